Context: an optimization exercise on an open-source flow, tuned for small area, a short achievable clock period and few clock cycles per item. The choices shown serve that exercise and are no tape-out recipe. Where RTL was checked, it was by simulation tests only, not by an equivalence proof against the original. Order is by start time. A run may have started before the one above it ended, and the first run may already hold edits. Not every run is shown, and edits may drop behaviour that the tests do not exercise. Only the layout flow was run in runs 3 to 7, 9 to 12, 22 and 24; the RTL was not checked for function there. In runs 15 to 30 the design's own scripts or RTL, not TritonCTS, make the clock network. No driver is modelled on the clock port, so clock power and skew are understated where the tree is cut down; a real chip needs a root buffer or a tree. Power is estimated from default activity; no workload was simulated.

### design/flow/config.mk
export PLATFORM = sky130hd
export DESIGN_NAME = crc_code_faulty_memory
export DESIGN_NICKNAME = crc_code_faulty_memory
export VERILOG_FILES = /design/flow/design.v
export SDC_FILE = /design/flow/constraint.sdc
export NUM_CORES = 4
export LEC_CHECK = 0
export CAP_MARGIN = 20
export CORE_MARGIN = 2
export CORE_UTILIZATION = 40
export PLACE_DENSITY = 0.6
export SLEW_MARGIN = 20
### design/flow/constraint.sdc
create_clock -name core_clock -period 6.0 [get_ports {clk}]
set_input_delay 1.2000 -clock core_clock [delete_from_list [all_inputs] [get_ports {clk}]]
set_output_delay 1.2000 -clock core_clock [all_outputs]
set_load 0.01 [all_outputs]
### design/flow/design.v
module crc_code_faulty_memory(
    input clk,
    input rst,
    input write,
    input read,
    input [7:0] data_in,
    input [3:0] addr_in,
    input [3:0] fault_addr,
    input [1:0] burst_error_length,
    input fault_enable,
    output mem_write_busy,
    output read_busy,
    output data_valid,
    output error_detected,
    output completed,
    output [7:0] data_out
);
    reg [7:0] mem [0:15];
    always @(posedge clk) begin
        if (write)
            mem[addr_in] <= data_in;
    end
    wire [4:0] burst_end = {1'b0, fault_addr} + {3'b000, burst_error_length};
    reg  [7:0] dmask;
    integer j;
    always @(*) begin
        for (j = 0; j < 8; j = j + 1)
            dmask[j] = fault_enable && (fault_addr <= j + 4) && (burst_end >= j + 4);
    end
    wire err = fault_enable && (fault_addr < 4'd12);
    reg       rd_p;
    reg       err_p;
    reg [3:0] addr_p;
    reg [7:0] dmask_p;
    always @(posedge clk or posedge rst) begin
        if (rst)
            rd_p <= 1'b0;
        else
            rd_p <= read;
    end
    always @(posedge clk) begin
        err_p   <= err;
        addr_p  <= addr_in;
        dmask_p <= dmask;
    end
    reg       done_r, valid_r, error_r;
    reg [7:0] data_r;
    always @(posedge clk or posedge rst) begin
        if (rst) begin
            done_r  <= 1'b0;
            valid_r <= 1'b0;
            error_r <= 1'b0;
        end else begin
            done_r  <= rd_p;
            valid_r <= rd_p & ~err_p;
            error_r <= rd_p & err_p;
        end
    end
    always @(posedge clk) begin
        data_r <= mem[addr_p] ^ dmask_p;
    end
    assign mem_write_busy = 1'b0;
    assign read_busy      = 1'b0;
    assign completed      = done_r;
    assign data_valid     = valid_r;
    assign error_detected = error_r;
    assign data_out       = data_r;
endmodule
### design/flow/run.sh
#!/bin/bash
# synth_recipe.tcl (not shown) runs the flow's synth.tcl, then flattens the netlist and writes it again
# the make line also repeats each setting of config.mk as NAME=value (left out here)
make -C /OpenROAD-flow-scripts/flow DESIGN_CONFIG=/design/flow/config.mk WORK_HOME=/design/flow/orfs CLKGATE_MAP_FILE= SYNTH_SCRIPT=/design/flow/synth_recipe.tcl finish
==> out/results.md, run 1 <==
| Result | Value |
|:---|:---|
| Post-detailed-placement half-perimeter wirelength | 6990 um |
| Number of rows created at floorplan | 44 |
| Predominant post-synthesis flop cell | edfxtp_1 |
| Register-to-register setup slack | 3.50 ns |
| Post-synthesis area per instance | 20.1 um^2 |
| Num ports | 36 |
| Unrepaired setup endpoints after global routing | no |
| Worst EP required | 6.35 ns |
| Antenna Cells | 0 |
| Most frequent cell on the critical path | a211oi_1 |
| Syn Inst Count | 298 |
| Fraction of power consumed by the clock network | 42.0% |
| Status | no timing/DRC/antenna violations |
| Most frequently used cell type in the post-synthesis netlist | edfxtp_1 |
| Cell Area, Synth | 6000 um^2 |
| Post-synthesis register bit count | 153 |
| R2r worst-path depth | 4 |
| Area enclosed by the die boundary | 16000 um^2 |
| Slew @ Worst Pin | 1.02 ns |
| Total number of H-tree levels | 4 |
| Vias | 2819 |
| Maximum fanout along the worst path | 6 |
| Crit path buffers/inverters | 2 |
| Endpoint of the worst register-to-register path | data_r[1]$_DFF_P_ |
| Total power per unit cell area | 332 nW/um^2 |
| Number of DRC violations after detailed-routing iteration 0 | 241 |
| Post-detailed-route DRC marker count | 0 |
| Number of nets with antenna violations after detailed routing | 0 |
| Max capacitance violation total | 0 |
| Critical path cell sequence | clkdlybuf4s50_1 -> ha_1 -> fa_1 -> inv_1 -> a211oi_1 -> nor2_1 -> a211oi_1 |
| Gates resized, CTS repair | 0 |
| Start point of the worst hold path | rd_p$_DFF_PP0_ |
| Clock root cell | clkbuf_16 |
| Fmax | 347 MHz |
| Worst-case vdd ir drop | 0.202 mV |
| Internal power consumption | 1.85 mW |
| Count of cells along the worst hold path | 0 |
| Static power due to leakage | 2.46 nW |
| Commonest cells post-synth | edfxtp_1, mux4_1, mux2i_1, dfxtp_1, nor2_1 |
| Tcrit/Tclk final | 48.1% |
| Number of global-route vias before repair | 2897 |
| Min Tclk post-route | 2.88 ns |
| Post-Route Utilization | 48.2% |
| Vias per cell | 5.27 |
| Largest net degree at the start of global routing | 33 |
| Sequential fraction of the synthesis area | 72.7% |
| Gp weighted congestion | 0.787 |
| Sw frac | 20.7% |
| Top area cells in the synthesized netlist | edfxtp_1, mux4_1, dfxtp_1 |
| Final setup TNS | 0 ns |
| Sink count of the clock tree | 153 |
| Largest area contributor in the synthesized netlist | edfxtp_1 |
| CTS clock-pin slew for the worst setup and hold paths | 0.06 ns |
| Wire length of the first global-routing pass | 17400 um |
| Kind of path behind the tightest hold check | flip-flop to flip-flop |
| Destination of the worst hold path | done_r$_DFF_PP0_ |
| DRT Wirelength | 11400 um |
| TritonCTS clock tree | built |
| 1st-pass router iterations | 4 |
| Number of nets at the end of the flow | 365 |
| Standard cell core area | 14600 um^2 |
| Setup skew after layout | 0.0234 ns |
| Filler cell count | 1197 |
| Share of cells above drive strength 1 | 10.5% |
| Overall overflow remaining after global route | 0 |
| Distinct cell type count after synthesis | 38 |
| Number of antenna violations at the first check in global routing | 0 |
| Cell with the biggest individual delay on the critical path | fa_1 |
| Share of flip-flops with an asynchronous set or reset | 2.61% |
| Worst Setup Start Kind | primary input |
| Final setup violation count | 0 |
| Worst skew pair latency | 0.43 ns |
| Sequential share of power | 51.7% |
| Buffers added on ports | 33 |
| Category of the most critical setup path | primary input to flip-flop |
| Final hold violation count | 0 |
| Die X | 126 um |
| Die Y | 126 um |
| Synth-to-layout area growth | 17.2% |
| Post-CTS Repair Setup Buffers | 0 |
| Largest incremental delay on the critical path | 0.62 ns |
| Hold-fix buffers at CTS | 0 |
| Clock Path Buffers | 2 |
| Post-synth EDFFs | 128 |
| Fraction of synthesized cell area taken by the top area cell type | 64.1% |
| Tot GR Track Use | 15.3% |
| Total CTS buffers | 17 |
| Psw | 0.484 mW |
| Cell family with the largest share of critical-path delay | adder cells |
| Yosys warning count | 1 |
| Crit path capture type | flip-flop |
| Routed wire length per instance | 21.3 um |
| Effective utilization at floorplan | 41.1% |
| Remaining max-slew budget at the tightest pin | 31.8% |
| Number of pins with negative max-slew slack in the final report | 0 |
| Comb pwr share | 6.3% |
| Arrival time worst endpoint | 3.23 ns |
## final cells by class
cell class	instances	area [um^2]	share of cell area [%]
clock buffer	25	475	6.76
clock inverter	6	67.6	0.961
inverter	4	15.0	0.214
tap	184	230	3.27
timing repair buffer	36	353	5.02
sequential	153	4370	62.1
multi-input combinational	127	1520	21.7
## cell usage in the layout (no fill, tap or decap), drive strengths merged, types with 2 or more instances in the layout
cell           count
inv                6
clkbuf            25
nand2              4
clkinvlp           2
clkdlybuf4s50     33
o22ai              2
nor2              15
dfxtp             21
conb               2
a211oi             2
dfrtp              4
xor2               9
o21ai              2
nor3               4
nand3b             2
a21oi              5
a221oi             2
ha                 2
mux2i             24
nand3              3
edfxtp           128
mux4              32
and2               2
buf                3
nand2b             3
## power groups by stage
stage	Clock [mW]	Combinational, mW	Sequential (mW)
3_5_place_dp	0	0.147	1.23
4_1_cts	1.01	0.148	1.21
2_1_floorplan	0	0.0825	1.22
6_report	0.982	0.146	1.21
5_1_grt	1.05	0.159	1.21
3_3_place_gp	0	0.144	1.23
## flip-flops by register name, indices dropped and copies added, names as in the netlist, named ones only
signal	cells
error_r	1
done_r	1
err_p	1
valid_r	1
mem	128
rd_p	1
dmask_p	8
data_r	8
## through the flow
stage,instance area [um^2],std cells,hold WS [ns],setup slack (ns),power (mW)
6_report,7030,535,0.395,3.12,2.34
2_1_floorplan,6000,299,0.359,3.31,1.30
5_1_grt,7030,535,0.423,2.96,2.42
3_3_place_gp,6480,504,0.372,2.54,1.37
3_5_place_dp,6480,504,0.376,2.44,1.38
4_1_cts,7030,535,0.397,2.89,2.37
## how the worst max path moves through the flow
stage                        startpoint                   to  cells after the start
after floorplan              addr_in[2]  mem[0][0]$_DFFE_PP_                      2
after global placement            write  mem[0][1]$_DFFE_PP_                      3
after detailed placement          write  mem[0][2]$_DFFE_PP_                      3
after CTS                         write  mem[0][6]$_DFFE_PP_                      3
after global routing      fault_addr[0]   dmask_p[6]$_DFF_P_                      7
final                     fault_addr[0]   dmask_p[6]$_DFF_P_                      7
## logic make-up (layout without fill, tap and decap cells)
family | Yosys count | after routing | share of synthesized area, %
buffers and inverters | 19 | 71 | 2.02
other | 1 | 2 | 0.0625
DFF | 153 | 153 | 72.7
and+or+nand+nor | 38 | 38 | 3.11
adders and majority gates | 3 | 3 | 0.751
xor gates and xnor gates | 9 | 9 | 1.31
AOI/OAI and AO/OA | 19 | 19 | 2.23
muxes | 56 | 56 | 17.8
## routing by layer
metal  vias to the layer above  GRT usage, %  wire, um  part of all wire, %
met5                         -             0         0                    0
met4                         0          4.85        67                 0.59
met1                      1442          20.9      5200                   46
met2                        76          23.3      5550                   49
met3                         5          5.19       585                  5.1
li1                       1296             -         -                    -
Testbench counts, summed over its fixed seeds: cycles 4,806, items 4,800.
==> inputs of run 2 (changes only) <==
--- a/design/flow/design.v
+++ b/design/flow/design.v
@@ -30,17 +30,2 @@
     wire err = fault_enable && (fault_addr < 4'd12);
-    reg       rd_p;
-    reg       err_p;
-    reg [3:0] addr_p;
-    reg [7:0] dmask_p;
-    always @(posedge clk or posedge rst) begin
-        if (rst)
-            rd_p <= 1'b0;
-        else
-            rd_p <= read;
-    end
-    always @(posedge clk) begin
-        err_p   <= err;
-        addr_p  <= addr_in;
-        dmask_p <= dmask;
-    end
     reg       done_r, valid_r, error_r;
@@ -53,5 +38,5 @@
         end else begin
-            done_r  <= rd_p;
-            valid_r <= rd_p & ~err_p;
-            error_r <= rd_p & err_p;
+            done_r  <= read;
+            valid_r <= read & ~err;
+            error_r <= read & err;
         end
@@ -59,3 +44,3 @@
     always @(posedge clk) begin
-        data_r <= mem[addr_p] ^ dmask_p;
+        data_r <= mem[addr_in] ^ dmask;
     end
==> out/results.md, run 2 <==
| Result | Value | vs previous |
|:---|:---|:---|
| Status | no timing/DRC/antenna violations |  |
| Final setup violation count | 0 | unchanged |
| Highest-count cells in the layout ignoring fill and taps | edfxtp_1, mux4_2, clkdlybuf4s50_1 |  |
| Maximum fanout along the worst path | 21 | +15 |
| Overall overflow remaining after global route | 0 | unchanged |
| Max capacitance violation total | 0 | unchanged |
| Worst slack at placement | 1.99 ns | -0.449 ns |
| Met2 wire length | 5620 um | +1.2% |
| Number of pins with negative max-slew slack in the final report | 0 | unchanged |
| Post-synthesis area per instance | 19.0 um^2 | -5.5% |
| Tot GR Track Use | 16.3% | +1.0 points |
| Post-synthesis register bit count | 139 | -9.2% |
| Distinct cell type count after synthesis | 39 | +2.6% |
| Remaining max-slew budget at the tightest pin | 32.6% | +0.82 points |
| Min Tclk post-route | 3.57 ns | +0.684 ns |
| Die X | 122 um | -3.6% |
| Static power due to leakage | 2.12 nW | -14% |
| Cell with the biggest individual delay on the critical path | clkdlybuf4s50_1 |  |
| Hold-fix buffers at CTS | 0 | unchanged |
| Unrepaired setup endpoints after global routing | no |  |
| Final setup TNS | 0 ns | unchanged |
| Flip-flop count of the largest register after layout | 128 | unchanged |
| Effective utilization at floorplan | 40.5% | -0.61 points |
| Sequential fraction of the synthesis area | 73.4% | +0.65 points |
| Sequential share of power | 50.4% | -1.3 points |
| Area enclosed by the die boundary | 14900 um^2 | -7.1% |
| Fmax | 280 MHz | -19% |
| Comb pwr share | 7.5% | +1.2 points |
| Top layer used by detailed routing | met4 |  |
| Vias | 2836 | +0.60% |
| Slew @ Worst Pin | 1.01 ns | -0.0140 ns |
| Post-route met1 wirelength | 4620 um | -11% |
| Wire length of the first global-routing pass | 17000 um | -2.5% |
| Worst Setup Start Kind | primary input |  |
| CTS clock-pin slew for the worst setup and hold paths | 0.05 ns | about the same |
| Number of rows created at floorplan | 43 | -2.3% |
| Fraction of power consumed by the clock network | 42.0% | about the same |
| Final hold violation count | 0 | unchanged |
| Synth-to-layout area growth | 18.3% |  |
| Fraction of synthesized cell area taken by the top area cell type | 69.2% | +5.1 points |
| Predominant post-synthesis flop cell | edfxtp_1 |  |
| Commonest cells post-synth | edfxtp_1, mux4_2, nor2_1, nand2_1, a22oi_1 |  |
| Vias per cell | 5.42 | +2.9% |
| Total placed instance area | 6040 um^2 | -6.8% |
| Cell family with the largest share of critical-path delay | buffers and inverters |  |
| Dpl cells | 492 | -2.4% |
| Setup skew after layout | 0.00791 ns | -0.0155 ns |
| Worst EP required | 6.04 ns | -0.31 ns |
| Tcrit/Tclk final | 59.5% | +11 points |
| Gates resized, CTS repair | 0 | unchanged |
| Number of global-route vias before repair | 2957 | +2.1% |
| Share of cells above drive strength 1 | 19.2% | +8.7 points |
| Yosys warning count | 1 | unchanged |
| Kind of path behind the tightest hold check | flip-flop to flip-flop |  |
| Register bank with the most flops | mem |  |
| Category of the most critical setup path | primary input to flip-flop |  |
| Sw frac | 20.8% | +0.061 points |
| Post-synth EDFFs | 128 | unchanged |
| Non-filler instance count after layout | 523 | -2.2% |
| Total area of sequential cells | 4080 um^2 | -6.6% |
| Number of nets at the end of the flow | 358 | -1.9% |
| Filler cell count | 1149 | -4.0% |
| Buffers added on ports | 33 | unchanged |
| Standard cell core area | 13700 um^2 | -6.0% |
| Most common library cell in the layout ignoring fill and taps | edfxtp_1 |  |
| Total CTS buffers | 17 | unchanged |
| Total number of H-tree levels | 4 | unchanged |
| Top area cells in the synthesized netlist | edfxtp_1, mux4_2, dfxtp_1 |  |
| Internal power consumption | 1.72 mW | -7.2% |
| Arrival time worst endpoint | 3.60 ns | +0.37 ns |
| Post-detailed-placement half-perimeter wirelength | 7340 um | +4.9% |
| Cell Area, Synth | 5560 um^2 | -7.4% |
| Worst-case vdd ir drop | 0.245 mV | +21% |
| Critical path cell sequence | clkdlybuf4s50_1 -> buf_4 -> nand2_1 -> nor2_1 |  |
| Clock Path Buffers | 2 | unchanged |
| Psw | 0.451 mW | -6.8% |
| Number of DRC violations after detailed-routing iteration 0 | 174 | -28% |
| Most frequently used cell type in the post-synthesis netlist | edfxtp_1 |  |
| Total met3 wirelength after detailed routing | 810 um | +38% |
| Largest registers | mem x128, data_r x8 |  |
| 1st-pass router iterations | 5 | +1 |
| Antenna Cells | 0 | unchanged |
| Clock root cell | clkbuf_16 |  |
| Post-CTS Repair Setup Buffers | 0 | unchanged |
| Syn Inst Count | 292 | -2.0% |
| Largest area contributor in the synthesized netlist | edfxtp_1 |  |
| Worst skew pair latency | 0.41 ns | -0.02 ns |
| Post-detailed-route DRC marker count | 0 | unchanged |
| Setup slack after layout | 2.43 ns | -0.684 ns |
| Number of nets with antenna violations after detailed routing | 0 | unchanged |
| Crit path buffers/inverters | 2 | unchanged |
| Post-route total power | 2.17 mW | -7.1% |
| DRT Wirelength | 11200 um | -1.8% |
| TritonCTS clock tree | built |  |
| Crit path capture type | flip-flop |  |
| Num ports | 36 | unchanged |
| Largest net degree at the start of global routing | 40 | +21% |
| Sink count of the clock tree | 139 | -9.2% |
| Total power per unit cell area | 330 nW/um^2 | -0.62% |
| Area of the multi-input gates | 1400 um^2 | -7.8% |
| Gp weighted congestion | 0.869 | +10% |
| Die Y | 122 um | -3.6% |
| Routed wire length per instance | 21.4 um | +0.49% |
| Final non-filler cell area | 6570 um^2 | -6.5% |
| Share of flip-flops with an asynchronous set or reset | 2.16% | -0.46 points |
| Largest incremental delay on the critical path | 1.13 ns | +0.51 ns |
| Number of antenna violations at the first check in global routing | 0 | unchanged |
## run 2: cell types whose count changed after synthesis, sizes merged, moves of 3 or more
cell    before  now
nand2        4   14
clkbuf       3    7
dfxtp       21    8
nor2b        1    5
o21ai        2    5
a22oi        0   16
xor2         9    3
xnor2        0    5
mux2i       24    1
inv          4    1
buf         12    9
## run 2: layer usage
| metal | up-vias | track usage [%] |
|---|---|---|
| li1 | 1261 | - |
| met1 | 1444 | 21.5 |
| met2 | 119 | 26.1 |
| met3 | 12 | 4.45 |
| met4 | 0 | 6.11 |
| met5 | - | 0 |
## run 2: logic make-up after synthesis
logic type      count (synthesis)  share of synthesized area, %
simple gates                   55                          4.89
compound gates                 36                          4.75
flops                         139                          73.4
other cells                     1                        0.0675
xor+xnor                        8                          1.26
buf+inv                        17                          1.69
fa+ha+maj                       3                         0.810
mux                            33                          13.1
## run 2: cell type report
type	instances	share of cell area, %
clock buffers	20	6.64
inverters	1	0.0571
well taps	180	3.43
flip-flops and latches	139	62.1
clock inverters	10	1.20
repair buffers	36	5.25
multi-input cells	137	21.4
## run 2: worst paths after layout
| kind | from | endpoint | slack, ns | cells after the start |
|---|---|---|---|---|
| worst max-delay path | addr_in[1] | mem[3][0]$_DFFE_PP_ | 2.43 | 4 |
| worst min-delay path | mem[15][0]$_DFFE_PP_ | data_r[0]$_DFF_P_ | 0.80 | 4 |
| worst max register to register | mem[2][6]$_DFFE_PP_ | data_r[6]$_DFF_P_ | 4.37 | 4 |
| worst min register to register | mem[15][0]$_DFFE_PP_ | data_r[0]$_DFF_P_ | 0.80 | 4 |
| max in group asynchronous | rst | valid_r$_DFF_PP0_ | 4.90 | 2 |
| min in group asynchronous | rst | error_r$_DFF_PP0_ | 0.97 | 2 |
## run 2: worst reg2reg max path, stage by stage, from the launching register on
cell      delay, ns
edfxtp_1       0.38
mux4_2         0.49
a22oi_1        0.34
nand2_1        0.16
xnor2_1        0.15
## run 2: stage by stage
stage	hold slack (ns)	utilization, %
2_1_floorplan	0.732	-
3_3_place_gp	0.774	44.0
3_5_place_dp	0.798	44.0
4_1_cts	0.804	47.8
5_1_grt	0.837	47.9
6_report	0.797	47.9
## run 2: power by group through the flow
stage	logic [mW]	clock network (mW)	registers, mW
detailed placement	0.165	0	1.12
finish	0.164	0.912	1.09
global placement	0.163	0	1.11
global route	0.178	0.974	1.10
floorplan	0.0861	0	1.12
CTS	0.166	0.931	1.10
Testbench counts for the RTL of run 2, summed over its fixed seeds: cycles 4,800, items 4,800.
==> inputs of run 3 (changes only) <==
--- a/design/flow/design.v
+++ b/design/flow/design.v
@@ -22,3 +22,20 @@
     end
-    wire [4:0] burst_end = {1'b0, fault_addr} + {3'b000, burst_error_length};
+    reg       rd_p;
+    reg [3:0] addr_p;
+    reg [3:0] fault_addr_p;
+    reg [1:0] burst_len_p;
+    reg       fault_en_p;
+    always @(posedge clk or posedge rst) begin
+        if (rst)
+            rd_p <= 1'b0;
+        else
+            rd_p <= read;
+    end
+    always @(posedge clk) begin
+        addr_p       <= addr_in;
+        fault_addr_p <= fault_addr;
+        burst_len_p  <= burst_error_length;
+        fault_en_p   <= fault_enable;
+    end
+    wire [4:0] burst_end = {1'b0, fault_addr_p} + {3'b000, burst_len_p};
     reg  [7:0] dmask;
@@ -27,5 +44,5 @@
         for (j = 0; j < 8; j = j + 1)
-            dmask[j] = fault_enable && (fault_addr <= j + 4) && (burst_end >= j + 4);
+            dmask[j] = fault_en_p && (fault_addr_p <= j + 4) && (burst_end >= j + 4);
     end
-    wire err = fault_enable && (fault_addr < 4'd12);
+    wire err = fault_en_p && (fault_addr_p < 4'd12);
     reg       done_r, valid_r, error_r;
@@ -38,5 +55,5 @@
         end else begin
-            done_r  <= read;
-            valid_r <= read & ~err;
-            error_r <= read & err;
+            done_r  <= rd_p;
+            valid_r <= rd_p & ~err;
+            error_r <= rd_p & err;
         end
@@ -44,3 +61,3 @@
     always @(posedge clk) begin
-        data_r <= mem[addr_in] ^ dmask;
+        data_r <= mem[addr_p] ^ dmask;
     end
==> out/results.md, run 3 <==
| Result | Value | vs previous |
|:---|:---|:---|
| Status | no timing/DRC/antenna violations |  |
| Register-to-register setup slack | 3.17 ns | -1.20 ns |
| Critical path destination | data_r[1]$_DFF_P_ |  |
| Predominant post-synthesis flop cell | edfxtp_1 |  |
| Area enclosed by the die boundary | 16000 um^2 | +7.4% |
| Yosys warning count | 1 | unchanged |
| Share of cells above drive strength 1 | 15.2% | -4.0 points |
| Arrival time worst endpoint | 3.13 ns | -0.47 ns |
| Sequential share of power | 50.9% | +0.5 points |
| Register bank with the most flops | mem |  |
| Number of DRC violations after detailed-routing iteration 0 | 261 | +50% |
| Gates resized, CTS repair | 0 | unchanged |
| Post-detailed-placement half-perimeter wirelength | 7820 um | +6.6% |
| Number of global-route vias before repair | 3075 | +4.0% |
| Max capacitance violation total | 0 | unchanged |
| TritonCTS clock tree | built |  |
| Syn Inst Count | 328 | +12% |
| Unrepaired setup endpoints after global routing | no |  |
| Vias per cell | 5.39 | -0.58% |
| Comb pwr share | 6.6% | -0.9 points |
| Number of nets at the end of the flow | 394 | +10% |
| Top area cells in the synthesized netlist | edfxtp_1, dfxtp_1, mux4_2 |  |
| Non-filler instance count after layout | 565 | +8.0% |
| DRT Wirelength | 12300 um | +9.5% |
| Overall overflow remaining after global route | 0 | unchanged |
| Min Tclk post-route | 2.83 ns | -0.735 ns |
| Distinct cell type count after synthesis | 48 | +23% |
| Tot GR Track Use | 16.0% | -0.30 points |
| Gp weighted congestion | 0.785 | -9.6% |
| Total area of sequential cells | 4330 um^2 | +6.0% |
| Flip-flop count of the largest register after layout | 128 | unchanged |
| Clock Path Buffers | 2 | unchanged |
| Top layer used by detailed routing | met4 |  |
| Category of the most critical setup path | flip-flop to flip-flop |  |
| Clock root cell | clkbuf_16 |  |
| Vias | 3046 | +7.4% |
| Antenna Cells | 0 | unchanged |
| Worst-case vdd ir drop | 0.203 mV | -17% |
| Wire length of the first global-routing pass | 18500 um | +9.0% |
| Most common library cell in the layout ignoring fill and taps | edfxtp_1 |  |
| Highest-count cells in the layout ignoring fill and taps | edfxtp_1, clkdlybuf4s50_1, mux2i_1 |  |
| Largest area contributor in the synthesized netlist | edfxtp_1 |  |
| Die X | 126 um | +3.6% |
| Total CTS buffers | 17 | unchanged |
| Buffers added on ports | 33 | unchanged |
| Sink count of the clock tree | 151 | +8.6% |
| Total power per unit cell area | 336 nW/um^2 | +1.6% |
| Post-route met1 wirelength | 5350 um | +16% |
| Routed wire length per instance | 21.7 um | +1.3% |
| Largest net degree at the start of global routing | 38 | -5.0% |
| Total number of H-tree levels | 4 | unchanged |
| Worst skew pair latency | 0.42 ns | about the same |
| Met2 wire length | 6010 um | +7.0% |
| Post-detailed-route DRC marker count | 0 | unchanged |
| Worst slack at placement | 2.78 ns | +0.789 ns |
| Post-CTS Repair Setup Buffers | 0 | unchanged |
| Number of antenna violations at the first check in global routing | 0 | unchanged |
| CTS clock-pin slew for the worst setup and hold paths | 0.06 ns | about the same |
| Die Y | 126 um | +3.6% |
| Effective utilization at floorplan | 41.0% | +0.50 points |
| Internal power consumption | 1.82 mW | +5.9% |
| Share of flip-flops with an asynchronous set or reset | 2.65% | +0.49 points |
| Remaining max-slew budget at the tightest pin | 30.8% | -1.8 points |
| Kind of path behind the tightest hold check | flip-flop to flip-flop |  |
| Final hold violation count | 0 | unchanged |
| Sequential fraction of the synthesis area | 72.3% | -1.1 points |
| Area of the multi-input gates | 1510 um^2 | +7.8% |
| Fraction of synthesized cell area taken by the top area cell type | 64.2% | -4.9 points |
| Synth-to-layout area growth | 16.8% |  |
| Static power due to leakage | 2.34 nW | +11% |
| Commonest cells post-synth | edfxtp_1, dfxtp_1, mux2i_1, nor2_1, mux4_2 |  |
| Final setup violation count | 0 | unchanged |
| Worst EP required | 6.30 ns | +0.26 ns |
| Post-synthesis area per instance | 18.2 um^2 | -4.2% |
| Psw | 0.523 mW | +16% |
| Number of pins with negative max-slew slack in the final report | 0 | unchanged |
| Tcrit/Tclk final | 47.2% | -12 points |
| Most frequently used cell type in the post-synthesis netlist | edfxtp_1 |  |
| Slew @ Worst Pin | 1.04 ns | +0.0297 ns |
| Number of nets with antenna violations after detailed routing | 0 | unchanged |
| 1st-pass router iterations | 4 | -1 |
| Largest registers | mem x128, data_r x8, fault_addr_p x4 |  |
| Num ports | 36 | unchanged |
| Final setup TNS | 0 ns | unchanged |
| Dpl cells | 533 | +8.3% |
| Endpoint of the worst register-to-register path | data_r[1]$_DFF_P_ |  |
| Post-synthesis register bit count | 151 | +8.6% |
| Sw frac | 22.3% | +1.5 points |
| Post-synth EDFFs | 128 | unchanged |
| Fmax | 353 MHz | +26% |
| Total met3 wirelength after detailed routing | 777 um | -4.1% |
| Fraction of power consumed by the clock network | 42.5% | +0.5 points |
| Standard cell core area | 14600 um^2 | +6.3% |
| Setup slack after layout | 3.17 ns | +0.735 ns |
| Hold-fix buffers at CTS | 0 | unchanged |
| R2r worst-path depth | 6 | +2 |
| Crit path capture type | flip-flop |  |
| Maximum fanout along the worst path | 15 | -29% |
| Setup skew after layout | 0.00427 ns | -0.00364 ns |
| Filler cell count | 1214 | +5.7% |
| Worst Setup Start Kind | flip-flop |  |
| Cell Area, Synth | 5980 um^2 | +7.7% |
| Number of rows created at floorplan | 44 | +2.3% |
[run 3: cell families (layout without fill, tap and decap cells)]
logic type      after synthesis  in the layout  synth area share, %
compound gates               42             42                 4.87
xor+xnor                      8              8                 1.17
fa+ha+maj                     3              3                0.753
buf+inv                      19             71                 2.68
flops                       151            151                 72.3
mux                          45             45                 13.1
other cells                   1              2               0.0627
simple gates                 59             59                 5.10
[run 3: power by group through the flow]
stage / Combinational, mW / Sequential [mW] / Clock, mW
floorplan: 0.0918 / 1.21 / 0
global placement: 0.153 / 1.22 / 0
detailed placement: 0.156 / 1.22 / 0
CTS: 0.157 / 1.19 / 1.02
global route: 0.168 / 1.20 / 1.06
finish: 0.154 / 1.19 / 0.998
[run 3: worst min path at each step]
stage | slack [ns] | start | endpoint | depth (start not counted)
floorplan | 0.36 | rd_p$_DFF_PP0_ | done_r$_DFF_PP0_ | 0
global placement | 0.38 | rd_p$_DFF_PP0_ | done_r$_DFF_PP0_ | 0
detailed placement | 0.38 | rd_p$_DFF_PP0_ | done_r$_DFF_PP0_ | 0
CTS | 0.40 | rd_p$_DFF_PP0_ | done_r$_DFF_PP0_ | 0
global route | 0.41 | rd_p$_DFF_PP0_ | done_r$_DFF_PP0_ | 0
finish | 0.39 | rd_p$_DFF_PP0_ | done_r$_DFF_PP0_ | 0
[run 3: layout make-up]
type                            count  area share [%]
Clock buffer                       19            6.19
Clock inverter                     13            1.72
Inverter                            2           0.107
Multi-Input combinational cell    159            21.6
Sequential cell                   151            61.9
Tap cell                          184            3.29
Timing Repair Buffer               37            5.16
[run 3: routing by layer]
| layer | GRT usage (%) | vias to the layer above |
|---|---|---|
| li1 | - | 1387 |
| met1 | 21.8 | 1536 |
| met2 | 25.4 | 115 |
| met3 | 4.60 | 8 |
| met4 | 4.85 | 0 |
| met5 | 0 | - |
[run 3: stage by stage]
stage / power (mW) / utilization, % / hold slack, ns / cell area [um^2]
after CTS: 2.37 / 47.9 / 0.399 / 6980
final: 2.35 / 47.9 / 0.393 / 6990
after detailed placement: 1.37 / 44.1 / 0.385 / 6430
after floorplan: 1.30 / - / 0.361 / 5990
after global placement: 1.37 / 44.0 / 0.379 / 6430
after global routing: 2.42 / 47.9 / 0.407 / 6990
[run 3: critical path, cell delays in order, from the launching register on]
cell and delay [ns]:
dfxtp_1 0.91, buf_4 0.40, mux4_2 0.53, nor2b_1 0.15
a211oi_1 0.39, a21oi_1 0.13, xor2_1 0.19
==> inputs of run 4 (changes only) <==
--- a/design/flow/config.mk
+++ b/design/flow/config.mk
@@ -9,4 +9,5 @@
 export CORE_MARGIN = 2
-export CORE_UTILIZATION = 40
-export PLACE_DENSITY = 0.6
+export CORE_UTILIZATION = 70
+export PLACE_DENSITY = 0.8
+export SETUP_SLACK_MARGIN = 3.8
 export SLEW_MARGIN = 20
==> out/results.md, run 4 <==
| Result | Value | vs previous |
|:---|:---|:---|
| Vias | 3392 | +11% |
| Post-detailed-route DRC marker count | 0 | unchanged |
| Critical path cell sequence | buf_2 |  |
| Global-route met1 utilization | 45.1% | +23 points |
| Final non-filler cell area | 7110 um^2 | +1.7% |
| Cell family with the largest share of critical-path delay | flip-flops |  |
| R2r worst-path depth | 5 | -1 |
| Antenna Cells | 0 | unchanged |
| Setup slack after layout | 3.79 ns | +0.623 ns |
| Final setup violation count | 0 | unchanged |
| Endpoint of the worst register-to-register path | data_r[6]$_DFF_P_ |  |
| Largest area contributor in the synthesized netlist | edfxtp_1 |  |
| CTS clock-pin slew for the worst setup and hold paths | 0.06 ns | about the same |
| Commonest cells post-synth | edfxtp_1, dfxtp_1, mux2i_1, nor2_1, mux4_2 |  |
| Unrepaired setup endpoints after global routing | yes |  |
| Synth-to-layout area growth | 18.8% |  |
| Remaining max-slew budget at the tightest pin | 44.0% | +13 points |
| Effective utilization at floorplan | 72.5% | +31 points |
| Total power per unit cell area | 337 nW/um^2 | +0.48% |
| Met3 track demand over resource in global routing | 6.90% | +2.3 points |
| Routed wire length per instance | 28.4 um | +31% |
| Total CTS buffers | 17 | unchanged |
| Largest incremental delay on the critical path | 0.36 ns | -0.55 ns |
| Area enclosed by the die boundary | 9300 um^2 | -42% |
| Most common library cell in the layout ignoring fill and taps | edfxtp_1 |  |
| Fraction of synthesized cell area taken by the top area cell type | 64.2% | unchanged |
| Sink count of the clock tree | 151 | unchanged |
| Flip-flop count of the largest register after layout | 128 | unchanged |
| Buffers added on ports | 33 | unchanged |
| Max capacitance violation total | 0 | unchanged |
| Number of rows created at floorplan | 33 | -25% |
| Gp weighted congestion | 0.794 | +1.1% |
| Global routing usage on met2 | 53.1% | +28 points |
| Vias per cell | 6.91 | +28% |
| Sequential fraction of the synthesis area | 72.3% | unchanged |
| 1st-pass router iterations | 5 | +1 |
| Crit path capture type | output pin |  |
| Fmax | 452 MHz | +28% |
| Final hold slack | 0.404 ns | +0.0106 ns |
| Worst Setup Start Kind | flip-flop |  |
| Die X | 96.5 um | -24% |
| Worst EP required | 4.80 ns | -1.50 ns |
| Share of flip-flops with an asynchronous set or reset | 2.65% | unchanged |
| Register bank with the most flops | mem |  |
| Worst slack at placement | 2.79 ns | +0.00672 ns |
| Number of antenna violations at the first check in global routing | 0 | unchanged |
| Setup skew after layout | 0.0110 ns | +0.00672 ns |
| Clock Path Buffers | 2 | unchanged |
| Yosys warning count | 1 | unchanged |
| Num ports | 36 | unchanged |
| Category of the most critical setup path | flip-flop to output pin |  |
| Start point of the worst hold path | rd_p$_DFF_PP0_ |  |
| Post-detailed-placement half-perimeter wirelength | 7730 um | -1.1% |
| Tcrit/Tclk final | 36.8% | -10 points |
| Slew @ Worst Pin | 0.839 ns | -0.199 ns |
| Overall overflow remaining after global route | 0 | unchanged |
| Hold-fix buffers at CTS | 0 | unchanged |
| Worst-case vdd ir drop | 0.218 mV | +7.6% |
| Clock root cell | clkbuf_8 |  |
| Busiest metal layer after global routing | met2 |  |
| Number of nets with antenna violations after detailed routing | 0 | unchanged |
| Kind of path behind the tightest hold check | flip-flop to flip-flop |  |
| Total number of H-tree levels | 4 | unchanged |
| Count of cells along the worst hold path | 0 | unchanged |
| Register-to-register setup slack | 3.88 ns | +0.71 ns |
| Static power due to leakage | 2.42 nW | +3.4% |
| Largest registers | mem x128, data_r x8, fault_addr_p x4 |  |
| Post-synthesis register bit count | 151 | unchanged |
| Wire length of the first global-routing pass | 20500 um | +11% |
| Total placed instance area | 6360 um^2 | -1.1% |
| Final setup TNS | 0 ns | unchanged |
| Number of global-route vias before repair | 3347 | +8.8% |
| Final hold violation count | 0 | unchanged |
| Min Tclk post-route | 2.21 ns | -0.623 ns |
| Tot GR Track Use | 32.8% | +17 points |
| Die Y | 96.5 um | -24% |
| Number of nets at the end of the flow | 400 | +1.5% |
| DRT Wirelength | 14000 um | +14% |
| Distinct cell type count after synthesis | 48 | unchanged |
| Cell Area, Synth | 5980 um^2 | unchanged |
| Highest-count cells in the layout ignoring fill and taps | edfxtp_1, mux2i_1, dfxtp_1, clkdlybuf4s50_1 |  |
| Standard cell core area | 8260 um^2 | -43% |
| Destination of the worst hold path | done_r$_DFF_PP0_ |  |
| Arrival time worst endpoint | 1.01 ns | -2.12 ns |
| Number of pins with negative max-slew slack in the final report | 0 | unchanged |
| Status | no timing/DRC/antenna violations |  |
| Syn Inst Count | 328 | unchanged |
| Maximum fanout along the worst path | 1 | -14 |
| Worst skew pair latency | 0.52 ns | +0.10 ns |
| TritonCTS clock tree | built |  |
| Share of cells above drive strength 1 | 24.9% | +9.6 points |
| Post-synth EDFFs | 128 | unchanged |
| Most frequently used cell type in the post-synthesis netlist | edfxtp_1 |  |
| Post-synthesis area per instance | 18.2 um^2 | unchanged |
| Top area cells in the synthesized netlist | edfxtp_1, dfxtp_1, mux4_2 |  |
| Cell with the biggest individual delay on the critical path | dfrtp_1 |  |
| Predominant post-synthesis flop cell | edfxtp_1 |  |
| Number of DRC violations after detailed-routing iteration 0 | 390 | +49% |
| Largest net degree at the start of global routing | 38 | unchanged |
| Crit path buffers/inverters | 1 | unchanged |
-- run 4: cell types whose count changed in the layout (fill, tap and decap cells not counted), sizes merged --
cell and delta:
buf +17, bufinv +1, clkbuf -2, clkdlybuf4s15 +2
clkdlybuf4s50 -16, clkinvlp -1, dlygate4sd2 +3, inv +1
-- run 4: report_power, final --
group	internal [mW]	switching [mW]	total (mW)	leakage, nW
clock	0.601	0.440	1.04	0.277
combinational	0.0709	0.0938	0.165	0.774
sequential	1.17	0.0209	1.19	1.37
total	1.84	0.555	2.40	2.42
-- run 4: how the worst max path moves through the flow --
stage | from | to | slack [ns] | cells past startpoint
5_1_grt | valid_r$_DFF_PP0_ | data_valid | 3.75 | 1
6_report | done_r$_DFF_PP0_ | completed | 3.79 | 1
2_1_floorplan | addr_in[2] | mem[0][0]$_DFFE_PP_ | 3.67 | 2
4_1_cts | valid_r$_DFF_PP0_ | data_valid | 3.77 | 1
3_5_place_dp | addr_in[0] | mem[13][3]$_DFFE_PP_ | 2.79 | 3
3_3_place_gp | addr_in[0] | mem[14][1]$_DFFE_PP_ | 2.89 | 3
-- run 4: through the flow --
| stage | instances | total power [mW] | utilization, % |
|---|---|---|---|
| after CTS | 491 | 2.39 | 85.9 |
| final | 491 | 2.40 | 86.1 |
| after global placement | 452 | 1.36 | 77.0 |
| after global routing | 491 | 2.45 | 86.1 |
| after detailed placement | 452 | 1.37 | 77.0 |
| after floorplan | 329 | 1.30 | - |
-- run 4: cell families (layout without fill, tap and decap cells) --
kind of cell / Yosys count / in the layout / share of synthesized area [%]
buf+inv: 19 / 76 / 2.68
simple gates: 59 / 59 / 5.10
fa+ha+maj: 3 / 3 / 0.753
mux: 45 / 45 / 13.1
xor+xnor: 8 / 8 / 1.17
flops: 151 / 151 / 72.3
other cells: 1 / 2 / 0.0627
compound gates: 42 / 42 / 4.87
-- run 4: area by class of cell --
class                      instances  area, um^2
multi-input combinational        159        1650
clock inverter                    14         165
fill                             355        1150
tap                              105         131
timing repair buffer              43         403
sequential                       151        4330
inverter                           2        7.51
clock buffer                      17         414
-- run 4: repair_timing --
item                                   in CTS  in global routing
cloned                                      0                  0
setup endpoints to repair                 147                 10
endpoints found under the hold margin       0                  0
gates resized for setup                    79                  5
buffers inserted                            8                  0
pin swaps                                   6                  0
-- run 4: layer usage --
layer  share of wire, %  wire (um)
met1                 38       5260
met2                 51       7100
met3                8.4       1170
met4                3.0        418
met5                  0          0
==> inputs of run 5 (changes only) <==
--- a/design/flow/config.mk
+++ b/design/flow/config.mk
@@ -9,5 +9,5 @@
 export CORE_MARGIN = 2
-export CORE_UTILIZATION = 70
-export PLACE_DENSITY = 0.8
-export SETUP_SLACK_MARGIN = 3.8
+export CORE_UTILIZATION = 40
+export PLACE_DENSITY = 0.6
+export SETUP_SLACK_MARGIN = 3.5
 export SLEW_MARGIN = 20
==> out/results.md, run 5 <==
| Result | Value | vs previous |
|:---|:---|:---|
| Status | no timing/DRC/antenna violations |  |
| Post-synthesis register bit count | 151 | unchanged |
| Commonest cells post-synth | edfxtp_1, dfxtp_1, mux2i_1, nor2_1, mux4_2 |  |
| Clock Path Buffers | 2 | unchanged |
| TritonCTS clock tree | built |  |
| Number of rows created at floorplan | 44 | +33% |
| Share of cells above drive strength 1 | 19.3% | -5.5 points |
| Register bank with the most flops | mem |  |
| Most frequently used cell type in the post-synthesis netlist | edfxtp_1 |  |
| Post-synthesis area per instance | 18.2 um^2 | unchanged |
| Overall overflow remaining after global route | 0 | unchanged |
| CTS clock-pin slew for the worst setup and hold paths | 0.06 ns | about the same |
| Tot GR Track Use | 15.9% | -17 points |
| Number of DRC violations after detailed-routing iteration 0 | 215 | -45% |
| Kind of path behind the tightest hold check | flip-flop to flip-flop |  |
| Wire length of the first global-routing pass | 18300 um | -10% |
| Distinct cell type count after synthesis | 48 | unchanged |
| Num ports | 36 | unchanged |
| Antenna Cells | 0 | unchanged |
| Worst EP required | 6.06 ns | +1.26 ns |
| Largest registers | mem x128, data_r x8, fault_addr_p x4 |  |
| Highest-count cells in the layout ignoring fill and taps | edfxtp_1, clkdlybuf4s50_1, mux2i_1 |  |
| Number of nets with antenna violations after detailed routing | 0 | unchanged |
| Filler cell count | 1153 | +220% |
| Remaining max-slew budget at the tightest pin | 41.5% | -2.5 points |
| Category of the most critical setup path | primary input to flip-flop |  |
| Area enclosed by the die boundary | 16000 um^2 | +71% |
| Register-to-register setup slack | 3.78 ns | -0.10 ns |
| Slew @ Worst Pin | 0.876 ns | +0.0371 ns |
| Largest area contributor in the synthesized netlist | edfxtp_1 |  |
| Cell Area, Synth | 5980 um^2 | unchanged |
| Predominant post-synthesis flop cell | edfxtp_1 |  |
| Worst slack at placement | 2.78 ns | -0.00782 ns |
| Endpoint of the worst register-to-register path | data_r[6]$_DFF_P_ |  |
| Min Tclk post-route | 2.62 ns | +0.409 ns |
| Share of flip-flops with an asynchronous set or reset | 2.65% | unchanged |
| Gp weighted congestion | 0.779 | -1.8% |
| Post-detailed-placement half-perimeter wirelength | 7670 um | -0.90% |
| Syn Inst Count | 328 | unchanged |
| R2r worst-path depth | 6 | +1 |
| Total number of H-tree levels | 4 | unchanged |
| Flip-flop count of the largest register after layout | 128 | unchanged |
| Worst Setup Start Kind | primary input |  |
| Standard cell core area | 14600 um^2 | +77% |
| Total placed instance area | 6440 um^2 | +1.2% |
| Number of global-route vias before repair | 3066 | -8.4% |
| Maximum fanout along the worst path | 8 | +7 |
| Final setup violation count | 0 | unchanged |
| Setup slack after layout | 3.38 ns | -0.409 ns |
| Most common library cell in the layout ignoring fill and taps | edfxtp_1 |  |
| Unrepaired setup endpoints after global routing | yes |  |
| Post-detailed-route DRC marker count | 0 | unchanged |
| Die X | 126 um | +31% |
| Crit path capture type | flip-flop |  |
| Sequential fraction of the synthesis area | 72.3% | unchanged |
| Total area of sequential cells | 4330 um^2 | -0.14% |
| Fraction of synthesized cell area taken by the top area cell type | 64.2% | unchanged |
| Number of nets at the end of the flow | 397 | -0.75% |
| Yosys warning count | 1 | unchanged |
| Post-synth EDFFs | 128 | unchanged |
| Die Y | 126 um | +31% |
| Buffers added on ports | 33 | unchanged |
| Number of antenna violations at the first check in global routing | 0 | unchanged |
| Vias | 3051 | -10% |
| Sink count of the clock tree | 151 | unchanged |
| Count of cells along the worst hold path | 0 | unchanged |
| Dpl cells | 534 | +18% |
| Tcrit/Tclk final | 43.7% | +6.8 points |
| 1st-pass router iterations | 4 | -1 |
| DRT Wirelength | 11900 um | -15% |
| Area of the multi-input gates | 1610 um^2 | -2.8% |
| Start point of the worst hold path | rd_p$_DFF_PP0_ |  |
| Fmax | 382 MHz | -16% |
| Worst skew pair latency | 0.42 ns | -0.10 ns |
| Number of pins with negative max-slew slack in the final report | 0 | unchanged |
| Total power per unit cell area | 332 nW/um^2 | -1.5% |
| Static power due to leakage | 2.46 nW | +1.7% |
| Final setup TNS | 0 ns | unchanged |
| Arrival time worst endpoint | 2.68 ns | +1.67 ns |
| Hold-fix buffers at CTS | 0 | unchanged |
| Synth-to-layout area growth | 19.9% |  |
| Post-Route Utilization | 49.2% | -37 points |
| Non-filler instance count after layout | 567 | +15% |
| Worst setup path startpoint | addr_in[1] |  |
| Routed wire length per instance | 21.0 um | -26% |
| Vias per cell | 5.38 | -22% |
| Top area cells in the synthesized netlist | edfxtp_1, dfxtp_1, mux4_2 |  |
| Final hold slack | 0.404 ns | +0.0000900 ns |
| Post-route total power | 2.38 mW | -0.61% |
| Effective utilization at floorplan | 41.0% | -31 points |
| Setup skew after layout | 0.0127 ns | +0.00170 ns |
| Final non-filler cell area | 7170 um^2 | +0.93% |
| Worst-case vdd ir drop | 0.291 mV | +33% |
| Final hold violation count | 0 | unchanged |
| Destination of the worst hold path | done_r$_DFF_PP0_ |  |
| Clock root cell | clkbuf_16 |  |
| Largest net degree at the start of global routing | 38 | unchanged |
| Total CTS buffers | 17 | unchanged |
| Max capacitance violation total | 0 | unchanged |
[run 5: cell types whose count changed in the layout (fill, tap and decap cells not counted), sizes merged]
cell	previous run	this run
buf	21	7
dlymetal6s2s	0	8
clkdlybuf4s50	17	24
clkdlybuf4s15	2	0
dlygate4sd2	3	1
inv	8	6
clkbuf	17	18
clkinvlp	2	3
[run 5: power breakdown]
group | switching, mW | internal [mW] | leakage, nW
logic | 0.0897 | 0.0762 | 0.819
clock network | 0.416 | 0.615 | 0.273
registers | 0.0144 | 1.17 | 1.37
[run 5: cell type report]
cell class | count | area share [%]
clock inverter | 13 | 2.04
sequential | 151 | 60.3
clock buffer | 18 | 5.98
inverter | 2 | 0.105
multi-input combinational | 159 | 22.4
tap | 184 | 3.21
timing repair buffer | 40 | 5.95
[run 5: routing by layer]
metal	global-route usage, %	up-vias	wire (um)
met5	0	-	0
met4	4.20	0	109
met3	5.48	14	639
met2	25.0	103	5840
met1	21.3	1538	5310
li1	-	1396	-
[run 5: worst max path at each step]
stage               slack (ns)                   end
finish                    3.38   mem[2][5]$_DFFE_PP_
global placement          2.84  mem[12][3]$_DFFE_PP_
detailed placement        2.78  mem[12][2]$_DFFE_PP_
floorplan                 3.53   mem[3][0]$_DFFE_PP_
global route              3.33   mem[2][5]$_DFFE_PP_
CTS                       3.33   mem[5][0]$_DFFE_PP_
[run 5: worst max-delay path: stages]
cell	delay (ns)
clkdlybuf4s50_1	0.73
nand2b_1	0.29
nor2_2	0.46
[run 5: cell families after synthesis]
| kind of cell | synth area share [%] |
|---|---|
| xor gates and xnor gates | 1.17 |
| AOI/OAI and AO/OA | 4.87 |
| adders and majority gates | 0.753 |
| and+or+nand+nor | 5.10 |
| muxes | 13.1 |
| buffers and inverters | 2.68 |
| DFF | 72.3 |
| other | 0.0627 |
[run 5: repair_timing]
item	CTS	global route
setup endpoints to repair	97	111
setup buffers	1	1
pin swaps	0	1
gates resized for setup	13	23
==> inputs of run 6 (changes only) <==
--- a/design/flow/config.mk
+++ b/design/flow/config.mk
@@ -11,3 +11,3 @@
 export PLACE_DENSITY = 0.6
-export SETUP_SLACK_MARGIN = 3.5
+export SETUP_SLACK_MARGIN = 3.8
 export SLEW_MARGIN = 20
==> out/results.md, run 6 <==
| Result | Value | vs previous |
|:---|:---|:---|
| Internal power consumption | 1.87 mW | +0.34% |
| Largest net degree at the start of global routing | 38 | unchanged |
| TritonCTS clock tree | built |  |
| Vias | 3093 | +1.4% |
| Psw | 0.544 mW | +4.6% |
| Most frequently used cell type in the post-synthesis netlist | edfxtp_1 |  |
| Syn Inst Count | 328 | unchanged |
| Routed wire length per instance | 21.4 um | +2.0% |
| Fraction of power consumed by the clock network | 44.0% | +0.7 points |
| Dpl cells | 532 | -0.37% |
| Die X | 126 um | unchanged |
| Overall overflow remaining after global route | 0 | unchanged |
| Total area of sequential cells | 4330 um^2 | unchanged |
| Clock Path Buffers | 2 | unchanged |
| Share of cells above drive strength 1 | 24.0% | +4.6 points |
| Wire length of the first global-routing pass | 19000 um | +3.8% |
| Category of the most critical setup path | flip-flop to output pin |  |
| Area of the multi-input gates | 1660 um^2 | +3.0% |
| Static power due to leakage | 2.43 nW | -1.2% |
| Standard cell core area | 14600 um^2 | unchanged |
| Fmax | 465 MHz | +22% |
| Final setup TNS | 0 ns | unchanged |
| Unrepaired setup endpoints after global routing | yes |  |
| Filler cell count | 1178 | +2.2% |
| Number of nets with antenna violations after detailed routing | 0 | unchanged |
| Total number of H-tree levels | 4 | unchanged |
| Crit path buffers/inverters | 1 | unchanged |
| Die Y | 126 um | unchanged |
| Tcrit/Tclk final | 35.9% | -7.8 points |
| Top area cells in the synthesized netlist | edfxtp_1, dfxtp_1, mux4_2 |  |
| 1st-pass router iterations | 4 | unchanged |
| Post-synthesis area per instance | 18.2 um^2 | unchanged |
| Fraction of synthesized cell area taken by the top area cell type | 64.2% | unchanged |
| Max capacitance violation total | 0 | unchanged |
| Worst Setup Start Kind | flip-flop |  |
| Sequential share of power | 49.1% | -0.7 points |
| Distinct cell type count after synthesis | 48 | unchanged |
| Tot GR Track Use | 16.6% | +0.69 points |
| Post-detailed-route DRC marker count | 0 | unchanged |
| Number of nets at the end of the flow | 401 | +1.0% |
| Share of flip-flops with an asynchronous set or reset | 2.65% | unchanged |
| Cell family with the largest share of critical-path delay | flip-flops |  |
| Predominant post-synthesis flop cell | edfxtp_1 |  |
| Slew @ Worst Pin | 0.888 ns | +0.0120 ns |
| Highest-count cells in the layout ignoring fill and taps | edfxtp_1, mux2i_1, dfxtp_1 |  |
| Arrival time worst endpoint | 0.95 ns | -1.73 ns |
| Num ports | 36 | unchanged |
| Vias per cell | 5.41 | +0.49% |
| Non-filler instance count after layout | 572 | +0.88% |
| Total power per unit cell area | 333 nW/um^2 | +0.41% |
| Cell with the biggest individual delay on the critical path | dfxtp_1 |  |
| Worst skew pair latency | 0.42 ns | about the same |
| CTS clock-pin slew for the worst setup and hold paths | 0.06 ns | about the same |
| Buffers added on ports | 33 | unchanged |
| Final hold violation count | 0 | unchanged |
| Number of antenna violations at the first check in global routing | 0 | unchanged |
| Number of DRC violations after detailed-routing iteration 0 | 306 | +42% |
| Largest area contributor in the synthesized netlist | edfxtp_1 |  |
| Min Tclk post-route | 2.15 ns | -0.468 ns |
| Maximum fanout along the worst path | 1 | -7 |
| Register bank with the most flops | mem |  |
| Sink count of the clock tree | 151 | unchanged |
| Status | no timing/DRC/antenna violations |  |
| Worst-case vdd ir drop | 0.258 mV | -12% |
| Total CTS buffers | 17 | unchanged |
| Antenna Cells | 0 | unchanged |
| Setup skew after layout | 0.0106 ns | -0.00211 ns |
| Effective utilization at floorplan | 41.0% | unchanged |
| Number of pins with negative max-slew slack in the final report | 0 | unchanged |
| Final hold slack | 0.391 ns | -0.0124 ns |
| Critical path cell sequence | clkdlybuf4s15_1 |  |
| Crit path capture type | output pin |  |
| Gp weighted congestion | 0.793 | +1.7% |
| Clock root cell | clkbuf_16 |  |
| Number of rows created at floorplan | 44 | unchanged |
| Post-synthesis register bit count | 151 | unchanged |
| Largest registers | mem x128, data_r x8, fault_addr_p x4 |  |
| Number of global-route vias before repair | 3078 | +0.39% |
| Cell Area, Synth | 5980 um^2 | unchanged |
| Kind of path behind the tightest hold check | flip-flop to flip-flop |  |
| Post-detailed-placement half-perimeter wirelength | 7740 um | +0.98% |
| Commonest cells post-synth | edfxtp_1, dfxtp_1, mux2i_1, nor2_1, mux4_2 |  |
| Sequential fraction of the synthesis area | 72.3% | unchanged |
| Remaining max-slew budget at the tightest pin | 40.7% | -0.80 points |
| Most common library cell in the layout ignoring fill and taps | edfxtp_1 |  |
| Flip-flop count of the largest register after layout | 128 | unchanged |
| Sw frac | 22.6% | +0.71 points |
| Final setup violation count | 0 | unchanged |
| Synth-to-layout area growth | 20.9% |  |
| Worst EP required | 4.80 ns | -1.26 ns |
| DRT Wirelength | 12200 um | +2.9% |
| Yosys warning count | 1 | unchanged |
| Comb pwr share | 6.8% | -0.2 points |
| Area enclosed by the die boundary | 16000 um^2 | unchanged |
| Post-synth EDFFs | 128 | unchanged |
| Largest incremental delay on the critical path | 0.31 ns | -0.42 ns |
-- run 6: cell types whose count changed in the layout (fill, tap and decap cells not counted), sizes merged --
cell           previous run  this run
buf                       7        15
clkbuf                   18        23
clkdlybuf4s15             0         5
clkdlybuf4s50            24        17
clkinv                    4         1
dlygate4sd2               1         3
dlymetal6s2s              8         0
inv                       6         9
-- run 6: cell type report --
class                      instances  share of cell area (%)
sequential                       151                    59.8
tap                              184                    3.18
timing repair buffer              44                    5.88
clock buffer                      19                    5.98
multi-input combinational        159                    22.9
inverter                           2                   0.104
clock inverter                    13                    2.18
-- run 6: repair_timing --
action,in CTS,in global routing
setup endpoints to repair,140,9
hold buffers,0,0
pin swaps,7,0
endpoints found under the hold margin,0,0
setup buffers,8,0
gates resized for setup,61,8
-- run 6: cells by family after synthesis --
| group | share of synthesized area, % |
|---|---|
| flip-flops | 72.3 |
| AND/OR/NAND/NOR | 5.10 |
| multiplexers | 13.1 |
| AO/OA/AOI/OAI | 4.87 |
| buffers and inverters | 2.68 |
| XOR/XNOR | 1.17 |
| adder cells (fa/ha/maj) | 0.753 |
| other | 0.0627 |
-- run 6: power groups by stage --
stage                     Combinational (mW)  Sequential [mW]  Clock [mW]
after global routing                   0.179             1.19        1.13
after floorplan                       0.0937             1.21           0
after CTS                              0.168             1.19        1.08
after global placement                 0.163             1.21           0
final                                  0.164             1.19        1.06
after detailed placement               0.165             1.21           0
-- run 6: path summary, 6_finish.rpt --
check | from | end | slack [ns] | depth (start not counted)
max | data_r[6]$_DFF_P_ | data_out[6] | 3.85 | 1
min | rd_p$_DFF_PP0_ | done_r$_DFF_PP0_ | 0.39 | 0
max reg2reg | flip-flop | data_r[1]$_DFF_P_ | 3.93 | 6
min reg2reg | rd_p$_DFF_PP0_ | done_r$_DFF_PP0_ | 0.39 | 0
max in group asynchronous | rst | error_r$_DFF_PP0_ | 4.90 | 2
min in group asynchronous | rst | rd_p$_DFF_PP0_ | 0.96 | 2
-- run 6: metrics by stage --
stage          util (%)  setup slack (ns)  power, mW  instance area [um^2]
2_1_floorplan         -              3.67       1.30                  6040
3_5_place_dp       44.3              2.83       1.37                  6470
4_1_cts            49.7              3.80       2.44                  7250
5_1_grt            49.6              3.80       2.50                  7230
3_3_place_gp       44.3              2.87       1.37                  6470
6_report           49.6              3.85       2.41                  7230
-- run 6: routing by layer --
| metal | global-route usage [%] | vias to the layer above | part of all wire (%) |
|---|---|---|---|
| met5 | 0 | - | 0 |
| met4 | 5.49 | 0 | 1.2 |
| met3 | 5.40 | 9 | 7.0 |
| met2 | 23.9 | 122 | 46 |
| met1 | 24.0 | 1558 | 46 |
| li1 | - | 1404 | - |
==> inputs of run 7 (changes only) <==
--- a/design/flow/config.mk
+++ b/design/flow/config.mk
@@ -9,4 +9,4 @@
 export CORE_MARGIN = 2
-export CORE_UTILIZATION = 40
-export PLACE_DENSITY = 0.6
+export CORE_UTILIZATION = 85
+export PLACE_DENSITY = 0.9
 export SETUP_SLACK_MARGIN = 3.8
==> out/results.md, run 7 <==
| Result | Value | vs previous |
|:---|:---|:---|
| Status | did not finish |  |
| Terminating stage of the flow | clock tree synthesis (4_1_cts) |  |
| Error | [ERROR DPL-0038] Utilization greater than 100%, impossible to legalize |  |
| Fraction of synthesized cell area taken by the top area cell type | 64.2% | unchanged |
| Top area cells in the synthesized netlist | edfxtp_1, dfxtp_1, mux4_2 |  |
| Sequential fraction of the synthesis area | 72.3% | unchanged |
| Post-synthesis area per instance | 18.2 um^2 | unchanged |
| Dpl cells | 443 | -17% |
| Commonest cells post-synth | edfxtp_1, dfxtp_1, mux2i_1, nor2_1, mux4_2 |  |
| Post-synthesis register bit count | 151 | unchanged |
| Gp weighted congestion | 0.871 | +9.9% |
| Total number of H-tree levels | 4 | unchanged |
| Cell Area, Synth | 5980 um^2 | unchanged |
| Sink count of the clock tree | 151 | unchanged |
| Post-detailed-placement half-perimeter wirelength | 9410 um | +22% |
| Die Y | 87.9 um | -30% |
| Num ports | 36 | unchanged |
| Most frequently used cell type in the post-synthesis netlist | edfxtp_1 |  |
| Number of rows created at floorplan | 30 | -32% |
| Total CTS buffers | 17 | unchanged |
| Effective utilization at floorplan | 88.1% | +47 points |
| Clock root cell | clkbuf_8 |  |
| Share of flip-flops with an asynchronous set or reset | 2.65% | unchanged |
| Predominant post-synthesis flop cell | edfxtp_1 |  |
| Largest area contributor in the synthesized netlist | edfxtp_1 |  |
| Die X | 87.9 um | -30% |
| Yosys warning count | 1 | unchanged |
| Post-synth EDFFs | 128 | unchanged |
| Syn Inst Count | 328 | unchanged |
| Worst slack at placement | 2.69 ns | -0.136 ns |
| Total placed instance area | 6350 um^2 | -1.8% |
| Buffers added on ports | 33 | unchanged |
| Clock Path Buffers | 2 | unchanged |
| Distinct cell type count after synthesis | 48 | unchanged |
==> run 7: cell counts after synthesis <==
Identical to the previous run, type by type.
==> run 7: logic make-up after synthesis <==
kind of cell	count (synthesis)	synth area share, %
other	1	0.0627
buffers and inverters	19	2.68
adder cells (fa/ha/maj)	3	0.753
multiplexers	45	13.1
flip-flops	151	72.3
AO/OA/AOI/OAI	42	4.87
AND/OR/NAND/NOR	59	5.10
XOR/XNOR	8	1.17
==> run 7: how the worst max path moves through the flow <==
stage / startpoint / endpoint
2_1_floorplan: addr_in[2] / mem[0][0]$_DFFE_PP_
3_3_place_gp: addr_in[0] / mem[15][3]$_DFFE_PP_
3_5_place_dp: addr_in[0] / mem[7][6]$_DFFE_PP_
==> run 7: power by group through the flow <==
stage,registers [mW],logic [mW],clock network [mW]
after detailed placement,1.21,0.167,0
after global placement,1.21,0.152,0
after floorplan,1.21,0.0937,0
==> inputs of run 8 (changes only) <==
==> design/flow/design.v (replaced) <==
module crc_code_faulty_memory(
    input clk,
    input rst,
    input write,
    input read,
    input [7:0] data_in,
    input [3:0] addr_in,
    input [3:0] fault_addr,
    input [1:0] burst_error_length,
    input fault_enable,
    output mem_write_busy,
    output read_busy,
    output data_valid,
    output error_detected,
    output completed,
    output [7:0] data_out
);
    reg [7:0] mem [0:15];
    always @(posedge clk) begin
        if (write)
            mem[addr_in] <= data_in;
    end
    wire [4:0] burst_end = {1'b0, fault_addr} + {3'b000, burst_error_length};
    reg  [7:0] dmask;
    integer j;
    always @(*) begin
        for (j = 0; j < 8; j = j + 1)
            dmask[j] = fault_enable && (fault_addr <= j + 4) && (burst_end >= j + 4);
    end
    wire err = fault_enable && (fault_addr < 4'd12);
    reg       done_r, valid_r, error_r;
    reg [7:0] data_r;
    always @(posedge clk or posedge rst) begin
        if (rst) begin
            done_r  <= 1'b0;
            valid_r <= 1'b0;
            error_r <= 1'b0;
        end else begin
            done_r  <= read;
            valid_r <= read & ~err;
            error_r <= read & err;
        end
    end
    always @(posedge clk) begin
        data_r <= mem[addr_in] ^ dmask;
    end
    assign mem_write_busy = 1'b0;
    assign read_busy      = 1'b0;
    assign completed      = done_r;
    assign data_valid     = valid_r;
    assign error_detected = error_r;
    assign data_out       = data_r;
endmodule
--- a/design/flow/config.mk
+++ b/design/flow/config.mk
@@ -9,4 +9,4 @@
 export CORE_MARGIN = 2
-export CORE_UTILIZATION = 85
-export PLACE_DENSITY = 0.9
+export CORE_UTILIZATION = 70
+export PLACE_DENSITY = 0.8
 export SETUP_SLACK_MARGIN = 3.8
==> out/results.md, run 8 <==
| Result | Value | vs previous |
|:---|:---|:---|
| Status | no timing/DRC/antenna violations |  |
| Min Tclk post-route | 2.57 ns |  |
| Final setup violation count | 0 |  |
| Max capacitance violation total | 0 |  |
| Post-detailed-placement half-perimeter wirelength | 6800 um | -28% |
| Num ports | 36 | unchanged |
| Overall overflow remaining after global route | 0 |  |
| Slew @ Worst Pin | 0.670 ns |  |
| Syn Inst Count | 292 | -11% |
| Die Y | 93.1 um | +5.9% |
| Gp weighted congestion | 0.759 | -13% |
| Dpl cells | 413 | -6.8% |
| Sequential fraction of the synthesis area | 73.4% | +1.1 points |
| Largest area contributor in the synthesized netlist | edfxtp_1 |  |
| Final non-filler cell area | 7020 um^2 |  |
| Number of DRC violations after detailed-routing iteration 0 | 382 |  |
| Standard cell core area | 7730 um^2 |  |
| Most frequently used cell type in the post-synthesis netlist | edfxtp_1 |  |
| Critical path cell sequence | buf_6 -> ha_4 -> fa_2 -> buf_12 -> nor2b_4 -> o211ai_1 -> a21oi_2 -> xor2_2 |  |
| Yosys warning count | 1 | unchanged |
| Largest incremental delay on the critical path | 0.58 ns |  |
| Worst skew pair latency | 0.53 ns |  |
| Total number of H-tree levels | 4 | unchanged |
| Commonest cells post-synth | edfxtp_1, mux4_2, nor2_1, nand2_1, a22oi_1 |  |
| Static power due to leakage | 2.38 nW |  |
| Cell with the biggest individual delay on the critical path | fa_2 |  |
| Highest-count cells in the layout ignoring fill and taps | edfxtp_1, mux4_2, clkbuf_16 |  |
| Predominant post-synthesis flop cell | edfxtp_1 |  |
| CTS clock-pin slew for the worst setup and hold paths | 0.06 ns |  |
| DRT Wirelength | 15200 um |  |
| Largest registers | mem x128, data_r x8 |  |
| Top area cells in the synthesized netlist | edfxtp_1, mux4_2, dfxtp_1 |  |
| Category of the most critical setup path | primary input to flip-flop |  |
| Share of cells above drive strength 1 | 41.9% |  |
| Vias per cell | 7.35 |  |
| Effective utilization at floorplan | 71.9% | -16 points |
| Worst Setup Start Kind | primary input |  |
| Worst-case vdd ir drop | 0.280 mV |  |
| Tot GR Track Use | 38.2% |  |
| 1st-pass router iterations | 5 |  |
| Comb pwr share | 9.1% |  |
| Synth-to-layout area growth | 26.3% |  |
| Clock Path Buffers | 2 | unchanged |
| Fmax | 389 MHz |  |
| Register bank with the most flops | mem |  |
| TritonCTS clock tree | built |  |
| Sink count of the clock tree | 139 | -7.9% |
| Die X | 93.1 um | +5.9% |
| Post-synthesis area per instance | 19.0 um^2 | +4.3% |
| Total power per unit cell area | 338 nW/um^2 |  |
| Non-filler instance count after layout | 465 |  |
| Number of global-route vias before repair | 3345 |  |
| Number of nets with antenna violations after detailed routing | 0 |  |
| Flip-flop count of the largest register after layout | 128 |  |
| Total CTS buffers | 17 | unchanged |
| Post-detailed-route DRC marker count | 0 |  |
| Vias | 3420 |  |
| Post-synth EDFFs | 128 | unchanged |
| Fraction of power consumed by the clock network | 44.4% |  |
| Clock root cell | clkbuf_8 |  |
| Number of pins with negative max-slew slack in the final report | 0 |  |
| Final hold violation count | 0 |  |
| Fraction of synthesized cell area taken by the top area cell type | 69.2% | +4.9 points |
| Psw | 0.553 mW |  |
| Crit path capture type | flip-flop |  |
| Wire length of the first global-routing pass | 22400 um |  |
| Kind of path behind the tightest hold check | flip-flop to flip-flop |  |
| Unrepaired setup endpoints after global routing | yes |  |
| Sequential share of power | 46.4% |  |
| Tcrit/Tclk final | 42.8% |  |
| Internal power consumption | 1.82 mW |  |
| Buffers added on ports | 33 | unchanged |
| Largest net degree at the start of global routing | 40 |  |
| Sw frac | 23.3% |  |
| Post-synthesis register bit count | 139 | -7.9% |
| Filler cell count | 222 |  |
| Maximum fanout along the worst path | 5 |  |
| Final setup TNS | 0 ns |  |
| Area enclosed by the die boundary | 8670 um^2 |  |
| Number of nets at the end of the flow | 376 |  |
| Total placed instance area | 6110 um^2 | -3.9% |
| Routed wire length per instance | 32.7 um |  |
| Setup skew after layout | 0.0169 ns |  |
| Number of antenna violations at the first check in global routing | 0 |  |
| Most common library cell in the layout ignoring fill and taps | edfxtp_1 |  |
| Number of rows created at floorplan | 32 | +6.7% |
| Cell Area, Synth | 5560 um^2 | -7.1% |
| Worst EP required | 6.43 ns |  |
| Remaining max-slew budget at the tightest pin | 55.2% |  |
| Share of flip-flops with an asynchronous set or reset | 2.16% | -0.49 points |
| Antenna Cells | 0 |  |
| Distinct cell type count after synthesis | 39 | -19% |
| Arrival time worst endpoint | 3.00 ns |  |
==> run 8: cell types whose count changed after synthesis, moves of 4 or more <==
| cell | previous run | this run |
|---|---|---|
| a22oi_1 | 2 | 13 |
| clkbuf_1 | 3 | 7 |
| buf_6 | 6 | 2 |
| mux4_2 | 16 | 32 |
| dfxtp_1 | 19 | 8 |
| mux4_1 | 8 | 0 |
| mux2i_1 | 19 | 1 |
| a21oi_1 | 9 | 4 |
| a221oi_1 | 5 | 0 |
| nand2_1 | 8 | 14 |
==> run 8: metrics by stage <==
| step | util (%) | hold WS [ns] | power [mW] | setup WS, ns |
|---|---|---|---|---|
| finish | 90.8 | 0.793 | 2.37 | 3.43 |
| global route | 90.8 | 0.819 | 2.42 | 3.42 |
| CTS | 90.0 | 0.818 | 2.33 | 3.68 |
| detailed placement | 79.0 | 0.766 | 1.29 | 2.39 |
| global placement | 79.0 | 0.763 | 1.28 | 2.48 |
| floorplan | - | 0.727 | 1.22 | 3.42 |
==> run 8: final timing paths <==
path,from,endpoint,cells after the start,slack (ns)
max reg2reg,mem[9][2]$_DFFE_PP_,data_r[2]$_DFF_P_,4,4.29
min in group asynchronous,rst,done_r$_DFF_PP0_,2,0.88
min,mem[12][5]$_DFFE_PP_,data_r[5]$_DFF_P_,4,0.79
min reg2reg,mem[12][5]$_DFFE_PP_,data_r[5]$_DFF_P_,4,0.79
max in group asynchronous,rst,valid_r$_DFF_PP0_,2,4.98
max,burst_error_length[0],data_r[2]$_DFF_P_,8,3.43
==> run 8: kinds of logic (layout without fill, tap and decap cells) <==
group	count (synthesis)	in the layout	share of synthesized area (%)
DFF	139	139	73.4
and+or+nand+nor	55	55	4.89
AOI/OAI and AO/OA	36	36	4.75
muxes	33	33	13.1
buffers and inverters	17	87	1.69
xor gates and xnor gates	8	8	1.26
adders and majority gates	3	3	0.810
other	1	2	0.0675
==> run 8: worst max-delay path, delay by kind of cell <==
family | cells | cell delay, ns
and+or+nand+nor | 1 | 0.12
AOI/OAI and AO/OA | 2 | 0.47
adders and majority gates | 2 | 0.74
buffers and inverters | 2 | 0.22
xor gates and xnor gates | 1 | 0.24
==> run 8: per-layer routing <==
| layer | global-route usage (%) | vias up | share of wire [%] | wire, um |
|---|---|---|---|---|
| met1 | 50.8 | 1691 | 34 | 5110 |
| met4 | 15.0 | 0 | 4.6 | 698 |
| met2 | 62.3 | 355 | 50 | 7680 |
| met5 | 0 | - | 0 | 0 |
| li1 | - | 1303 | - | - |
| met3 | 9.67 | 71 | 11 | 1720 |
==> run 8: power groups by stage <==
stage                     clock [mW]  sequential [mW]  combinational [mW]
after floorplan                    0             1.12               0.104
after global placement             0             1.11               0.165
after detailed placement           0             1.12               0.169
after CTS                       1.04             1.10               0.194
after global routing            1.09             1.10               0.225
final                           1.05             1.10               0.216
==> run 8: what timing repair did <==
action,CTS,global route
cloned,1,0
hold buffers,0,0
endpoints found under the setup margin,147,59
pin swaps,17,14
setup buffers,19,0
gates resized for setup,99,19
hold endpoints to repair,0,0
==> run 8: layout make-up <==
cell class | count | area, um^2 | area share (%)
Inverter | 1 | 3.75 | 0.0535
Tap cell | 102 | 128 | 1.82
Clock inverter | 15 | 174 | 2.48
Multi-Input combinational cell | 137 | 1670 | 23.8
Timing Repair Buffer | 54 | 546 | 7.77
Sequential cell | 139 | 4090 | 58.2
Clock buffer | 17 | 414 | 5.90
Testbench counts for the RTL of run 8, summed over its fixed seeds: cycles 4,800, items 4,800.
==> inputs of run 9 (changes only) <==
--- a/design/flow/design.v
+++ b/design/flow/design.v
@@ -22,3 +22,20 @@
     end
-    wire [4:0] burst_end = {1'b0, fault_addr} + {3'b000, burst_error_length};
+    reg       rd_p;
+    reg [3:0] addr_p;
+    reg [3:0] fault_addr_p;
+    reg [1:0] burst_len_p;
+    reg       fault_en_p;
+    always @(posedge clk or posedge rst) begin
+        if (rst)
+            rd_p <= 1'b0;
+        else
+            rd_p <= read;
+    end
+    always @(posedge clk) begin
+        addr_p       <= addr_in;
+        fault_addr_p <= fault_addr;
+        burst_len_p  <= burst_error_length;
+        fault_en_p   <= fault_enable;
+    end
+    wire [4:0] burst_end = {1'b0, fault_addr_p} + {3'b000, burst_len_p};
     reg  [7:0] dmask;
@@ -27,5 +44,5 @@
         for (j = 0; j < 8; j = j + 1)
-            dmask[j] = fault_enable && (fault_addr <= j + 4) && (burst_end >= j + 4);
+            dmask[j] = fault_en_p && (fault_addr_p <= j + 4) && (burst_end >= j + 4);
     end
-    wire err = fault_enable && (fault_addr < 4'd12);
+    wire err = fault_en_p && (fault_addr_p < 4'd12);
     reg       done_r, valid_r, error_r;
@@ -38,5 +55,5 @@
         end else begin
-            done_r  <= read;
-            valid_r <= read & ~err;
-            error_r <= read & err;
+            done_r  <= rd_p;
+            valid_r <= rd_p & ~err;
+            error_r <= rd_p & err;
         end
@@ -44,3 +61,3 @@
     always @(posedge clk) begin
-        data_r <= mem[addr_in] ^ dmask;
+        data_r <= mem[addr_p] ^ dmask;
     end
--- a/design/flow/config.mk
+++ b/design/flow/config.mk
@@ -11,3 +11,3 @@
 export PLACE_DENSITY = 0.8
-export SETUP_SLACK_MARGIN = 3.8
+export SETUP_SLACK_MARGIN = 4.0
 export SLEW_MARGIN = 20
==> out/results.md, run 9 <==
| Result | Value | vs previous |
|:---|:---|:---|
| Area enclosed by the die boundary | 9300 um^2 | +7.3% |
| Clock Path Buffers | 2 | unchanged |
| Origin of the critical flop-to-flop path | fault_addr_p[0]$_DFF_P_ |  |
| Worst skew pair latency | 0.53 ns | about the same |
| DRT Wirelength | 13200 um | -13% |
| TritonCTS clock tree | built |  |
| Status | no timing/DRC/antenna violations |  |
| Distinct cell type count after synthesis | 48 | +23% |
| Vias | 3264 | -4.6% |
| Unrepaired setup endpoints after global routing | yes |  |
| Predominant post-synthesis flop cell | edfxtp_1 |  |
| Worst-case vdd ir drop | 0.290 mV | +3.7% |
| Area of the multi-input gates | 1700 um^2 | +1.8% |
| Die Y | 96.5 um | +3.6% |
| Sequential share of power | 50.9% | +4.5 points |
| Gp weighted congestion | 0.810 | +6.7% |
| Number of global-route vias before repair | 3294 | -1.5% |
| Worst slack at placement | 2.82 ns | +0.431 ns |
| R2r worst-path depth | 8 | +4 |
| Endpoint of the worst register-to-register path | data_r[1]$_DFF_P_ |  |
| Static power due to leakage | 2.46 nW | +3.4% |
| Setup slack after layout | 3.79 ns | +0.359 ns |
| Share of the synthesized netlist area taken by xor and xnor gates | 1.17% | -0.090 points |
| Complex-gate fraction of the synthesized area | 4.87% | +0.12 points |
| Number of pins with negative max-slew slack in the final report | 0 | unchanged |
| Remaining max-slew budget at the tightest pin | 39.8% | -15 points |
| Worst EP required | 4.80 ns | -1.63 ns |
| Worst Setup Start Kind | flip-flop |  |
| Total number of H-tree levels | 4 | unchanged |
| Category of the most critical setup path | flip-flop to output pin |  |
| Standard cell core area | 8260 um^2 | +6.9% |
| Number of DRC violations after detailed-routing iteration 0 | 263 | -31% |
| 1st-pass router iterations | 5 | unchanged |
| Sequential fraction of the synthesis area | 72.3% | -1.1 points |
| Share of flip-flops with an asynchronous set or reset | 2.65% | +0.49 points |
| Wire length of the first global-routing pass | 19600 um | -13% |
| Cell family with the largest share of critical-path delay | flip-flops |  |
| Register bank with the most flops | mem |  |
| Number of nets at the end of the flow | 406 | +8.0% |
| Number of rows created at floorplan | 33 | +3.1% |
| Commonest cells post-synth | edfxtp_1, dfxtp_1, mux2i_1, nor2_1, mux4_2 |  |
| Area share of and/or/nand/nor cells after synthesis | 5.10% | +0.22 points |
| Vias per cell | 6.55 | -11% |
| Effective utilization at floorplan | 72.5% | +0.53 points |
| Adder-Cell Fraction of Synth Area | 0.753% | -0.058 points |
| Share of synthesized area spent on multiplexers | 13.1% | -0.056 points |
| Start point of the worst hold path | rd_p$_DFF_PP0_ |  |
| Total power per unit cell area | 324 nW/um^2 | -4.0% |
| Combinational family with the most area after synthesis | multiplexers |  |
| Sink count of the clock tree | 151 | +8.6% |
| Flip-flop count of the largest register after layout | 128 | unchanged |
| Count of cells along the worst hold path | 0 | -4 |
| Die X | 96.5 um | +3.6% |
| Max capacitance violation total | 0 | unchanged |
| Overall overflow remaining after global route | 0 | unchanged |
| Crit path capture type | output pin |  |
| Crit path buffers/inverters | 1 | -1 |
| Tcrit/Tclk final | 36.8% | -6.0 points |
| Total CTS buffers | 17 | unchanged |
| Share of cells above drive strength 1 | 29.8% | -12 points |
| Number of nets with antenna violations after detailed routing | 0 | unchanged |
| Post-detailed-placement half-perimeter wirelength | 7430 um | +9.3% |
| Min Tclk post-route | 2.21 ns | -0.359 ns |
| Destination of the worst hold path | done_r$_DFF_PP0_ |  |
| Cell Area, Synth | 5980 um^2 | +7.7% |
| Syn Inst Count | 328 | +12% |
| Arrival time worst endpoint | 1.01 ns | -1.99 ns |
| Sw frac | 24.0% | +0.70 points |
| Fraction of synthesized cell area taken by the top area cell type | 64.2% | -4.9 points |
| Largest area contributor in the synthesized netlist | edfxtp_1 |  |
| Setup skew after layout | 0.00926 ns | -0.00766 ns |
| Post-Route Utilization | 87.3% | -3.5 points |
| Post-synthesis register bit count | 151 | +8.6% |
| Post-detailed-route DRC marker count | 0 | unchanged |
| Register-to-register setup slack | 4.01 ns | -0.28 ns |
| Largest registers | mem x128, data_r x8, fault_addr_p x4 |  |
| Hold-fix buffers at CTS | 0 | unchanged |
| Num ports | 36 | unchanged |
| Comb pwr share | 7.9% | -1.2 points |
| Maximum fanout along the worst path | 1 | -4 |
| Kind of path behind the tightest hold check | flip-flop to flip-flop |  |
| Largest net degree at the start of global routing | 38 | -5.0% |
| CTS clock-pin slew for the worst setup and hold paths | 0.06 ns | about the same |
| Fraction of power consumed by the clock network | 41.1% | -3.3 points |
| Cell with the biggest individual delay on the critical path | dfrtp_1 |  |
| Fmax | 452 MHz | +16% |
| Most common library cell in the layout ignoring fill and taps | edfxtp_1 |  |
| Final setup TNS | 0 ns | unchanged |
| Post-synth EDFFs | 128 | unchanged |
| Psw | 0.562 mW | +1.5% |
| Tot GR Track Use | 31.1% | -7.1 points |
| Antenna Cells | 0 | unchanged |
| Highest-count cells in the layout ignoring fill and taps | edfxtp_1, mux2i_1, clkbuf_16, clkdlybuf4s50_1, mux4_2 |  |
| Critical path cell sequence | buf_6 |  |
| Most frequently used cell type in the post-synthesis netlist | edfxtp_1 |  |
| Clock root cell | clkbuf_8 |  |
| Internal power consumption | 1.77 mW | -2.3% |
| Post-synthesis area per instance | 18.2 um^2 | -4.2% |
| Number of antenna violations at the first check in global routing | 0 | unchanged |
| Final hold violation count | 0 | unchanged |
| Total area of sequential cells | 4340 um^2 | +6.2% |
| Routed wire length per instance | 26.5 um | -19% |
| Final setup violation count | 0 | unchanged |
| Slew @ Worst Pin | 0.901 ns | +0.232 ns |
| Largest incremental delay on the critical path | 0.37 ns | -0.21 ns |
| Filler cell count | 337 | +52% |
| Top area cells in the synthesized netlist | edfxtp_1, dfxtp_1, mux4_2 |  |
| Yosys warning count | 1 | unchanged |
| Synth-to-layout area growth | 20.5% |  |
| Buffers added on ports | 33 | unchanged |
[run 9: worst max path at each step]
stage                                start             endpoint  slack [ns]  depth (start not counted)
after global placement          addr_in[0]  mem[3][6]$_DFFE_PP_        2.93                          3
final                     done_r$_DFF_PP0_            completed        3.79                          1
after floorplan                 addr_in[2]  mem[0][0]$_DFFE_PP_        3.70                          2
after detailed placement        addr_in[0]  mem[3][3]$_DFFE_PP_        2.82                          3
after CTS                 done_r$_DFF_PP0_            completed        3.77                          1
after global routing      done_r$_DFF_PP0_            completed        3.76                          1
[run 9: worst register-to-register path: stages, from the launching register on]
cell,delay (ns)
dfxtp_4,0.37
ha_4,0.18
fa_2,0.55
buf_4,0.14
nor2_1,0.05
o21ai_0,0.19
nand3b_1,0.11
a21oi_1,0.17
xor2_1,0.15
[run 9: cells by family (layout without fill, tap and decap cells)]
logic type / after synthesis / count (layout)
muxes: 45 / 45
other: 1 / 2
and+or+nand+nor: 59 / 59
xor gates and xnor gates: 8 / 8
buffers and inverters: 19 / 83
DFF: 151 / 151
adders and majority gates: 3 / 3
AOI/OAI and AO/OA: 42 / 42
[run 9: power by group through the flow]
stage	Combinational (mW)	Sequential (mW)	Clock (mW)
after floorplan	0.0966	1.21	0
after global placement	0.162	1.21	0
after detailed placement	0.164	1.21	0
after CTS	0.168	1.19	0.959
after global routing	0.198	1.19	1.01
final	0.185	1.19	0.961
[run 9: final cells by class]
cell class	count	area share, %
Tap cell	105	1.82
Clock inverter	14	1.58
Clock buffer	18	5.80
Multi-Input combinational cell	159	23.6
Timing Repair Buffer	49	6.94
Inverter	2	0.104
Sequential cell	151	60.2
[run 9: per-stage QoR]
step	total power [mW]	cell area [um^2]	hold slack, ns	instances
finish	2.34	7210	0.415	498
global route	2.40	7210	0.447	498
floorplan	1.30	6110	0.361	329
detailed placement	1.37	6440	0.397	453
global placement	1.37	6440	0.381	453
CTS	2.31	7100	0.421	494
[run 9: repair_timing]
| action | CTS | global route |
|---|---|---|
| pin swaps | 5 | 7 |
| resized for setup | 73 | 26 |
| setup buffers | 9 | 3 |
| setup endpoints to repair | 147 | 98 |
| gates cloned | 0 | 1 |
[run 9: per-layer routing]
layer  wire (um)  vias to the layer above  track usage (%)
met2        6880                      172             51.2
li1            -                     1411                -
met4         323                        0             11.7
met1        5000                     1653             40.1
met5           0                        -                0
met3        1010                       28             9.08
==> inputs of run 10 (changes only) <==
--- a/design/flow/config.mk
+++ b/design/flow/config.mk
@@ -10,4 +10,6 @@
 export CORE_UTILIZATION = 70
+export CTS_BUF_LIST = sky130_fd_sc_hd__clkbuf_8
+export CTS_CLUSTER_SIZE = 40
 export PLACE_DENSITY = 0.8
-export SETUP_SLACK_MARGIN = 4.0
+export SETUP_SLACK_MARGIN = 3.8
 export SLEW_MARGIN = 20
==> out/results.md, run 10 <==
| Result | Value | vs previous |
|:---|:---|:---|
| Remaining max-slew budget at the tightest pin | 42.7% | +2.8 points |
| Number of DRC violations after detailed-routing iteration 0 | 358 | +36% |
| Unrepaired setup endpoints after global routing | yes |  |
| Final non-filler cell area | 6960 um^2 | -3.5% |
| Commonest cells post-synth | edfxtp_1, dfxtp_1, mux2i_1, nor2_1, mux4_2 |  |
| Worst skew pair latency | 0.44 ns | -0.09 ns |
| Final setup violation count | 0 | unchanged |
| Cell Area, Synth | 5980 um^2 | unchanged |
| 1st-pass router iterations | 5 | unchanged |
| Largest area contributor in the synthesized netlist | edfxtp_1 |  |
| Number of nets with antenna violations after detailed routing | 0 | unchanged |
| Worst-case vdd ir drop | 0.251 mV | -13% |
| Die Y | 96.5 um | unchanged |
| Vias | 3252 | -0.37% |
| Most frequently used cell type in the post-synthesis netlist | edfxtp_1 |  |
| Worst setup path startpoint | addr_in[2] |  |
| Met3 track demand over resource in global routing | 9.15% | +0.078 points |
| Synth-to-layout area growth | 16.3% |  |
| Sequential fraction of the synthesis area | 72.3% | unchanged |
| Overall overflow remaining after global route | 0 | unchanged |
| Total CTS buffers | 17 | unchanged |
| Busiest metal layer after global routing | met2 |  |
| Effective utilization at floorplan | 72.5% | unchanged |
| Post-synthesis register bit count | 151 | unchanged |
| Min Tclk post-route | 2.20 ns | -0.00744 ns |
| Category of the most critical setup path | primary input to flip-flop |  |
| Share of flip-flops with an asynchronous set or reset | 2.65% | unchanged |
| Post-detailed-route DRC marker count | 0 | unchanged |
| Worst EP required | 6.12 ns | +1.32 ns |
| Tot GR Track Use | 31.0% | -0.15 points |
| Post-synth EDFFs | 128 | unchanged |
| Worst slack at placement | 2.79 ns | -0.0291 ns |
| Total power per unit cell area | 306 nW/um^2 | -5.5% |
| Maximum fanout along the worst path | 8 | +7 |
| Number of rows created at floorplan | 33 | unchanged |
| Area enclosed by the die boundary | 9300 um^2 | unchanged |
| Worst Setup Start Kind | primary input |  |
| Global routing usage on met2 | 48.7% | -2.4 points |
| Arrival time worst endpoint | 2.32 ns | +1.31 ns |
| Die X | 96.5 um | unchanged |
| Largest net degree at the start of global routing | 38 | unchanged |
| Slew @ Worst Pin | 0.859 ns | -0.0424 ns |
| Start point of the worst hold path | rd_p$_DFF_PP0_ |  |
| Share of cells above drive strength 1 | 25.3% | -4.5 points |
| Final setup TNS | 0 ns | unchanged |
| CTS clock-pin slew for the worst setup and hold paths | 0.08 ns | +0.02 ns |
| Flip-flop count of the largest register after layout | 128 | unchanged |
| Distinct cell type count after synthesis | 48 | unchanged |
| Yosys warning count | 1 | unchanged |
| Sink count of the clock tree | 151 | unchanged |
| Setup skew after layout | 0.0116 ns | +0.00230 ns |
| Gp weighted congestion | 0.794 | -2.0% |
| Syn Inst Count | 328 | unchanged |
| Wire length of the first global-routing pass | 19200 um | -1.9% |
| Status | no timing/DRC/antenna violations |  |
| Setup slack after layout | 3.80 ns | +0.00744 ns |
| Standard cell core area | 8260 um^2 | unchanged |
| Predominant post-synthesis flop cell | edfxtp_1 |  |
| Number of global-route vias before repair | 3272 | -0.67% |
| Clock Path Buffers | 2 | unchanged |
| Antenna Cells | 0 | unchanged |
| Number of nets at the end of the flow | 402 | -0.99% |
| Largest registers | mem x128, data_r x8, fault_addr_p x4 |  |
| Final hold violation count | 0 | unchanged |
| Total number of H-tree levels | 4 | unchanged |
| Most common library cell in the layout ignoring fill and taps | edfxtp_1 |  |
| Max capacitance violation total | 0 | unchanged |
| Clock root cell | clkbuf_8 |  |
| Top area cells in the synthesized netlist | edfxtp_1, dfxtp_1, mux4_2 |  |
| Total placed instance area | 6360 um^2 | -1.2% |
| Fmax | 454 MHz | +0.34% |
| Number of antenna violations at the first check in global routing | 0 | unchanged |
| DRT Wirelength | 13000 um | -1.8% |
| Routed wire length per instance | 26.3 um | -0.79% |
| Static power due to leakage | 2.35 nW | -4.4% |
| Number of pins with negative max-slew slack in the final report | 0 | unchanged |
| Buffers added on ports | 33 | unchanged |
| Fraction of synthesized cell area taken by the top area cell type | 64.2% | unchanged |
| Global-route met1 utilization | 40.2% | +0.14 points |
| Post-synthesis area per instance | 18.2 um^2 | unchanged |
| Post-detailed-placement half-perimeter wirelength | 7730 um | +4.1% |
| Highest-count cells in the layout ignoring fill and taps | edfxtp_1, mux2i_1, dfxtp_1, clkbuf_8, clkdlybuf4s50_1 |  |
| Filler cell count | 376 | +12% |
| Kind of path behind the tightest hold check | flip-flop to flip-flop |  |
| Crit path capture type | flip-flop |  |
| Register bank with the most flops | mem |  |
| TritonCTS clock tree | built |  |
| Vias per cell | 6.60 | +0.64% |
| Tcrit/Tclk final | 36.7% | -0.12 points |
| Num ports | 36 | unchanged |
## run 10: worst paths after layout
check,endpoint,slack [ns],cells past startpoint
setup / recovery,mem[2][2]$_DFFE_PP_,3.80,4
setup reg to reg,data_r[2]$_DFF_P_,3.89,5
hold / removal,done_r$_DFF_PP0_,0.41,0
max in group asynchronous,done_r$_DFF_PP0_,4.92,2
min in group asynchronous,valid_r$_DFF_PP0_,0.92,2
hold reg to reg,done_r$_DFF_PP0_,0.41,0
## run 10: through the flow
stage               total power, mW  hold slack (ns)  cells  util, %
CTS                            2.13            0.407    491     84.4
detailed placement             1.37            0.380    452     77.0
global placement               1.36            0.372    452     77.0
finish                         2.13            0.412    493     84.3
global route                   2.19            0.420    493     84.3
floorplan                      1.30            0.361    329        -
## run 10: metal layers
layer / wire [um] / vias up
met5: 0 / -
met4: 508 / 0
met3: 1180 / 42
met2: 6510 / 216
met1: 4780 / 1595
li1: - / 1399
## run 10: repair_timing
item,4_1_cts,5_1_grt
gates cloned,0,0
pin swaps,7,2
gates resized for setup,68,15
hold endpoints to repair,0,0
hold buffers,0,0
setup endpoints to repair,147,23
buffers inserted,8,2
## run 10: kinds of logic (layout without fill, tap and decap cells)
logic type	Yosys count	in the layout	synth area share, %
xor gates and xnor gates	8	8	1.17
DFF	151	151	72.3
other	1	2	0.0627
and+or+nand+nor	59	59	5.10
adders and majority gates	3	3	0.753
muxes	45	45	13.1
buffers and inverters	19	78	2.68
AOI/OAI and AO/OA	42	42	4.87
## run 10: critical path, stage by stage
cell	delay, ns
clkdlybuf4s15_1	0.27
or3b_4	0.46
buf_12	0.15
nor2_4	0.24
## run 10: cell type report
| class | instances | area (um^2) | share of cell area, % |
|---|---|---|---|
| clock buffers | 17 | 234 | 3.36 |
| inverters | 2 | 7.51 | 0.108 |
| multi-input cells | 159 | 1650 | 23.7 |
| flip-flops and latches | 151 | 4330 | 62.2 |
| repair buffers | 45 | 442 | 6.35 |
| clock inverters | 14 | 165 | 2.37 |
| well taps | 105 | 131 | 1.89 |
## run 10: where the power goes
group	switching [mW]	internal (mW)
Sequential	0.0200	1.17
Clock	0.401	0.378
Combinational	0.0907	0.0722
==> inputs of run 11 (changes only) <==
==> design/flow/flow/run.sh (new file) <==
#!/bin/bash
# Layout: the standard flow (standard.sh), with its synthesis unchanged and
# these ORFS settings for the later steps:
#  - port buffers of the smallest plain buffer (the resizer sizes them up as
#    timing needs) instead of the default delay-cell buffers;
#  - clock tree synthesis without dummy loads.
set -uo pipefail
EXTRA=("BUFFER_PORTS_ARGS=-buffer_cell sky130_fd_sc_hd__buf_1" "CTS_ARGS=-sink_clustering_enable -repair_clock_nets -dont_use_dummy_load -buf_list sky130_fd_sc_hd__clkbuf_8")
bash standard.sh synth > synth.log 2>&1 || { tail -n 30 synth.log; exit 1; }
bash standard.sh "${EXTRA[@]}" finish > layout.log 2>&1 || { tail -n 30 layout.log; exit 1; }
==> design/flow/standard.sh (new file) <==
#!/bin/bash
# synth_recipe.tcl (not shown) runs the flow's synth.tcl, then flattens the netlist and writes it again
# the make line also repeats each setting of config.mk as NAME=value (left out here)
make -C /OpenROAD-flow-scripts/flow DESIGN_CONFIG=/design/flow/config.mk WORK_HOME=/design/flow/orfs CLKGATE_MAP_FILE= SYNTH_SCRIPT=/design/flow/synth_recipe.tcl "${@:-finish}"
--- a/design/flow/config.mk
+++ b/design/flow/config.mk
@@ -10,4 +10,2 @@
 export CORE_UTILIZATION = 70
-export CTS_BUF_LIST = sky130_fd_sc_hd__clkbuf_8
-export CTS_CLUSTER_SIZE = 40
 export PLACE_DENSITY = 0.8
removed: design/flow/run.sh
==> out/results.md, run 11 <==
| Result | Value | vs previous |
|:---|:---|:---|
| Status | no timing/DRC/antenna violations |  |
| Static power due to leakage | 2.14 nW | -8.8% |
| Die Y | 96.5 um | unchanged |
| Crit path capture type | flip-flop |  |
| Largest net degree at the start of global routing | 38 | unchanged |
| Most common library cell in the layout ignoring fill and taps | edfxtp_1 |  |
| Number of nets with antenna violations after detailed routing | 0 | unchanged |
| Standard cell core area | 8260 um^2 | unchanged |
| Kind of path behind the tightest hold check | flip-flop to flip-flop |  |
| Die X | 96.5 um | unchanged |
| 1st-pass router iterations | 5 | unchanged |
| Antenna Cells | 0 | unchanged |
| Vias per cell | 6.55 | -0.71% |
| Busiest metal layer after global routing | met2 |  |
| Clock root cell | clkbuf_8 |  |
| Syn Inst Count | 328 | unchanged |
| Remaining max-slew budget at the tightest pin | 40.9% | -1.8 points |
| Post-synthesis area per instance | 18.2 um^2 | unchanged |
| DRT Wirelength | 11000 um | -15% |
| Critical path destination | mem[14][3]$_DFFE_PP_ |  |
| Number of antenna violations at the first check in global routing | 0 | unchanged |
| Share of flip-flops with an asynchronous set or reset | 2.65% | unchanged |
| Post-detailed-placement half-perimeter wirelength | 7170 um | -7.3% |
| Number of global-route vias before repair | 2963 | -9.4% |
| Commonest cells post-synth | edfxtp_1, dfxtp_1, mux2i_1, nor2_1, mux4_2 |  |
| Number of DRC violations after detailed-routing iteration 0 | 299 | -16% |
| Gp weighted congestion | 0.783 | -1.4% |
| TritonCTS clock tree | built |  |
| Fmax | 466 MHz | +2.8% |
| Final setup TNS | 0 ns | unchanged |
| Number of pins with negative max-slew slack in the final report | 0 | unchanged |
| Worst setup path startpoint | addr_in[0] |  |
| Total number of H-tree levels | 4 | unchanged |
| Met3 track demand over resource in global routing | 5.82% | -3.3 points |
| Effective utilization at floorplan | 72.5% | unchanged |
| Total CTS buffers | 17 | unchanged |
| Total power per unit cell area | 287 nW/um^2 | -6.2% |
| Buffers added on ports | 33 | unchanged |
| Maximum fanout along the worst path | 8 | unchanged |
| Worst EP required | 6.05 ns | -0.07 ns |
| Setup skew after layout | 0.0322 ns | +0.0206 ns |
| Final setup violation count | 0 | unchanged |
| Area of the multi-input gates | 1630 um^2 | -1.4% |
| Wire length of the first global-routing pass | 16300 um | -15% |
| Worst skew pair latency | 0.44 ns | about the same |
| Highest-count cells in the layout ignoring fill and taps | edfxtp_1, buf_1, mux2i_1 |  |
| Worst-case vdd ir drop | 0.225 mV | -10% |
| Total area of sequential cells | 4330 um^2 | unchanged |
| Number of nets at the end of the flow | 396 | -1.5% |
| Worst Setup Start Kind | primary input |  |
| Register-to-register setup slack | 3.95 ns | +0.06 ns |
| Final hold slack | 0.386 ns | -0.0258 ns |
| Final hold violation count | 0 | unchanged |
| Category of the most critical setup path | primary input to flip-flop |  |
| Largest registers | mem x128, data_r x8, fault_addr_p x4 |  |
| Post-Route Utilization | 79.1% | -5.2 points |
| Post-synth EDFFs | 128 | unchanged |
| Sequential fraction of the synthesis area | 72.3% | unchanged |
| Fraction of synthesized cell area taken by the top area cell type | 64.2% | unchanged |
| Flip-flop count of the largest register after layout | 128 | unchanged |
| Setup slack after layout | 3.86 ns | +0.0591 ns |
| Overall overflow remaining after global route | 0 | unchanged |
| Share of cells above drive strength 1 | 17.9% | -7.3 points |
| Max capacitance violation total | 0 | unchanged |
| Vias | 3098 | -4.7% |
| Filler cell count | 451 | +20% |
| CTS clock-pin slew for the worst setup and hold paths | 0.06 ns | -0.02 ns |
| Number of rows created at floorplan | 33 | unchanged |
| Num ports | 36 | unchanged |
| Arrival time worst endpoint | 2.20 ns | -0.12 ns |
| Endpoint of the worst register-to-register path | data_r[7]$_DFF_P_ |  |
| Worst slack at placement | 3.14 ns | +0.348 ns |
| Sink count of the clock tree | 151 | unchanged |
| Unrepaired setup endpoints after global routing | no |  |
| Synth-to-layout area growth | 9.14% |  |
| Min Tclk post-route | 2.14 ns | -0.0591 ns |
| Predominant post-synthesis flop cell | edfxtp_1 |  |
| Most frequently used cell type in the post-synthesis netlist | edfxtp_1 |  |
| Routed wire length per instance | 23.3 um | -11% |
| Post-synthesis register bit count | 151 | unchanged |
| Cell Area, Synth | 5980 um^2 | unchanged |
| Slew @ Worst Pin | 0.885 ns | +0.0264 ns |
| R2r worst-path depth | 6 | +1 |
| Yosys warning count | 1 | unchanged |
| Global-route met1 utilization | 36.7% | -3.5 points |
| Tcrit/Tclk final | 35.7% | -0.99 points |
| Area enclosed by the die boundary | 9300 um^2 | unchanged |
| Top area cells in the synthesized netlist | edfxtp_1, dfxtp_1, mux4_2 |  |
| Post-detailed-route DRC marker count | 0 | unchanged |
| Register bank with the most flops | mem |  |
| Distinct cell type count after synthesis | 48 | unchanged |
| Origin of the critical flop-to-flop path | fault_addr_p[1]$_DFF_P_ |  |
| Clock Path Buffers | 2 | unchanged |
| Largest area contributor in the synthesized netlist | edfxtp_1 |  |
| Global routing usage on met2 | 40.4% | -8.3 points |
| Tot GR Track Use | 25.8% | -5.2 points |
-- run 11: cell count changes in the layout (fill, tap and decap cells not counted), moves of 4 or more --
cell / previous run / this run
buf_1: 0 / 31
nor2_2: 0 / 4
inv_6: 6 / 0
nor2_4: 12 / 8
clkdlybuf4s50_1: 17 / 0
buf_12: 6 / 2
buf_2: 9 / 0
-- run 11: cell type report --
type	instances	area share (%)
Multi-Input combinational cell	159	24.9
Sequential cell	151	66.3
Inverter	2	0.115
Tap cell	105	2.01
Clock buffer	17	3.58
Timing Repair Buffer	39	3.07
-- run 11: what timing repair did --
| item | in CTS | in global routing |
|---|---|---|
| hold buffers | 0 | 0 |
| gates resized for setup | 10 | 14 |
| pin swaps | 1 | 3 |
| setup buffers | 0 | 4 |
| setup endpoints to repair | 90 | 112 |
-- run 11: worst max-delay path: stages --
cell and delay (ns):
clkbuf_2 0.21, nand2b_1 0.35, nor2_2 0.43
-- run 11: worst min-delay path by stage --
stage	cells past startpoint	to	slack (ns)	startpoint
final	0	done_r$_DFF_PP0_	0.39	rd_p$_DFF_PP0_
after global routing	0	done_r$_DFF_PP0_	0.41	rd_p$_DFF_PP0_
after CTS	0	done_r$_DFF_PP0_	0.39	rd_p$_DFF_PP0_
after detailed placement	0	done_r$_DFF_PP0_	0.37	rd_p$_DFF_PP0_
after global placement	0	done_r$_DFF_PP0_	0.37	rd_p$_DFF_PP0_
after floorplan	0	done_r$_DFF_PP0_	0.36	rd_p$_DFF_PP0_
-- run 11: cells by family after synthesis --
| group | count (synthesis) | synth area share (%) |
|---|---|---|
| flops | 151 | 72.3 |
| simple gates | 59 | 5.10 |
| mux | 45 | 13.1 |
| compound gates | 42 | 4.87 |
| buf+inv | 19 | 2.68 |
| xor+xnor | 8 | 1.17 |
| fa+ha+maj | 3 | 0.753 |
| other cells | 1 | 0.0627 |
-- run 11: metrics by stage --
| stage | instances | instance area [um^2] | power, mW |
|---|---|---|---|
| 6_report | 473 | 6530 | 1.88 |
| 5_1_grt | 473 | 6530 | 1.94 |
| 4_1_cts | 469 | 6420 | 1.88 |
| 3_5_place_dp | 452 | 6160 | 1.35 |
| 3_3_place_gp | 452 | 6160 | 1.34 |
| 2_1_floorplan | 329 | 6040 | 1.30 |
-- run 11: power by group --
part	switching (mW)	total, mW	internal (mW)
Sequential	0.0205	1.19	1.17
Clock	0.296	0.545	0.249
Combinational	0.0824	0.140	0.0578
-- run 11: routing by layer --
metal | part of all wire (%) | up-vias
li1 | - | 1375
met1 | 42 | 1570
met2 | 50 | 139
met3 | 6.3 | 14
met4 | 1.5 | 0
met5 | 0 | -
==> inputs of run 12 (changes only) <==
--- a/design/flow/config.mk
+++ b/design/flow/config.mk
@@ -11,3 +11,3 @@
 export PLACE_DENSITY = 0.8
-export SETUP_SLACK_MARGIN = 3.8
+export SETUP_SLACK_MARGIN = 4.0
 export SLEW_MARGIN = 20
==> out/results.md, run 12 <==
| Result | Value | vs previous |
|:---|:---|:---|
| Static power due to leakage | 2.29 nW | +6.9% |
| Worst skew pair latency | 0.45 ns | about the same |
| Number of rows created at floorplan | 33 | unchanged |
| Worst-case vdd ir drop | 0.228 mV | +1.2% |
| Total CTS buffers | 17 | unchanged |
| Yosys warning count | 1 | unchanged |
| Cell with the biggest individual delay on the critical path | dfrtp_1 |  |
| Critical path cell sequence | buf_6 |  |
| Distinct cell type count after synthesis | 48 | unchanged |
| Final hold violation count | 0 | unchanged |
| Overall overflow remaining after global route | 0 | unchanged |
| Most common library cell in the layout ignoring fill and taps | edfxtp_1 |  |
| WP depth | 1 | -2 |
| Worst Setup Start Kind | flip-flop |  |
| Category of the most critical setup path | flip-flop to output pin |  |
| R2r worst-path depth | 7 | +1 |
| Number of global-route vias before repair | 3019 | +1.9% |
| Number of DRC violations after detailed-routing iteration 0 | 327 | +9.4% |
| Vias per cell | 6.73 | +2.7% |
| Worst setup path startpoint | done_r$_DFF_PP0_ |  |
| Register-to-register setup slack | 3.97 ns | +0.02 ns |
| Buffers added on ports | 33 | unchanged |
| Final non-filler cell area | 6860 um^2 | +5.0% |
| Gp weighted congestion | 0.806 | +3.0% |
| Flip-flop count of the largest register after layout | 128 | unchanged |
| Number of nets with antenna violations after detailed routing | 0 | unchanged |
| Area enclosed by the die boundary | 9300 um^2 | unchanged |
| Share of cells above drive strength 1 | 28.6% | +11 points |
| Wire length of the first global-routing pass | 16700 um | +2.3% |
| Worst EP required | 4.80 ns | -1.25 ns |
| Kind of path behind the tightest hold check | flip-flop to flip-flop |  |
| Min Tclk post-route | 2.13 ns | -0.0135 ns |
| TritonCTS clock tree | built |  |
| Sink count of the clock tree | 151 | unchanged |
| Vias | 3249 | +4.9% |
| Maximum fanout along the worst path | 1 | -7 |
| Antenna Cells | 0 | unchanged |
| Number of pins with negative max-slew slack in the final report | 0 | unchanged |
| Remaining max-slew budget at the tightest pin | 38.6% | -2.3 points |
| Post-detailed-route DRC marker count | 0 | unchanged |
| Largest registers | mem x128, data_r x8, fault_addr_p x4 |  |
| Endpoint of the worst register-to-register path | data_r[7]$_DFF_P_ |  |
| Hold-fix buffers at CTS | 0 | unchanged |
| Cell Area, Synth | 5980 um^2 | unchanged |
| Post-synthesis register bit count | 151 | unchanged |
| Number of antenna violations at the first check in global routing | 0 | unchanged |
| Num ports | 36 | unchanged |
| Total power per unit cell area | 281 nW/um^2 | -2.1% |
| Number of nets at the end of the flow | 406 | +2.5% |
| Sequential fraction of the synthesis area | 72.3% | unchanged |
| Clock Path Buffers | 2 | unchanged |
| DRT Wirelength | 12500 um | +13% |
| Most frequently used cell type in the post-synthesis netlist | edfxtp_1 |  |
| Cell family with the largest share of critical-path delay | flip-flops |  |
| Post-detailed-placement half-perimeter wirelength | 7160 um | -0.14% |
| Syn Inst Count | 328 | unchanged |
| Post-synth EDFFs | 128 | unchanged |
| Commonest cells post-synth | edfxtp_1, dfxtp_1, mux2i_1, nor2_1, mux4_2 |  |
| Clock root cell | clkbuf_8 |  |
| Fraction of synthesized cell area taken by the top area cell type | 64.2% | unchanged |
| Slew @ Worst Pin | 0.922 ns | +0.0364 ns |
| Routed wire length per instance | 25.8 um | +11% |
| Largest incremental delay on the critical path | 0.38 ns | -0.05 ns |
| Fmax | 469 MHz | +0.64% |
| Origin of the critical flop-to-flop path | fault_addr_p[0]$_DFF_P_ |  |
| Top area cells in the synthesized netlist | edfxtp_1, dfxtp_1, mux4_2 |  |
| 1st-pass router iterations | 5 | unchanged |
| Final setup TNS | 0 ns | unchanged |
| Register bank with the most flops | mem |  |
| Total number of H-tree levels | 4 | unchanged |
| Largest net degree at the start of global routing | 38 | unchanged |
| Setup slack after layout | 3.87 ns | +0.0135 ns |
| Predominant post-synthesis flop cell | edfxtp_1 |  |
| Largest area contributor in the synthesized netlist | edfxtp_1 |  |
| Highest-count cells in the layout ignoring fill and taps | edfxtp_1, mux2i_1, clkbuf_8, buf_1, mux4_2 |  |
| Standard cell core area | 8260 um^2 | unchanged |
| Unrepaired setup endpoints after global routing | yes |  |
| CTS clock-pin slew for the worst setup and hold paths | 0.06 ns | about the same |
| Max capacitance violation total | 0 | unchanged |
| Critical path destination | completed |  |
| Share of flip-flops with an asynchronous set or reset | 2.65% | unchanged |
| Worst slack at placement | 3.14 ns | +0.00691 ns |
| Final setup violation count | 0 | unchanged |
| Die X | 96.5 um | unchanged |
| Final hold slack | 0.413 ns | +0.0267 ns |
| Crit path buffers/inverters | 1 | unchanged |
| Status | no timing/DRC/antenna violations |  |
| Crit path capture type | output pin |  |
| Die Y | 96.5 um | unchanged |
| Post-synthesis area per instance | 18.2 um^2 | unchanged |
| Total placed instance area | 6230 um^2 | +1.2% |
| Tot GR Track Use | 27.1% | +1.3 points |
| Tcrit/Tclk final | 35.5% | -0.23 points |
| Effective utilization at floorplan | 72.5% | unchanged |
| Setup skew after layout | 0.0346 ns | +0.00244 ns |
| Arrival time worst endpoint | 0.93 ns | -1.27 ns |
| Synth-to-layout area growth | 14.6% |  |
==> run 12: cell types whose count changed in the layout (fill, tap and decap cells not counted), sizes merged <==
cell / delta
buf: +8
clkbuf: +2
==> run 12: layout make-up <==
class	instances	area, um^2
timing repair buffer	49	443
fill	383	1400
inverter	2	7.51
sequential	151	4340
clock buffer	17	234
multi-input combinational	159	1700
tap	105	131
==> run 12: worst min-delay path by stage <==
stage	from	end	depth (start not counted)
after global placement	rd_p$_DFF_PP0_	done_r$_DFF_PP0_	0
final	rd_p$_DFF_PP0_	done_r$_DFF_PP0_	0
after CTS	rd_p$_DFF_PP0_	done_r$_DFF_PP0_	0
after detailed placement	rd_p$_DFF_PP0_	done_r$_DFF_PP0_	0
after global routing	rd_p$_DFF_PP0_	done_r$_DFF_PP0_	0
after floorplan	rd_p$_DFF_PP0_	done_r$_DFF_PP0_	0
==> run 12: repair_timing <==
action,in CTS,in global routing
buffers inserted,6,7
cloned,0,1
setup endpoints to repair,139,62
resized for setup,22,46
pin swaps,3,6
==> run 12: cells by family (layout without fill, tap and decap cells) <==
family / after synthesis / count (layout) / share of synthesized area [%]
AO/OA/AOI/OAI: 42 / 42 / 4.87
XOR/XNOR: 8 / 8 / 1.17
adder cells (fa/ha/maj): 3 / 3 / 0.753
buffers and inverters: 19 / 68 / 2.68
flip-flops: 151 / 151 / 72.3
multiplexers: 45 / 45 / 13.1
other: 1 / 2 / 0.0627
AND/OR/NAND/NOR: 59 / 59 / 5.10
==> run 12: report_power, final <==
group	total, mW	switching [mW]	internal, mW
clock network	0.558	0.308	0.249
logic	0.177	0.0939	0.0833
registers	1.19	0.0217	1.17
==> run 12: layer usage <==
| metal | vias up | GRT usage, % | share of wire, % |
|---|---|---|---|
| met5 | - | 0 | 0 |
| met4 | 0 | 13.0 | 2.0 |
| met3 | 24 | 6.90 | 8.9 |
| met2 | 216 | 43.0 | 52 |
| met1 | 1613 | 35.8 | 38 |
| li1 | 1396 | - | - |
==> run 12: stage by stage <==
stage	total power [mW]	utilization [%]	cells
2_1_floorplan	1.30	-	329
3_3_place_gp	1.35	75.4	452
3_5_place_dp	1.35	75.4	452
4_1_cts	1.90	80.0	475
5_1_grt	1.98	83.0	483
6_report	1.93	83.0	483
==> inputs of run 13 (changes only) <==
--- a/design/flow/design.v
+++ b/design/flow/design.v
@@ -17,9 +17,6 @@
 );
-    reg [7:0] mem [0:15];
-    always @(posedge clk) begin
-        if (write)
-            mem[addr_in] <= data_in;
-    end
+    reg       wr_p;
     reg       rd_p;
     reg [3:0] addr_p;
+    reg [7:0] wdata_p;
     reg [3:0] fault_addr_p;
@@ -34,3 +31,5 @@
     always @(posedge clk) begin
+        wr_p         <= write;
         addr_p       <= addr_in;
+        wdata_p      <= data_in;
         fault_addr_p <= fault_addr;
@@ -38,2 +37,7 @@
         fault_en_p   <= fault_enable;
+    end
+    reg [7:0] mem [0:15];
+    always @(posedge clk) begin
+        if (wr_p)
+            mem[addr_p] <= wdata_p;
     end
@@ -50,14 +54,11 @@
     always @(posedge clk or posedge rst) begin
-        if (rst) begin
-            done_r  <= 1'b0;
-            valid_r <= 1'b0;
-            error_r <= 1'b0;
-        end else begin
-            done_r  <= rd_p;
-            valid_r <= rd_p & ~err;
-            error_r <= rd_p & err;
-        end
+        if (rst)
+            done_r <= 1'b0;
+        else
+            done_r <= rd_p;
     end
     always @(posedge clk) begin
-        data_r <= mem[addr_p] ^ dmask;
+        valid_r <= rd_p & ~err;
+        error_r <= rd_p & err;
+        data_r  <= mem[addr_p] ^ dmask;
     end
--- a/design/flow/config.mk
+++ b/design/flow/config.mk
@@ -11,3 +11,3 @@
 export PLACE_DENSITY = 0.8
-export SETUP_SLACK_MARGIN = 4.0
+export SETUP_SLACK_MARGIN = 3.8
 export SLEW_MARGIN = 20
==> out/results.md, run 13 <==
| Result | Value | vs previous |
|:---|:---|:---|
| Most common library cell in the layout ignoring fill and taps | edfxtp_1 |  |
| Syn Inst Count | 316 | -3.7% |
| Gates resized, CTS repair | 1 | -95% |
| Largest registers | mem x128, data_r x8, wdata_p x8 |  |
| Final setup TNS | 0 ns | unchanged |
| Die X | 96.3 um | -0.11% |
| Filler cell count | 440 | +15% |
| Critical path destination | data_r[6]$_DFF_P_ |  |
| Die Y | 96.3 um | -0.11% |
| Register-to-register setup slack | 3.87 ns | -0.10 ns |
| Origin of the critical flop-to-flop path | fault_addr_p[0]$_DFF_P_ |  |
| Largest incremental delay on the critical path | 0.67 ns | +0.29 ns |
| Hold-fix buffers at CTS | 0 | unchanged |
| Worst EP required | 6.30 ns | +1.50 ns |
| Final hold slack | 0.411 ns | -0.00210 ns |
| TritonCTS clock tree | built |  |
| Worst skew pair latency | 0.44 ns | about the same |
| Sink count of the clock tree | 160 | +6.0% |
| Routed wire length per instance | 22.7 um | -12% |
| Sequential fraction of the synthesis area | 75.3% | +3.0 points |
| Max capacitance violation total | 0 | unchanged |
| R2r worst-path depth | 6 | -1 |
| Slew @ Worst Pin | 0.880 ns | -0.0418 ns |
| Post-detailed-route DRC marker count | 0 | unchanged |
| Final hold violation count | 0 | unchanged |
| Post-route total power | 1.94 mW | +0.59% |
| Fmax | 470 MHz | +0.21% |
| Num ports | 36 | unchanged |
| Worst-case vdd ir drop | 0.204 mV | -10% |
| Share of cells above drive strength 1 | 17.1% | -11 points |
| Gp weighted congestion | 0.753 | -6.6% |
| Number of pins with negative max-slew slack in the final report | 0 | unchanged |
| Yosys warning count | 1 | unchanged |
| Tcrit/Tclk final | 35.4% | -0.073 points |
| Post-synthesis area per instance | 18.9 um^2 | +3.6% |
| Total number of H-tree levels | 4 | unchanged |
| Overall overflow remaining after global route | 0 | unchanged |
| Largest area contributor in the synthesized netlist | edfxtp_1 |  |
| Number of antenna violations at the first check in global routing | 0 | unchanged |
| Crit path capture type | flip-flop |  |
| Clock Path Buffers | 2 | unchanged |
| Total power per unit cell area | 302 nW/um^2 | +7.3% |
| Status | no timing/DRC/antenna violations |  |
| Clock root cell | clkbuf_8 |  |
| Post-CTS Repair Setup Buffers | 0 | -6 |
| Cell with the biggest individual delay on the critical path | fa_1 |  |
| Kind of path behind the tightest hold check | flip-flop to flip-flop |  |
| Cell Area, Synth | 5970 um^2 | -0.23% |
| Number of DRC violations after detailed-routing iteration 0 | 239 | -27% |
| Worst Setup Start Kind | flip-flop |  |
| Post-synth EDFFs | 128 | unchanged |
| Crit path buffers/inverters | 0 | -1 |
| Non-filler instance count after layout | 461 | -4.6% |
| Register bank with the most flops | mem |  |
| Flip-flop count of the largest register after layout | 128 | unchanged |
| Worst setup path startpoint | fault_addr_p[0]$_DFF_P_ |  |
| Area of the multi-input gates | 1390 um^2 | -18% |
| Maximum fanout along the worst path | 9 | +8 |
| Area enclosed by the die boundary | 9280 um^2 | -0.22% |
| Critical path cell sequence | ha_1 -> fa_1 -> o21ai_0 -> a211oi_1 -> o21ai_0 -> xnor2_1 |  |
| Number of global-route vias before repair | 2926 | -3.1% |
| Total CTS buffers | 17 | unchanged |
| Cell family with the largest share of critical-path delay | adder cells |  |
| Most frequent cell on the critical path | o21ai_0 |  |
| Share of flip-flops with an asynchronous set or reset | 1.25% | -1.4 points |
| Antenna Cells | 0 | unchanged |
| Post-synthesis register bit count | 160 | +6.0% |
| Arrival time worst endpoint | 2.43 ns | +1.50 ns |
| Distinct cell type count after synthesis | 38 | -21% |
| WP depth | 6 | +5 |
| Fraction of synthesized cell area taken by the top area cell type | 64.4% | +0.15 points |
| Standard cell core area | 8260 um^2 | unchanged |
| Category of the most critical setup path | flip-flop to flip-flop |  |
| Final setup violation count | 0 | unchanged |
| DRT Wirelength | 10500 um | -16% |
| Buffers added on ports | 33 | unchanged |
| Tot GR Track Use | 24.6% | -2.5 points |
| Static power due to leakage | 2.10 nW | -8.4% |
| Setup skew after layout | 0.0402 ns | +0.00559 ns |
| Endpoint of the worst register-to-register path | data_r[6]$_DFF_P_ |  |
| Most frequently used cell type in the post-synthesis netlist | edfxtp_1 |  |
| Unrepaired setup endpoints after global routing | no |  |
| Top area cells in the synthesized netlist | edfxtp_1, mux4_2, dfxtp_1 |  |
| 1st-pass router iterations | 5 | unchanged |
| Number of nets with antenna violations after detailed routing | 0 | unchanged |
| Number of rows created at floorplan | 33 | unchanged |
| Remaining max-slew budget at the tightest pin | 41.1% | +2.6 points |
| Number of nets at the end of the flow | 384 | -5.4% |
| Largest net degree at the start of global routing | 40 | +5.3% |
| Min Tclk post-route | 2.13 ns | -0.00441 ns |
| Highest-count cells in the layout ignoring fill and taps | edfxtp_1, buf_1, mux4_2 |  |
| Vias | 2918 | -10% |
| Wire length of the first global-routing pass | 15700 um | -6.0% |
| Vias per cell | 6.33 | -5.9% |
| CTS clock-pin slew for the worst setup and hold paths | 0.07 ns | about the same |
| Effective utilization at floorplan | 72.3% | -0.17 points |
| Predominant post-synthesis flop cell | edfxtp_1 |  |
| Synth-to-layout area growth | 7.65% |  |
| Total area of sequential cells | 4500 um^2 | +3.6% |
| Post-detailed-placement half-perimeter wirelength | 7050 um | -1.7% |
| Commonest cells post-synth | edfxtp_1, mux4_2, dfxtp_1, nor2_1, a22oi_1 |  |
| Dpl cells | 444 | -1.8% |
## run 13: cell types whose count changed in the layout (fill, tap and decap cells not counted), sizes merged, moves of 3 or more
cell,previous run,this run
nor2b,8,2
nand2,8,14
dfxtp,19,30
mux4,24,32
buf,45,39
a21oi,10,5
o21ai,9,6
a221oi,5,0
mux2i,19,1
a211oi,5,1
clkbuf,21,17
a22oi,2,16
## run 13: how the worst min path moves through the flow
stage / endpoint / startpoint / slack (ns) / cells after the start
CTS: done_r$_DFF_PP0_ / rd_p$_DFF_PP0_ / 0.42 / 0
global route: done_r$_DFF_PP0_ / rd_p$_DFF_PP0_ / 0.42 / 0
floorplan: done_r$_DFF_PP0_ / rd_p$_DFF_PP0_ / 0.36 / 0
detailed placement: done_r$_DFF_PP0_ / rd_p$_DFF_PP0_ / 0.40 / 0
finish: done_r$_DFF_PP0_ / rd_p$_DFF_PP0_ / 0.41 / 0
global placement: done_r$_DFF_PP0_ / rd_p$_DFF_PP0_ / 0.39 / 0
## run 13: cells by family after synthesis
logic type	share of synthesized area (%)
AO/OA/AOI/OAI	4.07
XOR/XNOR	1.32
adder cells (fa/ha/maj)	0.755
buffers and inverters	1.63
flip-flops	75.3
multiplexers	12.4
other	0.0628
AND/OR/NAND/NOR	4.44
## run 13: worst register-to-register path, cell delays in order, from the launching register on
cell and delay (ns):
dfxtp_1 0.35, ha_1 0.25, fa_1 0.67, o21ai_0 0.13, a211oi_1 0.27, o21ai_0 0.18
xnor2_1 0.16
## run 13: through the flow
| stage | setup slack (ns) | instance area, um^2 | util [%] |
|---|---|---|---|
| 4_1_cts | 3.77 | 6420 | 77.7 |
| 3_5_place_dp | 3.74 | 6180 | 74.8 |
| 6_report | 3.87 | 6430 | 77.8 |
| 5_1_grt | 3.82 | 6430 | 77.8 |
| 3_3_place_gp | 3.84 | 6180 | 74.8 |
| 2_1_floorplan | 4.10 | 5970 | - |
## run 13: where the power goes
part | internal, mW | total [mW] | switching [mW]
Sequential | 1.23 | 1.26 | 0.0269
Clock | 0.250 | 0.558 | 0.308
Combinational | 0.0552 | 0.121 | 0.0661
## run 13: cell type report
cell class / count / share of cell area (%)
timing repair buffer: 39 / 2.69
sequential: 160 / 70.0
inverter: 1 / 0.0584
tap: 105 / 2.04
clock buffer: 17 / 3.64
multi-input combinational: 139 / 21.6
## run 13: layer usage
metal	share of wire (%)	vias up	GRT usage [%]
li1	-	1315	-
met1	40	1463	30.9
met2	54	125	42.7
met3	4.7	15	5.01
met4	1.5	0	9.39
met5	0	-	0
Testbench counts for the RTL of run 13, summed over its fixed seeds: cycles 4,806, items 4,800.
==> inputs of run 14 (changes only) <==
--- a/design/flow/config.mk
+++ b/design/flow/config.mk
@@ -11,3 +11,3 @@
 export PLACE_DENSITY = 0.8
-export SETUP_SLACK_MARGIN = 3.8
+export SETUP_SLACK_MARGIN = 4.0
 export SLEW_MARGIN = 20
==> out/results.md, run 14 <==
| Result | Value | vs previous |
|:---|:---|:---|
| Critical path cell sequence | clkbuf_2 |  |
| Busiest metal layer after global routing | met2 |  |
| Buffers added on ports | 33 | unchanged |
| 1st-pass router iterations | 5 | unchanged |
| Post-detailed-placement half-perimeter wirelength | 7050 um | unchanged |
| Post-synthesis area per instance | 18.9 um^2 | unchanged |
| Area enclosed by the die boundary | 9280 um^2 | unchanged |
| Total area of sequential cells | 4510 um^2 | +0.25% |
| Final setup TNS | 0 ns | unchanged |
| Psw | 0.407 mW | +1.4% |
| Count of cells along the worst hold path | 0 | unchanged |
| Cell with the biggest individual delay on the critical path | dfrtp_1 |  |
| Share of flip-flops with an asynchronous set or reset | 1.25% | unchanged |
| Number of nets with antenna violations after detailed routing | 0 | unchanged |
| Number of rows created at floorplan | 33 | unchanged |
| Number of DRC violations after detailed-routing iteration 0 | 218 | -8.8% |
| Yosys warning count | 1 | unchanged |
| DRT Wirelength | 10600 um | +1.0% |
| Fraction of power consumed by the clock network | 28.5% | -0.3 points |
| Standard cell core area | 8260 um^2 | unchanged |
| Most frequently used cell type in the post-synthesis netlist | edfxtp_1 |  |
| Wire length of the first global-routing pass | 15700 um | +0.48% |
| Crit path buffers/inverters | 1 | +1 |
| Share of cells above drive strength 1 | 25.5% | +8.4 points |
| Post-route total power | 1.96 mW | +1.1% |
| Sink count of the clock tree | 160 | unchanged |
| Worst EP required | 4.80 ns | -1.50 ns |
| Clock Path Buffers | 2 | unchanged |
| Cell family with the largest share of critical-path delay | flip-flops |  |
| Setup skew after layout | 0.0413 ns | +0.00104 ns |
| Area of the multi-input gates | 1410 um^2 | +1.8% |
| Global routing usage on met2 | 42.9% | +0.29 points |
| Largest incremental delay on the critical path | 0.36 ns | -0.31 ns |
| Register-to-register setup slack | 3.99 ns | +0.12 ns |
| Post-synthesis register bit count | 160 | unchanged |
| Effective utilization at floorplan | 72.3% | unchanged |
| Die Y | 96.3 um | unchanged |
| Static power due to leakage | 2.15 nW | +2.6% |
| Number of nets at the end of the flow | 385 | +0.26% |
| Post-synth EDFFs | 128 | unchanged |
| Routed wire length per instance | 22.9 um | +0.80% |
| Kind of path behind the tightest hold check | flip-flop to flip-flop |  |
| Final non-filler cell area | 6540 um^2 | +1.8% |
| Maximum fanout along the worst path | 1 | -8 |
| Total placed instance area | 6180 um^2 | unchanged |
| Largest registers | mem x128, data_r x8, wdata_p x8 |  |
| Global-route met1 utilization | 30.9% | +0.058 points |
| Distinct cell type count after synthesis | 38 | unchanged |
| Fraction of synthesized cell area taken by the top area cell type | 64.4% | unchanged |
| TritonCTS clock tree | built |  |
| Vias | 2971 | +1.8% |
| Slew @ Worst Pin | 0.716 ns | -0.163 ns |
| Status | no timing/DRC/antenna violations |  |
| Number of antenna violations at the first check in global routing | 0 | unchanged |
| Num ports | 36 | unchanged |
| Number of pins with negative max-slew slack in the final report | 0 | unchanged |
| Post-Route Utilization | 79.2% | +1.4 points |
| R2r worst-path depth | 7 | +1 |
| Worst-case vdd ir drop | 0.204 mV | about the same |
| Crit path capture type | output pin |  |
| Gp weighted congestion | 0.753 | unchanged |
| Total number of H-tree levels | 4 | unchanged |
| WP depth | 1 | -5 |
| Synth-to-layout area growth | 9.56% |  |
| Total CTS buffers | 17 | unchanged |
| Tcrit/Tclk final | 35.1% | -0.32 points |
| Sw frac | 20.7% | +0.061 points |
| Predominant post-synthesis flop cell | edfxtp_1 |  |
| Worst skew pair latency | 0.44 ns | about the same |
| Cell Area, Synth | 5970 um^2 | unchanged |
| Tot GR Track Use | 24.7% | +0.10 points |
| Highest-count cells in the layout ignoring fill and taps | edfxtp_1, mux4_2, buf_1 |  |
| Largest net degree at the start of global routing | 40 | unchanged |
| Antenna Cells | 0 | unchanged |
| Post-detailed-route DRC marker count | 0 | unchanged |
| Met3 track demand over resource in global routing | 5.01% | unchanged |
| Min Tclk post-route | 2.11 ns | -0.0190 ns |
| Commonest cells post-synth | edfxtp_1, mux4_2, dfxtp_1, nor2_1, a22oi_1 |  |
| Largest area contributor in the synthesized netlist | edfxtp_1 |  |
| Arrival time worst endpoint | 0.91 ns | -1.52 ns |
| Fmax | 475 MHz | +0.90% |
| Sequential fraction of the synthesis area | 75.3% | unchanged |
| Top area cells in the synthesized netlist | edfxtp_1, mux4_2, dfxtp_1 |  |
| Most common library cell in the layout ignoring fill and taps | edfxtp_1 |  |
| Flip-flop count of the largest register after layout | 128 | unchanged |
| Category of the most critical setup path | flip-flop to output pin |  |
| Unrepaired setup endpoints after global routing | yes |  |
| Clock root cell | clkbuf_8 |  |
| CTS clock-pin slew for the worst setup and hold paths | 0.07 ns | about the same |
| Filler cell count | 424 | -3.6% |
| Sequential share of power | 64.5% | -0.5 points |
| Remaining max-slew budget at the tightest pin | 52.1% | +11 points |
| Worst Setup Start Kind | flip-flop |  |
| Total power per unit cell area | 300 nW/um^2 | -0.63% |
| Final setup violation count | 0 | unchanged |
| Die X | 96.3 um | unchanged |
| Max capacitance violation total | 0 | unchanged |
| Internal power consumption | 1.55 mW | +1.0% |
| Final hold violation count | 0 | unchanged |
| Comb pwr share | 7.0% | +0.7 points |
| Overall overflow remaining after global route | 0 | unchanged |
| Register bank with the most flops | mem |  |
| Syn Inst Count | 316 | unchanged |
| Number of global-route vias before repair | 2944 | +0.62% |
| Vias per cell | 6.43 | +1.6% |
## run 14: cell counts after synthesis
No cell type changed its count.
## run 14: path summary, 6_finish.rpt
path	from	end
worst max-delay path	done_r$_DFF_PP0_	completed
max in group asynchronous	rst	rd_p$_DFF_PP0_
worst max register to register	fault_addr_p[0]$_DFF_P_	data_r[5]$_DFF_P_
worst min register to register	rd_p$_DFF_PP0_	done_r$_DFF_PP0_
min in group asynchronous	rst	done_r$_DFF_PP0_
worst min-delay path	rd_p$_DFF_PP0_	done_r$_DFF_PP0_
## run 14: final cells by class
cell class              instances  share of cell area (%)
clock buffers                  17                    3.58
inverters                       1                  0.0574
flip-flops and latches        160                    68.9
multi-input cells             139                    21.6
well taps                     105                    2.01
repair buffers                 40                    3.83
## run 14: metal layers
metal  part of all wire [%]  vias to the layer above
li1                       -                     1318
met1                     39                     1497
met2                     54                      141
met3                    5.3                       15
met4                    1.5                        0
met5                      0                        -
## run 14: power by group through the flow
stage	combinational, mW	clock [mW]	sequential [mW]
finish	0.138	0.559	1.26
global route	0.149	0.600	1.27
CTS	0.132	0.566	1.26
detailed placement	0.120	0	1.29
global placement	0.117	0	1.28
floorplan	0.0858	0	1.28
## run 14: cells by family after synthesis
| group | Yosys count | share of synthesized area (%) |
|---|---|---|
| xor gates and xnor gates | 9 | 1.32 |
| buffers and inverters | 18 | 1.63 |
| AOI/OAI and AO/OA | 36 | 4.07 |
| DFF | 160 | 75.3 |
| muxes | 34 | 12.4 |
| adders and majority gates | 3 | 0.755 |
| other | 1 | 0.0628 |
| and+or+nand+nor | 55 | 4.44 |
## run 14: timing repair
action / in CTS / in global routing
pin swaps: 1 / 0
buffers inserted: 1 / 0
gates resized for setup: 31 / 16
endpoints found under the setup margin: 98 / 40
hold buffers: 0 / 0
## run 14: stage by stage
step / hold WS (ns) / instances / setup WS (ns)
after global placement: 0.389 / 444 / 3.84
final: 0.412 / 462 / 3.89
after global routing: 0.425 / 462 / 3.84
after CTS: 0.421 / 462 / 3.87
after floorplan: 0.361 / 317 / 4.10
after detailed placement: 0.398 / 444 / 3.74
==> inputs of run 15 (changes only) <==
==> design/flow/flow/run.sh (replaced) <==
#!/bin/bash
# Layout: the standard flow (standard.sh), with its synthesis unchanged and
# these ORFS settings for the later steps:
#  - port buffers of the smallest plain buffer (the resizer sizes them up as
#    timing needs) instead of the default delay-cell buffers;
#  - a two-level clock tree built by flow/mcts.tcl in place of TritonCTS
#    (PRE_CTS hook): the registers are split by position into groups, each
#    driven by a leaf clock buffer at its centre; the clock port drives a few
#    mid-level buffers, each driving the leaf buffers of neighbouring groups.
set -uo pipefail
export MCTS_GROUPS=8 MCTS_ROOT=2 MCTS_BUF=sky130_fd_sc_hd__clkbuf_8 MCTS_LPM=2 MCTS_MID=sky130_fd_sc_hd__clkbuf_8
EXTRA=("BUFFER_PORTS_ARGS=-buffer_cell sky130_fd_sc_hd__buf_1" "PRE_CTS_TCL=$PWD/flow/pre_cts.tcl")
bash standard.sh synth > synth.log 2>&1 || { tail -n 30 synth.log; exit 1; }
bash standard.sh "${EXTRA[@]}" finish > layout.log 2>&1 || { tail -n 30 layout.log; exit 1; }
==> design/flow/flow/mcts.tcl (new file) <==
# Manual clock tree: the registers are split by position into MCTS_GROUPS
# groups (2 columns, then rows), each driven by one leaf clock buffer placed
# at the centre of its group. The leaf buffers are driven by the clock port
# directly, or, with MCTS_ROOT set, by one root buffer at their centre.
proc manual_cts {args} {
  set ngrp [expr {[info exists ::env(MCTS_GROUPS)] ? $::env(MCTS_GROUPS) : 4}]
  set root [expr {[info exists ::env(MCTS_ROOT)] ? $::env(MCTS_ROOT) : 0}]
  set bufm [expr {[info exists ::env(MCTS_BUF)] ? $::env(MCTS_BUF) : "sky130_fd_sc_hd__clkbuf_16"}]
  mcts_dissolve
  set block [ord::get_db_block]
  set clknet [$block findNet clk]
  set sinks {}
  foreach it [$clknet getITerms] {
    set inst [$it getInst]
    lassign [$inst getLocation] x y
    set w [[$inst getMaster] getWidth]
    lappend sinks [list $it [expr {$x + $w/2}] $y]
  }
  set n [llength $sinks]
  # split into two halves by x, then each half into ngrp/2 by y
  set byx [lsort -integer -index 1 $sinks]
  set groups {}
  set ncol [expr {$ngrp >= 4 ? 2 : 1}]
  if {$ngrp % $ncol} { error "manual_cts: MCTS_GROUPS must be even" }
  set nrow [expr {$ngrp / $ncol}]
  set per [expr {int(ceil(double($n) / $ncol))}]
  for {set c 0} {$c < $ncol} {incr c} {
    set col [lrange $byx [expr {$c*$per}] [expr {($c+1)*$per - 1}]]
    set col [lsort -integer -index 2 $col]
    set m [llength $col]
    set per2 [expr {int(ceil(double($m) / $nrow))}]
    for {set r 0} {$r < $nrow} {incr r} {
      lappend groups [lrange $col [expr {$r*$per2}] [expr {($r+1)*$per2 - 1}]]
    }
  }
  set master [[ord::get_db] findMaster $bufm]
  set drv $clknet
  if {$root == 2} {
    # one mid-level buffer per MCTS_LPM leaf groups, driven by the clock port
    set mids {}
    set lpm [expr {[info exists ::env(MCTS_LPM)] ? $::env(MCTS_LPM) : 2}]
    set midm [expr {[info exists ::env(MCTS_MID)] ? $::env(MCTS_MID) : "sky130_fd_sc_hd__clkbuf_16"}]
    for {set q 0} {$q < [llength $groups] / $lpm} {incr q} {
      set minst [odb::dbInst_create $block [[ord::get_db] findMaster $midm] "clkbuf_m_mid_$q"]
      set mnet [odb::dbNet_create $block "clknet_m_mid_$q"]
      $mnet setSigType CLOCK
      [$minst findITerm A] connect $clknet
      [$minst findITerm X] connect $mnet
      set pair [concat {*}[lrange $groups [expr {$lpm*$q}] [expr {$lpm*$q + $lpm - 1}]]]
      set sx 0; set sy 0
      foreach s $pair { set sx [expr {$sx + [lindex $s 1]}]; set sy [expr {$sy + [lindex $s 2]}] }
      $minst setLocation [expr {$sx / [llength $pair]}] [expr {$sy / [llength $pair]}]
      $minst setPlacementStatus PLACED
      lappend mids $mnet
    }
  }
  if {$root == 1} {
    set rinst [odb::dbInst_create $block [[ord::get_db] findMaster sky130_fd_sc_hd__clkbuf_16] "clkbuf_m_root"]
    set drv [odb::dbNet_create $block "clknet_m_root"]
    $drv setSigType CLOCK
    [$rinst findITerm A] connect $clknet
    [$rinst findITerm X] connect $drv
    set sx 0; set sy 0
    foreach s $sinks { set sx [expr {$sx + [lindex $s 1]}]; set sy [expr {$sy + [lindex $s 2]}] }
    $rinst setLocation [expr {$sx / $n}] [expr {$sy / $n}]
    $rinst setPlacementStatus PLACED
  }
  set k 0
  foreach g $groups {
    if {[llength $g] == 0} continue
    set sx 0; set sy 0
    foreach s $g { set sx [expr {$sx + [lindex $s 1]}]; set sy [expr {$sy + [lindex $s 2]}] }
    set cx [expr {$sx / [llength $g]}]; set cy [expr {$sy / [llength $g]}]
    set inst [odb::dbInst_create $block $master "clkbuf_m_$k"]
    set net [odb::dbNet_create $block "clknet_m_$k"]
    $net setSigType CLOCK
    foreach s $g { set it [lindex $s 0]; $it disconnect; $it connect $net }
    if {$root == 2} { set drv [lindex $mids [expr {$k / $lpm}]] }
    [$inst findITerm A] connect $drv
    [$inst findITerm X] connect $net
    $inst setLocation $cx $cy
    $inst setPlacementStatus PLACED
    puts "manual_cts: clkbuf_m_$k drives [llength $g] sinks at ($cx, $cy)"
    incr k
  }
  $clknet setSigType CLOCK
}

# Before placement: group the registers by function (each memory word with
# the words that share its first read-multiplexer level, the other registers
# spread evenly) and give each group a clock buffer, so that global placement
# pulls each group together. manual_cts replaces this tree by one grouped on
# the final register positions.
proc mcts_pregroup {} {
  set ngrp [expr {[info exists ::env(MCTS_GROUPS)] ? $::env(MCTS_GROUPS) : 4}]
  set bufm [expr {[info exists ::env(MCTS_BUF)] ? $::env(MCTS_BUF) : "sky130_fd_sc_hd__clkbuf_16"}]
  set block [ord::get_db_block]
  set clknet [$block findNet clk]
  set master [[ord::get_db] findMaster $bufm]
  set nets {}
  for {set k 0} {$k < $ngrp} {incr k} {
    set inst [odb::dbInst_create $block $master "clkbuf_p_$k"]
    set net [odb::dbNet_create $block "clknet_p_$k"]
    $net setSigType CLOCK
    [$inst findITerm A] connect $clknet
    [$inst findITerm X] connect $net
    $inst setDoNotTouch 1
    lappend nets $net
  }
  set wpg [expr {16 / $ngrp}]
  set rr 0
  foreach it [$clknet getITerms] {
    set inst [$it getInst]
    if {[string match clkbuf_p_* [$inst getName]]} continue
    if {[regexp {^mem\[([0-9]+)\]} [$inst getName] -> w]} {
      set g [expr {($w / $wpg) % $ngrp}]
    } else {
      set g [expr {$rr % $ngrp}]
      incr rr
    }
    $it disconnect
    $it connect [lindex $nets $g]
  }
}

# Undo mcts_pregroup: the registers go back onto the clock port's net.
proc mcts_dissolve {} {
  set block [ord::get_db_block]
  set clknet [$block findNet clk]
  foreach inst [$block getInsts] {
    if {![string match clkbuf_p_* [$inst getName]]} continue
    set net [[$inst findITerm X] getNet]
    foreach it [$net getITerms] {
      if {[$it getInst] eq $inst} continue
      $it disconnect
      $it connect $clknet
    }
    $inst setDoNotTouch 0
    odb::dbInst_destroy $inst
    odb::dbNet_destroy $net
  }
}
==> design/flow/flow/pre_cts.tcl (new file) <==
# ORFS PRE_CTS hook: build the clock tree with manual_cts (mcts.tcl) in place
# of TritonCTS; the rest of the CTS step (placement legalisation, timing
# repair) runs as usual.
source [file join [file dirname [info script]] mcts.tcl]
proc clock_tree_synthesis {args} { manual_cts }
==> out/results.md, run 15 <==
| Result | Value | vs previous |
|:---|:---|:---|
| Final setup violation count | 0 | unchanged |
| Gp weighted congestion | 0.753 | unchanged |
| Worst skew pair latency | 0.29 ns | -0.15 ns |
| Vias | 2916 | -1.9% |
| Largest registers | mem x128, data_r x8, wdata_p x8 |  |
| Fmax | 501 MHz | +5.6% |
| Number of pins with negative max-slew slack in the final report | 0 | unchanged |
| Overall overflow remaining after global route | 0 | unchanged |
| Synth-to-layout area growth | 7.73% |  |
| DRT Wirelength | 10400 um | -2.1% |
| Slew @ Worst Pin | 0.723 ns | +0.00687 ns |
| Area enclosed by the die boundary | 9280 um^2 | unchanged |
| Die Y | 96.3 um | unchanged |
| Most common library cell in the layout ignoring fill and taps | edfxtp_1 |  |
| Share of cells above drive strength 1 | 22.9% | -2.6 points |
| Distinct cell type count after synthesis | 38 | unchanged |
| Tcrit/Tclk final | 33.3% | -1.9 points |
| Post-detailed-route DRC marker count | 0 | unchanged |
| Post-synthesis register bit count | 160 | unchanged |
| Origin of the critical flop-to-flop path | fault_addr_p[0]$_DFF_P_ |  |
| Count of cells along the worst hold path | 0 | unchanged |
| Destination of the worst hold path | done_r$_DFF_PP0_ |  |
| Die X | 96.3 um | unchanged |
| Setup skew after layout | 0.0134 ns | -0.0278 ns |
| Tot GR Track Use | 23.0% | -1.6 points |
| Endpoint of the worst register-to-register path | data_r[5]$_DFF_P_ |  |
| Number of DRC violations after detailed-routing iteration 0 | 229 | +5.0% |
| Top area cells in the synthesized netlist | edfxtp_1, mux4_2, dfxtp_1 |  |
| Wire length of the first global-routing pass | 15600 um | -0.83% |
| Category of the most critical setup path | flip-flop to flip-flop |  |
| Unrepaired setup endpoints after global routing | yes |  |
| Flip-flop count of the largest register after layout | 128 | unchanged |
| Highest-count cells in the layout ignoring fill and taps | edfxtp_1, mux4_2, dfxtp_1 |  |
| Start point of the worst hold path | rd_p$_DFF_PP0_ |  |
| Vias per cell | 6.35 | -1.2% |
| Number of global-route vias before repair | 2943 | -0.034% |
| Static power due to leakage | 2.11 nW | -2.0% |
| Worst EP required | 6.19 ns | +1.39 ns |
| Num ports | 36 | unchanged |
| Number of rows created at floorplan | 33 | unchanged |
| Filler cell count | 441 | +4.0% |
| Standard cell core area | 8260 um^2 | unchanged |
| Yosys warning count | 1 | unchanged |
| Number of nets at the end of the flow | 382 | -0.78% |
| Largest area contributor in the synthesized netlist | edfxtp_1 |  |
| Register bank with the most flops | mem |  |
| Most frequently used cell type in the post-synthesis netlist | edfxtp_1 |  |
| Hold-fix buffers at CTS | 0 | unchanged |
| Fraction of synthesized cell area taken by the top area cell type | 64.4% | unchanged |
| Syn Inst Count | 316 | unchanged |
| Worst Setup Start Kind | flip-flop |  |
| Final setup TNS | 0 ns | unchanged |
| Final hold violation count | 0 | unchanged |
| CTS clock-pin slew for the worst setup and hold paths | 0.11 ns | +0.04 ns |
| Remaining max-slew budget at the tightest pin | 51.6% | -0.46 points |
| Total area of sequential cells | 4500 um^2 | -0.17% |
| Commonest cells post-synth | edfxtp_1, mux4_2, dfxtp_1, nor2_1, a22oi_1 |  |
| Sequential fraction of the synthesis area | 75.3% | unchanged |
| Share of flip-flops with an asynchronous set or reset | 1.25% | unchanged |
| R2r worst-path depth | 7 | unchanged |
| Total power per unit cell area | 288 nW/um^2 | -4.1% |
| 1st-pass router iterations | 4 | -1 |
| Predominant post-synthesis flop cell | edfxtp_1 |  |
| Kind of path behind the tightest hold check | flip-flop to flip-flop |  |
| Worst slack at placement | 3.74 ns | unchanged |
| Largest net degree at the start of global routing | 40 | unchanged |
| Arrival time worst endpoint | 2.18 ns | +1.27 ns |
| Buffers added on ports | 33 | unchanged |
| Status | no timing/DRC/antenna violations |  |
| Antenna Cells | 0 | unchanged |
| Area of the multi-input gates | 1420 um^2 | about the same |
| Maximum fanout along the worst path | 6 | +5 |
| Routed wire length per instance | 22.6 um | -1.4% |
| Post-synth EDFFs | 128 | unchanged |
| Min Tclk post-route | 2.00 ns | -0.112 ns |
| Max capacitance violation total | 0 | unchanged |
| Crit path capture type | flip-flop |  |
| Register-to-register setup slack | 4.00 ns | about the same |
| Post-synthesis area per instance | 18.9 um^2 | unchanged |
| Number of antenna violations at the first check in global routing | 0 | unchanged |
| Worst-case vdd ir drop | 0.196 mV | -4.1% |
| Setup slack after layout | 4.00 ns | +0.112 ns |
| Cell Area, Synth | 5970 um^2 | unchanged |
| Number of nets with antenna violations after detailed routing | 0 | unchanged |
| Post-detailed-placement half-perimeter wirelength | 7050 um | unchanged |
| Effective utilization at floorplan | 72.3% | unchanged |
## run 15: area by class of cell
| type | instances | share of cell area, % |
|---|---|---|
| Sequential cell | 160 | 70.0 |
| Multi-Input combinational cell | 139 | 22.0 |
| Timing Repair Buffer | 42 | 3.37 |
| Buffer | 12 | 2.57 |
| Tap cell | 105 | 2.04 |
| Inverter | 1 | 0.0584 |
## run 15: through the flow
stage               instance area, um^2  utilization [%]  instances  hold WS (ns)  power [mW]
floorplan                          5970                -        317         0.361        1.36
global placement                   6180             74.8        444         0.389        1.40
detailed placement                 6180             74.8        444         0.398        1.41
CTS                                6360             77.1        456         0.406        1.76
global route                       6430             77.9        459         0.435        1.91
finish                             6430             77.9        459         0.421        1.85
## run 15: power breakdown
group          switching (mW)  leakage, nW  internal, mW
sequential             0.0273         1.43          1.23
combinational          0.0677        0.594        0.0620
clock                   0.278       0.0863         0.182
total                   0.373         2.11          1.48
## run 15: critical path, stage by stage (launching register included)
cell and delay (ns):
dfxtp_2 0.39, ha_1 0.22, fa_2 0.51, buf_4 0.16
o31a_1 0.27, o22ai_1 0.15, nor2_1 0.07, xor2_1 0.13
## run 15: what timing repair did
action | CTS | global route
buffers inserted | 0 | 3
setup endpoints to repair | 96 | 85
pin swaps | 0 | 2
gates resized for setup | 8 | 23
## run 15: kinds of logic after synthesis
logic type               share of synthesized area, %
AND/OR/NAND/NOR                                  4.44
AO/OA/AOI/OAI                                    4.07
multiplexers                                     12.4
adder cells (fa/ha/maj)                         0.755
XOR/XNOR                                         1.32
flip-flops                                       75.3
other                                          0.0628
buffers and inverters                            1.63
## run 15: worst max path at each step
stage                             from                    to  slack (ns)  cells past startpoint
2_1_floorplan  fault_addr_p[0]$_DFF_P_     data_r[6]$_DFF_P_        4.10                      7
3_3_place_gp         addr_p[0]$_DFF_P_  mem[11][2]$_DFFE_PP_        3.84                      3
3_5_place_dp         addr_p[0]$_DFF_P_  mem[11][0]$_DFFE_PP_        3.74                      3
4_1_cts              addr_p[1]$_DFF_P_   mem[2][6]$_DFFE_PP_        3.96                      3
5_1_grt        fault_addr_p[0]$_DFF_P_     data_r[5]$_DFF_P_        3.95                      7
6_report       fault_addr_p[0]$_DFF_P_     data_r[5]$_DFF_P_        4.00                      7
## run 15: layer usage
layer | GRT usage (%) | routed length (um)
met3 | 1.57 | 513
met2 | 41.4 | 5470
met4 | 5.87 | 229
met5 | 0 | 0
met1 | 31.3 | 4140
==> inputs of run 16 (changes only) <==
--- a/design/flow/flow/run.sh
+++ b/design/flow/flow/run.sh
@@ -10,3 +10,3 @@
 set -uo pipefail
-export MCTS_GROUPS=8 MCTS_ROOT=2 MCTS_BUF=sky130_fd_sc_hd__clkbuf_8 MCTS_LPM=2 MCTS_MID=sky130_fd_sc_hd__clkbuf_8
+export MCTS_GROUPS=12 MCTS_ROOT=2 MCTS_BUF=sky130_fd_sc_hd__clkbuf_8 MCTS_LPM=3 MCTS_MID=sky130_fd_sc_hd__clkbuf_16
 EXTRA=("BUFFER_PORTS_ARGS=-buffer_cell sky130_fd_sc_hd__buf_1" "PRE_CTS_TCL=$PWD/flow/pre_cts.tcl")
==> out/results.md, run 16 <==
| Result | Value | vs previous |
|:---|:---|:---|
| Post-Route Utilization | 78.8% | +0.88 points |
| Met3 track demand over resource in global routing | 2.35% | +0.78 points |
| Dpl cells | 444 | unchanged |
| Standard cell core area | 8260 um^2 | unchanged |
| Filler cell count | 439 | -0.45% |
| Synth-to-layout area growth | 8.95% |  |
| Post-synthesis register bit count | 160 | unchanged |
| Largest incremental delay on the critical path | 0.62 ns | +0.11 ns |
| Area share of and/or/nand/nor cells after synthesis | 4.44% | unchanged |
| Total power per unit cell area | 305 nW/um^2 | +6.0% |
| 1st-pass router iterations | 5 | +1 |
| Unrepaired setup endpoints after global routing | yes |  |
| Number of antenna violations at the first check in global routing | 0 | unchanged |
| Register bank with the most flops | mem |  |
| Combinational family with the most area after synthesis | multiplexers |  |
| Largest registers | mem x128, data_r x8, wdata_p x8 |  |
| Number of nets at the end of the flow | 384 | +0.52% |
| Share of the synthesized netlist area taken by xor and xnor gates | 1.32% | unchanged |
| Share of flip-flops with an asynchronous set or reset | 1.25% | unchanged |
| Overall overflow remaining after global route | 0 | unchanged |
| Number of pins with negative max-slew slack in the final report | 0 | unchanged |
| Worst EP required | 6.17 ns | -0.02 ns |
| Arrival time worst endpoint | 2.12 ns | -0.06 ns |
| Maximum fanout along the worst path | 7 | +1 |
| Post-detailed-placement half-perimeter wirelength | 7050 um | unchanged |
| Internal power consumption | 1.59 mW | +7.6% |
| Flip-flop count of the largest register after layout | 128 | unchanged |
| Number of DRC violations after detailed-routing iteration 0 | 237 | +3.5% |
| Sw frac | 19.9% | -0.29 points |
| Crit path buffers/inverters | 0 | -1 |
| Routed wire length per instance | 23.0 um | +2.1% |
| Top area cells in the synthesized netlist | edfxtp_1, mux4_2, dfxtp_1 |  |
| Predominant post-synthesis flop cell | edfxtp_1 |  |
| Area of the multi-input gates | 1410 um^2 | about the same |
| Highest-count cells in the layout ignoring fill and taps | edfxtp_1, mux4_2, buf_1 |  |
| Fraction of synthesized cell area taken by the top area cell type | 64.4% | unchanged |
| Psw | 0.394 mW | +5.7% |
| Wire length of the first global-routing pass | 15900 um | +2.0% |
| Tot GR Track Use | 23.7% | +0.70 points |
| Post-synth EDFFs | 128 | unchanged |
| Largest net degree at the start of global routing | 40 | unchanged |
| Max capacitance violation total | 0 | unchanged |
| Complex-gate fraction of the synthesized area | 4.07% | unchanged |
| Sequential fraction of the synthesis area | 75.3% | unchanged |
| Final setup TNS | 0 ns | unchanged |
| DRT Wirelength | 10600 um | +2.6% |
| Crit path capture type | flip-flop |  |
| Largest area contributor in the synthesized netlist | edfxtp_1 |  |
| Comb pwr share | 6.4% | -0.6 points |
| Worst slack at placement | 3.74 ns | unchanged |
| Remaining max-slew budget at the tightest pin | 52.3% | +0.71 points |
| Status | no timing/DRC/antenna violations |  |
| Number of global-route vias before repair | 2955 | +0.41% |
| Most common library cell in the layout ignoring fill and taps | edfxtp_1 |  |
| Sequential share of power | 63.5% | -4.6 points |
| Most frequently used cell type in the post-synthesis netlist | edfxtp_1 |  |
| Vias | 2966 | +1.7% |
| CTS clock-pin slew for the worst setup and hold paths | 0.09 ns | -0.02 ns |
| Global-route met1 utilization | 32.6% | +1.3 points |
| Tcrit/Tclk final | 32.6% | -0.67 points |
| Cell Area, Synth | 5970 um^2 | unchanged |
| Area enclosed by the die boundary | 9280 um^2 | unchanged |
| Final setup violation count | 0 | unchanged |
| Setup skew after layout | 0.0211 ns | +0.00766 ns |
| Post-synthesis area per instance | 18.9 um^2 | unchanged |
| Fmax | 511 MHz | +2.0% |
| Number of nets with antenna violations after detailed routing | 0 | unchanged |
| Setup slack after layout | 4.04 ns | +0.0400 ns |
| Global routing usage on met2 | 42.0% | +0.52 points |
| Die Y | 96.3 um | unchanged |
| Worst skew pair latency | 0.27 ns | -0.02 ns |
| Fraction of power consumed by the clock network | 30.1% | +5.2 points |
| Syn Inst Count | 316 | unchanged |
| Total area of sequential cells | 4500 um^2 | about the same |
| Vias per cell | 6.43 | +1.3% |
| Effective utilization at floorplan | 72.3% | unchanged |
| Non-filler instance count after layout | 461 | +0.44% |
| Worst-case vdd ir drop | 0.224 mV | +14% |
| Kind of path behind the tightest hold check | flip-flop to flip-flop |  |
| Buffers added on ports | 33 | unchanged |
| Adder-Cell Fraction of Synth Area | 0.755% | unchanged |
| Post-detailed-route DRC marker count | 0 | unchanged |
| Slew @ Worst Pin | 0.713 ns | -0.0106 ns |
| Static power due to leakage | 2.13 nW | +0.74% |
| Cell with the biggest individual delay on the critical path | fa_2 |  |
| Yosys warning count | 1 | unchanged |
| Gp weighted congestion | 0.753 | unchanged |
| Share of synthesized area spent on multiplexers | 12.4% | unchanged |
| Category of the most critical setup path | flip-flop to flip-flop |  |
| Worst Setup Start Kind | flip-flop |  |
| Num ports | 36 | unchanged |
| Busiest metal layer after global routing | met2 |  |
| Min Tclk post-route | 1.96 ns | -0.0400 ns |
| Cell family with the largest share of critical-path delay | adder cells |  |
| Commonest cells post-synth | edfxtp_1, mux4_2, dfxtp_1, nor2_1, a22oi_1 |  |
| Critical path cell sequence | ha_2 -> fa_2 -> o21ai_0 -> a211oi_1 -> o21ai_1 -> xnor2_1 |  |
| Share of cells above drive strength 1 | 20.8% | -2.1 points |
| Distinct cell type count after synthesis | 38 | unchanged |
| Final hold violation count | 0 | unchanged |
| Number of rows created at floorplan | 33 | unchanged |
| Hold-fix buffers at CTS | 0 | unchanged |
| Antenna Cells | 0 | unchanged |
| Die X | 96.3 um | unchanged |
[run 16: cell counts after synthesis]
Identical to the previous run, type by type.
[run 16: cells by family (layout without fill, tap and decap cells)]
| logic type | after synthesis | count (layout) |
|---|---|---|
| muxes | 34 | 34 |
| DFF | 160 | 160 |
| buffers and inverters | 18 | 57 |
| xor gates and xnor gates | 9 | 9 |
| and+or+nand+nor | 55 | 55 |
| adders and majority gates | 3 | 3 |
| other | 1 | 2 |
| AOI/OAI and AO/OA | 36 | 36 |
[run 16: per-stage QoR]
| stage | hold slack, ns | total power, mW | cell area, um^2 |
|---|---|---|---|
| 5_1_grt | 0.409 | 2.05 | 6500 |
| 2_1_floorplan | 0.361 | 1.36 | 5970 |
| 4_1_cts | 0.406 | 1.89 | 6460 |
| 3_5_place_dp | 0.398 | 1.41 | 6180 |
| 3_3_place_gp | 0.389 | 1.40 | 6180 |
| 6_report | 0.399 | 1.98 | 6500 |
[run 16: worst register-to-register path: cells and delay by family (launching register included)]
kind	cells	cell delay, ns
AOI/OAI and AO/OA	3	0.53
xor gates and xnor gates	1	0.14
adders and majority gates	2	0.83
DFF	1	0.35
[run 16: final timing paths]
kind,from,end,slack [ns],cells after the start
worst max register to register,fault_addr_p[0]$_DFF_P_,data_r[6]$_DFF_P_,4.04,6
worst min-delay path,rd_p$_DFF_PP0_,done_r$_DFF_PP0_,0.40,0
max in group asynchronous,rst,rd_p$_DFF_PP0_,5.14,2
worst max-delay path,fault_addr_p[0]$_DFF_P_,data_r[6]$_DFF_P_,4.04,6
min in group asynchronous,rst,done_r$_DFF_PP0_,0.74,2
worst min register to register,rd_p$_DFF_PP0_,done_r$_DFF_PP0_,0.40,0
[run 16: final cells by class]
class / instances / share of cell area, %
sequential: 160 / 69.1
multi-input combinational: 139 / 21.7
buffer: 16 / 4.08
timing repair buffer: 40 / 2.96
tap: 105 / 2.02
inverter: 1 / 0.0577
[run 16: power by group through the flow]
stage	clock network [mW]	logic, mW	registers (mW)
after global routing	0.647	0.137	1.27
final	0.597	0.126	1.26
after CTS	0.482	0.122	1.29
after floorplan	0	0.0858	1.28
after detailed placement	0	0.120	1.29
after global placement	0	0.117	1.28
[run 16: what timing repair did]
action | 4_1_cts | 5_1_grt
hold endpoints to repair | 0 | 0
gates cloned | 0 | 0
pin swaps | 0 | 2
endpoints found under the setup margin | 88 | 71
buffers inserted | 0 | 1
gates resized for setup | 8 | 14
[run 16: metal layers]
layer	share of wire [%]	vias to the layer above
met2	53	128
li1	-	1317
met1	39	1500
met5	0	-
met4	2.3	0
met3	5.7	21
==> inputs of run 17 (changes only) <==
--- a/design/flow/design.v
+++ b/design/flow/design.v
@@ -43,4 +43,7 @@
     end
-    wire [4:0] burst_end = {1'b0, fault_addr_p} + {3'b000, burst_len_p};
-    reg  [7:0] dmask;
+    wire [15:0] start_at = 16'd1 << fault_addr_p;
+    wire        len_ge1  = |burst_len_p;
+    wire        len_ge2  = burst_len_p[1];
+    wire        len_eq3  = &burst_len_p;
+    reg  [7:0]  dmask;
     integer j;
@@ -48,3 +51,6 @@
         for (j = 0; j < 8; j = j + 1)
-            dmask[j] = fault_en_p && (fault_addr_p <= j + 4) && (burst_end >= j + 4);
+            dmask[j] = fault_en_p && (start_at[j + 4] ||
+                                      (start_at[j + 3] && len_ge1) ||
+                                      (start_at[j + 2] && len_ge2) ||
+                                      (start_at[j + 1] && len_eq3));
     end
--- a/design/flow/flow/run.sh
+++ b/design/flow/flow/run.sh
@@ -10,3 +10,3 @@
 set -uo pipefail
-export MCTS_GROUPS=12 MCTS_ROOT=2 MCTS_BUF=sky130_fd_sc_hd__clkbuf_8 MCTS_LPM=3 MCTS_MID=sky130_fd_sc_hd__clkbuf_16
+export MCTS_GROUPS=8 MCTS_ROOT=2 MCTS_BUF=sky130_fd_sc_hd__clkbuf_8 MCTS_LPM=2 MCTS_MID=sky130_fd_sc_hd__clkbuf_8
 EXTRA=("BUFFER_PORTS_ARGS=-buffer_cell sky130_fd_sc_hd__buf_1" "PRE_CTS_TCL=$PWD/flow/pre_cts.tcl")
--- a/design/flow/config.mk
+++ b/design/flow/config.mk
@@ -11,3 +11,3 @@
 export PLACE_DENSITY = 0.8
-export SETUP_SLACK_MARGIN = 4.0
+export SETUP_SLACK_MARGIN = 4.1
 export SLEW_MARGIN = 20
==> out/results.md, run 17 <==
| Result | Value | vs previous |
|:---|:---|:---|
| Number of global-route vias before repair | 2729 | -7.6% |
| Adder-Cell Fraction of Synth Area | 0% | -0.75 points |
| Wire length of the first global-routing pass | 15400 um | -2.9% |
| CTS clock-pin slew for the worst setup and hold paths | 0.11 ns | +0.02 ns |
| Fraction of synthesized cell area taken by the top area cell type | 64.6% | +0.22 points |
| Slew @ Worst Pin | 0.693 ns | -0.0201 ns |
| Largest area contributor in the synthesized netlist | edfxtp_1 |  |
| Antenna Cells | 0 | unchanged |
| Origin of the critical flop-to-flop path | addr_p[2]$_DFF_P_ |  |
| Register-to-register setup slack | 4.11 ns | +0.07 ns |
| Setup skew after layout | 0.0279 ns | +0.00681 ns |
| Fmax | 506 MHz | -0.97% |
| Top area cells in the synthesized netlist | edfxtp_1, dfxtp_1, mux4_2 |  |
| Overall overflow remaining after global route | 0 | unchanged |
| Final setup violation count | 0 | unchanged |
| Largest registers | mem x128, data_r x8, wdata_p x8 |  |
| Worst setup path startpoint | done_r$_DFF_PP0_ |  |
| Tcrit/Tclk final | 32.9% | +0.32 points |
| Share of the synthesized netlist area taken by xor and xnor gates | 1.18% | -0.14 points |
| Remaining max-slew budget at the tightest pin | 53.7% | +1.4 points |
| Share of cells above drive strength 1 | 21.9% | +1.1 points |
| Number of antenna violations at the first check in global routing | 0 | unchanged |
| Post-detailed-placement half-perimeter wirelength | 6570 um | -6.7% |
| Area share of and/or/nand/nor cells after synthesis | 4.65% | +0.20 points |
| Busiest metal layer after global routing | met2 |  |
| Global-route met1 utilization | 34.5% | +1.9 points |
| Routed wire length per instance | 24.1 um | +4.7% |
| Effective utilization at floorplan | 72.4% | +0.12 points |
| Synth-to-layout area growth | 8.77% |  |
| Crit path capture type | output pin |  |
| Largest incremental delay on the critical path | 0.38 ns | -0.24 ns |
| Sequential fraction of the synthesis area | 75.5% | +0.25 points |
| Post-synthesis area per instance | 19.4 um^2 | +2.6% |
| Yosys warning count | 1 | unchanged |
| Number of DRC violations after detailed-routing iteration 0 | 246 | +3.8% |
| Number of nets at the end of the flow | 367 | -4.4% |
| Largest net degree at the start of global routing | 40 | unchanged |
| Unrepaired setup endpoints after global routing | yes |  |
| Share of synthesized area spent on multiplexers | 12.8% | +0.38 points |
| Vias | 2895 | -2.4% |
| Hold-fix buffers at CTS | 0 | unchanged |
| Combinational family with the most area after synthesis | multiplexers |  |
| DRT Wirelength | 10800 um | +1.6% |
| Worst skew pair latency | 0.30 ns | +0.03 ns |
| 1st-pass router iterations | 5 | unchanged |
| Commonest cells post-synth | edfxtp_1, dfxtp_1, mux4_2, a22oi_1, nor2_1 |  |
| Predominant post-synthesis flop cell | edfxtp_1 |  |
| Start point of the worst hold path | rd_p$_DFF_PP0_ |  |
| Total power per unit cell area | 285 nW/um^2 | -6.5% |
| Num ports | 36 | unchanged |
| Status | no timing/DRC/antenna violations |  |
| Register bank with the most flops | mem |  |
| Crit path buffers/inverters | 1 | +1 |
| Setup slack after layout | 4.03 ns | -0.0192 ns |
| Post-CTS Repair Setup Buffers | 0 | unchanged |
| Die X | 96.2 um | -0.16% |
| Cell with the biggest individual delay on the critical path | dfrtp_1 |  |
| Cell family with the largest share of critical-path delay | flip-flops |  |
| Max capacitance violation total | 0 | unchanged |
| Worst-case vdd ir drop | 0.184 mV | -18% |
| Kind of path behind the tightest hold check | flip-flop to flip-flop |  |
| Most frequently used cell type in the post-synthesis netlist | edfxtp_1 |  |
| Flip-flop count of the largest register after layout | 128 | unchanged |
| Met3 track demand over resource in global routing | 3.68% | +1.3 points |
| Area enclosed by the die boundary | 9250 um^2 | -0.32% |
| Highest-count cells in the layout ignoring fill and taps | edfxtp_1, buf_1, mux4_2 |  |
| Arrival time worst endpoint | 0.77 ns | -1.35 ns |
| Filler cell count | 408 | -7.1% |
| Number of rows created at floorplan | 33 | unchanged |
| Die Y | 96.2 um | -0.16% |
| Category of the most critical setup path | flip-flop to output pin |  |
| Most common library cell in the layout ignoring fill and taps | edfxtp_1 |  |
| Post-synth EDFFs | 128 | unchanged |
| Standard cell core area | 8220 um^2 | -0.50% |
| Worst slack at placement | 3.79 ns | +0.0567 ns |
| Complex-gate fraction of the synthesized area | 3.72% | -0.34 points |
| Post-detailed-route DRC marker count | 0 | unchanged |
| Tot GR Track Use | 23.4% | -0.33 points |
| Post-route total power | 1.84 mW | -7.0% |
| Global routing usage on met2 | 38.3% | -3.7 points |
| Buffers added on ports | 33 | unchanged |
| Worst EP required | 4.80 ns | -1.37 ns |
| Final setup TNS | 0 ns | unchanged |
| Distinct cell type count after synthesis | 36 | -5.3% |
| Maximum fanout along the worst path | 1 | -6 |
| Static power due to leakage | 2.10 nW | -1.2% |
| Worst Setup Start Kind | flip-flop |  |
| Min Tclk post-route | 1.97 ns | +0.0192 ns |
| Number of nets with antenna violations after detailed routing | 0 | unchanged |
| Syn Inst Count | 307 | -2.8% |
| Critical path cell sequence | buf_1 |  |
| Post-synthesis register bit count | 160 | unchanged |
| Final hold violation count | 0 | unchanged |
| Vias per cell | 6.48 | +0.66% |
| Gp weighted congestion | 0.739 | -1.9% |
| Number of pins with negative max-slew slack in the final report | 0 | unchanged |
| Cell Area, Synth | 5950 um^2 | -0.34% |
| Share of flip-flops with an asynchronous set or reset | 1.25% | unchanged |
-- run 17: cell count changes after synthesis, moves of 3 or more --
cell      change
mux4_1       +11
mux4_2       -11
nand2b_1      +4
xnor2_1       +3
xor2_1        -4
-- run 17: kinds of logic after synthesis --
| kind of cell | count (synthesis) |
|---|---|
| compound gates | 33 |
| xor+xnor | 8 |
| buf+inv | 18 |
| flops | 160 |
| mux | 32 |
| other cells | 1 |
| simple gates | 55 |
-- run 17: final cells by class --
class                   instances  area, um^2  area share [%]
plain buffers                  12         165            2.55
inverters                       1        3.75          0.0580
multi-input cells             130        1390            21.5
flip-flops and latches        160        4510            69.6
well taps                     105         131            2.03
repair buffers                 39         272            4.20
-- run 17: final timing paths --
| check | end | cells past startpoint |
|---|---|---|
| setup / recovery | completed | 1 |
| hold / removal | done_r$_DFF_PP0_ | 0 |
| setup reg to reg | mem[0][4]$_DFFE_PP_ | 2 |
| hold reg to reg | done_r$_DFF_PP0_ | 0 |
| max in group asynchronous | done_r$_DFF_PP0_ | 2 |
| min in group asynchronous | rd_p$_DFF_PP0_ | 2 |
-- run 17: power by group --
part / switching, mW / internal, mW
clock: 0.278 / 0.182
combinational: 0.0599 / 0.0620
sequential: 0.0295 / 1.23
total: 0.368 / 1.48
-- run 17: routing by layer --
layer  routed length [um]  up-vias
li1                     -     1283
met1                 4360     1462
met2                 5340      131
met3                  786       19
met4                  299        0
met5                    0        -
-- run 17: timing repair --
item / 4_1_cts / 5_1_grt
cloned: 0 / 1
endpoints found under the setup margin: 116 / 93
pin swaps: 0 / 0
gates resized for setup: 13 / 47
-- run 17: metrics by stage --
step / std cells / hold WS (ns) / instance area [um^2] / util [%]
floorplan: 308 / 0.361 / 5950 / -
global route: 447 / 0.454 / 6470 / 78.8
detailed placement: 434 / 0.391 / 6130 / 74.6
CTS: 446 / 0.389 / 6330 / 77.1
global placement: 434 / 0.372 / 6130 / 74.6
finish: 447 / 0.409 / 6470 / 78.8
Testbench counts for the RTL of run 17, summed over its fixed seeds: cycles 4,806, items 4,800.
==> inputs of run 18 (changes only) <==
--- a/design/flow/config.mk
+++ b/design/flow/config.mk
@@ -11,3 +11,3 @@
 export PLACE_DENSITY = 0.8
-export SETUP_SLACK_MARGIN = 4.1
+export SETUP_SLACK_MARGIN = 4.25
 export SLEW_MARGIN = 20
==> out/results.md, run 18 <==
| Result | Value | vs previous |
|:---|:---|:---|
| Buffers added on ports | 33 | unchanged |
| Number of DRC violations after detailed-routing iteration 0 | 260 | +5.7% |
| Largest area contributor in the synthesized netlist | edfxtp_1 |  |
| Commonest cells post-synth | edfxtp_1, dfxtp_1, mux4_2, a22oi_1, nor2_1 |  |
| Comb pwr share | 7.8% | +1.2 points |
| Post-synthesis area per instance | 19.4 um^2 | unchanged |
| Tcrit/Tclk final | 33.1% | +0.19 points |
| Register bank with the most flops | mem |  |
| Category of the most critical setup path | flip-flop to output pin |  |
| Fraction of power consumed by the clock network | 24.8% | -0.2 points |
| Post-detailed-placement half-perimeter wirelength | 6630 um | +0.80% |
| Fmax | 504 MHz | -0.58% |
| Distinct cell type count after synthesis | 36 | unchanged |
| Post-detailed-route DRC marker count | 0 | unchanged |
| Maximum fanout along the worst path | 1 | unchanged |
| Top layer used by detailed routing | met4 |  |
| Final setup violation count | 0 | unchanged |
| Final hold violation count | 0 | unchanged |
| Standard cell core area | 8220 um^2 | unchanged |
| Overall overflow remaining after global route | 0 | unchanged |
| Max capacitance violation total | 0 | unchanged |
| Most common library cell in the layout ignoring fill and taps | edfxtp_1 |  |
| Yosys warning count | 1 | unchanged |
| R2r worst-path depth | 2 | unchanged |
| Vias | 3000 | +3.6% |
| Kind of path behind the tightest hold check | flip-flop to flip-flop |  |
| Crit path buffers/inverters | 1 | unchanged |
| Flip-flop count of the largest register after layout | 128 | unchanged |
| Sw frac | 20.5% | +0.59 points |
| Most frequently used cell type in the post-synthesis netlist | edfxtp_1 |  |
| Share of cells above drive strength 1 | 31.0% | +9.0 points |
| Number of rows created at floorplan | 33 | unchanged |
| Psw | 0.385 mW | +4.8% |
| Non-filler instance count after layout | 457 | +2.2% |
| Setup skew after layout | 0.0189 ns | -0.00894 ns |
| Sequential fraction of the synthesis area | 75.5% | unchanged |
| DRT Wirelength | 11800 um | +9.4% |
| Destination of the worst hold path | done_r$_DFF_PP0_ |  |
| Synth-to-layout area growth | 13.4% |  |
| Sequential share of power | 67.4% | -1.0 points |
| Total power per unit cell area | 278 nW/um^2 | -2.4% |
| Vias per cell | 6.56 | +1.4% |
| Die Y | 96.2 um | unchanged |
| Cell with the biggest individual delay on the critical path | dfrtp_1 |  |
| Gp weighted congestion | 0.732 | -0.93% |
| Worst setup path startpoint | done_r$_DFF_PP0_ |  |
| Slew @ Worst Pin | 0.872 ns | +0.180 ns |
| Unrepaired setup endpoints after global routing | yes |  |
| Area enclosed by the die boundary | 9250 um^2 | unchanged |
| Post-route met1 wirelength | 4710 um | +8.0% |
| Number of antenna violations at the first check in global routing | 0 | unchanged |
| Status | no timing/DRC/antenna violations |  |
| Number of nets with antenna violations after detailed routing | 0 | unchanged |
| Crit path capture type | output pin |  |
| Largest incremental delay on the critical path | 0.38 ns | about the same |
| Number of nets at the end of the flow | 377 | +2.7% |
| Largest registers | mem x128, data_r x8, wdata_p x8 |  |
| Fraction of synthesized cell area taken by the top area cell type | 64.6% | unchanged |
| Number of global-route vias before repair | 2881 | +5.6% |
| Post-synth EDFFs | 128 | unchanged |
| Met2 wire length | 6070 um | +14% |
| Critical path cell sequence | clkbuf_2 |  |
| Effective utilization at floorplan | 72.4% | unchanged |
| Die X | 96.2 um | unchanged |
| Worst-case vdd ir drop | 0.280 mV | +53% |
| Routed wire length per instance | 25.8 um | +7.0% |
| Count of cells along the worst hold path | 0 | unchanged |
| Syn Inst Count | 307 | unchanged |
| Worst Setup Start Kind | flip-flop |  |
| Start point of the worst hold path | rd_p$_DFF_PP0_ |  |
| Wire length of the first global-routing pass | 16200 um | +4.7% |
| 1st-pass router iterations | 6 | +1 |
| Post-synthesis register bit count | 160 | unchanged |
| Antenna Cells | 0 | unchanged |
| Predominant post-synthesis flop cell | edfxtp_1 |  |
| Origin of the critical flop-to-flop path | addr_p[2]$_DFF_P_ |  |
| Internal power consumption | 1.49 mW | +1.0% |
| Total met3 wirelength after detailed routing | 757 um | -3.7% |
| Dpl cells | 433 | -0.23% |
| Static power due to leakage | 2.19 nW | +4.0% |
| Endpoint of the worst register-to-register path | mem[12][6]$_DFFE_PP_ |  |
| Highest-count cells in the layout ignoring fill and taps | edfxtp_1, mux4_2, buf_1 |  |
| Worst EP required | 4.80 ns | about the same |
| Min Tclk post-route | 1.99 ns | +0.0114 ns |
| Cell family with the largest share of critical-path delay | flip-flops |  |
| Arrival time worst endpoint | 0.79 ns | +0.02 ns |
| Register-to-register setup slack | 4.20 ns | +0.09 ns |
| Number of pins with negative max-slew slack in the final report | 0 | unchanged |
| Share of flip-flops with an asynchronous set or reset | 1.25% | unchanged |
| Tot GR Track Use | 24.5% | +1.1 points |
| Top area cells in the synthesized netlist | edfxtp_1, dfxtp_1, mux4_2 |  |
| Worst skew pair latency | 0.30 ns | about the same |
| Largest net degree at the start of global routing | 40 | unchanged |
| Num ports | 36 | unchanged |
| Cell Area, Synth | 5950 um^2 | unchanged |
| CTS clock-pin slew for the worst setup and hold paths | 0.11 ns | about the same |
| Remaining max-slew budget at the tightest pin | 41.6% | -12 points |
| Final setup TNS | 0 ns | unchanged |
[run 18: cells by family (layout without fill, tap and decap cells)]
family	after synthesis	after routing	synth area share (%)
compound gates	33	33	3.72
xor+xnor	8	8	1.18
buf+inv	18	62	2.04
flops	160	160	75.5
mux	32	32	12.8
other cells	1	2	0.0630
simple gates	55	55	4.65
[run 18: metal layers]
metal  track usage [%]  vias up
met2              40.5      143
met4              5.24        0
li1                  -     1300
met5                 0        -
met1              36.5     1536
met3              2.82       21
[run 18: how the worst max path moves through the flow]
| stage | endpoint | slack [ns] | cells after the start |
|---|---|---|---|
| 4_1_cts | mem[1][3]$_DFFE_PP_ | 4.10 | 2 |
| 3_3_place_gp | data_r[0]$_DFF_P_ | 3.82 | 5 |
| 2_1_floorplan | mem[15][0]$_DFFE_PP_ | 4.25 | 4 |
| 6_report | completed | 4.01 | 1 |
| 5_1_grt | completed | 3.97 | 1 |
| 3_5_place_dp | data_r[0]$_DFF_P_ | 3.77 | 5 |
[run 18: per-stage QoR]
step / instance area (um^2) / util [%] / hold WS, ns / setup WS, ns / power [mW]
floorplan: 5960 / - / 0.361 / 4.25 / 1.35
global placement: 6130 / 74.6 / 0.375 / 3.82 / 1.38
detailed placement: 6130 / 74.6 / 0.391 / 3.77 / 1.39
CTS: 6430 / 78.3 / 0.391 / 4.10 / 1.76
global route: 6750 / 82.1 / 0.427 / 3.97 / 1.94
finish: 6750 / 82.1 / 0.410 / 4.01 / 1.88
[run 18: final cells by class]
class | count | area (um^2)
buffer | 12 | 165
fill | 396 | 1470
inverter | 1 | 3.75
multi-input combinational | 130 | 1490
sequential | 160 | 4510
tap | 105 | 131
timing repair buffer | 49 | 443
[run 18: power by group through the flow]
stage | clock network (mW) | logic [mW] | registers, mW
after floorplan | 0 | 0.0755 | 1.27
after global placement | 0 | 0.102 | 1.28
after detailed placement | 0 | 0.104 | 1.28
after CTS | 0.357 | 0.114 | 1.28
after global routing | 0.509 | 0.157 | 1.27
final | 0.465 | 0.147 | 1.27
[run 18: what timing repair did]
| action | in CTS | in global routing |
|---|---|---|
| hold buffers | 0 | 0 |
| endpoints found under the setup margin | 112 | 91 |
| resized for setup | 25 | 71 |
| gates cloned | 2 | 4 |
| pin swaps | 2 | 9 |
| setup buffers | 0 | 6 |
==> inputs of run 19 (changes only) <==
--- a/design/flow/flow/run.sh
+++ b/design/flow/flow/run.sh
@@ -5,3 +5,3 @@
 #    timing needs) instead of the default delay-cell buffers;
-#  - a two-level clock tree built by flow/mcts.tcl in place of TritonCTS
+#  - a two-level clock tree of inverters built by flow/mcts.tcl in place of TritonCTS
 #    (PRE_CTS hook): the registers are split by position into groups, each
@@ -10,3 +10,3 @@
 set -uo pipefail
-export MCTS_GROUPS=8 MCTS_ROOT=2 MCTS_BUF=sky130_fd_sc_hd__clkbuf_8 MCTS_LPM=2 MCTS_MID=sky130_fd_sc_hd__clkbuf_8
+export MCTS_GROUPS=8 MCTS_ROOT=2 MCTS_BUF=sky130_fd_sc_hd__clkinv_8 MCTS_LPM=2 MCTS_MID=sky130_fd_sc_hd__clkinv_8
 EXTRA=("BUFFER_PORTS_ARGS=-buffer_cell sky130_fd_sc_hd__buf_1" "PRE_CTS_TCL=$PWD/flow/pre_cts.tcl")
--- a/design/flow/flow/mcts.tcl
+++ b/design/flow/flow/mcts.tcl
@@ -47,3 +47,3 @@
       [$minst findITerm A] connect $clknet
-      [$minst findITerm X] connect $mnet
+      [mcts_out $minst] connect $mnet
       set pair [concat {*}[lrange $groups [expr {$lpm*$q}] [expr {$lpm*$q + $lpm - 1}]]]
@@ -61,3 +61,3 @@
     [$rinst findITerm A] connect $clknet
-    [$rinst findITerm X] connect $drv
+    [mcts_out $rinst] connect $drv
     set sx 0; set sy 0
@@ -79,3 +79,3 @@
     [$inst findITerm A] connect $drv
-    [$inst findITerm X] connect $net
+    [mcts_out $inst] connect $net
     $inst setLocation $cx $cy
@@ -105,3 +105,3 @@
     [$inst findITerm A] connect $clknet
-    [$inst findITerm X] connect $net
+    [mcts_out $inst] connect $net
     $inst setDoNotTouch 1
@@ -131,3 +131,3 @@
     if {![string match clkbuf_p_* [$inst getName]]} continue
-    set net [[$inst findITerm X] getNet]
+    set net [[mcts_out $inst] getNet]
     foreach it [$net getITerms] {
@@ -142 +142,8 @@
 }
+
+# Output pin of a clock buffer (X) or inverter (Y).
+proc mcts_out {inst} {
+  set it [$inst findITerm X]
+  if {$it eq "NULL" || $it eq ""} { set it [$inst findITerm Y] }
+  return $it
+}
--- a/design/flow/config.mk
+++ b/design/flow/config.mk
@@ -11,3 +11,3 @@
 export PLACE_DENSITY = 0.8
-export SETUP_SLACK_MARGIN = 4.25
+export SETUP_SLACK_MARGIN = 4.1
 export SLEW_MARGIN = 20
==> out/results.md, run 19 <==
| Result | Value | vs previous |
|:---|:---|:---|
| Number of DRC violations after detailed-routing iteration 0 | 252 | -3.1% |
| Remaining max-slew budget at the tightest pin | 51.4% | +9.8 points |
| Post-Route Utilization | 78.0% | -4.1 points |
| Post-synthesis area per instance | 19.4 um^2 | unchanged |
| Post-route total power | 1.81 mW | -3.7% |
| Number of global-route vias before repair | 2724 | -5.4% |
| Wire length of the first global-routing pass | 15400 um | -5.0% |
| Final hold slack | 0.400 ns | -0.0107 ns |
| Die Y | 96.2 um | unchanged |
| Share of flip-flops with an asynchronous set or reset | 1.25% | unchanged |
| Final hold violation count | 0 | unchanged |
| Maximum fanout along the worst path | 8 | +7 |
| Highest-count cells in the layout ignoring fill and taps | edfxtp_1, buf_1, dfxtp_1 |  |
| Register bank with the most flops | mem |  |
| Final setup TNS | 0 ns | unchanged |
| Cell Area, Synth | 5950 um^2 | unchanged |
| Final setup violation count | 0 | unchanged |
| Post-synth EDFFs | 128 | unchanged |
| Max capacitance violation total | 0 | unchanged |
| Antenna Cells | 0 | unchanged |
| Final non-filler cell area | 6410 um^2 | -5.0% |
| Number of pins with negative max-slew slack in the final report | 0 | unchanged |
| Num ports | 36 | unchanged |
| Largest area contributor in the synthesized netlist | edfxtp_1 |  |
| Worst Setup Start Kind | flip-flop |  |
| Die X | 96.2 um | unchanged |
| Share of cells above drive strength 1 | 16.4% | -15 points |
| Post-detailed-route DRC marker count | 0 | unchanged |
| Buffers added on ports | 33 | unchanged |
| Tot GR Track Use | 23.3% | -1.3 points |
| Commonest cells post-synth | edfxtp_1, dfxtp_1, mux4_2, a22oi_1, nor2_1 |  |
| Worst-case vdd ir drop | 0.172 mV | -39% |
| Total placed instance area | 6130 um^2 | about the same |
| Largest net degree at the start of global routing | 40 | unchanged |
| Worst EP required | 5.85 ns | +1.05 ns |
| Count of cells along the worst hold path | 0 | unchanged |
| Post-CTS Repair Setup Buffers | 0 | unchanged |
| Most common library cell in the layout ignoring fill and taps | edfxtp_1 |  |
| Top area cells in the synthesized netlist | edfxtp_1, dfxtp_1, mux4_2 |  |
| Syn Inst Count | 307 | unchanged |
| Vias per cell | 6.48 | -1.3% |
| Min Tclk post-route | 1.89 ns | -0.0913 ns |
| Number of rows created at floorplan | 33 | unchanged |
| Tcrit/Tclk final | 31.6% | -1.5 points |
| Setup slack after layout | 4.11 ns | +0.0913 ns |
| Worst slack at placement | 3.79 ns | +0.0200 ns |
| Arrival time worst endpoint | 1.74 ns | +0.95 ns |
| Yosys warning count | 1 | unchanged |
| Largest registers | mem x128, data_r x8, wdata_p x8 |  |
| Non-filler instance count after layout | 447 | -2.2% |
| Gp weighted congestion | 0.739 | +0.94% |
| Vias | 2895 | -3.5% |
| Crit path capture type | flip-flop |  |
| R2r worst-path depth | 3 | +1 |
| Unrepaired setup endpoints after global routing | yes |  |
| Fraction of synthesized cell area taken by the top area cell type | 64.6% | unchanged |
| Static power due to leakage | 2.05 nW | -6.3% |
| Post-synthesis register bit count | 160 | unchanged |
| Fmax | 528 MHz | +4.8% |
| Worst skew pair latency | 0.14 ns | -0.16 ns |
| Overall overflow remaining after global route | 0 | unchanged |
| Distinct cell type count after synthesis | 36 | unchanged |
| CTS clock-pin slew for the worst setup and hold paths | 0.07 ns | -0.04 ns |
| Total area of sequential cells | 4500 um^2 | -0.31% |
| Most frequently used cell type in the post-synthesis netlist | edfxtp_1 |  |
| Area enclosed by the die boundary | 9250 um^2 | unchanged |
| Filler cell count | 420 | +6.1% |
| Status | no timing/DRC/antenna violations |  |
| Slew @ Worst Pin | 0.723 ns | -0.149 ns |
| Number of nets at the end of the flow | 367 | -2.7% |
| Flip-flop count of the largest register after layout | 128 | unchanged |
| Number of nets with antenna violations after detailed routing | 0 | unchanged |
| Kind of path behind the tightest hold check | flip-flop to flip-flop |  |
| Number of antenna violations at the first check in global routing | 0 | unchanged |
| Area of the multi-input gates | 1380 um^2 | -7.4% |
| Setup skew after layout | 0.0153 ns | -0.00367 ns |
| Sequential fraction of the synthesis area | 75.5% | unchanged |
| 1st-pass router iterations | 5 | -1 |
| DRT Wirelength | 10700 um | -9.6% |
| Synth-to-layout area growth | 7.76% |  |
| Total power per unit cell area | 282 nW/um^2 | +1.4% |
| Dpl cells | 434 | +0.23% |
| Category of the most critical setup path | flip-flop to flip-flop |  |
| Routed wire length per instance | 23.9 um | -7.6% |
| Predominant post-synthesis flop cell | edfxtp_1 |  |
| Post-detailed-placement half-perimeter wirelength | 6570 um | -0.79% |
| Standard cell core area | 8220 um^2 | unchanged |
| Effective utilization at floorplan | 72.4% | unchanged |
## run 19: cell count changes in the layout (fill, tap and decap cells not counted), sizes merged
cell	previous run	this run
buf	45	38
clkbuf	16	1
clkinv	0	12
## run 19: cells by family (layout without fill, tap and decap cells)
logic type	Yosys count	after routing	synth area share, %
AND/OR/NAND/NOR	55	55	4.65
other	1	2	0.0630
flip-flops	160	160	75.5
XOR/XNOR	8	8	1.18
buffers and inverters	18	52	2.04
multiplexers	32	32	12.8
AO/OA/AOI/OAI	33	33	3.72
## run 19: timing repair
item	4_1_cts	5_1_grt
hold buffers	0	0
setup endpoints to repair	116	81
gates cloned	0	1
resized for setup	13	6
## run 19: worst paths after layout
| kind | start | end | slack [ns] |
|---|---|---|---|
| hold reg to reg | rd_p$_DFF_PP0_ | done_r$_DFF_PP0_ | 0.40 |
| setup reg to reg | addr_p[2]$_DFF_P_ | mem[12][6]$_DFFE_PP_ | 4.11 |
| hold / removal | rd_p$_DFF_PP0_ | done_r$_DFF_PP0_ | 0.40 |
| max in group asynchronous | rst | done_r$_DFF_PP0_ | 5.02 |
| min in group asynchronous | rst | rd_p$_DFF_PP0_ | 0.88 |
| setup / recovery | addr_p[2]$_DFF_P_ | mem[12][6]$_DFFE_PP_ | 4.11 |
## run 19: area by class of cell
class / instances / share of cell area, %
sequential: 160 / 70.1
timing repair buffer: 39 / 3.16
inverter: 13 / 3.10
multi-input combinational: 130 / 21.6
tap: 105 / 2.05
## run 19: per-layer routing
layer  global-route usage [%]  part of all wire (%)  routed length, um  up-vias
met3                     3.92                   6.9                734       15
met4                     4.17                   2.6                282        0
met2                     38.0                    50               5330      120
met5                        0                     0                  0        -
met1                     34.4                    40               4310     1470
li1                         -                     -                  -     1290
## run 19: critical path, stage by stage, from the launching register on
cell and delay [ns]:
dfxtp_1 0.46, nand3_1 0.26, nor3_1 0.63, buf_4 0.26
## run 19: power breakdown
group	total (mW)	internal (mW)	switching (mW)
Sequential	1.26	1.23	0.0280
Clock	0.439	0.0905	0.349
Combinational	0.110	0.0508	0.0593
==> inputs of run 20 (changes only) <==
--- a/design/flow/design.v
+++ b/design/flow/design.v
@@ -20,6 +20,3 @@
     reg [3:0] addr_p;
-    reg [7:0] wdata_p;
-    reg [3:0] fault_addr_p;
-    reg [1:0] burst_len_p;
-    reg       fault_en_p;
+    reg [7:0] pay_p;
     always @(posedge clk or posedge rst) begin
@@ -31,9 +28,10 @@
     always @(posedge clk) begin
-        wr_p         <= write;
-        addr_p       <= addr_in;
-        wdata_p      <= data_in;
-        fault_addr_p <= fault_addr;
-        burst_len_p  <= burst_error_length;
-        fault_en_p   <= fault_enable;
+        wr_p   <= write;
+        addr_p <= addr_in;
+        pay_p  <= read ? {1'b0, fault_enable, burst_error_length, fault_addr} : data_in;
     end
+    wire [7:0] wdata_p      = pay_p;
+    wire [3:0] fault_addr_p = pay_p[3:0];
+    wire [1:0] burst_len_p  = pay_p[5:4];
+    wire       fault_en_p   = pay_p[6];
     reg [7:0] mem [0:15];
==> out/results.md, run 20 <==
| Result | Value | vs previous |
|:---|:---|:---|
| Share of flip-flops with an asynchronous set or reset | 1.31% | +0.057 points |
| Antenna Cells | 0 | unchanged |
| Remaining max-slew budget at the tightest pin | 37.2% | -14 points |
| Static power due to leakage | 2.01 nW | -1.7% |
| Sequential fraction of the synthesis area | 73.8% | -1.7 points |
| Tcrit/Tclk final | 30.7% | -0.84 points |
| Number of nets at the end of the flow | 370 | +0.82% |
| Post-synthesis register bit count | 153 | -4.4% |
| R2r worst-path depth | 5 | +2 |
| Final hold violation count | 0 | unchanged |
| Fraction of synthesized cell area taken by the top area cell type | 65.2% | +0.58 points |
| Worst skew pair latency | 0.14 ns | about the same |
| Standard cell core area | 8180 um^2 | -0.50% |
| Post-detailed-placement half-perimeter wirelength | 6760 um | +2.9% |
| Status | no timing/DRC/antenna violations |  |
| Count of cells along the worst hold path | 0 | unchanged |
| Number of pins with negative max-slew slack in the final report | 0 | unchanged |
| Routed wire length per instance | 25.1 um | +5.3% |
| Setup skew after layout | 0.0102 ns | -0.00505 ns |
| Maximum fanout along the worst path | 1 | -7 |
| Die Y | 95.8 um | -0.42% |
| Post-synthesis area per instance | 19.1 um^2 | -1.5% |
| Predominant post-synthesis flop cell | edfxtp_1 |  |
| Min Tclk post-route | 1.84 ns | -0.0506 ns |
| Highest-count cells in the layout ignoring fill and taps | edfxtp_1, buf_1, mux4_2 |  |
| Worst Setup Start Kind | flip-flop |  |
| Syn Inst Count | 309 | +0.65% |
| Post-synth EDFFs | 128 | unchanged |
| Final setup TNS | 0 ns | unchanged |
| 1st-pass router iterations | 5 | unchanged |
| Final setup violation count | 0 | unchanged |
| Worst slack at placement | 3.83 ns | +0.0412 ns |
| Number of rows created at floorplan | 33 | unchanged |
| Largest registers | mem x128, data_r x8, pay_p x8 |  |
| DRT Wirelength | 11300 um | +6.0% |
| Post-detailed-route DRC marker count | 0 | unchanged |
| Vias | 2972 | +2.7% |
| Largest incremental delay on the critical path | 0.39 ns | -0.24 ns |
| Commonest cells post-synth | edfxtp_1, dfxtp_1, mux4_2, a22oi_1, nor2_1 |  |
| Number of antenna violations at the first check in global routing | 0 | unchanged |
| Fmax | 542 MHz | +2.7% |
| Category of the most critical setup path | flip-flop to output pin |  |
| Setup slack after layout | 4.16 ns | +0.0506 ns |
| Top area cells in the synthesized netlist | edfxtp_1, mux4_2, dfxtp_1 |  |
| Tot GR Track Use | 24.3% | +0.99 points |
| Crit path capture type | output pin |  |
| Buffers added on ports | 33 | unchanged |
| Cell family with the largest share of critical-path delay | flip-flops |  |
| Kind of path behind the tightest hold check | flip-flop to flip-flop |  |
| Cell with the biggest individual delay on the critical path | dfrtp_1 |  |
| Crit path buffers/inverters | 1 | unchanged |
| Synth-to-layout area growth | 8.19% |  |
| Worst EP required | 4.80 ns | -1.05 ns |
| Slew @ Worst Pin | 0.940 ns | +0.217 ns |
| Distinct cell type count after synthesis | 36 | unchanged |
| Non-filler instance count after layout | 450 | +0.67% |
| Vias per cell | 6.60 | +2.0% |
| Max capacitance violation total | 0 | unchanged |
| Number of nets with antenna violations after detailed routing | 0 | unchanged |
| Largest area contributor in the synthesized netlist | edfxtp_1 |  |
| Worst-case vdd ir drop | 0.170 mV | -1.4% |
| Number of global-route vias before repair | 2931 | +7.6% |
| Share of cells above drive strength 1 | 18.8% | +2.5 points |
| Most common library cell in the layout ignoring fill and taps | edfxtp_1 |  |
| Filler cell count | 443 | +5.5% |
| WP depth | 1 | -2 |
| Largest net degree at the start of global routing | 40 | unchanged |
| Wire length of the first global-routing pass | 16000 um | +4.4% |
| Cell Area, Synth | 5900 um^2 | -0.88% |
| Overall overflow remaining after global route | 0 | unchanged |
| Gp weighted congestion | 0.759 | +2.7% |
| Register bank with the most flops | mem |  |
| Flip-flop count of the largest register after layout | 128 | unchanged |
| Arrival time worst endpoint | 0.64 ns | -1.10 ns |
| Effective utilization at floorplan | 72.1% | -0.28 points |
| Die X | 95.8 um | -0.42% |
| Most frequently used cell type in the post-synthesis netlist | edfxtp_1 |  |
| CTS clock-pin slew for the worst setup and hold paths | 0.06 ns | about the same |
| Unrepaired setup endpoints after global routing | no |  |
| Number of DRC violations after detailed-routing iteration 0 | 261 | +3.6% |
| Critical path cell sequence | buf_1 |  |
| Num ports | 36 | unchanged |
| Total power per unit cell area | 281 nW/um^2 | -0.41% |
| Dpl cells | 436 | +0.46% |
| Yosys warning count | 1 | unchanged |
| Final hold slack | 0.433 ns | +0.0331 ns |
| Area enclosed by the die boundary | 9170 um^2 | -0.84% |
## run 20: cell families (layout without fill, tap and decap cells)
family          after synthesis  in the layout  share of synthesized area [%]
compound gates               33             33                           3.76
buf+inv                      19             54                           2.12
xor+xnor                      8              8                           1.19
simple gates                 56             56                           4.77
mux                          39             39                           14.3
other cells                   1              2                         0.0636
flops                       153            153                           73.8
## run 20: final cells by class
class	count	area, um^2	area share [%]
timing repair buffer	41	239	3.75
inverter	13	199	3.12
tap	105	131	2.06
multi-input combinational	138	1450	22.7
sequential	153	4360	68.3
## run 20: through the flow
stage | power, mW | util (%) | instance area (um^2)
floorplan | 1.33 | - | 5900
finish | 1.79 | 78.0 | 6380
global route | 1.85 | 78.0 | 6380
CTS | 1.72 | 77.2 | 6310
detailed placement | 1.37 | 74.4 | 6090
global placement | 1.36 | 74.3 | 6070
## run 20: per-layer routing
layer	vias to the layer above	wire length [um]	global-route usage [%]	part of all wire [%]
li1	1296	-	-	-
met1	1527	4740	38.7	42
met2	134	5690	39.2	50
met3	15	657	0.783	5.8
met4	0	209	4.88	1.8
met5	-	0	0	0
## run 20: report_power, final
group | total (mW) | switching [mW] | internal, mW
combinational | 0.127 | 0.0677 | 0.0594
clock | 0.435 | 0.345 | 0.0906
sequential | 1.23 | 0.0374 | 1.19
## run 20: final timing paths
check | endpoint | startpoint | slack [ns]
min in group asynchronous | done_r$_DFF_PP0_ | rst | 0.89
min | done_r$_DFF_PP0_ | rd_p$_DFF_PP0_ | 0.43
max in group asynchronous | rd_p$_DFF_PP0_ | rst | 4.99
max | completed | done_r$_DFF_PP0_ | 4.16
max reg2reg | data_r[6]$_DFF_P_ | addr_p[0]$_DFF_P_ | 4.17
min reg2reg | done_r$_DFF_PP0_ | rd_p$_DFF_PP0_ | 0.43
## run 20: repair_timing
action	4_1_cts	5_1_grt
gates cloned	0	2
endpoints found under the setup margin	111	87
setup buffers	0	0
resized for setup	11	8
hold buffers	0	0
Testbench counts for the RTL of run 20, summed over its fixed seeds: cycles 4,806, items 4,800.
==> inputs of run 21 (changes only) <==
--- a/design/flow/config.mk
+++ b/design/flow/config.mk
@@ -11,3 +11,3 @@
 export PLACE_DENSITY = 0.8
-export SETUP_SLACK_MARGIN = 4.1
+export SETUP_SLACK_MARGIN = 4.2
 export SLEW_MARGIN = 20
==> out/results.md, run 21 <==
| Result | Value | vs previous |
|:---|:---|:---|
| Largest net degree at the start of global routing | 40 | unchanged |
| Final setup TNS | 0 ns | unchanged |
| Sequential fraction of the synthesis area | 73.8% | unchanged |
| Slew @ Worst Pin | 0.883 ns | -0.0573 ns |
| Vias per cell | 6.79 | +2.8% |
| Post-detailed-placement half-perimeter wirelength | 6800 um | +0.52% |
| Routed wire length per instance | 26.1 um | +4.0% |
| Arrival time worst endpoint | 1.62 ns | +0.98 ns |
| Distinct cell type count after synthesis | 36 | unchanged |
| Worst EP required | 5.76 ns | +0.96 ns |
| Worst slack at placement | 3.82 ns | -0.0100 ns |
| 1st-pass router iterations | 5 | unchanged |
| Total power per unit cell area | 276 nW/um^2 | -1.8% |
| Maximum fanout along the worst path | 39 | +38 |
| DRT Wirelength | 11800 um | +4.4% |
| Final hold violation count | 0 | unchanged |
| Final setup violation count | 0 | unchanged |
| Synth-to-layout area growth | 10.9% |  |
| Overall overflow remaining after global route | 0 | unchanged |
| Effective utilization at floorplan | 72.1% | unchanged |
| Wire length of the first global-routing pass | 16700 um | +4.3% |
| Crit path capture type | flip-flop |  |
| Most frequently used cell type in the post-synthesis netlist | edfxtp_1 |  |
| Standard cell core area | 8180 um^2 | unchanged |
| Largest registers | mem x128, data_r x8, pay_p x8 |  |
| Syn Inst Count | 309 | unchanged |
| Category of the most critical setup path | flip-flop to flip-flop |  |
| Register bank with the most flops | mem |  |
| CTS clock-pin slew for the worst setup and hold paths | 0.07 ns | about the same |
| Setup slack after layout | 4.14 ns | -0.0161 ns |
| Area enclosed by the die boundary | 9170 um^2 | unchanged |
| Setup skew after layout | 0.0127 ns | +0.00248 ns |
| Tcrit/Tclk final | 31.0% | +0.27 points |
| Commonest cells post-synth | edfxtp_1, dfxtp_1, mux4_2, a22oi_1, nor2_1 |  |
| Post-route total power | 1.80 mW | +0.63% |
| Die X | 95.8 um | unchanged |
| Static power due to leakage | 2.09 nW | +3.7% |
| Yosys warning count | 1 | unchanged |
| Tot GR Track Use | 25.7% | +1.4 points |
| Post-detailed-route DRC marker count | 0 | unchanged |
| Fmax | 538 MHz | -0.87% |
| Dpl cells | 433 | -0.69% |
| Number of nets at the end of the flow | 372 | +0.54% |
| Cell Area, Synth | 5900 um^2 | unchanged |
| Antenna Cells | 0 | unchanged |
| Remaining max-slew budget at the tightest pin | 41.1% | +3.8 points |
| Worst Setup Start Kind | flip-flop |  |
| Top area cells in the synthesized netlist | edfxtp_1, mux4_2, dfxtp_1 |  |
| Num ports | 36 | unchanged |
| Predominant post-synthesis flop cell | edfxtp_1 |  |
| Post-synthesis register bit count | 153 | unchanged |
| Non-filler instance count after layout | 452 | +0.44% |
| Max capacitance violation total | 0 | unchanged |
| Buffers added on ports | 33 | unchanged |
| Number of DRC violations after detailed-routing iteration 0 | 358 | +37% |
| Number of pins with negative max-slew slack in the final report | 0 | unchanged |
| Number of nets with antenna violations after detailed routing | 0 | unchanged |
| Flip-flop count of the largest register after layout | 128 | unchanged |
| Highest-count cells in the layout ignoring fill and taps | edfxtp_1, mux4_2, buf_1 |  |
| Number of global-route vias before repair | 2854 | -2.6% |
| Min Tclk post-route | 1.86 ns | +0.0161 ns |
| Number of antenna violations at the first check in global routing | 0 | unchanged |
| Worst skew pair latency | 0.13 ns | about the same |
| Worst-case vdd ir drop | 0.232 mV | +37% |
| Unrepaired setup endpoints after global routing | yes |  |
| Status | no timing/DRC/antenna violations |  |
| Share of cells above drive strength 1 | 28.0% | +9.1 points |
| Gp weighted congestion | 0.772 | +1.6% |
| Post-synthesis area per instance | 19.1 um^2 | unchanged |
| Fraction of synthesized cell area taken by the top area cell type | 65.2% | unchanged |
| Final non-filler cell area | 6540 um^2 | +2.5% |
| Number of rows created at floorplan | 33 | unchanged |
| Largest area contributor in the synthesized netlist | edfxtp_1 |  |
| Vias | 3069 | +3.3% |
| Most common library cell in the layout ignoring fill and taps | edfxtp_1 |  |
| Share of flip-flops with an asynchronous set or reset | 1.31% | unchanged |
| Post-synth EDFFs | 128 | unchanged |
| Total placed instance area | 6070 um^2 | -0.21% |
| Kind of path behind the tightest hold check | flip-flop to flip-flop |  |
| Die Y | 95.8 um | unchanged |
-- run 21: cell counts after synthesis --
Identical to the previous run, type by type.
-- run 21: final timing paths --
| path | cells after the start | end | startpoint | slack, ns |
|---|---|---|---|---|
| setup / recovery | 3 | mem[9][1]$_DFFE_PP_ | addr_p[1]$_DFF_P_ | 4.14 |
| setup reg to reg | 3 | mem[9][1]$_DFFE_PP_ | addr_p[1]$_DFF_P_ | 4.14 |
| max in group asynchronous | 2 | done_r$_DFF_PP0_ | rst | 5.01 |
| min in group asynchronous | 2 | rd_p$_DFF_PP0_ | rst | 0.89 |
| hold / removal | 0 | done_r$_DFF_PP0_ | rd_p$_DFF_PP0_ | 0.39 |
| hold reg to reg | 0 | done_r$_DFF_PP0_ | rd_p$_DFF_PP0_ | 0.39 |
-- run 21: routing by layer --
metal  track usage (%)  share of wire (%)  wire length (um)  vias to the layer above
li1                  -                  -                 -                     1310
met1              39.5                 39              4580                     1564
met2              41.4                 51              6030                      175
met3              1.96                7.9               937                       20
met4              6.43                2.1               248                        0
met5                 0                  0                 0                        -
-- run 21: logic make-up after synthesis --
kind of cell	after synthesis	share of synthesized area (%)
AOI/OAI and AO/OA	33	3.76
muxes	39	14.3
buffers and inverters	19	2.12
xor gates and xnor gates	8	1.19
and+or+nand+nor	56	4.77
other	1	0.0636
DFF	153	73.8
-- run 21: timing repair --
action | in CTS | in global routing
gates cloned | 2 | 2
pin swaps | 0 | 5
endpoints found under the setup margin | 120 | 122
hold buffers | 0 | 0
hold endpoints to repair | 0 | 0
buffers inserted | 0 | 3
resized for setup | 23 | 40
-- run 21: critical path, cell delays in order, from the launching register on --
cell and delay (ns):
dfxtp_1 0.32, buf_6 0.22, nand2b_1 0.26, nor2_1 0.67
-- run 21: layout make-up --
class                   instances  area, um^2
fillers                       405        1630
inverters                      13         199
multi-input cells             138        1490
flip-flops and latches        153        4370
well taps                     105         131
repair buffers                 43         343
-- run 21: stage by stage --
step | util [%] | hold slack (ns)
2_1_floorplan | - | 0.361
3_3_place_gp | 74.2 | 0.371
3_5_place_dp | 74.3 | 0.379
4_1_cts | 78.2 | 0.379
5_1_grt | 80.0 | 0.412
6_report | 80.0 | 0.391
-- run 21: report_power, final --
group / switching (mW) / total (mW) / internal (mW)
sequential: 0.0418 / 1.24 / 1.19
clock: 0.336 / 0.427 / 0.0905
combinational: 0.0690 / 0.141 / 0.0719
==> inputs of run 22 (changes only) <==
--- a/design/flow/design.v
+++ b/design/flow/design.v
@@ -36,6 +36,19 @@
     wire       fault_en_p   = pay_p[6];
-    reg [7:0] mem [0:15];
-    always @(posedge clk) begin
-        if (wr_p)
-            mem[addr_p] <= wdata_p;
+    reg  [7:0]  mem [0:15];
+    wire [15:0] word_sel = 16'd1 << addr_p;
+    genvar w;
+    generate
+        for (w = 0; w < 16; w = w + 1) begin : g_word
+            always @(posedge clk) begin
+                if (wr_p && word_sel[w])
+                    mem[w] <= wdata_p;
+            end
+        end
+    endgenerate
+    reg [7:0] rdata;
+    integer k;
+    always @(*) begin
+        rdata = 8'h00;
+        for (k = 0; k < 16; k = k + 1)
+            rdata = rdata | (mem[k] & {8{word_sel[k]}});
     end
@@ -66,3 +79,3 @@
         error_r <= rd_p & err;
-        data_r  <= mem[addr_p] ^ dmask;
+        data_r  <= rdata ^ dmask;
     end
--- a/design/flow/flow/run.sh
+++ b/design/flow/flow/run.sh
@@ -5,3 +5,3 @@
 #    timing needs) instead of the default delay-cell buffers;
-#  - a two-level clock tree of inverters built by flow/mcts.tcl in place of TritonCTS
+#  - a two-level clock tree built by flow/mcts.tcl in place of TritonCTS
 #    (PRE_CTS hook): the registers are split by position into groups, each
--- a/design/flow/config.mk
+++ b/design/flow/config.mk
@@ -11,3 +11,3 @@
 export PLACE_DENSITY = 0.8
-export SETUP_SLACK_MARGIN = 4.2
+export SETUP_SLACK_MARGIN = 4.1
 export SLEW_MARGIN = 20
==> out/results.md, run 22 <==
| Result | Value | vs previous |
|:---|:---|:---|
| Status | no timing/DRC/antenna violations |  |
| Comb pwr share | 9.1% | +1.3 points |
| Number of antenna violations at the first check in global routing | 0 | unchanged |
| Tcrit/Tclk final | 31.5% | +0.46 points |
| Number of global-route vias before repair | 3304 | +16% |
| Syn Inst Count | 362 | +17% |
| Post-detailed-route DRC marker count | 0 | unchanged |
| Setup skew after layout | 0.0159 ns | +0.00322 ns |
| Largest area contributor in the synthesized netlist | edfxtp_1 |  |
| Buffers added on ports | 33 | unchanged |
| Highest-count cells in the layout ignoring fill and taps | edfxtp_1, a221oi_1, buf_1 |  |
| Number of rows created at floorplan | 33 | unchanged |
| Worst setup path startpoint | addr_p[2]$_DFF_P_ |  |
| Cell Area, Synth | 5840 um^2 | -0.93% |
| Wire length of the first global-routing pass | 18800 um | +12% |
| Number of nets with antenna violations after detailed routing | 0 | unchanged |
| Global routing usage on met2 | 44.8% | +3.4 points |
| Worst Setup Start Kind | flip-flop |  |
| Remaining max-slew budget at the tightest pin | 44.0% | +2.9 points |
| Crit path capture type | flip-flop |  |
| Busiest metal layer after global routing | met2 |  |
| Effective utilization at floorplan | 71.8% | -0.31 points |
| Area of the multi-input gates | 1470 um^2 | -1.9% |
| Post-synth EDFFs | 128 | unchanged |
| CTS clock-pin slew for the worst setup and hold paths | 0.07 ns | about the same |
| Overall overflow remaining after global route | 0 | unchanged |
| Maximum fanout along the worst path | 20 | -49% |
| Number of pins with negative max-slew slack in the final report | 0 | unchanged |
| Total area of sequential cells | 4370 um^2 | -0.17% |
| Sw frac | 26.1% | +1.3 points |
| Routed wire length per instance | 25.0 um | -4.2% |
| Gp weighted congestion | 0.841 | +9.1% |
| Post-synthesis register bit count | 153 | unchanged |
| Start point of the worst hold path | rd_p$_DFF_PP0_ |  |
| Final non-filler cell area | 6470 um^2 | -1.1% |
| Static power due to leakage | 2.07 nW | -0.91% |
| DRT Wirelength | 12800 um | +8.3% |
| Largest incremental delay on the critical path | 0.51 ns | -0.16 ns |
| Antenna Cells | 0 | unchanged |
| Arrival time worst endpoint | 1.96 ns | +0.34 ns |
| Kind of path behind the tightest hold check | flip-flop to flip-flop |  |
| Sequential share of power | 66.9% | -1.6 points |
| Flip-flop count of the largest register after layout | 128 | unchanged |
| Final hold slack | 0.409 ns | +0.0181 ns |
| 1st-pass router iterations | 5 | unchanged |
| Die X | 95.4 um | -0.45% |
| Die Y | 95.4 um | -0.45% |
| Final hold violation count | 0 | unchanged |
| Post-Route Utilization | 79.5% | -0.50 points |
| Fmax | 530 MHz | -1.5% |
| Origin of the critical flop-to-flop path | addr_p[2]$_DFF_P_ |  |
| Worst EP required | 6.07 ns | +0.31 ns |
| Share of flip-flops with an asynchronous set or reset | 1.31% | unchanged |
| Unrepaired setup endpoints after global routing | yes |  |
| Standard cell core area | 8130 um^2 | -0.51% |
| Most frequently used cell type in the post-synthesis netlist | edfxtp_1 |  |
| Sequential fraction of the synthesis area | 74.5% | +0.70 points |
| Post-synthesis area per instance | 16.1 um^2 | -15% |
| Vias per cell | 7.00 | +3.1% |
| Number of nets at the end of the flow | 431 | +16% |
| Max capacitance violation total | 0 | unchanged |
| Synth-to-layout area growth | 10.7% |  |
| Final setup TNS | 0 ns | unchanged |
| Final setup violation count | 0 | unchanged |
| Fraction of power consumed by the clock network | 24.1% | +0.4 points |
| Top area cells in the synthesized netlist | edfxtp_1, dfxtp_1, a221oi_1 |  |
| Area enclosed by the die boundary | 9090 um^2 | -0.90% |
| Slew @ Worst Pin | 0.837 ns | -0.0460 ns |
| Fraction of synthesized cell area taken by the top area cell type | 65.8% | +0.61 points |
| Predominant post-synthesis flop cell | edfxtp_1 |  |
| Min Tclk post-route | 1.89 ns | +0.0275 ns |
| Met3 track demand over resource in global routing | 5.53% | +3.6 points |
| Num ports | 36 | unchanged |
| Yosys warning count | 2 | +1 |
| Most common library cell in the layout ignoring fill and taps | edfxtp_1 |  |
| Largest registers | mem x128, data_r x8, pay_p x8 |  |
| Worst skew pair latency | 0.14 ns | about the same |
| Filler cell count | 435 | +7.4% |
| Tot GR Track Use | 28.3% | +2.6 points |
| Vias | 3577 | +17% |
| Commonest cells post-synth | edfxtp_1, a221oi_1, dfxtp_1, nor2_1, nand2_1 |  |
| Post-detailed-placement half-perimeter wirelength | 7730 um | +14% |
| Category of the most critical setup path | flip-flop to flip-flop |  |
| Critical path cell sequence | mux2_2 -> a221oi_1 -> nor3_1 -> nor2_1 -> xor2_1 |  |
| Share of cells above drive strength 1 | 17.2% | -11 points |
| Global-route met1 utilization | 41.3% | +1.7 points |
| Cell with the biggest individual delay on the critical path | dfxtp_4 |  |
| Total placed instance area | 6050 um^2 | -0.43% |
| Psw | 0.475 mW | +6.2% |
| Register bank with the most flops | mem |  |
| Number of DRC violations after detailed-routing iteration 0 | 547 | +53% |
| Hold-fix buffers at CTS | 0 | unchanged |
| Internal power consumption | 1.34 mW | -0.91% |
| Largest net degree at the start of global routing | 27 | -33% |
| Total power per unit cell area | 281 nW/um^2 | +2.0% |
| Worst-case vdd ir drop | 0.161 mV | -31% |
| Distinct cell type count after synthesis | 42 | +17% |
-- run 22: changes by cell type in the layout (fill, tap and decap cells not counted), sizes merged, moves of 9 or more --
cell	change
a221oi	+48
mux4	-32
buf	+12
a22oi	-16
o2bb2ai	+9
-- run 22: timing repair --
action	CTS	global route
gates resized for setup	29	6
setup buffers	0	9
endpoints found under the setup margin	135	79
gates cloned	2	2
pin swaps	2	3
-- run 22: metrics by stage --
step           power (mW)  instances  setup slack (ns)
2_1_floorplan        1.33        363              4.15
3_3_place_gp         1.38        486              3.52
5_1_grt              1.88        511              4.05
4_1_cts              1.74        500              4.01
3_5_place_dp         1.38        486              3.39
6_report             1.82        511              4.11
-- run 22: power by group through the flow --
stage                     clock network (mW)  logic [mW]  registers [mW]
after floorplan                            0      0.0864            1.24
after global routing                   0.478       0.177            1.22
after detailed placement                   0       0.145            1.24
final                                  0.438       0.165            1.22
after CTS                              0.348       0.151            1.24
after global placement                     0       0.140            1.24
-- run 22: critical path, delay by kind of cell (launching register included) --
family | cells | cell delay (ns)
xor+xnor | 1 | 0.15
simple gates | 2 | 0.38
compound gates | 1 | 0.40
mux | 1 | 0.37
flops | 1 | 0.51
-- run 22: worst paths after layout --
check	to	slack, ns	cells after the start
max	data_r[3]$_DFF_P_	4.11	5
min reg2reg	done_r$_DFF_PP0_	0.41	0
max in group asynchronous	rd_p$_DFF_PP0_	5.01	2
max reg2reg	data_r[3]$_DFF_P_	4.11	5
min	done_r$_DFF_PP0_	0.41	0
min in group asynchronous	done_r$_DFF_PP0_	0.88	2
-- run 22: final cells by class --
type,count,share of cell area (%)
well taps,105,2.03
inverters,16,3.25
multi-input cells,187,22.7
flip-flops and latches,153,67.5
repair buffers,50,4.55
-- run 22: cell families (layout without fill, tap and decap cells) --
logic type	after synthesis	after routing	share of synthesized area, %
compound gates	83	83	11.8
simple gates	72	76	6.66
other cells	1	2	0.0642
xor+xnor	8	8	1.20
buf+inv	27	66	2.46
flops	153	153	74.5
mux	18	18	3.32
-- run 22: layer usage --
metal  share of wire, %  wire [um]
met1                 38       4870
met2                 48       6150
met3                 11       1430
met4                2.6        327
met5                  0          0
==> inputs of run 23 (changes only) <==
--- a/design/flow/design.v
+++ b/design/flow/design.v
@@ -36,19 +36,6 @@
     wire       fault_en_p   = pay_p[6];
-    reg  [7:0]  mem [0:15];
-    wire [15:0] word_sel = 16'd1 << addr_p;
-    genvar w;
-    generate
-        for (w = 0; w < 16; w = w + 1) begin : g_word
-            always @(posedge clk) begin
-                if (wr_p && word_sel[w])
-                    mem[w] <= wdata_p;
-            end
-        end
-    endgenerate
-    reg [7:0] rdata;
-    integer k;
-    always @(*) begin
-        rdata = 8'h00;
-        for (k = 0; k < 16; k = k + 1)
-            rdata = rdata | (mem[k] & {8{word_sel[k]}});
+    reg [7:0] mem [0:15];
+    always @(posedge clk) begin
+        if (wr_p)
+            mem[addr_p] <= wdata_p;
     end
@@ -79,3 +66,3 @@
         error_r <= rd_p & err;
-        data_r  <= rdata ^ dmask;
+        data_r  <= mem[addr_p] ^ dmask;
     end
--- a/design/flow/flow/run.sh
+++ b/design/flow/flow/run.sh
@@ -10,3 +10,3 @@
 set -uo pipefail
-export MCTS_GROUPS=8 MCTS_ROOT=2 MCTS_BUF=sky130_fd_sc_hd__clkinv_8 MCTS_LPM=2 MCTS_MID=sky130_fd_sc_hd__clkinv_8
+export MCTS_GROUPS=8 MCTS_ROOT=2 MCTS_BUF=sky130_fd_sc_hd__inv_8 MCTS_LPM=2 MCTS_MID=sky130_fd_sc_hd__inv_8
 EXTRA=("BUFFER_PORTS_ARGS=-buffer_cell sky130_fd_sc_hd__buf_1" "PRE_CTS_TCL=$PWD/flow/pre_cts.tcl")
--- a/design/flow/config.mk
+++ b/design/flow/config.mk
@@ -7,2 +7,3 @@
 export LEC_CHECK = 0
+export ABC_AREA = 1
 export CAP_MARGIN = 20
==> out/results.md, run 23 <==
| Result | Value | vs previous |
|:---|:---|:---|
| Post-route total power | 1.81 mW | -0.44% |
| Die Y | 100 um | +4.8% |
| Unrepaired setup endpoints after global routing | yes |  |
| Syn Inst Count | 677 | +87% |
| Largest net degree at the start of global routing | 68 | +150% |
| Number of antenna violations at the first check in global routing | 0 | unchanged |
| Gp weighted congestion | 0.936 | +11% |
| Worst skew pair latency | 0.12 ns | -0.02 ns |
| Number of global-route vias before repair | 4336 | +31% |
| Vias per cell | 5.52 | -21% |
| Predominant post-synthesis flop cell | edfxtp_1 |  |
| Tot GR Track Use | 27.2% | -1.1 points |
| Distinct cell type count after synthesis | 19 | -55% |
| Largest registers | mem x128, data_r x8, pay_p x8 |  |
| Final non-filler cell area | 6960 um^2 | +7.6% |
| Number of nets at the end of the flow | 731 | +70% |
| Final hold violation count | 0 | unchanged |
| Number of pins with negative max-slew slack in the final report | 0 | unchanged |
| Slew @ Worst Pin | 0.663 ns | -0.174 ns |
| Die X | 100 um | +4.8% |
| Buffers added on ports | 33 | unchanged |
| Largest area contributor in the synthesized netlist | edfxtp_1 |  |
| Category of the most critical setup path | flip-flop to flip-flop |  |
| Most common library cell in the layout ignoring fill and taps | nand2_1 |  |
| Yosys warning count | 1 | -1 |
| Synth-to-layout area growth | 7.94% |  |
| Vias | 4510 | +26% |
| Post-synth EDFFs | 128 | unchanged |
| Remaining max-slew budget at the tightest pin | 55.8% | +12 points |
| Tcrit/Tclk final | 30.4% | -1.1 points |
| Share of cells above drive strength 1 | 8.07% | -9.2 points |
| Wire length of the first global-routing pass | 20900 um | +12% |
| Most frequently used cell type in the post-synthesis netlist | nand2_1 |  |
| Num ports | 36 | unchanged |
| Sequential fraction of the synthesis area | 67.5% | -7.0 points |
| Fraction of synthesized cell area taken by the top area cell type | 59.6% | -6.2 points |
| Standard cell core area | 9060 um^2 | +11% |
| Flip-flop count of the largest register after layout | 128 | unchanged |
| Commonest cells post-synth | nand2_1, edfxtp_1, nor2_1, inv_1, dfxtp_1 |  |
| Fmax | 549 MHz | +3.5% |
| Share of flip-flops with an asynchronous set or reset | 1.31% | unchanged |
| Highest-count cells in the layout ignoring fill and taps | nand2_1, edfxtp_1, buf_1 |  |
| Global-route met1 utilization | 38.4% | -2.8 points |
| Number of DRC violations after detailed-routing iteration 0 | 348 | -36% |
| Busiest metal layer after global routing | met2 |  |
| Post-detailed-placement half-perimeter wirelength | 8580 um | +11% |
| Register bank with the most flops | mem |  |
| Max capacitance violation total | 0 | unchanged |
| Overall overflow remaining after global route | 0 | unchanged |
| Final setup TNS | 0 ns | unchanged |
| Area enclosed by the die boundary | 9990 um^2 | +9.9% |
| Maximum fanout along the worst path | 9 | -55% |
| Static power due to leakage | 2.96 nW | +43% |
| DRT Wirelength | 13300 um | +4.4% |
| Effective utilization at floorplan | 71.1% | -0.71 points |
| Total power per unit cell area | 260 nW/um^2 | -7.5% |
| Setup skew after layout | 0.00893 ns | -0.00699 ns |
| 1st-pass router iterations | 5 | unchanged |
| Top area cells in the synthesized netlist | edfxtp_1, nand2_1, dfxtp_1 |  |
| Crit path capture type | flip-flop |  |
| Number of nets with antenna violations after detailed routing | 0 | unchanged |
| Post-synthesis register bit count | 153 | unchanged |
| Worst slack at placement | 3.19 ns | -0.203 ns |
| Min Tclk post-route | 1.82 ns | -0.0645 ns |
| CTS clock-pin slew for the worst setup and hold paths | 0.09 ns | +0.02 ns |
| Worst-case vdd ir drop | 0.214 mV | +33% |
| Setup slack after layout | 4.18 ns | +0.0645 ns |
| Antenna Cells | 0 | unchanged |
| Status | no timing/DRC/antenna violations |  |
| Post-synthesis area per instance | 9.52 um^2 | -41% |
| Met3 track demand over resource in global routing | 1.95% | -3.6 points |
| Arrival time worst endpoint | 1.63 ns | -0.33 ns |
| Total placed instance area | 6660 um^2 | +10% |
| Number of rows created at floorplan | 35 | +6.1% |
| Post-CTS Repair Setup Buffers | 0 | unchanged |
| Final setup violation count | 0 | unchanged |
| Hold-fix buffers at CTS | 0 | unchanged |
| Routed wire length per instance | 16.3 um | -35% |
| Cell Area, Synth | 6450 um^2 | +10% |
| Post-detailed-route DRC marker count | 0 | unchanged |
| Kind of path behind the tightest hold check | flip-flop to flip-flop |  |
| Worst EP required | 5.80 ns | -0.27 ns |
| Worst Setup Start Kind | flip-flop |  |
| Global routing usage on met2 | 46.4% | +1.6 points |
==> run 23: cell count changes in the layout (fill, tap and decap cells not counted), sizes merged, moves of 8 or more <==
| cell | previous run | this run |
|---|---|---|
| a221oi | 48 | 0 |
| buf | 50 | 42 |
| clkinv | 12 | 0 |
| inv | 4 | 43 |
| nand2 | 12 | 391 |
| nand2b | 10 | 0 |
| nand3 | 2 | 11 |
| nor2 | 20 | 38 |
| o21ai | 4 | 12 |
| o2bb2ai | 9 | 0 |
==> run 23: area by class of cell <==
cell class              count  area (um^2)
multi-input cells         468         1990
repair buffers             42          205
inverters                  43          269
flip-flops and latches    153         4360
well taps                 111          139
fillers                   607         2110
==> run 23: routing by layer <==
| layer | up-vias | part of all wire [%] |
|---|---|---|
| met5 | - | 0 |
| met4 | 0 | 3.0 |
| met3 | 30 | 7.7 |
| met2 | 205 | 48 |
| met1 | 2053 | 42 |
| li1 | 2222 | - |
==> run 23: report_power, final <==
| part | switching [mW] | total [mW] | internal (mW) |
|---|---|---|---|
| Combinational | 0.140 | 0.193 | 0.0530 |
| Clock | 0.331 | 0.413 | 0.0815 |
| Sequential | 0.0123 | 1.21 | 1.19 |
==> run 23: critical path, stage by stage (launching register included) <==
cell     delay, ns
dfxtp_1       0.35
nor2_1        0.49
inv_1         0.33
nor2_4        0.32
==> run 23: repair_timing <==
item                                    CTS  global route
resized for setup                        31            16
pin swaps                                 0             0
endpoints found under the setup margin  143           136
==> run 23: kinds of logic after synthesis <==
| kind of cell | synth area share (%) |
|---|---|
| simple gates | 26.0 |
| flops | 67.5 |
| buf+inv | 3.75 |
| compound gates | 1.40 |
| mux | 1.22 |
| other cells | 0.0582 |
==> run 23: worst paths after layout <==
| kind | from | to | slack [ns] | cells after the start |
|---|---|---|---|---|
| min reg2reg | rd_p$_DFF_PP0_ | done_r$_DFF_PP0_ | 0.43 | 0 |
| max in group asynchronous | rst | done_r$_DFF_PP0_ | 5.01 | 2 |
| max | addr_p[2]$_DFF_P_ | mem[1][4]$_DFFE_PP_ | 4.18 | 3 |
| max reg2reg | addr_p[2]$_DFF_P_ | mem[1][4]$_DFFE_PP_ | 4.18 | 3 |
| min | rd_p$_DFF_PP0_ | done_r$_DFF_PP0_ | 0.43 | 0 |
| min in group asynchronous | rst | rd_p$_DFF_PP0_ | 0.89 | 2 |
==> run 23: metrics by stage <==
step	hold WS [ns]	util (%)	cells
floorplan	0.354	-	678
global placement	0.410	73.4	805
detailed placement	0.413	73.4	805
CTS	0.421	76.0	817
global route	0.436	76.8	817
finish	0.430	76.8	817
Testbench counts for the RTL of run 23, summed over its fixed seeds: cycles 4,806, items 4,800.
==> inputs of run 24 (changes only) <==
--- a/design/flow/design.v
+++ b/design/flow/design.v
@@ -36,6 +36,19 @@
     wire       fault_en_p   = pay_p[6];
-    reg [7:0] mem [0:15];
-    always @(posedge clk) begin
-        if (wr_p)
-            mem[addr_p] <= wdata_p;
+    reg  [7:0]  mem [0:15];
+    wire [15:0] word_sel = 16'd1 << addr_p;
+    genvar w;
+    generate
+        for (w = 0; w < 16; w = w + 1) begin : g_word
+            always @(posedge clk) begin
+                if (wr_p && word_sel[w])
+                    mem[w] <= wdata_p;
+            end
+        end
+    endgenerate
+    reg [7:0] rdata;
+    integer k;
+    always @(*) begin
+        rdata = 8'h00;
+        for (k = 0; k < 16; k = k + 1)
+            rdata = rdata | (mem[k] & {8{word_sel[k]}});
     end
@@ -66,3 +79,3 @@
         error_r <= rd_p & err;
-        data_r  <= mem[addr_p] ^ dmask;
+        data_r  <= rdata ^ dmask;
     end
==> out/results.md, run 24 <==
| Result | Value | vs previous |
|:---|:---|:---|
| Commonest cells post-synth | edfxtp_1, nand2_1, nor2_1, inv_1, nand4_1 |  |
| Crit path buffers/inverters | 0 | -1 |
| Post-detailed-route DRC marker count | 0 | unchanged |
| Number of pins with negative max-slew slack in the final report | 0 | unchanged |
| Total power per unit cell area | 253 nW/um^2 | -2.9% |
| Post-synthesis register bit count | 153 | unchanged |
| Fraction of synthesized cell area taken by the top area cell type | 56.3% | -3.4 points |
| Number of DRC violations after detailed-routing iteration 0 | 397 | +14% |
| Start point of the worst hold path | rd_p$_DFF_PP0_ |  |
| Num ports | 36 | unchanged |
| Syn Inst Count | 647 | -4.4% |
| Vias | 4688 | +3.9% |
| Max capacitance violation total | 0 | unchanged |
| Post-CTS Repair Setup Buffers | 0 | unchanged |
| Number of rows created at floorplan | 36 | +2.9% |
| Most frequently used cell type in the post-synthesis netlist | edfxtp_1 |  |
| Status | no timing/DRC/antenna violations |  |
| Post-route total power | 1.80 mW | -0.39% |
| Post-synthesis area per instance | 10.6 um^2 | +11% |
| Number of antenna violations at the first check in global routing | 0 | unchanged |
| Maximum fanout along the worst path | 28 | +19 |
| Routed wire length per instance | 18.5 um | +13% |
| Highest-count cells in the layout ignoring fill and taps | edfxtp_1, nand2_1, inv_1 |  |
| Worst-case vdd ir drop | 0.170 mV | -20% |
| Post-synth EDFFs | 128 | unchanged |
| Die Y | 103 um | +2.8% |
| Crit path capture type | flip-flop |  |
| Number of global-route vias before repair | 4212 | -2.9% |
| Gp weighted congestion | 0.992 | +6.0% |
| Top area cells in the synthesized netlist | edfxtp_1, nand4_1, dfxtp_1 |  |
| Comb pwr share | 8.6% | -2.0 points |
| Synth-to-layout area growth | 4.50% |  |
| Die X | 103 um | +2.8% |
| CTS clock-pin slew for the worst setup and hold paths | 0.09 ns | about the same |
| Final setup TNS | 0 ns | unchanged |
| Vias per cell | 5.90 | +6.8% |
| Predominant post-synthesis flop cell | edfxtp_1 |  |
| Sequential fraction of the synthesis area | 63.7% | -3.8 points |
| Min Tclk post-route | 1.82 ns | -0.00217 ns |
| Area enclosed by the die boundary | 10600 um^2 | +5.8% |
| Setup skew after layout | 0.0105 ns | +0.00156 ns |
| Largest area contributor in the synthesized netlist | edfxtp_1 |  |
| Fraction of power consumed by the clock network | 22.7% | about the same |
| Worst setup path startpoint | addr_p[1]$_DFF_P_ |  |
| Share of cells above drive strength 1 | 9.67% | +1.6 points |
| Cell family with the largest share of critical-path delay | simple AND/OR/NAND/NOR gates |  |
| Overall overflow remaining after global route | 0 | unchanged |
| Antenna Cells | 0 | unchanged |
| Worst EP required | 5.78 ns | -0.02 ns |
| Worst Setup Start Kind | flip-flop |  |
| Remaining max-slew budget at the tightest pin | 28.5% | -27 points |
| Fmax | 549 MHz | +0.12% |
| 1st-pass router iterations | 5 | unchanged |
| Register-to-register setup slack | 4.18 ns | about the same |
| Unrepaired setup endpoints after global routing | yes |  |
| Final setup violation count | 0 | unchanged |
| Largest registers | mem x128, data_r x8, pay_p x8 |  |
| Setup slack after layout | 4.18 ns | +0.00217 ns |
| Yosys warning count | 2 | +1 |
| Sequential share of power | 68.6% | +2.0 points |
| Critical path cell sequence | nor2_8 -> nand3_2 -> nor2_2 |  |
| Number of nets with antenna violations after detailed routing | 0 | unchanged |
| Cell Area, Synth | 6830 um^2 | +6.0% |
| Number of nets at the end of the flow | 687 | -6.0% |
| Psw | 0.483 mW | about the same |
| Arrival time worst endpoint | 1.60 ns | -0.03 ns |
| Hold-fix buffers at CTS | 0 | unchanged |
| Slew @ Worst Pin | 1.07 ns | +0.409 ns |
| Buffers added on ports | 33 | unchanged |
| Final hold violation count | 0 | unchanged |
| Register bank with the most flops | mem |  |
| Kind of path behind the tightest hold check | flip-flop to flip-flop |  |
| Wire length of the first global-routing pass | 22400 um | +7.2% |
| Sw frac | 26.8% | +0.093 points |
| Worst skew pair latency | 0.12 ns | about the same |
| Post-Route Utilization | 74.1% | -2.7 points |
| Category of the most critical setup path | flip-flop to flip-flop |  |
| DRT Wirelength | 14700 um | +10% |
| Tcrit/Tclk final | 30.3% | -0.036 points |
| Cell with the biggest individual delay on the critical path | dfxtp_4 |  |
| Largest incremental delay on the critical path | 0.44 ns | -0.05 ns |
| Static power due to leakage | 2.79 nW | -5.8% |
| Flip-flop count of the largest register after layout | 128 | unchanged |
| Most common library cell in the layout ignoring fill and taps | edfxtp_1 |  |
| Largest net degree at the start of global routing | 64 | -5.9% |
| Standard cell core area | 9640 um^2 | +6.3% |
| Distinct cell type count after synthesis | 30 | +11 |
| Tot GR Track Use | 28.3% | +1.0 points |
| Internal power consumption | 1.32 mW | -0.52% |
| Effective utilization at floorplan | 70.9% | -0.23 points |
| Worst slack at placement | 3.56 ns | +0.373 ns |
| Share of flip-flops with an asynchronous set or reset | 1.31% | unchanged |
| Origin of the critical flop-to-flop path | addr_p[1]$_DFF_P_ |  |
| Post-detailed-placement half-perimeter wirelength | 9310 um | +8.5% |
==> run 24: path summary, 6_finish.rpt <==
kind                            depth (start not counted)              endpoint
worst max register to register                          3  mem[12][5]$_DFFE_PP_
max in group asynchronous                               2      done_r$_DFF_PP0_
worst max-delay path                                    3  mem[12][5]$_DFFE_PP_
min in group asynchronous                               2        rd_p$_DFF_PP0_
worst min-delay path                                    0      done_r$_DFF_PP0_
worst min register to register                          0      done_r$_DFF_PP0_
==> run 24: stage by stage <==
step                hold slack (ns)  cells  instance area, um^2
CTS                           0.367    795                 7110
floorplan                     0.354    648                 6850
finish                        0.380    795                 7140
global placement              0.364    783                 6900
detailed placement            0.367    783                 6900
global route                  0.407    795                 7140
==> run 24: what timing repair did <==
action / in CTS / in global routing
gates resized for setup: 28 / 12
endpoints found under the setup margin: 143 / 121
pin swaps: 1 / 0
==> run 24: worst reg2reg max path, stage by stage (launching register included) <==
cell	delay (ns)
dfxtp_4	0.44
nor2_8	0.38
nand3_2	0.27
nor2_2	0.40
==> run 24: final cells by class <==
cell class	instances	area, um^2
Inverter	106	510
Fill cell	689	2500
Tap cell	133	166
Multi-Input combinational cell	367	1920
Sequential cell	153	4370
Timing Repair Buffer	36	166
==> run 24: cell families (layout without fill, tap and decap cells) <==
| family | after synthesis | in the layout | synth area share [%] |
|---|---|---|---|
| AOI/OAI and AO/OA | 13 | 13 | 1.10 |
| buffers and inverters | 128 | 142 | 9.17 |
| DFF | 153 | 153 | 63.7 |
| muxes | 7 | 7 | 1.15 |
| other | 1 | 2 | 0.0549 |
| and+or+nand+nor | 345 | 345 | 24.8 |
==> run 24: power by group through the flow <==
stage / clock network (mW) / registers (mW) / logic, mW
CTS: 0.324 / 1.26 / 0.152
global route: 0.459 / 1.24 / 0.173
global placement: 0 / 1.26 / 0.144
detailed placement: 0 / 1.26 / 0.147
finish: 0.410 / 1.24 / 0.156
floorplan: 0 / 1.24 / 0.115
==> run 24: routing by layer <==
metal / share of wire, % / GRT usage, % / routed length, um
met5: 0 / 0 / 0
met4: 2.8 / 8.30 / 416
met3: 9.5 / 2.31 / 1390
met1: 41 / 42.8 / 6080
met2: 46 / 44.7 / 6810
==> inputs of run 25 (changes only) <==
--- a/design/flow/design.v
+++ b/design/flow/design.v
@@ -36,19 +36,6 @@
     wire       fault_en_p   = pay_p[6];
-    reg  [7:0]  mem [0:15];
-    wire [15:0] word_sel = 16'd1 << addr_p;
-    genvar w;
-    generate
-        for (w = 0; w < 16; w = w + 1) begin : g_word
-            always @(posedge clk) begin
-                if (wr_p && word_sel[w])
-                    mem[w] <= wdata_p;
-            end
-        end
-    endgenerate
-    reg [7:0] rdata;
-    integer k;
-    always @(*) begin
-        rdata = 8'h00;
-        for (k = 0; k < 16; k = k + 1)
-            rdata = rdata | (mem[k] & {8{word_sel[k]}});
+    reg [7:0] mem [0:15];
+    always @(posedge clk) begin
+        if (wr_p)
+            mem[addr_p] <= wdata_p;
     end
@@ -79,3 +66,3 @@
         error_r <= rd_p & err;
-        data_r  <= rdata ^ dmask;
+        data_r  <= mem[addr_p] ^ dmask;
     end
--- a/design/flow/flow/run.sh
+++ b/design/flow/flow/run.sh
@@ -5,6 +5,8 @@
 #    timing needs) instead of the default delay-cell buffers;
-#  - a two-level clock tree built by flow/mcts.tcl in place of TritonCTS
-#    (PRE_CTS hook): the registers are split by position into groups, each
-#    driven by a leaf clock buffer at its centre; the clock port drives a few
-#    mid-level buffers, each driving the leaf buffers of neighbouring groups.
+#  - before clock tree synthesis, mux4_1 cells become the smaller mux4_2;
+#  - a two-level clock tree of inverters built by flow/mcts.tcl in place of
+#    TritonCTS (PRE_CTS hook): the registers are split by position into
+#    groups, each driven by a leaf inverter at its centre; the clock port
+#    drives a few mid-level inverters, each driving the leaves of
+#    neighbouring groups. Every register sees two inversions.
 set -uo pipefail
--- a/design/flow/flow/mcts.tcl
+++ b/design/flow/flow/mcts.tcl
@@ -149 +149,14 @@
 }
+
+# Swap cells for the same function in a smaller and no weaker drive:
+# sky130_fd_sc_hd__mux4_2 is smaller than mux4_1.
+proc swap_dominated_cells {} {
+  set n 0
+  foreach inst [[ord::get_db_block] getInsts] {
+    if {[[$inst getMaster] getName] eq "sky130_fd_sc_hd__mux4_1"} {
+      replace_cell [$inst getName] sky130_fd_sc_hd__mux4_2
+      incr n
+    }
+  }
+  puts "swap_dominated_cells: $n mux4_1 -> mux4_2"
+}
==> design/flow/flow/pre_cts.tcl (replaced) <==
# ORFS PRE_CTS hook: swap dominated cells, then build the clock tree with
# manual_cts (mcts.tcl) in place of TritonCTS; the rest of the CTS step
# (placement legalisation, timing repair) runs as usual.
source [file join [file dirname [info script]] mcts.tcl]
swap_dominated_cells
proc clock_tree_synthesis {args} { manual_cts }
--- a/design/flow/config.mk
+++ b/design/flow/config.mk
@@ -7,3 +7,2 @@
 export LEC_CHECK = 0
-export ABC_AREA = 1
 export CAP_MARGIN = 20
@@ -12,3 +11,3 @@
 export PLACE_DENSITY = 0.8
-export SETUP_SLACK_MARGIN = 4.1
+export SETUP_SLACK_MARGIN = 4.15
 export SLEW_MARGIN = 20
==> out/results.md, run 25 <==
| Result | Value | vs previous |
|:---|:---|:---|
| Status | no timing/DRC/antenna violations |  |
| WP depth | 1 | -2 |
| Tot GR Track Use | 24.3% | -3.9 points |
| Top area cells in the synthesized netlist | edfxtp_1, mux4_2, dfxtp_1 |  |
| Yosys warning count | 1 | -1 |
| Worst setup path startpoint | error_r$_DFF_P_ |  |
| Number of antenna violations at the first check in global routing | 0 | unchanged |
| Largest registers | mem x128, data_r x8, pay_p x8 |  |
| Post-CTS Repair Setup Buffers | 0 | unchanged |
| Filler cell count | 457 | -34% |
| Routed wire length per instance | 24.5 um | +33% |
| Destination of the worst hold path | done_r$_DFF_PP0_ |  |
| Worst skew pair latency | 0.12 ns | about the same |
| Non-filler instance count after layout | 450 | -43% |
| Worst EP required | 4.80 ns | -0.98 ns |
| Fmax | 544 MHz | -1.0% |
| Cell Area, Synth | 5900 um^2 | -14% |
| Commonest cells post-synth | edfxtp_1, dfxtp_1, mux4_2, a22oi_1, nor2_1 |  |
| Share of cells above drive strength 1 | 24.6% | +15 points |
| DRT Wirelength | 11000 um | -25% |
| Largest area contributor in the synthesized netlist | edfxtp_1 |  |
| Post-synth EDFFs | 128 | unchanged |
| Register-to-register setup slack | 4.22 ns | +0.04 ns |
| Count of cells along the worst hold path | 0 | unchanged |
| Setup skew after layout | 0.0165 ns | +0.00602 ns |
| Min Tclk post-route | 1.84 ns | +0.0184 ns |
| R2r worst-path depth | 3 | unchanged |
| Most common library cell in the layout ignoring fill and taps | edfxtp_1 |  |
| Num ports | 36 | unchanged |
| Static power due to leakage | 1.97 nW | -29% |
| Overall overflow remaining after global route | 0 | unchanged |
| Largest net degree at the start of global routing | 40 | -38% |
| Largest incremental delay on the critical path | 0.35 ns | -0.09 ns |
| Syn Inst Count | 309 | -52% |
| Antenna Cells | 0 | unchanged |
| Crit path capture type | output pin |  |
| Max capacitance violation total | 0 | unchanged |
| Remaining max-slew budget at the tightest pin | 40.6% | +12 points |
| 1st-pass router iterations | 4 | -1 |
| Post-synthesis area per instance | 19.1 um^2 | +81% |
| Die Y | 95.8 um | -6.8% |
| Post-detailed-placement half-perimeter wirelength | 6760 um | -27% |
| Number of rows created at floorplan | 33 | -8.3% |
| Worst Setup Start Kind | flip-flop |  |
| Final hold violation count | 0 | unchanged |
| Tcrit/Tclk final | 30.7% | +0.31 points |
| Total power per unit cell area | 281 nW/um^2 | +11% |
| Die X | 95.8 um | -6.8% |
| Kind of path behind the tightest hold check | flip-flop to flip-flop |  |
| Share of flip-flops with an asynchronous set or reset | 1.31% | unchanged |
| Number of pins with negative max-slew slack in the final report | 0 | unchanged |
| Number of DRC violations after detailed-routing iteration 0 | 258 | -35% |
| Category of the most critical setup path | flip-flop to output pin |  |
| Distinct cell type count after synthesis | 36 | +20% |
| Post-detailed-route DRC marker count | 0 | unchanged |
| Post-route total power | 1.77 mW | -1.6% |
| Synth-to-layout area growth | 7.00% |  |
| Worst-case vdd ir drop | 0.215 mV | +26% |
| Cell family with the largest share of critical-path delay | flip-flops |  |
| Post-synthesis register bit count | 153 | unchanged |
| Fraction of synthesized cell area taken by the top area cell type | 65.2% | +8.9 points |
| Critical path cell sequence | buf_1 |  |
| Cell with the biggest individual delay on the critical path | dfxtp_1 |  |
| Maximum fanout along the worst path | 1 | -96% |
| Wire length of the first global-routing pass | 16100 um | -28% |
| Number of nets with antenna violations after detailed routing | 0 | unchanged |
| Gp weighted congestion | 0.759 | -23% |
| Vias per cell | 6.53 | +11% |
| Final setup violation count | 0 | unchanged |
| Buffers added on ports | 33 | unchanged |
| Final non-filler cell area | 6310 um^2 | -12% |
| Start point of the worst hold path | rd_p$_DFF_PP0_ |  |
| Flip-flop count of the largest register after layout | 128 | unchanged |
| CTS clock-pin slew for the worst setup and hold paths | 0.10 ns | about the same |
| Arrival time worst endpoint | 0.64 ns | -0.96 ns |
| Highest-count cells in the layout ignoring fill and taps | edfxtp_1, mux4_2, buf_1 |  |
| Area enclosed by the die boundary | 9170 um^2 | -13% |
| Sequential fraction of the synthesis area | 73.8% | +10 points |
| Register bank with the most flops | mem |  |
| Crit path buffers/inverters | 1 | +1 |
| Most frequently used cell type in the post-synthesis netlist | edfxtp_1 |  |
| Slew @ Worst Pin | 0.890 ns | -0.182 ns |
| Predominant post-synthesis flop cell | edfxtp_1 |  |
| Origin of the critical flop-to-flop path | addr_p[1]$_DFF_P_ |  |
| Effective utilization at floorplan | 72.1% | +1.2 points |
| Vias | 2939 | -37% |
| Unrepaired setup endpoints after global routing | yes |  |
| Total placed instance area | 6090 um^2 | -12% |
| Endpoint of the worst register-to-register path | mem[2][0]$_DFFE_PP_ |  |
| Worst slack at placement | 3.83 ns | +0.272 ns |
| Number of nets at the end of the flow | 370 | -46% |
| Setup slack after layout | 4.16 ns | -0.0184 ns |
| Dpl cells | 436 | -44% |
| Standard cell core area | 8180 um^2 | -15% |
| Number of global-route vias before repair | 2959 | -30% |
| Final setup TNS | 0 ns | unchanged |
==> run 25: changes by cell type after synthesis, moves of 21 or more <==
cell     change
inv_1       -89
nand3_1     -37
mux4_2      +21
nor2_1      -85
nand4_1     -80
nand2_1     -97
==> run 25: cells by family (layout without fill, tap and decap cells) <==
group	count (synthesis)	in the layout	synth area share, %
compound gates	33	33	3.76
xor+xnor	8	8	1.19
buf+inv	19	54	2.12
simple gates	56	56	4.77
other cells	1	2	0.0636
flops	153	153	73.8
mux	39	39	14.3
==> run 25: how the worst max path moves through the flow <==
stage	endpoint
after floorplan	mem[0][0]$_DFFE_PP_
after global placement	data_r[6]$_DFF_P_
after detailed placement	data_r[6]$_DFF_P_
after CTS	mem[6][6]$_DFFE_PP_
after global routing	mem[4][4]$_DFFE_PP_
final	error_detected
==> run 25: area by class of cell <==
cell class	count	area, um^2	area share, %
repair buffers	41	243	3.85
multi-input cells	138	1440	22.7
inverters	13	139	2.20
well taps	105	131	2.08
flip-flops and latches	153	4360	69.1
==> run 25: what timing repair did <==
item	CTS	global route
endpoints found under the setup margin	111	86
gates resized for setup	14	15
hold buffers	0	0
cloned	0	2
==> run 25: metrics by stage <==
stage,utilization [%],hold WS [ns]
2_1_floorplan,-,0.361
3_3_place_gp,74.3,0.370
3_5_place_dp,74.4,0.395
4_1_cts,76.0,0.395
5_1_grt,77.2,0.430
6_report,77.2,0.410
==> run 25: report_power, final <==
group	switching, mW	leakage (nW)	total (mW)	internal, mW
logic	0.0685	0.545	0.130	0.0617
clock network	0.331	0.0726	0.413	0.0818
registers	0.0370	1.36	1.23	1.19
==> run 25: worst reg2reg max path, cell delays in order (launching register included) <==
cell and delay (ns):
dfxtp_1 0.35, buf_6 0.34, nand2b_1 0.29, nor2_2 0.46
==> run 25: routing by layer <==
metal	wire (um)	global-route usage [%]
met4	280	5.24
met3	786	0.861
met2	5530	39.2
met1	4440	38.7
met5	0	0
Testbench counts for the RTL of run 25, summed over its fixed seeds: cycles 4,806, items 4,800.
==> inputs of run 26 (changes only) <==
--- a/design/flow/config.mk
+++ b/design/flow/config.mk
@@ -11,3 +11,3 @@
 export PLACE_DENSITY = 0.8
-export SETUP_SLACK_MARGIN = 4.15
+export SETUP_SLACK_MARGIN = 4.1
 export SLEW_MARGIN = 20
==> out/results.md, run 26 <==
| Result | Value | vs previous |
|:---|:---|:---|
| Status | no timing/DRC/antenna violations |  |
| Number of antenna violations at the first check in global routing | 0 | unchanged |
| Vias per cell | 6.49 | -0.60% |
| Overall overflow remaining after global route | 0 | unchanged |
| Post-detailed-route DRC marker count | 0 | unchanged |
| Yosys warning count | 1 | unchanged |
| Category of the most critical setup path | flip-flop to flip-flop |  |
| Worst EP required | 6.02 ns | +1.22 ns |
| Maximum fanout along the worst path | 20 | +19 |
| Max capacitance violation total | 0 | unchanged |
| Synth-to-layout area growth | 6.13% |  |
| Kind of path behind the tightest hold check | flip-flop to flip-flop |  |
| Share of flip-flops with an asynchronous set or reset | 1.31% | unchanged |
| 1st-pass router iterations | 5 | +1 |
| Share of cells above drive strength 1 | 22.1% | -2.5 points |
| Worst Setup Start Kind | flip-flop |  |
| Crit path buffers/inverters | 1 | unchanged |
| Post-synthesis register bit count | 153 | unchanged |
| Post-CTS Repair Setup Buffers | 0 | unchanged |
| Most frequently used cell type in the post-synthesis netlist | edfxtp_1 |  |
| Post-synth EDFFs | 128 | unchanged |
| Num ports | 36 | unchanged |
| Final hold violation count | 0 | unchanged |
| Vias | 2915 | -0.82% |
| Area enclosed by the die boundary | 9170 um^2 | unchanged |
| Largest incremental delay on the critical path | 0.57 ns | +0.22 ns |
| Cell family with the largest share of critical-path delay | multiplexers |  |
| Standard cell core area | 8180 um^2 | unchanged |
| Final setup TNS | 0 ns | unchanged |
| DRT Wirelength | 10800 um | -1.7% |
| Setup skew after layout | 0.0109 ns | -0.00560 ns |
| Buffers added on ports | 33 | unchanged |
| Routed wire length per instance | 24.2 um | -1.5% |
| Tcrit/Tclk final | 30.6% | -0.10 points |
| Largest area contributor in the synthesized netlist | edfxtp_1 |  |
| Largest net degree at the start of global routing | 40 | unchanged |
| Unrepaired setup endpoints after global routing | no |  |
| Number of nets at the end of the flow | 369 | -0.27% |
| Static power due to leakage | 1.95 nW | -1.2% |
| Highest-count cells in the layout ignoring fill and taps | edfxtp_1, mux4_2, buf_1 |  |
| Post-Route Utilization | 76.6% | -0.63 points |
| Worst skew pair latency | 0.12 ns | about the same |
| Cell with the biggest individual delay on the critical path | mux4_2 |  |
| Commonest cells post-synth | edfxtp_1, dfxtp_1, mux4_2, a22oi_1, nor2_1 |  |
| Hold-fix buffers at CTS | 0 | unchanged |
| Final setup violation count | 0 | unchanged |
| Remaining max-slew budget at the tightest pin | 39.3% | -1.3 points |
| Fmax | 545 MHz | +0.33% |
| Distinct cell type count after synthesis | 36 | unchanged |
| Cell Area, Synth | 5900 um^2 | unchanged |
| Critical path cell sequence | buf_12 -> mux4_2 -> a22oi_1 -> nand2_1 -> xnor2_1 |  |
| Flip-flop count of the largest register after layout | 128 | unchanged |
| Most common library cell in the layout ignoring fill and taps | edfxtp_1 |  |
| CTS clock-pin slew for the worst setup and hold paths | 0.09 ns | about the same |
| Total power per unit cell area | 282 nW/um^2 | +0.45% |
| Top area cells in the synthesized netlist | edfxtp_1, mux4_2, dfxtp_1 |  |
| Number of pins with negative max-slew slack in the final report | 0 | unchanged |
| Filler cell count | 460 | +0.66% |
| Worst-case vdd ir drop | 0.217 mV | +0.87% |
| Area of the multi-input gates | 1420 um^2 | -1.4% |
| Fraction of synthesized cell area taken by the top area cell type | 65.2% | unchanged |
| Number of rows created at floorplan | 33 | unchanged |
| Total area of sequential cells | 4360 um^2 | about the same |
| Number of DRC violations after detailed-routing iteration 0 | 241 | -6.6% |
| Post-route total power | 1.77 mW | -0.36% |
| Syn Inst Count | 309 | unchanged |
| Arrival time worst endpoint | 1.85 ns | +1.21 ns |
| Die Y | 95.8 um | unchanged |
| Gp weighted congestion | 0.759 | unchanged |
| Number of nets with antenna violations after detailed routing | 0 | unchanged |
| Register bank with the most flops | mem |  |
| Crit path capture type | flip-flop |  |
| Largest registers | mem x128, data_r x8, pay_p x8 |  |
| Slew @ Worst Pin | 0.909 ns | +0.0191 ns |
| Sequential fraction of the synthesis area | 73.8% | unchanged |
| Post-synthesis area per instance | 19.1 um^2 | unchanged |
| Die X | 95.8 um | unchanged |
| Tot GR Track Use | 24.2% | -0.10 points |
| Min Tclk post-route | 1.83 ns | -0.00608 ns |
| Post-detailed-placement half-perimeter wirelength | 6760 um | unchanged |
| Antenna Cells | 0 | unchanged |
| Number of global-route vias before repair | 2945 | -0.47% |
| Wire length of the first global-routing pass | 16100 um | -0.47% |
| Effective utilization at floorplan | 72.1% | unchanged |
| Predominant post-synthesis flop cell | edfxtp_1 |  |
==> run 26: cell counts after synthesis <==
Identical to the previous run, type by type.
==> run 26: worst paths after layout <==
| path | start | to | slack (ns) | cells past startpoint |
|---|---|---|---|---|
| max | addr_p[0]$_DFF_P_ | data_r[3]$_DFF_P_ | 4.17 | 5 |
| min | rd_p$_DFF_PP0_ | done_r$_DFF_PP0_ | 0.41 | 0 |
| max reg2reg | addr_p[0]$_DFF_P_ | data_r[3]$_DFF_P_ | 4.17 | 5 |
| min reg2reg | rd_p$_DFF_PP0_ | done_r$_DFF_PP0_ | 0.41 | 0 |
| max in group asynchronous | rst | done_r$_DFF_PP0_ | 4.98 | 2 |
| min in group asynchronous | rst | rd_p$_DFF_PP0_ | 0.91 | 2 |
==> run 26: final cells by class <==
type / instances / area share (%)
flip-flops and latches: 153 / 69.7
multi-input cells: 138 / 22.6
repair buffers: 40 / 3.42
inverters: 13 / 2.22
well taps: 105 / 2.10
==> run 26: logic make-up (layout without fill, tap and decap cells) <==
group / after synthesis / after routing / synth area share [%]
DFF: 153 / 153 / 73.8
and+or+nand+nor: 56 / 56 / 4.77
muxes: 39 / 39 / 14.3
AOI/OAI and AO/OA: 33 / 33 / 3.76
buffers and inverters: 19 / 53 / 2.12
xor gates and xnor gates: 8 / 8 / 1.19
other: 1 / 2 / 0.0636
==> run 26: routing by layer <==
metal	up-vias	global-route usage, %	wire [um]
met1	1496	38.6	4610
li1	1285	-	-
met5	-	0	0
met2	117	38.9	5430
met3	17	0.861	548
met4	0	5.24	259
==> run 26: through the flow <==
step	std cells	hold slack (ns)	setup WS [ns]	area, um^2
2_1_floorplan	310	0.361	4.16	5900
3_3_place_gp	435	0.370	3.82	6070
3_5_place_dp	436	0.395	3.83	6090
4_1_cts	448	0.395	3.96	6210
5_1_grt	449	0.430	4.10	6260
6_report	449	0.409	4.17	6260
==> run 26: what timing repair did <==
| action | CTS | global route |
|---|---|---|
| gates resized for setup | 11 | 9 |
| cloned | 0 | 1 |
| hold endpoints to repair | 0 | 0 |
| setup endpoints to repair | 111 | 87 |
==> run 26: power by group <==
part / internal [mW] / switching, mW
registers: 1.19 / 0.0364
logic: 0.0589 / 0.0672
clock network: 0.0817 / 0.329
total: 1.34 / 0.433
==> inputs of run 27 (changes only) <==
--- a/design/flow/config.mk
+++ b/design/flow/config.mk
@@ -9,4 +9,4 @@
 export CORE_MARGIN = 2
-export CORE_UTILIZATION = 70
-export PLACE_DENSITY = 0.8
+export CORE_UTILIZATION = 80
+export PLACE_DENSITY = 0.85
 export SETUP_SLACK_MARGIN = 4.1
==> out/results.md, run 27 <==
| Result | Value | vs previous |
|:---|:---|:---|
| Static power due to leakage | 1.95 nW | -0.20% |
| Sequential fraction of the synthesis area | 73.8% | unchanged |
| Total area of sequential cells | 4360 um^2 | about the same |
| Largest net degree at the start of global routing | 40 | unchanged |
| Setup skew after layout | 0.0192 ns | +0.00834 ns |
| Number of antenna violations at the first check in global routing | 0 | unchanged |
| Number of nets at the end of the flow | 368 | -0.27% |
| Standard cell core area | 7180 um^2 | -12% |
| Area enclosed by the die boundary | 8070 um^2 | -12% |
| Share of cells above drive strength 1 | 23.0% | +0.94 points |
| Wire length of the first global-routing pass | 17000 um | +5.6% |
| Post-detailed-route DRC marker count | 0 | unchanged |
| Effective utilization at floorplan | 82.2% | +10 points |
| Number of global-route vias before repair | 3009 | +2.2% |
| Cell family with the largest share of critical-path delay | flip-flops |  |
| Syn Inst Count | 309 | unchanged |
| Flip-flop count of the largest register after layout | 128 | unchanged |
| Arrival time worst endpoint | 0.66 ns | -1.19 ns |
| Cell Area, Synth | 5900 um^2 | unchanged |
| Die X | 89.9 um | -6.2% |
| Largest area contributor in the synthesized netlist | edfxtp_1 |  |
| Vias | 3084 | +5.8% |
| Most common library cell in the layout ignoring fill and taps | edfxtp_1 |  |
| Final hold violation count | 0 | unchanged |
| Max capacitance violation total | 0 | unchanged |
| Crit path capture type | output pin |  |
| Final setup TNS | 0 ns | unchanged |
| Die Y | 89.9 um | -6.2% |
| Most frequently used cell type in the post-synthesis netlist | edfxtp_1 |  |
| Overall overflow remaining after global route | 0 | unchanged |
| Post-synthesis register bit count | 153 | unchanged |
| Post-synth EDFFs | 128 | unchanged |
| Antenna Cells | 0 | unchanged |
| Critical path cell sequence | buf_1 |  |
| Unrepaired setup endpoints after global routing | no |  |
| Share of flip-flops with an asynchronous set or reset | 1.31% | unchanged |
| Min Tclk post-route | 1.86 ns | +0.0219 ns |
| Vias per cell | 6.98 | +7.5% |
| Filler cell count | 300 | -35% |
| Tcrit/Tclk final | 30.9% | +0.37 points |
| Worst EP required | 4.80 ns | -1.22 ns |
| Distinct cell type count after synthesis | 36 | unchanged |
| 1st-pass router iterations | 5 | unchanged |
| Post-Route Utilization | 87.1% | +11 points |
| Gp weighted congestion | 0.805 | +6.1% |
| Buffers added on ports | 33 | unchanged |
| Register bank with the most flops | mem |  |
| Fmax | 539 MHz | -1.2% |
| Commonest cells post-synth | edfxtp_1, dfxtp_1, mux4_2, a22oi_1, nor2_1 |  |
| Slew @ Worst Pin | 0.870 ns | -0.0387 ns |
| Top area cells in the synthesized netlist | edfxtp_1, mux4_2, dfxtp_1 |  |
| Cell with the biggest individual delay on the critical path | dfxtp_1 |  |
| Yosys warning count | 1 | unchanged |
| Largest registers | mem x128, data_r x8, pay_p x8 |  |
| Crit path buffers/inverters | 1 | unchanged |
| Maximum fanout along the worst path | 1 | -95% |
| Routed wire length per instance | 26.1 um | +7.9% |
| Number of pins with negative max-slew slack in the final report | 0 | unchanged |
| Area of the multi-input gates | 1430 um^2 | +0.71% |
| Tot GR Track Use | 28.0% | +3.8 points |
| DRT Wirelength | 11500 um | +6.2% |
| Number of DRC violations after detailed-routing iteration 0 | 372 | +54% |
| Total power per unit cell area | 284 nW/um^2 | +0.56% |
| Kind of path behind the tightest hold check | flip-flop to flip-flop |  |
| Synth-to-layout area growth | 6.05% | about the same |
| Highest-count cells in the layout ignoring fill and taps | edfxtp_1, mux4_2, buf_1 |  |
| Status | no timing/DRC/antenna violations |  |
| Post-detailed-placement half-perimeter wirelength | 6820 um | +0.79% |
| Predominant post-synthesis flop cell | edfxtp_1 |  |
| Worst-case vdd ir drop | 0.229 mV | +5.5% |
| Number of rows created at floorplan | 31 | -6.1% |
| Final setup violation count | 0 | unchanged |
| Worst Setup Start Kind | flip-flop |  |
| Num ports | 36 | unchanged |
| CTS clock-pin slew for the worst setup and hold paths | 0.09 ns | about the same |
| Largest incremental delay on the critical path | 0.37 ns | -0.20 ns |
| Category of the most critical setup path | flip-flop to output pin |  |
| Fraction of synthesized cell area taken by the top area cell type | 65.2% | unchanged |
| Worst skew pair latency | 0.12 ns | about the same |
| Number of nets with antenna violations after detailed routing | 0 | unchanged |
| Remaining max-slew budget at the tightest pin | 41.9% | +2.6 points |
| Post-synthesis area per instance | 19.1 um^2 | unchanged |
[run 27: changes by cell type in the layout (fill, tap and decap cells not counted), moves of 2 or more]
cell	previous run	this run
dfxtp_1	19	17
buf_4	5	3
nor2_1	5	3
dfxtp_2	4	6
[run 27: repair_timing]
item | 4_1_cts | 5_1_grt
resized for setup | 13 | 12
setup buffers | 0 | 0
setup endpoints to repair | 111 | 84
hold buffers | 0 | 0
gates cloned | 0 | 1
pin swaps | 0 | 0
[run 27: kinds of logic (layout without fill, tap and decap cells)]
group	count (synthesis)	after routing	share of synthesized area (%)
AOI/OAI and AO/OA	33	33	3.76
and+or+nand+nor	56	56	4.77
muxes	39	39	14.3
DFF	153	153	73.8
other	1	2	0.0636
xor gates and xnor gates	8	8	1.19
buffers and inverters	19	52	2.12
[run 27: layer usage]
| layer | vias to the layer above | routed length (um) | global-route usage (%) |
|---|---|---|---|
| met5 | - | 0 | 0 |
| met4 | 0 | 397 | 8.85 |
| met3 | 32 | 1180 | 6.20 |
| met2 | 218 | 5660 | 43.8 |
| met1 | 1545 | 4280 | 41.3 |
| li1 | 1289 | - | - |
[run 27: final timing paths]
kind                                    from  slack (ns)           endpoint  cells past startpoint
setup / recovery             error_r$_DFF_P_        4.14     error_detected                      1
hold / removal                rd_p$_DFF_PP0_        0.43   done_r$_DFF_PP0_                      0
setup reg to reg           addr_p[0]$_DFF_P_        4.17  data_r[3]$_DFF_P_                      5
hold reg to reg               rd_p$_DFF_PP0_        0.43   done_r$_DFF_PP0_                      0
max in group asynchronous                rst        4.97     rd_p$_DFF_PP0_                      2
min in group asynchronous                rst        0.91   done_r$_DFF_PP0_                      2
[run 27: where the power goes]
part / internal, mW / switching [mW]
clock: 0.0816 / 0.335
sequential: 1.19 / 0.0400
combinational: 0.0582 / 0.0667
total: 1.33 / 0.442
[run 27: layout make-up]
cell class	count	share of cell area, %
sequential	153	69.7
multi-input combinational	138	22.8
timing repair buffer	39	3.26
inverter	13	2.22
tap	99	1.98
[run 27: stage by stage]
step	std cells	worst slack, ns	hold WS (ns)	power, mW	instance area [um^2]
floorplan	310	4.16	0.361	1.33	5900
global placement	428	3.90	0.372	1.36	6060
detailed placement	429	3.84	0.390	1.37	6070
CTS	441	3.99	0.380	1.70	6200
global route	442	4.08	0.436	1.82	6250
finish	442	4.14	0.435	1.78	6250
==> inputs of run 28 (changes only) <==
--- a/design/flow/flow/run.sh
+++ b/design/flow/flow/run.sh
@@ -12,3 +12,3 @@
 set -uo pipefail
-export MCTS_GROUPS=8 MCTS_ROOT=2 MCTS_BUF=sky130_fd_sc_hd__inv_8 MCTS_LPM=2 MCTS_MID=sky130_fd_sc_hd__inv_8
+export MCTS_GROUPS=4 MCTS_ROOT=2 MCTS_BUF=sky130_fd_sc_hd__inv_16 MCTS_LPM=1 MCTS_MID=sky130_fd_sc_hd__inv_6
 EXTRA=("BUFFER_PORTS_ARGS=-buffer_cell sky130_fd_sc_hd__buf_1" "PRE_CTS_TCL=$PWD/flow/pre_cts.tcl")
--- a/design/flow/config.mk
+++ b/design/flow/config.mk
@@ -9,4 +9,4 @@
 export CORE_MARGIN = 2
-export CORE_UTILIZATION = 80
-export PLACE_DENSITY = 0.85
+export CORE_UTILIZATION = 70
+export PLACE_DENSITY = 0.8
 export SETUP_SLACK_MARGIN = 4.1
==> out/results.md, run 28 <==
| Result | Value | vs previous |
|:---|:---|:---|
| Setup skew after layout | 0.0135 ns | -0.00577 ns |
| Most frequently used cell type in the post-synthesis netlist | edfxtp_1 |  |
| Number of global-route vias before repair | 2869 | -4.7% |
| 1st-pass router iterations | 4 | -1 |
| Share of flip-flops with an asynchronous set or reset | 1.31% | unchanged |
| Buffers added on ports | 33 | unchanged |
| Share of cells above drive strength 1 | 21.2% | -1.9 points |
| Setup slack after layout | 4.17 ns | +0.0252 ns |
| Worst EP required | 4.80 ns | about the same |
| Unrepaired setup endpoints after global routing | yes |  |
| Cell Area, Synth | 5900 um^2 | unchanged |
| Final setup TNS | 0 ns | unchanged |
| Post-detailed-placement half-perimeter wirelength | 6760 um | -0.78% |
| Worst slack at placement | 3.83 ns | -0.00656 ns |
| Top layer used by detailed routing | met4 |  |
| Fmax | 546 MHz | +1.4% |
| Vias | 2892 | -6.2% |
| Standard cell core area | 8180 um^2 | +14% |
| Yosys warning count | 1 | unchanged |
| Synth-to-layout area growth | 5.79% |  |
| Overall overflow remaining after global route | 0 | unchanged |
| Tot GR Track Use | 23.8% | -4.2 points |
| Largest area contributor in the synthesized netlist | edfxtp_1 |  |
| R2r worst-path depth | 5 | unchanged |
| Number of nets with antenna violations after detailed routing | 0 | unchanged |
| Worst setup path startpoint | done_r$_DFF_PP0_ |  |
| Largest registers | mem x128, data_r x8, pay_p x8 |  |
| Top area cells in the synthesized netlist | edfxtp_1, mux4_2, dfxtp_1 |  |
| Post-synthesis area per instance | 19.1 um^2 | unchanged |
| Register bank with the most flops | mem |  |
| WP depth | 1 | unchanged |
| Filler cell count | 457 | +52% |
| Max capacitance violation total | 0 | unchanged |
| Endpoint of the worst register-to-register path | data_r[3]$_DFF_P_ |  |
| Antenna Cells | 0 | unchanged |
| Total met3 wirelength after detailed routing | 681 um | -42% |
| Routed wire length per instance | 24.2 um | -7.1% |
| Predominant post-synthesis flop cell | edfxtp_1 |  |
| Post-route met1 wirelength | 4390 um | +2.6% |
| Area enclosed by the die boundary | 9170 um^2 | +14% |
| Origin of the critical flop-to-flop path | addr_p[0]$_DFF_P_ |  |
| Worst skew pair latency | 0.14 ns | +0.02 ns |
| Number of DRC violations after detailed-routing iteration 0 | 236 | -37% |
| Tcrit/Tclk final | 30.5% | -0.42 points |
| Total power per unit cell area | 279 nW/um^2 | -1.8% |
| Min Tclk post-route | 1.83 ns | -0.0252 ns |
| Register-to-register setup slack | 4.17 ns | about the same |
| Number of antenna violations at the first check in global routing | 0 | unchanged |
| Die X | 95.8 um | +6.6% |
| Post-synthesis register bit count | 153 | unchanged |
| Hold-fix buffers at CTS | 0 | unchanged |
| Worst Setup Start Kind | flip-flop |  |
| Critical path cell sequence | buf_1 |  |
| Final hold violation count | 0 | unchanged |
| Crit path capture type | output pin |  |
| Arrival time worst endpoint | 0.63 ns | -0.03 ns |
| Status | no timing/DRC/antenna violations |  |
| Commonest cells post-synth | edfxtp_1, dfxtp_1, mux4_2, a22oi_1, nor2_1 |  |
| Category of the most critical setup path | flip-flop to output pin |  |
| Static power due to leakage | 1.93 nW | -0.59% |
| Vias per cell | 6.50 | -6.9% |
| CTS clock-pin slew for the worst setup and hold paths | 0.10 ns | about the same |
| Wire length of the first global-routing pass | 15800 um | -6.7% |
| Crit path buffers/inverters | 1 | unchanged |
| Slew @ Worst Pin | 0.908 ns | +0.0373 ns |
| Maximum fanout along the worst path | 1 | unchanged |
| Flip-flop count of the largest register after layout | 128 | unchanged |
| Number of rows created at floorplan | 33 | +6.5% |
| Cell with the biggest individual delay on the critical path | dfrtp_1 |  |
| Distinct cell type count after synthesis | 36 | unchanged |
| Met2 wire length | 5490 um | -3.0% |
| Worst-case vdd ir drop | 0.199 mV | -13% |
| Critical path destination | completed |  |
| Num ports | 36 | unchanged |
| Syn Inst Count | 309 | unchanged |
| Largest net degree at the start of global routing | 40 | unchanged |
| Remaining max-slew budget at the tightest pin | 39.4% | -2.5 points |
| Sequential fraction of the synthesis area | 73.8% | unchanged |
| Fraction of synthesized cell area taken by the top area cell type | 65.2% | unchanged |
| DRT Wirelength | 10800 um | -6.5% |
| Post-detailed-route DRC marker count | 0 | unchanged |
| Number of pins with negative max-slew slack in the final report | 0 | unchanged |
| Effective utilization at floorplan | 72.1% | -10 points |
| Final setup violation count | 0 | unchanged |
| Post-synth EDFFs | 128 | unchanged |
| Highest-count cells in the layout ignoring fill and taps | edfxtp_1, mux4_2, buf_1 |  |
| Most common library cell in the layout ignoring fill and taps | edfxtp_1 |  |
| Largest incremental delay on the critical path | 0.38 ns | about the same |
| Die Y | 95.8 um | +6.6% |
| Cell family with the largest share of critical-path delay | flip-flops |  |
| Gp weighted congestion | 0.759 | -5.7% |
| Post-CTS Repair Setup Buffers | 0 | unchanged |
| Number of nets at the end of the flow | 365 | -0.82% |
| Kind of path behind the tightest hold check | flip-flop to flip-flop |  |
-- run 28: cell count changes in the layout (fill, tap and decap cells not counted), moves of 2 or more --
cell | previous run | this run
inv_6 | 0 | 4
inv_16 | 0 | 4
buf_4 | 3 | 5
dfxtp_1 | 17 | 19
inv_8 | 12 | 0
nor2_1 | 3 | 5
dfxtp_2 | 6 | 4
-- run 28: how the worst min path moves through the flow --
stage          depth (start not counted)           start               end
5_1_grt                                0  rd_p$_DFF_PP0_  done_r$_DFF_PP0_
4_1_cts                                0  rd_p$_DFF_PP0_  done_r$_DFF_PP0_
6_report                               0  rd_p$_DFF_PP0_  done_r$_DFF_PP0_
2_1_floorplan                          0  rd_p$_DFF_PP0_  done_r$_DFF_PP0_
3_5_place_dp                           0  rd_p$_DFF_PP0_  done_r$_DFF_PP0_
3_3_place_gp                           0  rd_p$_DFF_PP0_  done_r$_DFF_PP0_
-- run 28: logic make-up (layout without fill, tap and decap cells) --
group           after synthesis  after routing  synth area share, %
mux                          39             39                 14.3
simple gates                 56             56                 4.77
other cells                   1              2               0.0636
flops                       153            153                 73.8
xor+xnor                      8              8                 1.19
compound gates               33             33                 3.76
buf+inv                      19             49                 2.12
-- run 28: final cells by class --
type	instances	area (um^2)	share of cell area [%]
timing repair buffer	40	214	3.43
sequential	153	4360	69.9
tap	105	131	2.11
multi-input combinational	138	1420	22.7
inverter	9	119	1.91
-- run 28: timing repair --
action                                  4_1_cts  5_1_grt
pin swaps                                     0        0
cloned                                        0        1
endpoints found under the setup margin      111       87
resized for setup                            11        9
-- run 28: layer usage --
layer	vias to the layer above	global-route usage, %
li1	1273	-
met2	125	38.8
met5	-	0
met3	14	1.17
met1	1480	38.0
met4	0	3.69
-- run 28: where the power goes --
group	internal [mW]	switching, mW	leakage (nW)
clock network	0.0712	0.314	0.0573
registers	1.19	0.0367	1.36
logic	0.0589	0.0671	0.521
total	1.32	0.418	1.93
-- run 28: per-stage QoR --
stage	power, mW	hold slack, ns	cell area, um^2	util [%]	std cells
3_5_place_dp	1.37	0.395	6090	74.4	436
5_1_grt	1.80	0.436	6240	76.3	445
2_1_floorplan	1.33	0.361	5900	-	310
4_1_cts	1.68	0.395	6190	75.7	444
6_report	1.74	0.419	6240	76.3	445
3_3_place_gp	1.36	0.370	6070	74.3	435
==> inputs of run 29 (changes only) <==
--- a/design/flow/flow/run.sh
+++ b/design/flow/flow/run.sh
@@ -12,3 +12,3 @@
 set -uo pipefail
-export MCTS_GROUPS=4 MCTS_ROOT=2 MCTS_BUF=sky130_fd_sc_hd__inv_16 MCTS_LPM=1 MCTS_MID=sky130_fd_sc_hd__inv_6
+export MCTS_GROUPS=8 MCTS_ROOT=2 MCTS_BUF=sky130_fd_sc_hd__inv_8 MCTS_LPM=2 MCTS_MID=sky130_fd_sc_hd__inv_8
 EXTRA=("BUFFER_PORTS_ARGS=-buffer_cell sky130_fd_sc_hd__buf_1" "PRE_CTS_TCL=$PWD/flow/pre_cts.tcl")
--- a/design/flow/config.mk
+++ b/design/flow/config.mk
@@ -9,4 +9,4 @@
 export CORE_MARGIN = 2
-export CORE_UTILIZATION = 70
-export PLACE_DENSITY = 0.8
+export CORE_UTILIZATION = 60
+export PLACE_DENSITY = 0.75
 export SETUP_SLACK_MARGIN = 4.1
==> out/results.md, run 29 <==
| Result | Value | vs previous |
|:---|:---|:---|
| Largest area contributor in the synthesized netlist | edfxtp_1 |  |
| Status | no timing/DRC/antenna violations |  |
| Register-to-register setup slack | 4.08 ns | -0.09 ns |
| Filler cell count | 671 | +47% |
| Vias | 2902 | +0.35% |
| Effective utilization at floorplan | 61.2% | -11 points |
| Num ports | 36 | unchanged |
| Number of antenna violations at the first check in global routing | 0 | unchanged |
| Post-route total power | 1.77 mW | +1.5% |
| Flip-flop count of the largest register after layout | 128 | unchanged |
| Synth-to-layout area growth | 7.34% |  |
| Min Tclk post-route | 1.92 ns | +0.0855 ns |
| Largest registers | mem x128, data_r x8, pay_p x8 |  |
| Die X | 103 um | +7.7% |
| Setup skew after layout | 0.0166 ns | +0.00317 ns |
| Post-CTS Repair Setup Buffers | 0 | unchanged |
| Setup slack after layout | 4.08 ns | -0.0855 ns |
| Post-synthesis register bit count | 153 | unchanged |
| Critical path cell sequence | or3b_2 -> nor3_2 -> buf_4 |  |
| Final setup TNS | 0 ns | unchanged |
| Worst slack at placement | 3.79 ns | -0.0402 ns |
| Unrepaired setup endpoints after global routing | yes |  |
| Wire length of the first global-routing pass | 16300 um | +2.9% |
| Tcrit/Tclk final | 31.9% | +1.4 points |
| Sequential fraction of the synthesis area | 73.8% | unchanged |
| Crit path capture type | flip-flop |  |
| Total placed instance area | 6130 um^2 | +0.70% |
| Final setup violation count | 0 | unchanged |
| Final hold slack | 0.427 ns | +0.00799 ns |
| Dpl cells | 465 | +6.7% |
| Number of DRC violations after detailed-routing iteration 0 | 347 | +47% |
| Endpoint of the worst register-to-register path | mem[0][0]$_DFFE_PP_ |  |
| Slew @ Worst Pin | 0.812 ns | -0.0954 ns |
| Share of flip-flops with an asynchronous set or reset | 1.31% | unchanged |
| Vias per cell | 6.07 | -6.6% |
| Arrival time worst endpoint | 1.76 ns | +1.13 ns |
| Largest incremental delay on the critical path | 0.59 ns | +0.21 ns |
| Overall overflow remaining after global route | 0 | unchanged |
| Post-detailed-route DRC marker count | 0 | unchanged |
| Static power due to leakage | 1.96 nW | +1.1% |
| Kind of path behind the tightest hold check | flip-flop to flip-flop |  |
| Number of nets with antenna violations after detailed routing | 0 | unchanged |
| Final hold violation count | 0 | unchanged |
| Max capacitance violation total | 0 | unchanged |
| DRT Wirelength | 11000 um | +1.9% |
| Distinct cell type count after synthesis | 36 | unchanged |
| Remaining max-slew budget at the tightest pin | 45.8% | +6.4 points |
| Cell with the biggest individual delay on the critical path | or3b_2 |  |
| Tot GR Track Use | 20.9% | -2.9 points |
| Worst Setup Start Kind | flip-flop |  |
| Maximum fanout along the worst path | 5 | +4 |
| Destination of the worst hold path | done_r$_DFF_PP0_ |  |
| Number of global-route vias before repair | 2826 | -1.5% |
| Die Y | 103 um | +7.7% |
| Fraction of synthesized cell area taken by the top area cell type | 65.2% | unchanged |
| Area enclosed by the die boundary | 10600 um^2 | +16% |
| Most frequently used cell type in the post-synthesis netlist | edfxtp_1 |  |
| 1st-pass router iterations | 5 | +1 |
| Share of cells above drive strength 1 | 23.5% | +2.3 points |
| Post-synth EDFFs | 128 | unchanged |
| Worst EP required | 5.84 ns | +1.04 ns |
| Total power per unit cell area | 279 nW/um^2 | about the same |
| CTS clock-pin slew for the worst setup and hold paths | 0.09 ns | about the same |
| Post-detailed-placement half-perimeter wirelength | 6760 um | about the same |
| Largest net degree at the start of global routing | 40 | unchanged |
| Predominant post-synthesis flop cell | edfxtp_1 |  |
| Post-Route Utilization | 65.7% | -11 points |
| Register bank with the most flops | mem |  |
| Routed wire length per instance | 23.0 um | -5.1% |
| Worst skew pair latency | 0.12 ns | -0.02 ns |
| Origin of the critical flop-to-flop path | wr_p$_DFF_P_ |  |
| Worst-case vdd ir drop | 0.175 mV | -12% |
| Non-filler instance count after layout | 478 | +7.4% |
| Number of nets at the end of the flow | 370 | +1.4% |
| Antenna Cells | 0 | unchanged |
| Most common library cell in the layout ignoring fill and taps | edfxtp_1 |  |
| Standard cell core area | 9640 um^2 | +18% |
| Fmax | 522 MHz | -4.5% |
| Gp weighted congestion | 0.814 | +7.2% |
| Highest-count cells in the layout ignoring fill and taps | edfxtp_1, mux4_2, buf_1 |  |
| Start point of the worst hold path | rd_p$_DFF_PP0_ |  |
| R2r worst-path depth | 3 | -2 |
| Post-synthesis area per instance | 19.1 um^2 | unchanged |
| Yosys warning count | 1 | unchanged |
| Number of pins with negative max-slew slack in the final report | 0 | unchanged |
| Syn Inst Count | 309 | unchanged |
| Buffers added on ports | 33 | unchanged |
| Final non-filler cell area | 6330 um^2 | +1.5% |
| Number of rows created at floorplan | 36 | +9.1% |
| Top area cells in the synthesized netlist | edfxtp_1, mux4_2, dfxtp_1 |  |
| Commonest cells post-synth | edfxtp_1, dfxtp_1, mux4_2, a22oi_1, nor2_1 |  |
| Category of the most critical setup path | flip-flop to flip-flop |  |
| Cell Area, Synth | 5900 um^2 | unchanged |
| Count of cells along the worst hold path | 0 | unchanged |
-- run 29: cell counts after synthesis --
Identical to the previous run, type by type.
-- run 29: worst max-delay path: cells and delay by family (launching register included) --
family / cells / cell delay [ns]
buffers and inverters: 1 / 0.23
AND/OR/NAND/NOR: 2 / 0.95
flip-flops: 1 / 0.46
-- run 29: what timing repair did --
action                                  in CTS  in global routing
gates cloned                                 0                  1
resized for setup                           13                 14
hold buffers                                 0                  0
endpoints found under the setup margin     115                 86
-- run 29: kinds of logic (layout without fill, tap and decap cells) --
family | count (synthesis) | in the layout | synth area share (%)
other | 1 | 2 | 0.0636
AOI/OAI and AO/OA | 33 | 33 | 3.76
buffers and inverters | 19 | 54 | 2.12
and+or+nand+nor | 56 | 56 | 4.77
muxes | 39 | 39 | 14.3
xor gates and xnor gates | 8 | 8 | 1.19
DFF | 153 | 153 | 73.8
-- run 29: worst max path at each step --
| stage | startpoint | end | slack (ns) | depth (start not counted) |
|---|---|---|---|---|
| 6_report | wr_p$_DFF_P_ | mem[0][0]$_DFFE_PP_ | 4.08 | 3 |
| 3_3_place_gp | addr_p[0]$_DFF_P_ | data_r[3]$_DFF_P_ | 3.77 | 5 |
| 5_1_grt | wr_p$_DFF_P_ | mem[0][5]$_DFFE_PP_ | 3.98 | 3 |
| 4_1_cts | addr_p[1]$_DFF_P_ | mem[3][5]$_DFFE_PP_ | 3.95 | 3 |
| 2_1_floorplan | addr_p[2]$_DFF_P_ | mem[0][0]$_DFFE_PP_ | 4.16 | 2 |
| 3_5_place_dp | addr_p[0]$_DFF_P_ | data_r[3]$_DFF_P_ | 3.79 | 5 |
-- run 29: area by class of cell --
cell class / instances / area (um^2) / area share (%)
inverters: 13 / 139 / 2.19
multi-input cells: 138 / 1450 / 22.8
flip-flops and latches: 153 / 4360 / 68.9
well taps: 133 / 166 / 2.63
repair buffers: 41 / 219 / 3.46
-- run 29: power by group --
part           leakage (nW)  switching, mW  total, mW  internal (mW)
Sequential             1.36         0.0313       1.23           1.19
Combinational         0.527         0.0733      0.133         0.0596
Clock                0.0726          0.326      0.408         0.0817
-- run 29: routing by layer --
metal | GRT usage, % | vias up | part of all wire, %
met5 | 0 | - | 0
met4 | 3.04 | 0 | 1.2
met3 | 1.36 | 13 | 6.0
met2 | 33.7 | 113 | 51
met1 | 33.1 | 1485 | 42
li1 | - | 1291 | -
==> inputs of run 30 (changes only) <==
--- a/design/flow/config.mk
+++ b/design/flow/config.mk
@@ -9,5 +9,5 @@
 export CORE_MARGIN = 2
-export CORE_UTILIZATION = 60
-export PLACE_DENSITY = 0.75
-export SETUP_SLACK_MARGIN = 4.1
+export CORE_UTILIZATION = 70
+export PLACE_DENSITY = 0.8
+export SETUP_SLACK_MARGIN = 4.05
 export SLEW_MARGIN = 20
==> out/results.md, run 30 <==
| Result | Value | vs previous |
|:---|:---|:---|
| Distinct cell type count after synthesis | 36 | unchanged |
| Area of the multi-input gates | 1430 um^2 | -1.2% |
| Internal power consumption | 1.34 mW | about the same |
| Sequential share of power | 69.7% | +0.3 points |
| Filler cell count | 474 | -29% |
| Max capacitance violation total | 0 | unchanged |
| Min Tclk post-route | 1.85 ns | -0.0675 ns |
| Count of cells along the worst hold path | 0 | unchanged |
| Endpoint of the worst register-to-register path | data_r[7]$_DFF_P_ |  |
| Sw frac | 24.3% | -0.056 points |
| Kind of path behind the tightest hold check | flip-flop to flip-flop |  |
| Complex-gate fraction of the synthesized area | 3.76% | unchanged |
| R2r worst-path depth | 5 | +2 |
| Remaining max-slew budget at the tightest pin | 36.5% | -9.3 points |
| Static power due to leakage | 1.94 nW | -0.56% |
| Worst skew pair latency | 0.12 ns | about the same |
| Crit path capture type | flip-flop |  |
| Setup skew after layout | 0.0129 ns | -0.00371 ns |
| Slew @ Worst Pin | 0.951 ns | +0.139 ns |
| Largest registers | mem x128, data_r x8, pay_p x8 |  |
| Share of synthesized area spent on multiplexers | 14.3% | unchanged |
| Worst-case vdd ir drop | 0.169 mV | -3.3% |
| Wire length of the first global-routing pass | 16200 um | -0.59% |
| Standard cell core area | 8180 um^2 | -15% |
| Highest-count cells in the layout ignoring fill and taps | edfxtp_1, mux4_2, buf_1 |  |
| Number of rows created at floorplan | 33 | -8.3% |
| Worst EP required | 6.01 ns | +0.17 ns |
| Register-to-register setup slack | 4.15 ns | +0.07 ns |
| Sequential fraction of the synthesis area | 73.8% | unchanged |
| Vias | 2914 | +0.41% |
| CTS clock-pin slew for the worst setup and hold paths | 0.09 ns | about the same |
| Number of nets with antenna violations after detailed routing | 0 | unchanged |
| Register bank with the most flops | mem |  |
| Number of DRC violations after detailed-routing iteration 0 | 294 | -15% |
| Comb pwr share | 7.3% | -0.2 points |
| Post-synth EDFFs | 128 | unchanged |
| Fraction of synthesized cell area taken by the top area cell type | 65.2% | unchanged |
| Final setup TNS | 0 ns | unchanged |
| Most common library cell in the layout ignoring fill and taps | edfxtp_1 |  |
| Area enclosed by the die boundary | 9170 um^2 | -14% |
| Number of antenna violations at the first check in global routing | 0 | unchanged |
| Total placed instance area | 6080 um^2 | -0.74% |
| Antenna Cells | 0 | unchanged |
| Tcrit/Tclk final | 30.8% | -1.1 points |
| Post-detailed-placement half-perimeter wirelength | 6870 um | +1.5% |
| Gp weighted congestion | 0.776 | -4.8% |
| Fmax | 541 MHz | +3.7% |
| Predominant post-synthesis flop cell | edfxtp_1 |  |
| Worst Setup Start Kind | flip-flop |  |
| Cell Area, Synth | 5900 um^2 | unchanged |
| Status | no timing/DRC/antenna violations |  |
| Flip-flop count of the largest register after layout | 128 | unchanged |
| Area share of and/or/nand/nor cells after synthesis | 4.77% | unchanged |
| Fraction of power consumed by the clock network | 23.0% | about the same |
| Total area of sequential cells | 4360 um^2 | about the same |
| Most frequently used cell type in the post-synthesis netlist | edfxtp_1 |  |
| Maximum fanout along the worst path | 20 | +15 |
| Overall overflow remaining after global route | 0 | unchanged |
| Non-filler instance count after layout | 448 | -6.3% |
| Final setup violation count | 0 | unchanged |
| Total power per unit cell area | 282 nW/um^2 | +0.97% |
| Share of the synthesized netlist area taken by xor and xnor gates | 1.19% | unchanged |
| Category of the most critical setup path | flip-flop to flip-flop |  |
| Post-detailed-route DRC marker count | 0 | unchanged |
| Buffers added on ports | 33 | unchanged |
| Post-synthesis register bit count | 153 | unchanged |
| Post-synthesis area per instance | 19.1 um^2 | unchanged |
| Die Y | 95.8 um | -7.1% |
| Origin of the critical flop-to-flop path | addr_p[0]$_DFF_P_ |  |
| Largest area contributor in the synthesized netlist | edfxtp_1 |  |
| Unrepaired setup endpoints after global routing | no |  |
| Share of flip-flops with an asynchronous set or reset | 1.31% | unchanged |
| Combinational family with the most area after synthesis | multiplexers |  |
| Commonest cells post-synth | edfxtp_1, dfxtp_1, mux4_2, a22oi_1, nor2_1 |  |
| Number of pins with negative max-slew slack in the final report | 0 | unchanged |
| Arrival time worst endpoint | 1.86 ns | +0.10 ns |
| Psw | 0.429 mW | -0.35% |
| Adder-Cell Fraction of Synth Area | 0% | unchanged |
| Routed wire length per instance | 24.4 um | +6.3% |
| Syn Inst Count | 309 | unchanged |
| Share of cells above drive strength 1 | 22.4% | -1.0 points |
| Die X | 95.8 um | -7.1% |
| Final hold violation count | 0 | unchanged |
| Final non-filler cell area | 6260 um^2 | -1.1% |
| Largest net degree at the start of global routing | 40 | unchanged |
| Number of global-route vias before repair | 2830 | +0.14% |
| Yosys warning count | 1 | unchanged |
| Num ports | 36 | unchanged |
| DRT Wirelength | 10900 um | -0.33% |
| Effective utilization at floorplan | 72.1% | +11 points |
| Dpl cells | 435 | -6.5% |
| Vias per cell | 6.50 | +7.1% |
| Number of nets at the end of the flow | 368 | -0.54% |
| Top area cells in the synthesized netlist | edfxtp_1, mux4_2, dfxtp_1 |  |
| Start point of the worst hold path | rd_p$_DFF_PP0_ |  |
| Tot GR Track Use | 24.5% | +3.6 points |
| 1st-pass router iterations | 4 | -1 |
| Destination of the worst hold path | done_r$_DFF_PP0_ |  |
| Synth-to-layout area growth | 6.17% |  |
-- run 30: power by group through the flow --
stage / sequential (mW) / clock [mW] / combinational [mW]
final: 1.23 / 0.406 / 0.129
after floorplan: 1.24 / 0 / 0.0860
after global placement: 1.25 / 0 / 0.117
after detailed placement: 1.25 / 0 / 0.122
after CTS: 1.25 / 0.324 / 0.126
after global routing: 1.23 / 0.448 / 0.141
-- run 30: final cells by class --
type,instances,area share (%)
Sequential cell,153,69.6
Multi-Input combinational cell,138,22.8
Timing Repair Buffer,39,3.26
Inverter,13,2.22
Tap cell,105,2.10
-- run 30: cell families (layout without fill, tap and decap cells) --
logic type / count (synthesis) / count (layout)
buffers and inverters: 19 / 52
other: 1 / 2
AND/OR/NAND/NOR: 56 / 56
AO/OA/AOI/OAI: 33 / 33
multiplexers: 39 / 39
flip-flops: 153 / 153
XOR/XNOR: 8 / 8
-- run 30: through the flow --
stage / power (mW) / utilization, % / worst slack (ns) / hold WS [ns]
2_1_floorplan: 1.33 / - / 4.07 / 0.361
3_3_place_gp: 1.37 / 74.3 / 3.86 / 0.370
3_5_place_dp: 1.37 / 74.4 / 3.79 / 0.396
4_1_cts: 1.70 / 76.0 / 4.07 / 0.396
5_1_grt: 1.82 / 76.6 / 4.05 / 0.417
6_report: 1.76 / 76.6 / 4.15 / 0.411
-- run 30: layer usage --
| metal | share of wire, % | track usage, % | vias up |
|---|---|---|---|
| met4 | 2.4 | 5.95 | 0 |
| met2 | 50 | 39.6 | 136 |
| met1 | 40 | 37.3 | 1475 |
| met3 | 7.5 | 2.51 | 18 |
| li1 | - | - | 1285 |
| met5 | 0 | 0 | - |
-- run 30: what timing repair did --
action,CTS,global route
setup buffers,0,0
hold buffers,0,0
setup endpoints to repair,111,86
resized for setup,14,7
hold endpoints to repair,0,0
cloned,0,1
-- run 30: worst max path at each step --
stage,from,cells past startpoint,slack [ns],end
2_1_floorplan,read,2,4.07,pay_p[0]$_DFF_P_
3_3_place_gp,addr_p[0]$_DFF_P_,5,3.86,data_r[5]$_DFF_P_
3_5_place_dp,addr_p[0]$_DFF_P_,3,3.79,mem[1][6]$_DFFE_PP_
4_1_cts,addr_p[1]$_DFF_P_,3,4.07,mem[10][1]$_DFFE_PP_
5_1_grt,addr_p[1]$_DFF_P_,3,4.05,mem[9][1]$_DFFE_PP_
6_report,addr_p[0]$_DFF_P_,5,4.15,data_r[7]$_DFF_P_
-- run 30: critical path, stage by stage (launching register included) --
cell and delay, ns:
dfxtp_2 0.39, buf_12 0.23, mux4_2 0.55, a22oi_1 0.28
nand2_1 0.14, xnor2_1 0.14

==> port drivers added, routing unchanged <==
Ports are ideal in the flow. The routed layouts listed here were re-timed in OpenROAD. Step 1, drivers: a clkbuf_16 drives clk and a buf_2 each remaining input, both assumed. Step 2, shift: input delay + t, output delay - t, t = (earliest + latest rising clock arrival at the registers) / 2. This alone moves slack from input paths to output paths. a / b / c = no drivers / after step 1 / after step 2; a / b = the first two.
| run | t (ns) | slack for setup (ns) | worst data-port slew with drivers (ns) |
|---|---|---|---|
| run 1 | 0.461 | 3.116 / 3.130 / 2.669 | 0.03 |
| run 2 | 0.447 | 2.432 / 2.445 / 1.998 | 0.03 |
| run 3 | 0.453 | 3.167 / 3.167 / 2.736 | 0.04 |
| run 4 | 0.548 | 3.790 / 3.758 / 3.289 | 0.05 |
| run 5 | 0.457 | 3.380 / 3.396 / 2.939 | 0.04 |
| run 6 | 0.461 | 3.849 / 3.806 / 3.414 | 0.04 |
| run 8 | 0.559 | 3.431 / 3.422 / 2.863 | 0.12 |
| run 9 | 0.555 | 3.789 / 3.759 / 3.484 | 0.05 |
| run 10 | 0.473 | 3.797 / 3.791 / 3.318 | 0.05 |
| run 11 | 0.459 | 3.856 / 3.866 / 3.412 | 0.04 |
| run 12 | 0.467 | 3.870 / 3.836 / 3.513 | 0.05 |
| run 13 | 0.449 | 3.874 / 3.866 / 3.874 | 0.04 |
| run 14 | 0.453 | 3.893 / 3.858 / 3.995 | 0.04 |
| run 15 | 0.350 | 4.005 / 3.949 / 4.005 | 0.04 |
| run 16 | 0.350 | 4.045 / 3.960 / 4.045 | 0.05 |
| run 17 | 0.359 | 4.025 / 3.957 / 4.106 | 0.03 |
| run 18 | 0.357 | 4.014 / 3.945 / 4.199 | 0.04 |
| run 19 | 0.270 | 4.105 / 4.050 / 4.105 | 0.04 |
| run 20 | 0.267 | 4.156 / 4.019 / 4.141 | 0.04 |
| run 21 | 0.267 | 4.140 / 4.059 / 4.140 | 0.04 |
| run 22 | 0.268 | 4.112 / 4.023 / 4.112 | 0.03 |
| run 23 | 0.243 | 4.177 / 4.056 / 4.132 | 0.04 |
| run 24 | 0.242 | 4.179 / 4.072 / 4.124 | 0.03 |
| run 25 | 0.241 | 4.161 / 4.035 / 4.154 | 0.04 |
| run 26 | 0.235 | 4.167 / 4.077 / 4.155 | 0.04 |
| run 27 | 0.243 | 4.145 / 4.017 / 4.129 | 0.04 |
| run 28 | 0.236 | 4.170 / 4.066 / 4.161 | 0.03 |
| run 29 | 0.234 | 4.084 / 4.061 / 4.084 | 0.04 |
| run 30 | 0.232 | 4.152 / 4.056 / 4.105 | 0.04 |
After both steps setup and hold are still met in every run listed. The setup slack of run 8, which loses most, moves by -0.009 ns with the drivers and by -0.568 ns with both steps.
